From an optimization exercise on the open Yosys and OpenROAD flow, aimed at small area; shortcuts taken in it are not production practice.
At most, simulation tests tie the RTL to the original design; equivalence was not proved.
The runs stand in the order in which they began. Some may have run side by side, so a run need not build on the results above it, and the first need not be the original design.
Not every run is shown, and edits may drop behaviour that the tests do not exercise.
No functional check of the RTL was part of runs 10 and 25.
Power and IR drop assume default switching activity.

<file path="design.v">
module mux16b2(
    input[15:0] a,
    input[15:0] b,
    input[0:0] s,
    output[15:0] r
);
assign r = (s == 0) ? a : b;
endmodule
module mux16b4(
    input[15:0] a,
    input[15:0] b,
    input[15:0] c,
    input[15:0] d,
    input[1:0] s,
    output[15:0] r
    );
assign r = s[1] ? (s[0] ? d : c) : (s[0] ? b : a); 
endmodule
module decoder3b8(
    input [2:0] in,
    output [7:0] out
);
assign out[0] = (in == 3'b000) ? 1 : 0;
assign out[1] = (in == 3'b001) ? 1 : 0;
assign out[2] = (in == 3'b010) ? 1 : 0;
assign out[3] = (in == 3'b011) ? 1 : 0;
assign out[4] = (in == 3'b100) ? 1 : 0;
assign out[5] = (in == 3'b101) ? 1 : 0;
assign out[6] = (in == 3'b110) ? 1 : 0;
assign out[7] = (in == 3'b111) ? 1 : 0;
endmodule
module Register(
    input [15:0] reg_input,
    input [0:0] reg_write,
    input [0:0] reset,
    input [0:0] CLK,
    output reg [15:0] reg_output
);
always @ (posedge(CLK))
begin
    if (reset != 1) begin
        if (reg_write == 1) begin
            reg_output <= reg_input;
        end
    end else begin 
        reg_output <= 'h0000;
    end
end
endmodule
module Register_neg(
    input [15:0] reg_input,
    input [0:0] reg_write,
    input [0:0] reset,
    input [0:0] CLK,
    output reg [15:0] reg_output
);
always @ (negedge(CLK))
begin
    if (reset != 1) begin
        if (reg_write == 1) begin
            reg_output <= reg_input;
        end
    end else begin 
        reg_output <= 'h0000;
    end
end
endmodule
module Register_File(
    input [2:0] Reg_address1,
    input [2:0] Reg_address2,
    input [2:0] Reg_address3,
    input [2:0] Reg_input_address,
    input [15:0] Reg_input_data,
    input CLK,
    input Reset,
    input Reg_Write,
    output [15:0] Reg_output1,
    output [15:0] Reg_output2,
    output [15:0] Reg_output3
);
wire [15:0] registers[7:0];
wire [7:0] decoder_output;
decoder3b8 decoder_inst (.in(Reg_input_address), .out(decoder_output));
Register_neg reg0(.reg_input(Reg_input_data), .reg_write(decoder_output[0] && Reg_Write),
    .reset(1'b1), .CLK(CLK), .reg_output(registers[0]));
Register_neg reg1(.reg_input(Reg_input_data), .reg_write(decoder_output[1] && Reg_Write),
    .reset(Reset), .CLK(CLK), .reg_output(registers[1]));
Register_neg reg2(.reg_input(Reg_input_data), .reg_write(decoder_output[2] && Reg_Write),
    .reset(Reset), .CLK(CLK), .reg_output(registers[2]));
Register_neg reg3(.reg_input(Reg_input_data), .reg_write(decoder_output[3] && Reg_Write),
    .reset(Reset), .CLK(CLK), .reg_output(registers[3]));
Register_neg reg4(.reg_input(Reg_input_data), .reg_write(decoder_output[4] && Reg_Write),
    .reset(Reset), .CLK(CLK), .reg_output(registers[4]));
Register_neg reg5(.reg_input(Reg_input_data), .reg_write(decoder_output[5] && Reg_Write),
    .reset(Reset), .CLK(CLK), .reg_output(registers[5]));
Register_neg reg6(.reg_input(Reg_input_data), .reg_write(decoder_output[6] && Reg_Write),
    .reset(Reset), .CLK(CLK), .reg_output(registers[6]));
Register_neg reg7(.reg_input(Reg_input_data), .reg_write(decoder_output[7] && Reg_Write),
    .reset(Reset), .CLK(CLK), .reg_output(registers[7]));
    wire [15:0] mux_connection1[1:0];
    wire [15:0] output1;
    mux16b4 lower1_mux1(.a(registers[0]), .b(registers[1]), .c(registers[2]), .d(registers[3]), 
                .s(Reg_address1[1:0]), .r(mux_connection1[0]));
    mux16b4 lower2_mux1(.a(registers[4]), .b(registers[5]), .c(registers[6]), .d(registers[7]), 
                .s(Reg_address1[1:0]), .r(mux_connection1[1]));
    mux16b2 upper_mux1(.a(mux_connection1[0]), .b(mux_connection1[1]), .s(Reg_address1[2]), .r(output1));
    wire [15:0] mux_connection2[1:0];
    wire [15:0] output2;
    mux16b4 lower1_mux2(.a(registers[0]), .b(registers[1]), .c(registers[2]), .d(registers[3]), 
                .s(Reg_address2[1:0]), .r(mux_connection2[0]));
    mux16b4 lower2_mux2(.a(registers[4]), .b(registers[5]), .c(registers[6]), .d(registers[7]), 
                .s(Reg_address2[1:0]), .r(mux_connection2[1]));
    mux16b2 upper_mux2(.a(mux_connection2[0]), .b(mux_connection2[1]), .s(Reg_address2[2]), .r(output2));
    wire [15:0] mux_connection3[1:0];
    wire [15:0] output3;
    mux16b4 lower1_mux3(.a(registers[0]), .b(registers[1]), .c(registers[2]), .d(registers[3]), 
                .s(Reg_address3[1:0]), .r(mux_connection3[0]));
    mux16b4 lower2_mux3(.a(registers[4]), .b(registers[5]), .c(registers[6]), .d(registers[7]), 
                .s(Reg_address3[1:0]), .r(mux_connection3[1]));
    mux16b2 upper_mux3(.a(mux_connection3[0]), .b(mux_connection3[1]), .s(Reg_address3[2]), .r(output3));
assign Reg_output1 = output1;
assign Reg_output2 = output2;
assign Reg_output3 = output3;
endmodule
module IF_ID(
    input [15:0] IPCP2,
    input [15:0] IPC,
    input [15:0] IIR,
    input CLK,
    input Reset,
    input RegWrite,
    output reg [15:0] OPCP2,
    output reg [15:0] OPC,
    output reg [15:0] OIR
);
always @ (posedge(CLK))
begin
    if (Reset != 1) begin
        if(RegWrite == 1) begin
            OPC <= IPC;
            OPCP2 <= IPCP2;
            OIR <= IIR;
        end
    end else begin 
        OPCP2 <= 'h0000;
        OPC <= 'h0000;
        OIR <= 'h0000;
    end
end
endmodule
module ID_EX(
    input [0:0] IRegWrite,
    input [0:0] IALUSrc,
    input [2:0] IALUOP,
    input [0:0] IMemWrite,
    input [0:0] IMemRead,
    input [1:0] IRegStore,
    input [15:0] IPCP2,
    input [15:0] I1stArg,
    input [15:0] I2ndArg,
    input [15:0] I3rdArg,
    input [15:0] IImm,
    input [2:0] IRs1,
    input [2:0] IRs2,
    input [2:0] IRd,
    input CLK,
    input Reset,
    input RB_write,
    output reg[0:0] ORegWrite,
    output reg[0:0] OALUSrc,
    output reg[2:0] OALUOP,
    output reg[0:0] OMemWrite,
    output reg[0:0] OMemRead,
    output reg[1:0] ORegStore,
    output reg[15:0] OPCP2,
    output reg[15:0] O1stArg,
    output reg[15:0] O2ndArg,
    output reg[15:0] O3rdArg,
    output reg[15:0] OImm,
    output reg[2:0] ORs1,
    output reg[2:0] ORs2,
    output reg[2:0] ORd
);
always @ (posedge(CLK))
begin
    if (Reset != 1) begin
        if(RB_write == 1) begin
            ORegWrite <= IRegWrite;
            OALUSrc <= IALUSrc;
            OALUOP <= IALUOP;
            OMemWrite <= IMemWrite;
            OMemRead <= IMemRead;
            ORegStore <= IRegStore;
            OPCP2 <= IPCP2;
            O1stArg <= I1stArg;
            O2ndArg <= I2ndArg;
            O3rdArg <= I3rdArg;
            OImm <= IImm;
            ORs1 <= IRs1;
            ORs2 <= IRs2;
            ORd <= IRd;
        end
    end else begin 
            ORegWrite <= 0;
            OALUSrc <= 0;
            OALUOP <= 0;
            OMemWrite <= 0;
            OMemRead <= 0;
            ORegStore <= 0;
            OPCP2 <= 0;
            O1stArg <= 0;
            O2ndArg <= 0;
            O3rdArg <= 0;
            OImm <= 0;
            ORs1 <= 0;
            ORs2 <= 0;
            ORd <= 0;
    end
end
endmodule
module EX_MEM(
    input [0:0] IRegWrite,
    input [0:0] IMemWrite,
    input [0:0] IMemRead,
    input [1:0] IRegStore,
    input [15:0] IPCP2,
    input [15:0] IALUResult,
    input [15:0] I3rdArg,
    input [2:0] IRd,
    input CLK,
    input Reset,
    input RegWrite,
    output reg[0:0] ORegWrite,
    output reg[0:0] OMemWrite,
    output reg[0:0] OMemRead,
    output reg[1:0] ORegStore,
    output reg[15:0] OPCP2,
    output reg[15:0] OALUResult,
    output reg[15:0] O3rdArg,
    output reg[2:0] ORd
);
always @ (posedge(CLK))
begin
    if (Reset != 1) begin
        if(RegWrite == 1) begin
            ORegWrite <= IRegWrite;
            OMemWrite <= IMemWrite;
            OMemRead <= IMemRead;
            ORegStore <= IRegStore;
            OPCP2 <= IPCP2;
            OALUResult <= IALUResult;
            O3rdArg <= I3rdArg;
            ORd <= IRd;
        end
    end else begin 
            ORegWrite <= 0;
            OMemWrite <= 0;
            OMemRead <= 0;
            ORegStore <= 0;
            OPCP2 <= 0;
            OALUResult <= 0;
            O3rdArg <= 0;
            ORd <= 0;
    end
end
endmodule
module MEM_WB(
    input [0:0] IRegWrite,
    input [1:0] IRegStore,
    input [15:0] IPCP2,
    input [15:0] IALUResult,
    input [15:0] IStoreMem,
    input [2:0] IRd,
    input CLK,
    input Reset,
    input RegWrite,
    output reg[0:0] ORegWrite,
    output reg[1:0] ORegStore,
    output reg[15:0] OPCP2,
    output reg[15:0] OALUResult,
    output reg[15:0] OStoreMem,
    output reg[2:0] ORd
);
always @ (posedge(CLK))
begin
    if (Reset != 1) begin
        if(RegWrite == 1) begin
            ORegWrite <= IRegWrite;
            ORegStore <= IRegStore;
            OPCP2 <= IPCP2;
            OALUResult <= IALUResult;
            OStoreMem <= IStoreMem;
            ORd <= IRd;
        end
    end else begin 
            ORegWrite <= 0;
            ORegStore <= 0;
            OPCP2 <= 0;
            OALUResult <= 0;
            OStoreMem <= 0;
            ORd <= 0;
    end
end
endmodule
module Control(
    input [2:0] opcode,
    input [3:0] func,
    input reset,
	input CLK,
    output reg RegWrite,
    output reg ALUsrc,
    output reg [2:0] ALUop,
    output reg MemWrite,
    output reg MemRead,
    output reg [1:0] RegStore,
    output reg Branch,
	output reg JumpOut
);
always @ *
begin
    RegWrite = 0;
    ALUsrc = 0;
    ALUop = 0;
    MemWrite = 0;
    MemRead = 0;
    RegStore = 0;
    Branch = 0;
    JumpOut = 0;
    if(opcode == 0) begin  
		ALUsrc = 1;
		RegStore = 1;
		RegWrite = 1;
		MemRead = 0;
		MemWrite = 0;
		Branch = 0;
		JumpOut = 0;
		if(func == 0) begin
			ALUop = 1;
		end
		if(func == 1) begin
			ALUop = 2;
		end
		if(func == 2) begin
			ALUop = 3;
		end
		if(func == 3) begin
			ALUop = 4;
		end
	 end
	 if(opcode == 1) begin  
		ALUsrc = 0;
		RegStore = 1;
		RegWrite = 1;
		MemRead = 0;
		MemWrite = 0;
		Branch = 0;
		JumpOut = 0;
		if(func[3:2] == 0) begin
			ALUop = 1;
		end
		if(func[3:2] == 1) begin
			ALUop = 5;
		end
		if(func[3:2] == 2) begin
			ALUop = 6;
		end
		if(func[3:2] == 3) begin
			ALUop = 7;
		end
	 end
	 if(opcode == 2) begin  
		ALUsrc = 0;
		RegStore = 0;
		RegWrite = 1;
		MemRead = 1;
		MemWrite = 0;
		Branch = 0;
		JumpOut = 0;
		ALUop = 1;
	 end
	 if(opcode == 3) begin  
		ALUsrc = 0;
		RegStore = 0;
		RegWrite = 0;
		MemRead = 0;
		MemWrite = 1;
		Branch = 0;
		JumpOut = 0;
		ALUop = 1;
	 end
	 if(opcode == 4 || opcode == 5) begin  
		ALUsrc = 0;
		RegStore = 0;
		RegWrite = 0;
		MemRead = 0;
		MemWrite = 0;
		Branch = 1;
		JumpOut = 0;
		ALUop = 2;
	 end
	 if(opcode == 6) begin  
		ALUsrc = 0;
		RegStore = 2;
		RegWrite = 1	;
		MemRead = 0;
		MemWrite = 0;
		Branch = 1;
		JumpOut = 0;
		ALUop = 0;
	 end
	 if(opcode == 7) begin  
		ALUsrc = 0;
		RegStore = 0;
		RegWrite = 0;
		MemRead = 0;
		MemWrite = 0;
		Branch = 1;
		JumpOut = 1;
		ALUop = 0;
	 end
	 if(reset == 1) begin  
		ALUsrc = 0;
		RegStore = 0;
		RegWrite = 0;
		MemRead = 0;
		MemWrite = 0;
		Branch = 0;
		JumpOut = 0;
		ALUop = 0;
	end
end
endmodule
module Comparator(
	input [15:0] FirstInput,
	input [15:0] SecondInput,
   	input [0:0] CLK,
	input [2:0] OPCode,
   	output reg [0:0]BranchComparison
);
always @ (*)
begin
	if (OPCode > 5) begin
		BranchComparison = 1;
	end
	else begin
		if (OPCode[0] == 0) begin
			if (FirstInput == SecondInput) begin 
			BranchComparison = 1;
			end
			else BranchComparison = 0;
		end
		else begin
			if (FirstInput < SecondInput) begin
				BranchComparison = 1;
			end
			else BranchComparison = 0;
		end
	end
end
endmodule
module Imm_Gen(
    input [15:0] instruction,
    output reg [15:0] immediate
);
wire [2:0] opcode = instruction[2:0];
always @* begin
    case (opcode)
        3'b001: immediate = {{11{instruction[13]}}, {instruction[13:9]}};
        3'b010: immediate = {{9{instruction[15]}}, {instruction[15:9]}};
        3'b011: immediate = {{9{instruction[15]}}, {instruction[15:9]}};
        3'b100: immediate = {{9{instruction[15]}}, {instruction[15:12]}, {instruction[5:3]}, 1'b0};
        3'b101: immediate = {{8{instruction[15]}}, {instruction[15:12]}, {instruction[5:3]}, 1'b0};
        3'b110: immediate = {{5{instruction[15]}}, {instruction[15:6]}, 1'b0};
        3'b111: immediate = {{5{instruction[15]}}, {instruction[15:6]}, 1'b0};
        default: immediate = 16'b0;
endcase
end
endmodule
module ALU(
	input signed [15:0] FirstInput,
	input signed [15:0] SecondInput,
	input [2:0] ALUOp,
    output reg signed[15:0]OutputData
);
always @ (*)
    begin
        OutputData = 0;  
        if (ALUOp == 0) begin 
                    OutputData = 0;
        end else if (ALUOp == 1) begin 
            OutputData = SecondInput + FirstInput;
        end else if (ALUOp == 2) begin 
                    OutputData = FirstInput - SecondInput;
        end else if (ALUOp == 3) begin 
                    OutputData = FirstInput | SecondInput;
        end else if (ALUOp == 4) begin 
                    OutputData = FirstInput & SecondInput;
        end else if (ALUOp == 5) begin 
                    OutputData = FirstInput << SecondInput;
        end else if (ALUOp == 6) begin 
                    OutputData = FirstInput >> SecondInput;
        end else if (ALUOp == 7) begin 
                    OutputData = (FirstInput | SecondInput) & ~(FirstInput & SecondInput);
        end 
    end
endmodule
module Forward(
	input [2:0] rs1EX,
	input [2:0] rs2EX,
	input [2:0] rdEX,
	input [2:0] rdMEM,
	input [2:0] rdWB,
	input [2:0] rs1,
	input [2:0] rs2,
	input RegWriteMEM,
	input RegWriteWB,
	output reg [1:0] fwd1EX,
	output reg [1:0] fwd2EX,
	output reg [0:0] fwd3EX,
	output reg [1:0] Bfwd1,
	output reg [1:0] Bfwd2,
	output reg [0:0] fwdMEM
);
	always @(*) begin
		fwd1EX = 2;
		fwd2EX = 2;
		fwd3EX = 1;
		fwdMEM = 1;
		Bfwd1 = 2;
		Bfwd2 = 2;
		if (rs1EX == rdMEM && RegWriteMEM == 1 && rs1EX != 0) begin
			fwd1EX = 0;
		end
		if (rs2EX == rdMEM && RegWriteMEM == 1 && rs2EX != 0) begin
			fwd2EX = 0;
		end
		if (rdEX == rdWB && RegWriteWB == 1 && rdEX != 0) begin
			fwd3EX = 0;
		end
		if (rdMEM == rdWB && RegWriteWB == 1 && rdMEM != 0) begin
			fwdMEM = 0;
		end
		if (rs1EX == rdWB && rs1EX != rdMEM && RegWriteWB == 1 && rs1EX != 0) begin
			fwd1EX = 1;
		end
		if (rs2EX == rdWB && rs2EX != rdMEM && RegWriteWB == 1 && rs2EX != 0) begin
			fwd2EX = 1;
		end
		if (rs1 == rdMEM && rs1 != 0 && RegWriteMEM == 1) begin
			Bfwd1 = 0;
		end
		if (rs2 == rdMEM && RegWriteMEM == 1 && rs2 != 0) begin
			Bfwd2 = 0;
		end
		if (rs1 == rdWB && RegWriteWB == 1 && rs1 != 0) begin
			Bfwd1 = 1;
		end
		if (rs2 == rdWB && RegWriteWB == 1 && rs2 != 0) begin
			Bfwd2 = 1;
		end
	end
endmodule
module Memory_Text
(
	input [15:0] data,
	input [15:0] addr,
	input we, clk,
	output [15:0] q,
	output [7:0] mem_addr,
	input [15:0] mem_q
);
wire[8:0] modified_addr;
assign modified_addr = {1'b0, addr[8:1]};
	reg [8:0] addr_reg;
	always @ (posedge clk)
	begin
		addr_reg <= modified_addr;
	end
	assign mem_addr = addr_reg[7:0];
	assign q = mem_q;
endmodule
module Memory_Data
(
	input [15:0] data,
	input [15:0] addr,
	input [15:0] in,
	input we, clk,
	output [15:0] out,
	output [15:0] q,
	output [7:0] mem_addr,
	output [15:0] mem_data,
	output mem_we,
	input [15:0] mem_q
);
wire[15:0] mem_in;
wire[15:0] mem_out;
assign mem_in = (addr == 0) ? 0 : data;
assign out = ((addr == 0) && (we == 1)) ? data : 0;  
assign mem_addr = addr[8:1];
assign mem_data = mem_in;
assign mem_we = we;
assign mem_out = mem_q;
assign q = (addr == 0) ? in : mem_out;
endmodule
module Fetch_Stage(
    input [15:0] pc_in,
    input reset,
    input clk,
    output reg [15:0] new_pc,
    output [15:0] old_pcp2,
    output reg [15:0] old_pc,
    output [15:0] ir,
    output [7:0] imem_addr,
    input [15:0] imem_data
);
wire [15:0] pc_out;
Register_neg pc (
    .reg_input(pc_in),
    .reg_write(1'b1),
    .reset(reset),
    .CLK(clk),
    .reg_output(pc_out)
);
wire [15:0] delayed_pc;
Register current_pc(
    .reg_input(pc_out),
    .reg_write(1'b1),
    .reset(reset),
    .CLK(clk),
    .reg_output(delayed_pc)
);
wire [15:0] current_pcp2_con;
assign current_pcp2_con = pc_out + 2;
Register current_pcp2(
    .reg_input(current_pcp2_con),
    .reg_write(1'b1),
    .reset(reset),
    .CLK(clk),
    .reg_output(old_pcp2)
);
Memory_Text instruction_memory(
    .data(16'h0000),
    .addr(pc_out),
    .we(1'b0),
    .clk(clk),
    .q(ir),
    .mem_addr(imem_addr),
    .mem_q(imem_data)
);
always @(*) begin
    if (reset == 0) begin
        new_pc = pc_out + 2;
        old_pc = delayed_pc;
    end
    else begin
        new_pc = 2;
        old_pc = 0;
    end
end
endmodule
module Decode_Stage(
    input [15:0] IPCP2,
    input [15:0] pc_in,
    input [15:0] ir_in,
    input [2:0] loadAddr,
    input [15:0] loadData,
    input [1:0] comparatorMux1Control,
    input [1:0] comparatorMux2Control,
    input [15:0] comparatorMuxForwardMEM,
    input [15:0] comparatorMuxForwardWB,
    input rf_write,
    input reset,
    input clk,
    input RB_write,
    output RegWrite,
    output ALUSrc,
    output [2:0] ALUOp,
    output [0:0] MemWrite,
    output [0:0] MemRead,
    output [1:0] RegStore,
    output [15:0] OPCP2,
    output [15:0] Arg1,
    output [15:0] Arg2,
    output [15:0] Arg3,
    output [15:0] Imm,
    output [2:0] Rs1,
    output [2:0] Rs2,
    output [2:0] Rd,
    output [15:0] new_pc,
    output [0:0] jump
);
wire [15:0] pc;
wire [15:0] ir;
IF_ID IFIDRB(
    .IPCP2(IPCP2),
    .IPC(pc_in),
    .IIR(ir_in),
    .CLK(clk),
    .Reset(reset),
    .RegWrite(RB_write),
    .OPCP2(OPCP2),
    .OPC(pc),
    .OIR(ir)
);
assign Rs1 = ir[8:6];
assign Rs2 = ir[11:9];
assign Rd = ir[5:3];
wire BranchCon;
wire JumpCon;
Control CUnit(
    .opcode(ir[2:0]),
    .func(ir[15:12]),
    .reset(reset),
    .CLK(clk),
    .RegWrite(RegWrite),
    .ALUsrc(ALUSrc),
    .ALUop(ALUOp),
    .MemWrite(MemWrite),
    .MemRead(MemRead),
    .RegStore(RegStore),
    .Branch(BranchCon),
    .JumpOut(JumpCon)
);
wire [15:0] arg1;
wire [15:0] arg2;
wire [15:0] arg3;
Register_File Regs(
    .Reg_address1(ir[8:6]),
    .Reg_address2(ir[11:9]),
    .Reg_address3(ir[5:3]),
    .Reg_input_address(loadAddr),
    .Reg_input_data(loadData),
    .CLK(clk),
    .Reset(reset),
    .Reg_Write(rf_write),
    .Reg_output1(arg1),
    .Reg_output2(arg2),
    .Reg_output3(arg3)
);
wire [15:0] immCon;
Imm_Gen genie(
    .instruction(ir),
    .immediate(immCon)
);
assign Imm = immCon;
wire [15:0] comparatorData1;
wire [15:0] comparatorData2;
mux16b4 comparatorMux1(
    .a(comparatorMuxForwardMEM),
    .b(comparatorMuxForwardWB),
    .c(arg1),
    .d(16'b0),
    .s(comparatorMux1Control),
    .r(comparatorData1)
);
mux16b4 comparatorMux2(
    .a(comparatorMuxForwardMEM),
    .b(comparatorMuxForwardWB),
    .c(arg2),
    .d(16'b0),
    .s(comparatorMux2Control),
    .r(comparatorData2)
);
reg [15:0] pc_added;
wire branchCompCon;
Comparator comp(
    .FirstInput(comparatorData1),
    .SecondInput(comparatorData2),
    .CLK(clk),
    .OPCode(ir[2:0]),
    .BranchComparison(branchCompCon)
);
assign jump = ~(BranchCon && branchCompCon);
always @ * begin
    pc_added = pc + immCon;
end
mux16b2 jumpMux(
    .a(pc_added),
    .b(arg3),
    .s(JumpCon),
    .r(new_pc)
);
assign Arg1 = arg1;
assign Arg2 = arg2;
assign Arg3 = arg3;
endmodule
module Execute_Stage(
    input IRegWrite,
    input IALUSrc,
    input [2:0] IALUOp,
    input IMemWrite,
    input IMemRead,
    input [1:0] IRegStore,
    input [15:0] IPCP2,
    input [15:0] I1stArg,
    input [15:0] I2ndArg,
    input [15:0] I3rdArg,
    input [15:0] Imm,
    input [2:0] IRs1,
    input [2:0] IRs2,
    input [2:0] IRd,
    input [15:0] ALUResultMEM,
    input [15:0] loadDataWB,
    input [1:0] muxFwd1select,
    input [1:0] muxFwd2select,
    input [0:0] muxFwd3select,
    input reset,
    input clk,
    input RB_write,
    output ORegWrite,
    output [1:0] ORegStore,
    output OMemWrite,
    output OMemRead,
    output [15:0] OPCP2,
    output [15:0] OALUResult,
    output [15:0] O3rdArg,
    output [2:0] ORs1,
    output [2:0] ORs2,
    output [2:0] ORd
);
wire ALUSrcCon;
wire [2:0] ALUOpCon;
wire [15:0] arg1;
wire [15:0] arg2;
wire [15:0] arg3;
wire [15:0] immCon;
ID_EX IDEXRB (
    .IRegWrite(IRegWrite),
    .IALUSrc(IALUSrc),
    .IALUOP(IALUOp),
    .IMemWrite(IMemWrite),
    .IMemRead(IMemRead),
    .IRegStore(IRegStore),
    .IPCP2(IPCP2),
    .I1stArg(I1stArg),
    .I2ndArg(I2ndArg),
    .I3rdArg(I3rdArg),
    .IImm(Imm),
    .IRs1(IRs1),
    .IRs2(IRs2),
    .IRd(IRd),
    .CLK(clk),
    .Reset(reset),
    .RB_write(RB_write),
    .ORegWrite(ORegWrite),
    .OALUSrc(ALUSrcCon),
    .OALUOP(ALUOpCon),
    .OMemWrite(OMemWrite),
    .OMemRead(OMemRead),
    .ORegStore(ORegStore),
    .OPCP2(OPCP2),
    .O1stArg(arg1),
    .O2ndArg(arg2),
    .O3rdArg(arg3),
    .OImm(immCon),
    .ORs1(ORs1),
    .ORs2(ORs2),
    .ORd(ORd)
);
wire [15:0] arg1MuxCon;
wire [15:0] arg2MuxCon;
mux16b4 arg1mux(
    .a(ALUResultMEM),
    .b(loadDataWB),
    .c(arg1),
    .d(16'b0),
    .s(muxFwd1select),
    .r(arg1MuxCon)
);
mux16b4 arg2mux(
    .a(ALUResultMEM),
    .b(loadDataWB),
    .c(arg2),
    .d(16'b0),
    .s(muxFwd2select),
    .r(arg2MuxCon)
);
mux16b2 fwd3rdargData(
    .a(loadDataWB),
    .b(arg3),
    .s(muxFwd3select),
    .r(O3rdArg)
);
wire [15:0] ALUIn2;
mux16b2 ALUIn2Mux(
    .a(immCon),
    .b(arg2MuxCon),
    .s(ALUSrcCon),
    .r(ALUIn2)
);
ALU exALU(
    .FirstInput(arg1MuxCon),
    .SecondInput(ALUIn2),
    .ALUOp(ALUOpCon),
    .OutputData(OALUResult)
);
endmodule
module Memory_Stage(
    input reset,
    input clk,
    input IRegWrite,
    input [1:0] IRegStore,
    input MemWrite,
    input MemRead,
    input [15:0] IPCP2,
    input [15:0] IALUResult,
    input [15:0] thirdArg,
    input [2:0] rdMem,
    input [15:0] loadData,
    input DataInSelect,
    input [15:0] in,
    output ORegWrite,
    output [1:0] ORegStore,
    output [15:0] OPCP2,
    output [15:0] OALUResult,
    output [15:0] OStoreMem,
    output [2:0] rdWB,
    output [15:0] out,
    output [7:0] dmem_addr,
    output [15:0] dmem_wdata,
    output dmem_we,
    input [15:0] dmem_rdata
);
wire [0:0] MemWriteCon;
wire [0:0] MemReadCon;
wire [15:0] thirdArgCon;
wire [15:0] ALUResultCon;
EX_MEM EXMEMRB(
    .IRegWrite(IRegWrite),
    .IMemWrite(MemWrite),
    .IMemRead(MemRead),
    .IRegStore(IRegStore),
    .IPCP2(IPCP2),
    .IALUResult(IALUResult),
    .I3rdArg(thirdArg),
    .IRd(rdMem),
    .CLK(clk),
    .Reset(reset),
    .RegWrite(1'b1),
    .ORegWrite(ORegWrite),
    .OMemWrite(MemWriteCon),
    .OMemRead(MemReadCon),
    .ORegStore(ORegStore),
    .OPCP2(OPCP2),
    .OALUResult(ALUResultCon),
    .O3rdArg(thirdArgCon),
    .ORd(rdWB)
);
assign OALUResult = ALUResultCon;
wire [15:0] dataInCon;
mux16b2 dataInMux(
    .a(loadData),
    .b(thirdArgCon),
    .s(DataInSelect),
    .r(dataInCon)
);
wire [15:0] StoreMemCon;
Memory_Data mem (
	.data(dataInCon),
	.addr(ALUResultCon),
	.we(MemWriteCon),
    .in(in),
	.clk(clk),
    .out(out),
	.q(StoreMemCon),
	.mem_addr(dmem_addr),
	.mem_data(dmem_wdata),
	.mem_we(dmem_we),
	.mem_q(dmem_rdata)
);
assign OStoreMem = StoreMemCon;
endmodule
module Write_Stage(
    input reset,
    input clk,
    input RegWrite,
    input [1:0] RegStore,
    input [15:0] IPCP2,
    input [15:0] ALUResult,
    input [15:0] StoreMem,
    input [2:0] rdWB,
    output [15:0] loadData,
    output [2:0] loadAddr,
    output [0:0] regWriteOut
);
wire [15:0] StoreMemCon;
wire [15:0] ALUResultCon;
wire [1:0] RegStoreCon;
wire [15:0] PCP2Con;
MEM_WB MEMWBRB(
    .IRegWrite(RegWrite),
    .IRegStore(RegStore),
    .IPCP2(IPCP2),
    .IALUResult(ALUResult),
    .IStoreMem(StoreMem),
    .IRd(rdWB),
    .CLK(clk),
    .Reset(reset),
    .RegWrite(1'b1),
    .ORegWrite(regWriteOut),
    .ORegStore(RegStoreCon),
    .OPCP2(PCP2Con),
    .OALUResult(ALUResultCon),
    .OStoreMem(StoreMemCon),
    .ORd(loadAddr)
);
mux16b4 RegStoreMux(
    .a(StoreMemCon),
    .b(ALUResultCon),
    .c(PCP2Con),
    .d(16'b0),
    .s(RegStoreCon),
    .r(loadData)
);
endmodule
module CPU(
    input [0:0] clk,
    input [0:0] reset,
    input [15:0] in,
    output [15:0] out,
    output [7:0] imem_addr,
    input [15:0] imem_data,
    output [7:0] dmem_addr,
    output [15:0] dmem_wdata,
    output dmem_we,
    input [15:0] dmem_rdata
);
wire [15:0] FnewPCCon;
wire [15:0] FPCP2Con;
wire [15:0] FPCCon;
wire [15:0] irCon;
wire jumpCon;
wire [15:0] newPCInCon;
wire [2:0] loadAddrWB;
wire [15:0] loadDataWB;
wire RegWriteDE;
wire ALUSrcDE;
wire [2:0] ALUOpDE;
wire [0:0] MemWriteDE;
wire [0:0] MemReadDE;
wire [1:0] RegStoreDE;
wire [15:0] OPCP2DE;
wire [15:0] Arg1DE;
wire [15:0] Arg2DE;
wire [15:0] Arg3DE;
wire [15:0] ImmDE;
wire [2:0] Rs1DE;
wire [2:0] Rs2DE;
wire [2:0] RdDE;
wire [15:0] new_pcDE;
wire ORegWriteEX;
wire [1:0] ORegStoreEX;
wire OMemWriteEX;
wire OMemReadEX;
wire [15:0] OPCP2EX;
wire [15:0] OALUResultEX;
wire [15:0] O3rdArgEX;
wire [2:0] ORs1EX;
wire [2:0] ORs2EX;
wire [2:0] ORdEX;
wire ORegWriteMEM;
wire [1:0] ORegStoreMEM;
wire [15:0] OPCP2MEM;
wire [15:0] OALUResultMEM;
wire [15:0] StoreMemMEM;
wire [2:0] rdMEM;
wire RegWriteWB;
wire [1:0] fwd1EX;
wire [1:0] fwd2EX;
wire [0:0] fwd3EX;
wire [1:0] Bfwd1;
wire [1:0] Bfwd2;
wire [0:0] fwdMEM;
mux16b2 pcMux (
    .a(new_pcDE),
    .b(FnewPCCon),
    .s(jumpCon),
    .r(newPCInCon)
);
Fetch_Stage fetch (
    .pc_in(newPCInCon),
    .reset(reset),
    .clk(clk),
    .new_pc(FnewPCCon),
    .old_pcp2(FPCP2Con),
    .old_pc(FPCCon),
    .ir(irCon),
    .imem_addr(imem_addr),
    .imem_data(imem_data)
);
Decode_Stage DeStage (
    .IPCP2(FPCP2Con),
    .pc_in(FPCCon),
    .ir_in(irCon),
    .loadAddr(loadAddrWB), 
    .loadData(loadDataWB),  
    .comparatorMux1Control(Bfwd1),
    .comparatorMux2Control(Bfwd2),
    .comparatorMuxForwardMEM(loadDataWB),
    .comparatorMuxForwardWB(loadDataWB),
    .rf_write(RegWriteWB),
    .reset(reset),
    .clk(clk),
    .RB_write(1'b1),
    .RegWrite(RegWriteDE),
    .ALUSrc(ALUSrcDE),
    .ALUOp(ALUOpDE),
    .MemWrite(MemWriteDE),
    .MemRead(MemReadDE),
    .RegStore(RegStoreDE),
    .OPCP2(OPCP2DE),
    .Arg1(Arg1DE),
    .Arg2(Arg2DE),
    .Arg3(Arg3DE),
    .Imm(ImmDE),
    .Rs1(Rs1DE),
    .Rs2(Rs2DE),
    .Rd(RdDE),
    .new_pc(new_pcDE),
    .jump(jumpCon)
);
Execute_Stage EXStage (
    .IRegWrite(RegWriteDE),
    .IALUSrc(ALUSrcDE),
    .IALUOp(ALUOpDE),
    .IMemWrite(MemWriteDE),
    .IMemRead(MemReadDE),
    .IRegStore(RegStoreDE),
    .IPCP2(OPCP2DE),
    .I1stArg(Arg1DE),
    .I2ndArg(Arg2DE),
    .I3rdArg(Arg3DE),
    .Imm(ImmDE),
    .IRs1(Rs1DE),
    .IRs2(Rs2DE),
    .IRd(RdDE),
    .ALUResultMEM(OALUResultMEM),
    .loadDataWB(loadDataWB),
    .muxFwd1select(fwd1EX),
    .muxFwd2select(fwd2EX),
    .muxFwd3select(fwd3EX),
    .reset(reset),
    .clk(clk),
    .RB_write(1'b1),
    .ORegWrite(ORegWriteEX),
    .ORegStore(ORegStoreEX),
    .OMemWrite(OMemWriteEX),
    .OMemRead(OMemReadEX),
    .OPCP2(OPCP2EX),
    .OALUResult(OALUResultEX),
    .O3rdArg(O3rdArgEX),
    .ORs1(ORs1EX),
    .ORs2(ORs2EX),
    .ORd(ORdEX)
);
Memory_Stage MEMStage (
    .reset(reset),
    .clk(clk),
    .IRegWrite(ORegWriteEX),
    .IRegStore(ORegStoreEX),
    .MemWrite(OMemWriteEX),
    .MemRead(OMemReadEX),
    .IPCP2(OPCP2EX),
    .IALUResult(OALUResultEX),
    .thirdArg(O3rdArgEX),
    .rdMem(ORdEX),
    .loadData(loadDataWB),
    .DataInSelect(fwdMEM),
    .in(in),
    .ORegWrite(ORegWriteMEM),
    .ORegStore(ORegStoreMEM),
    .OPCP2(OPCP2MEM),
    .OALUResult(OALUResultMEM),
    .OStoreMem(StoreMemMEM),
    .rdWB(rdMEM),
    .out(out),
    .dmem_addr(dmem_addr),
    .dmem_wdata(dmem_wdata),
    .dmem_we(dmem_we),
    .dmem_rdata(dmem_rdata)
);
Write_Stage WBStage (
    .reset(reset),
    .clk(clk),
    .RegWrite(ORegWriteMEM),
    .RegStore(ORegStoreMEM),
    .IPCP2(OPCP2MEM),
    .ALUResult(OALUResultMEM),
    .StoreMem(StoreMemMEM),
    .rdWB(rdMEM),
    .loadData(loadDataWB),
    .loadAddr(loadAddrWB),
    .regWriteOut(RegWriteWB)
);
Forward Forward_Unit (
    .rs1EX(ORs1EX),
    .rs2EX(ORs2EX),
    .rdEX(ORdEX),
    .rdMEM(rdMEM),
    .rdWB(loadAddrWB),
    .rs1(Rs1DE),
    .rs2(Rs2DE),
    .RegWriteMEM(ORegWriteMEM),
	.RegWriteWB(RegWriteWB),
    .fwd1EX(fwd1EX),
    .fwd2EX(fwd2EX),
    .fwd3EX(fwd3EX),
    .Bfwd1(Bfwd1),
    .Bfwd2(Bfwd2),
    .fwdMEM(fwdMEM)
);
endmodule
</file>
<file path="run.sh">
#!/bin/bash
# synth_recipe.tcl (not shown) runs the flow's synth.tcl, then flattens the netlist and writes it again
# the make line also repeats each setting of config.mk as NAME=value (left out here)
make -C /OpenROAD-flow-scripts/flow DESIGN_CONFIG=/design/flow/config.mk WORK_HOME=/design/flow/orfs CLKGATE_MAP_FILE= SYNTH_SCRIPT=/design/flow/synth_recipe.tcl finish
</file>
<file path="config.mk">
export PLATFORM = sky130hd
export DESIGN_NAME = CPU
export DESIGN_NICKNAME = CPU
export VERILOG_FILES = /design/flow/design.v
export SDC_FILE = /design/flow/constraint.sdc
export NUM_CORES = 4
export LEC_CHECK = 0
export CAP_MARGIN = 20
export CORE_MARGIN = 2
export CORE_UTILIZATION = 40
export SLEW_MARGIN = 20
</file>
<file path="constraint.sdc">
create_clock -name core_clock -period 14.0 [get_ports {clk}]
set_input_delay 2.8000 -clock core_clock [delete_from_list [all_inputs] [get_ports {clk}]]
set_output_delay 2.8000 -clock core_clock [all_outputs]
set_load 0.01 [all_outputs]
</file>
==> impl_results.md, run 1 <==
- Status: finished clean
- Gr usage total: 25.7%
- Leak Pwr: 10.0 nW
- Resized cells post-CTS: 0
- Total setup buffers inserted after CTS: 0
- Worst slew pin tran: 1210 ps
- Die area: 58600 sq um
- Register area share after synthesis: 36.7%
- Worst hold-check path type: reg -> reg
- VDD IR max: 105 uV
- Worst-path clk slew: 60 ps
- Max Cap Violations: 0
- Commonest cells post-synth: dfxtp_1, nor2_1, nor2b_1
- Critical Path Sink Type: flip-flop
- Worst Path Required: 7470 ps
- RSZ-0062 raised after global routing: no
- Met3 Usage GRT: 4.45%
- Largest area contributor in the netlist: dfxtp_1
- CP max FO: 17
- Die H: 242 um
- Cts hold-fix bufs: 0
- Startpoint Class: flip-flop
- Clock sinks: 415
- DR vias/cell: 5.84
- # DRC: 0
- Ant. Diodes: 0
- Asr flop ratio synth: 0%
- Placed Instance Area: 24100 sq um
- CTS root buf: clkbuf_16
- Worst Skew: 86.2 ps
- WP data arrival: 5400 ps
- Final setup fails: 0
- Post-route ant nets: 0
- Syn_area_per_cell: 8.85 sq um
- Fin nets: 2784
- Kind of critical path: reg -> reg
- Worst path max stage delay: 960 ps
- Starting DRC count in detailed routing: 2280
- Largest net degree at the start of global routing: 144
- Core ar.: 56200 sq um
- Antenna violations before repair: 2
- Clock latency on the worst-skew pair: 630 ps
- CTS tree: done
- Busiest grt layer: met2
- Slew headroom: 18.6%
- Num ports: 99
- Starting Density: 40.3%
- Ys Warns: 15
- DP HPWL: 54.9 mm
- Cell Chain, Critical Path: nor2b_2 > a21oi_1 > mux2i_1 > ha_1 > nand4_1 > o41ai_1 > a31oi_1 > or3b_2 > a21oi_2 > buf_4 > mux2_2
- Post-synth top area share: 36.7%
- Die Width: 242 um
- RD Place Congestion: 1.01
- Number of global-route vias before repair: 19400
- Fin area: 26000 sq um
- Yosys cell types: 96
- Layout cells sized above 1: 12.2%
- Global route overflow: 0
- Max-slew violation count: 0
- Grt met2 use: 41.7%
- Synth Register Bits: 415
- PwrDens: 118 nW/um^2
- Mapped Area: 22700 sq um
- Area contributors post-synth: dfxtp_1, nor2_1, a211oi_1
- Syn Nets: 2692
- Crit-path slowest cell: a21oi_1
- Layout Utilization: 46.3%
- Site Rows: 87
- First-pass GRT wire length: 118 mm
- Syn Inst Count: 2559
- Via count: 20100
- H-tree Lvls: 2
- Primary FF master, synth: dfxtp_1
- Total chip power: 3.06 mW
- Num CTS Buffers: 43
- Post-synth EDFFs: 0
- DR pass1 iterations: 6
- Final hold vios: 0
- Area Growth Syn to Fin: 14.7%
- Max clock buf depth: 3
- WL/cell: 22.7 um
- Met1 usage: 33.1%
- Total wire length: 78.0 mm
- Most frequent cell after synthesis: dfxtp_1
- Setup TNS: 0 ps
- PortBufs: 98
## power breakdown
group | switching, mW | internal (mW) | leakage, nW
Sequential | 0.0284 | 1.22 | 3.37
Combinational | 0.352 | 0.185 | 5.30
Clock | 0.593 | 0.680 | 1.36
Total | 0.973 | 2.08 | 10.0
## worst max-delay path, delay by kind of cell (launching register included)
kind	cells	cell delay (ps)
flops	1	930
simple gates	3	930
fa+ha+maj	1	380
compound gates	4	1690
buf+inv	1	300
mux	2	590
## final timing paths
path	startpoint	end	slack [ps]	cells past startpoint
min reg2reg	MEMStage.EXMEMRB.OPCP2[9]$_SDFF_PP0_	WBStage.MEMWBRB.OPCP2[9]$_SDFF_PP0_	430	1
max	WBStage.MEMWBRB.ORegStore[1]$_SDFF_PP0_	fetch.pc.reg_output[0]$_SDFFE_NP0P_	2070	11
min	MEMStage.EXMEMRB.OPCP2[9]$_SDFF_PP0_	WBStage.MEMWBRB.OPCP2[9]$_SDFF_PP0_	430	1
max reg2reg	WBStage.MEMWBRB.ORegStore[1]$_SDFF_PP0_	fetch.pc.reg_output[0]$_SDFFE_NP0P_	2070	11
## cells in the final DEF (no fill, tap or decap), types with 8 or more instances in the layout
cell type,instances
nor2b_1,176
o211ai_1,23
o31ai_1,9
o21ai_0,133
nand4_1,8
a2bb2oi_1,8
nand2_1,142
a21oi_1,110
ha_1,80
a21o_1,19
a221oi_1,9
mux2i_1,69
buf_4,52
a31oi_1,15
o22ai_1,12
or3_1,12
nor2_1,340
dfxtp_1,412
xor2_1,33
nand3_1,32
nand2b_1,11
inv_1,188
and2_1,15
xnor2_1,32
mux4_2,49
a211oi_1,152
mux2_2,87
clkbuf_16,44
nor3_1,27
clkdlybuf4s50_1,97
nor4_1,9
a221o_1,59
o21a_1,8
## per-layer routing
metal,vias to the layer above,part of all wire [%]
met5,-,0.029
met3,204,7.7
met1,9549,42
met2,952,46
met4,4,4.9
li1,9365,-
## cell families (layout without fill, tap and decap cells)
kind of cell,Yosys count,in the layout,share of synthesized area (%)
mux,208,208,12.5
buf+inv,300,425,5.43
simple gates,817,817,17.1
flops,415,415,36.7
compound gates,671,671,21.1
xor+xnor,65,65,2.51
fa+ha+maj,83,83,4.68
## final cells by class
cell class | count | area, sq um
Clock buffer | 50 | 1140
Clock inverter | 156 | 723
Fill cell | 5537 | 30200
Inverter | 68 | 256
Multi-Input combinational cell | 1844 | 13200
Sequential cell | 415 | 8310
Tap cell | 756 | 946
Timing Repair Buffer | 151 | 1400
## metrics by stage
step | worst slack [ps] | hold WS, ps | cells
after floorplan | 2270 | 414 | 2559
after global routing | 1870 | 446 | 3440
after CTS | 1950 | 431 | 3440
after global placement | 2010 | 416 | 3235
final | 2070 | 429 | 3440
after detailed placement | 1950 | 420 | 3235
==> run 2, diff against run 1 <==
==> design.v (replaced) <==
module CPU(
    input [0:0] clk,
    input [0:0] reset,
    input [15:0] in,
    output [15:0] out,
    output [7:0] imem_addr,
    input [15:0] imem_data,
    output [7:0] dmem_addr,
    output [15:0] dmem_wdata,
    output dmem_we,
    input [15:0] dmem_rdata
);
reg [15:0] pc;       
reg [15:0] fpc;      
reg [15:0] ir;       
reg        v;        
reg        lz;       
reg [15:0] A, B;     
reg [15:3] irE;      
reg [2:0]  opE;      
reg [15:0] resM;     
reg [15:0] dM;       
reg [2:0]  rdM;
reg        rwM, mwM, msM, jalM;
reg [15:0] valW;     
reg [2:0]  rdW;
reg        rwW;
reg [15:0] rf [1:7];  
wire [2:0] opD  = ir[2:0];
wire [2:0] rs1D = ir[8:6];
wire [2:0] rs2D = ir[11:9];
wire [2:0] rdD  = ir[5:3];
wire       useRd = (opD == 3'd3) || (opD == 3'd7);
wire [2:0] rbD   = useRd ? rdD : rs2D;
wire [15:0] ra = (rs1D == 3'd0) ? 16'd0 : rf[rs1D];
wire [15:0] rb = (rbD  == 3'd0) ? 16'd0 : rf[rbD];
wire c1f = (rs1D != 3'd0) && ((rs1D == rdM && rwM) || (rs1D == rdW && rwW));
wire c2f = (rs2D != 3'd0) && ((rs2D == rdM && rwM) || (rs2D == rdW && rwW));
wire [15:0] c1 = c1f ? valW : ra;
wire [15:0] c2 = c2f ? valW : rb;
wire isJalD = (opD == 3'd6);
wire take = v && (opD[2] && (opD[1] || (opD[0] ? (c1 < c2) : (c1 == c2))));
wire [15:0] immB = isJalD ? {{5{ir[15]}}, ir[15:6], 1'b0}
                          : {{8{ir[15]}}, ir[15:12], ir[5:3], 1'b0};
wire [15:0] target = (opD == 3'd7) ? rb : fpc + immB;
wire [15:0] inc = pc + {14'd0, ~(lz && v && isJalD), 1'b0};
always @(negedge clk) begin
    if (reset) pc <= 16'd0;
    else pc <= take ? target : inc;
    fpc <= pc;
end
assign imem_addr = fpc[8:1];
always @(posedge clk) begin
    ir <= imem_data;
    v  <= ~reset;
    lz <= ~v;
end
always @(posedge clk) begin
    A   <= isJalD ? inc : ra;
    B   <= rb;
    irE <= {ir[15], ir[14] | ~v, ir[13:6], ir[5:3] & {3{v}}};
    opE <= opD & {3{v}};
end
wire isR   = (opE == 3'd0);
wire isI   = (opE == 3'd1);
wire isL   = (opE == 3'd2);
wire isS   = (opE == 3'd3);
wire isBr  = (opE == 3'd4) || (opE == 3'd5);
wire isJal = (opE == 3'd6);
wire isJr  = (opE == 3'd7);
wire rwE   = isR || isI || isL || isJal;
wire msE   = !(isR || isI || isJal);    
wire [2:0] rs1E = irE[8:6];
wire [2:0] rs2E = irE[11:9];
wire [2:0] rdE  = irE[5:3];
wire [2:0] rsBE = isS ? rdE : rs2E;
wire [15:0] resMf = jalM ? 16'd0 : resM;
wire mA = !isJal && rs1E != 3'd0 && rs1E == rdM && rwM;
wire wA = !isJal && rs1E != 3'd0 && rs1E == rdW && rwW && rs1E != rdM;
wire [15:0] Af = mA ? resMf : (wA ? valW : A);
wire mB = !isS && rsBE != 3'd0 && rsBE == rdM && rwM;
wire wB = rsBE != 3'd0 && rsBE == rdW && rwW && (isS || rsBE != rdM);
wire [15:0] Bf = mB ? resMf : (wB ? valW : B);
wire [15:0] imm = isI   ? {{11{irE[13]}}, irE[13:9]} :
                  isJal ? {{5{irE[15]}}, irE[15:6], 1'b0} :
                  isBr  ? {{8{irE[15]}}, irE[15:12], irE[5:3], 1'b0} :
                          {{9{irE[15]}}, irE[15:9]};
wire [15:0] bin = isR ? Bf : imm;
wire [3:0] func = irE[15:12];
wire sub = (isR && func == 4'd1) || isJal || isBr;
wire [15:0] sum = Af + (sub ? ~bin : bin) + {15'd0, sub};
reg [15:0] alu;
always @(*) begin
    alu = sum;
    if (isJr) alu = 16'd0;
    else if (isR) begin
        case (func)
            4'd0, 4'd1: alu = sum;
            4'd2: alu = Af | Bf;
            4'd3: alu = Af & Bf;
            default: alu = 16'd0;
        endcase
    end else if (isI) begin
        case (irE[15:14])
            2'd0: alu = sum;
            2'd1: alu = irE[13] ? 16'd0 : (Af << irE[12:9]);
            2'd2: alu = irE[13] ? 16'd0 : (Af >> irE[12:9]);
            default: alu = Af ^ imm;
        endcase
    end
end
always @(posedge clk) begin
    resM <= alu;
    dM   <= Bf;
    rdM  <= rdE;
    msM  <= msE;
    jalM <= isJal;
    rwM  <= ~reset & rwE;
    mwM  <= ~reset & isS;
end
wire z = (resM == 16'd0);
wire fwdM = rdM != 3'd0 && rdM == rdW && rwW;
wire [15:0] sdata = fwdM ? valW : dM;
assign dmem_addr  = resM[8:1];
assign dmem_we    = mwM;
assign dmem_wdata = z ? 16'd0 : sdata;
assign out        = (z && mwM) ? sdata : 16'd0;
always @(posedge clk) begin
    valW <= msM ? (z ? in : dmem_rdata) : resM;
    rdW  <= rdM;
    rwW  <= rwM;
end
genvar gi;
generate
    for (gi = 1; gi < 8; gi = gi + 1) begin : regs
        always @(negedge clk) begin
            if (reset) rf[gi] <= 16'd0;
            else if (rwW && rdW == gi) rf[gi] <= valW;
        end
    end
endgenerate
endmodule
==> impl_results.md, run 2 <==
- Post-synth top area share: 30.9% (-5.7 points)
- Status: finished clean
- Num CTS Buffers: 34 (-21%)
- HP Start: pc[1]$_SDFF_NP0_
- Largest Register: rf
- Syn Nets: 2376 (-12%)
- Layout cells sized above 1: 8.05% (-4.1 points)
- Die Width: 213 um (-12%)
- CTS root buf: clkbuf_16
- Most frequent cell after synthesis: nand2_1
- Primary FF master, synth: dfxtp_1
- Global route overflow: 0 (unchanged)
- Crit-path slowest cell: nor2_1
- RD Place Congestion: 0.977 (-3.6%)
- Worst Path Required: 7520 ps (+50 ps)
- Final hold vios: 0 (unchanged)
- Power Internal: 1.72 mW (-18%)
- Switching power: 1.06 mW (+9.3%)
- Clock latency on the worst-skew pair: 610 ps (-20 ps)
- RSZ-0062 raised after global routing: no
- Die area: 45200 sq um (-23%)
- # DRC: 0 (unchanged)
- Setup TNS: 0 ps (unchanged)
- Fin nets: 2513 (-9.7%)
- DR pass1 iterations: 5 (-1)
- Syn_area_per_cell: 7.65 sq um (-14%)
- Worst-path clk slew: 70 ps (about the same)
- Yosys cell types: 84 (-13%)
- CP max FO: 32 (+15)
- Startpoint Class: flip-flop
- Ant. Diodes: 0 (unchanged)
- PwrDens: 136 nW/um^2 (+16%)
- Largest area contributor in the netlist: dfxtp_1
- Worst path max stage delay: 630 ps (-330 ps)
- Slew headroom: 23.8% (+5.3 points)
- WL/cell: 25.5 um (+12%)
- Max reg flops: 112
- Mapped Area: 17400 sq um (-23%)
- Fillers: 4316 (-22%)
- Cts hold-fix bufs: 0 (unchanged)
- Post-synth EDFFs: 0 (unchanged)
- Starting DRC count in detailed routing: 1789 (-22%)
- WP data arrival: 5880 ps (+480 ps)
- Area occupied by multi-input gates: 11100 sq um (-16%)
- Num ports: 99 (unchanged)
- Commonest non-fill, non-tap cell in the layout: nand2_1
- Ys Warns: 18 (+3)
- Cell Chain, Critical Path: nand2_1 > mux2_2 > nor2_1 > a221oi_1 > nor3_1 > mux2i_1 > ha_1 > nor2b_1 > o21a_1 > o21a_1 > o21a_1 > o21a_1 > o21a_1 > o21ai_0 > a21o_1 > a21oi_2 > buf_4 > or4_1 > a21oi_1
- Number of global-route vias before repair: 17400 (-10%)
- H-tree Lvls: 2 (unchanged)
- Site Rows: 76 (-13%)
- Synth Register Bits: 269 (-35%)
- VDD IR max: 148 uV (+40%)
- Max-slew violation count: 0 (unchanged)
- Max clock buf depth: 3 (unchanged)
- Max Cap Violations: 0 (unchanged)
- CTS tree: done
- DP HPWL: 55.9 mm (+1.7%)
- Logic pwr share: 26.6% (+9.0 points)
- PortBufs: 98 (unchanged)
- Die H: 213 um (-12%)
- Worst Skew: 77.8 ps (-8.47 ps)
- Area contributors post-synth: dfxtp_1, nand2_1, a21oi_1
- Area Growth Syn to Fin: 17.3%
- Gr usage total: 33.5% (+7.8 points)
- Leading cell types in the layout, fill and taps excluded: nand2_1, a21oi_1, dfxtp_1, inv_1, nor2_1
- First-pass GRT wire length: 112 mm (-4.9%)
- Leak Pwr: 8.11 nW (-19%)
- Clock sinks: 269 (-35%)
- Core ar.: 43000 sq um (-23%)
- Clock Power Share: 38.5% (-3.1 points)
- Asr flop ratio synth: 0% (unchanged)
- Worst slew pin tran: 1140 ps (-67.6 ps)
- Antenna violations before repair: 1 (-1)
- Crit Reg-Reg Startpoint: ir[0]$_DFF_P_
- Hold slack: 358 ps (-70.9 ps)
- DR vias/cell: 6.03 (+3.4%)
- Sw frac: 38.2% (+6.4 points)
- Syn Inst Count: 2275 (-11%)
- Crit path launch: ir[0]$_DFF_P_
- Total wire length: 76.9 mm (-1.5%)
- Critical Path Sink Type: flip-flop
- Register area share after synthesis: 30.9% (-5.7 points)
- Worst hold-check path type: reg -> reg
- Seq. cell area: 5390 sq um (-35%)
- Via count: 18200 (-9.2%)
- Final setup fails: 0 (unchanged)
- Post-route ant nets: 0 (unchanged)
- Seq pwr share: 34.9% (-5.9 points)
- Total setup buffers inserted after CTS: 0 (unchanged)
- Starting Density: 40.5% (+0.15 points)
- Kind of critical path: reg -> reg
- Commonest cells post-synth: nand2_1, a21oi_1, dfxtp_1
- Crit-path most repeated cell: o21a_1
- Largest net degree at the start of global routing: 89 (-38%)
- Resized cells post-CTS: 0 (unchanged)
-- run 2: cell count changes in the layout (fill, tap and decap cells not counted), sizes merged, moves of 52 or more --
| cell | before | now |
|---|---|---|
| a211oi | 157 | 25 |
| a21oi | 113 | 291 |
| dfxtp | 415 | 269 |
| mux2 | 87 | 25 |
| mux2i | 72 | 124 |
| nand2 | 142 | 419 |
| nor2 | 348 | 174 |
| nor2b | 177 | 19 |
-- run 2: path summary, 6_finish.rpt --
check	endpoint	slack (ps)	cells after the start
worst max register to register	pc[15]$_SDFF_NP0_	1640	19
worst max-delay path	pc[15]$_SDFF_NP0_	1640	19
worst min register to register	fpc[1]$_DFF_N_	360	0
worst min-delay path	fpc[1]$_DFF_N_	360	0
-- run 2: layer usage --
layer | global-route usage [%] | share of wire, % | vias up
li1 | - | - | 8347
met2 | 54.8 | 46 | 907
met3 | 6.07 | 7.7 | 191
met5 | 0 | 0 | -
met1 | 42.2 | 41 | 8775
met4 | 17.0 | 5.3 | 0
-- run 2: through the flow --
stage | total power [mW] | utilization [%] | std cells | area (sq um) | worst slack (ps)
2_1_floorplan | 1.46 | - | 2275 | 17400 | 2580
3_3_place_gp | 1.76 | 43.6 | 2818 | 18800 | 1900
4_1_cts | 2.78 | 47.5 | 3021 | 20400 | 1730
5_1_grt | 2.91 | 47.5 | 3021 | 20400 | 1260
6_report | 2.78 | 47.5 | 3021 | 20400 | 1640
3_5_place_dp | 1.76 | 43.6 | 2818 | 18800 | 1780
-- run 2: layout make-up --
class / instances / area share (%)
timing repair buffer: 148 / 6.63
inverter: 37 / 0.680
sequential: 269 / 26.4
clock buffer: 39 / 4.41
tap: 585 / 3.59
clock inverter: 165 / 3.74
multi-input combinational: 1778 / 54.5
-- run 2: cells by family after synthesis --
group | share of synthesized area (%)
xor+xnor | 4.53
mux | 11.1
compound gates | 22.7
fa+ha+maj | 4.73
flops | 30.9
buf+inv | 5.50
simple gates | 20.5
-- run 2: critical path: cells and delay by family, from the launching register on --
kind	cells	cell delay [ps]
flops	1	480
buf+inv	1	240
fa+ha+maj	1	340
mux	2	670
compound gates	10	1530
simple gates	5	2060
-- run 2: power by group through the flow --
stage	logic, mW	registers (mW)	clock network [mW]
floorplan	0.520	0.882	0.0626
global route	0.789	0.975	1.15
global placement	0.717	0.977	0.0626
finish	0.740	0.971	1.07
CTS	0.724	0.965	1.09
detailed placement	0.720	0.976	0.0626
==> run 3, diff against run 2 <==
--- a/config.mk
+++ b/config.mk
@@ -5,7 +5,9 @@
 export SDC_FILE = /design/flow/constraint.sdc
 export NUM_CORES = 4
 export LEC_CHECK = 0
+export ABC_AREA = 1
 export CAP_MARGIN = 20
 export CORE_MARGIN = 2
 export CORE_UTILIZATION = 40
+export CTS_BUF_LIST = sky130_fd_sc_hd__clkbuf_4
 export SLEW_MARGIN = 20
==> impl_results.md, run 3 <==
- Status: finished clean
- Clock sinks: 269 (unchanged)
- Slew headroom: 24.8% (+0.96 points)
- Max-slew violation count: 0 (unchanged)
- Post-route ant nets: 0 (unchanged)
- Area Growth Syn to Fin: 16.5%
- Syn Nets: 2608 (+9.8%)
- Crit path launch: ir[7]$_DFF_P_
- CTS tree: done
- HP Start: pc[15]$_SDFF_NP0_
- Synth Area in Compound Gates: 26.9% (+4.1 points)
- Clock latency on the worst-skew pair: 800 ps (+190 ps)
- Largest Register: rf
- Resized cells post-CTS: 0 (unchanged)
- Number of global-route vias before repair: 18200 (+4.4%)
- Crit-path slowest cell: dfxtp_1
- Asr flop ratio synth: 0% (unchanged)
- Num CTS Buffers: 78 (+130%)
- Adder-Cell Fraction of Synth Area: 3.92% (-0.81 points)
- VDD IR max: 51.9 uV (-65%)
- Post-synth top area share: 32.3% (+1.4 points)
- DP HPWL: 53.5 mm (-4.2%)
- Yosys cell types: 61 (-27%)
- Primary FF master, synth: dfxtp_1
- Max Cap Violations: 0 (unchanged)
- Layout cells sized above 1: 7.90% (-0.15 points)
- H-tree Lvls: 3 (+1)
- Grt met2 use: 49.6% (-5.2 points)
- Fin area: 19400 sq um (-4.9%)
- # DRC: 0 (unchanged)
- Syn_area_per_cell: 6.65 sq um (-13%)
- DR pass1 iterations: 5 (unchanged)
- Post-synthesis mux area share: 0% (-11 points)
- CP max FO: 30 (-6.3%)
- Site Rows: 74 (-2.6%)
- Max reg flops: 112 (unchanged)
- Worst hold-check path type: reg -> reg
- RD Place Congestion: 1.04 (+6.1%)
- First-pass GRT wire length: 108 mm (-3.6%)
- Max clock buf depth: 3 (unchanged)
- Layout Utilization: 47.3% (-0.16 points)
- Total setup buffers inserted after CTS: 0 (unchanged)
- Syn Inst Count: 2507 (+10%)
- Total chip power: 2.54 mW (-8.7%)
- Seq. cell area: 5390 sq um (about the same)
- WL/cell: 21.8 um (-15%)
- Die Width: 208 um (-2.1%)
- Global route overflow: 0 (unchanged)
- Crit-path most repeated cell: nand2_1
- Kind of critical path: reg -> reg
- Largest family of logic cells by synthesized area: compound AO/OA/AOI/OAI gates
- Worst-path clk slew: 60 ps (about the same)
- Final hold vios: 0 (unchanged)
- Worst Skew: 83.3 ps (+5.55 ps)
- Fillers: 4371 (+1.3%)
- Worst Path Required: 7590 ps (+70 ps)
- PortBufs: 98 (unchanged)
- Most frequent cell after synthesis: nand2_1
- Register area share after synthesis: 32.3% (+1.4 points)
- Synth Register Bits: 269 (unchanged)
- Num ports: 99 (unchanged)
- Post-synthesis simple-gate area fraction: 23.3% (+2.9 points)
- Worst path max stage delay: 650 ps (+20 ps)
- Area contributors post-synth: dfxtp_1, nand2_1, o21ai_0
- Commonest cells post-synth: nand2_1, o21ai_0, inv_1
- Commonest non-fill, non-tap cell in the layout: nand2_1
- RSZ-0062 raised after global routing: no
- Delay-heaviest family, CP: buffers and inverters
- Mapped Area: 16700 sq um (-4.2%)
- Fin nets: 2807 (+12%)
- Post-synth EDFFs: 0 (unchanged)
- Critical Path Sink Type: flip-flop
- Total wire length: 71.6 mm (-6.8%)
- Worst slew pin tran: 1130 ps (-15.9 ps)
- Startpoint Class: flip-flop
- Starting DRC count in detailed routing: 2180 (+22%)
- Largest net degree at the start of global routing: 66 (-26%)
- DR vias/cell: 5.75 (-4.7%)
- WP data arrival: 6410 ps (+530 ps)
- Die area: 43300 sq um (-4.2%)
- Starting Density: 40.6% (+0.14 points)
- Core ar.: 41000 sq um (-4.6%)
- Gr usage total: 32.4% (-1.1 points)
- Setup TNS: 0 ps (unchanged)
- Cell Chain, Critical Path: nor2_1 > buf_4 > inv_1 > nor2_1 > inv_1 > nand2_1 > inv_1 > o21ai_0 > ha_1 > nand2_1 > inv_1 > nand3_1 > o211ai_1 > nand2_1 > o2111ai_1 > nand2_1 > nand2_1 > clkinv_1 > o21ai_0 > a31oi_1
- PwrDens: 131 nW/um^2 (-4.0%)
- Via count: 18900 (+3.9%)
- Leak Pwr: 8.91 nW (+9.9%)
- CP bufs+invs: 6 (+5)
- Met1 usage: 42.3% (+0.10 points)
- Largest area contributor in the netlist: dfxtp_1
- Area occupied by multi-input gates: 9490 sq um (-15%)
- Leading cell types in the layout, fill and taps excluded: nand2_1, inv_1, o21ai_0, dfxtp_1, a21oi_1
- Final setup fails: 0 (unchanged)
- Cts hold-fix bufs: 0 (unchanged)
- Ys Warns: 18 (unchanged)
- Met3 Usage GRT: 7.02% (+0.95 points)
- Xor/xnor share of the synthesized area: 2.62% (-1.9 points)
- Antenna violations before repair: 2 (+1)
- CTS root buf: clkbuf_4
- Die H: 208 um (-2.1%)
- Crit Reg-Reg Startpoint: ir[7]$_DFF_P_
- Busiest grt layer: met2
- Placed Instance Area: 17900 sq um (-4.6%)
[run 3: changes by cell type after synthesis, sizes merged, moves of 50 or more]
cell / previous run / this run
inv: 36 / 302
o21ai: 122 / 339
nand3: 58 / 183
mux2i: 124 / 0
a21oi: 291 / 229
nand2: 419 / 481
xnor2: 65 / 15
[run 3: per-stage QoR]
stage	hold WS, ps	setup WS [ps]	cells
2_1_floorplan	326	3260	2507
3_3_place_gp	355	1550	3014
3_5_place_dp	360	1480	3015
4_1_cts	361	1450	3292
5_1_grt	366	620	3293
6_report	363	1170	3293
[run 3: worst paths after layout]
kind / to / slack [ps] / cells after the start
max: pc[2]$_SDFF_NP0_ / 1170 / 20
min: fpc[15]$_DFF_N_ / 360 / 0
max reg2reg: pc[2]$_SDFF_NP0_ / 1170 / 20
min reg2reg: fpc[15]$_DFF_N_ / 360 / 0
[run 3: cells by family after synthesis]
| kind of cell | Yosys count |
|---|---|
| DFF | 269 |
| buffers and inverters | 457 |
| xor gates and xnor gates | 49 |
| AOI/OAI and AO/OA | 777 |
| and+or+nand+nor | 904 |
| adders and majority gates | 51 |
[run 3: cell type report]
type                       instances  area share, %
multi-input combinational       1781           48.9
sequential                       269           27.7
timing repair buffer             126           6.24
inverter                         306           5.92
clock inverter                   181           4.04
clock buffer                      97           3.75
tap                              532           3.43
antenna                            1         0.0129
[run 3: worst reg2reg max path, delay by kind of cell (launching register included)]
| family | cells | cell delay (ps) |
|---|---|---|
| compound gates | 5 | 970 |
| fa+ha+maj | 1 | 340 |
| buf+inv | 6 | 2540 |
| flops | 1 | 650 |
| simple gates | 8 | 1160 |
[run 3: report_power, final]
part	switching [mW]	internal [mW]	total [mW]
clock network	0.488	0.433	0.921
logic	0.476	0.221	0.697
registers	0.0851	0.835	0.920
[run 3: routing by layer]
metal | part of all wire [%] | vias up
met5 | 0.015 | -
met4 | 5.3 | 2
met3 | 8.8 | 209
met2 | 44 | 1029
met1 | 42 | 8767
li1 | - | 8928
==> run 4, diff against run 3 <==
--- a/config.mk
+++ b/config.mk
@@ -9,5 +9,7 @@
 export CAP_MARGIN = 20
 export CORE_MARGIN = 2
 export CORE_UTILIZATION = 40
-export CTS_BUF_LIST = sky130_fd_sc_hd__clkbuf_4
+export CTS_BUF_LIST = sky130_fd_sc_hd__clkbuf_16
+export CTS_CLUSTER_DIAMETER = 60
+export CTS_CLUSTER_SIZE = 25
 export SLEW_MARGIN = 20
==> impl_results.md, run 4 <==
- Ant. Diodes: 0 (-1)
- Worst Hold Depth: 0 (unchanged)
- Leading cell types in the layout, fill and taps excluded: nand2_1, inv_1, o21ai_0, dfxtp_1, a21oi_1
- Syn Nets: 2608 (unchanged)
- R2R depth: 22 (+10%)
- Setup TNS: 0 ps (unchanged)
- Placed insts: 3015 (unchanged)
- Worst Skew: 72.4 ps (-10.9 ps)
- CP bufs+invs: 7 (+1)
- Register-to-register setup slack: 1290 ps (+120 ps)
- # DRC: 0 (unchanged)
- Worst Path Required: 7500 ps (-90 ps)
- WL/cell: 22.0 um (+1.3%)
- Clock Power Share: 37.1% (+0.8 points)
- Final hold vios: 0 (unchanged)
- Total wire length: 70.7 mm (-1.3%)
- RSZ-0062 raised after global routing: no
- Max reg flops: 112 (unchanged)
- Syn_area_per_cell: 6.65 sq um (unchanged)
- Largest area contributor in the netlist: dfxtp_1
- Die Width: 208 um (unchanged)
- Number of global-route vias before repair: 17700 (-2.9%)
- CTS root buf: clkbuf_16
- Via count: 18600 (-1.7%)
- Num ports: 99 (unchanged)
- Logic pwr share: 27.1% (-0.4 points)
- Starting Density: 40.6% (unchanged)
- Switching power: 1.06 mW (+0.90%)
- Fin nets: 2756 (-1.8%)
- Worst path max stage delay: 640 ps (about the same)
- Largest Register: rf
- RD Place Congestion: 1.04 (unchanged)
- Clock sinks: 269 (unchanged)
- Startpoint Class: flip-flop
- Critical Path Sink Type: flip-flop
- Cell Chain, Critical Path: nor2_1 > buf_4 > inv_1 > nor2_1 > inv_1 > nand2_1 > inv_1 > o21ai_0 > ha_1 > nand2_1 > inv_1 > nand3_1 > o211ai_1 > nand2_1 > o2111ai_1 > nand2_1 > nand2_1 > clkinv_1 > nor2_1 > nor2_1 > o21ai_0 > inv_1
- Power Internal: 1.51 mW (+1.4%)
- Max clock buf depth: 3 (unchanged)
- DP HPWL: 53.5 mm (unchanged)
- Total setup buffers inserted after CTS: 0 (unchanged)
- Seq pwr share: 35.8% (-0.4 points)
- Worst slew pin tran: 1110 ps (-13.6 ps)
- Area Growth Syn to Fin: 16.4%
- Post-synth EDFFs: 0 (unchanged)
- Resized cells post-CTS: 0 (unchanged)
- Final setup fails: 0 (unchanged)
- Commonest non-fill, non-tap cell in the layout: nand2_1
- Kind of critical path: reg -> reg
- Crit-path slowest cell: dfxtp_1
- Worst r2r dst: pc[9]$_SDFF_NP0_
- Register area share after synthesis: 32.3% (unchanged)
- CTS tree: done
- PwrDens: 132 nW/um^2 (+1.3%)
- Post-route ant nets: 0 (unchanged)
- Slew headroom: 25.8% (+0.99 points)
- Synth Register Bits: 269 (unchanged)
- Final std cells w/o fill: 3208 (-2.6%)
- Area contributors post-synth: dfxtp_1, nand2_1, o21ai_0
- Status: finished clean
- First-pass GRT wire length: 107 mm (-0.95%)
- Max Cap Violations: 0 (unchanged)
- Asr flop ratio synth: 0% (unchanged)
- Sw frac: 41.2% (-0.12 points)
- DR vias/cell: 5.80 (+0.94%)
- Antenna violations before repair: 0 (-2)
- Layout cells sized above 1: 5.64% (-2.3 points)
- Die area: 43300 sq um (unchanged)
- Worst hold-check path type: reg -> reg
- VDD IR max: 84.9 uV (+64%)
- Worst-path clk slew: 70 ps (about the same)
- Crit Reg-Reg Startpoint: ir[7]$_DFF_P_
- Clock latency on the worst-skew pair: 640 ps (-160 ps)
- Largest net degree at the start of global routing: 66 (unchanged)
- Core ar.: 41000 sq um (unchanged)
- Site Rows: 74 (unchanged)
- Global route overflow: 0 (unchanged)
- Delay-heaviest family, CP: buffers and inverters
- Min-Delay Endpoint: fpc[15]$_DFF_N_
- Die H: 208 um (unchanged)
- Ys Warns: 18 (unchanged)
- H-tree Lvls: 1 (-2)
- Total chip power: 2.57 mW (+1.2%)
- PortBufs: 98 (unchanged)
- Most frequent cell after synthesis: nand2_1
- Yosys cell types: 61 (unchanged)
- Starting DRC count in detailed routing: 2280 (+4.6%)
- Gr usage total: 31.9% (-0.50 points)
- Max-slew violation count: 0 (unchanged)
- WP data arrival: 6210 ps (-200 ps)
- HP Start: pc[15]$_SDFF_NP0_
- Commonest cells post-synth: nand2_1, o21ai_0, inv_1
- DR pass1 iterations: 7 (+2)
- Cts hold-fix bufs: 0 (unchanged)
- Primary FF master, synth: dfxtp_1
- Mapped Area: 16700 sq um (unchanged)
- Leak Pwr: 8.78 nW (-1.6%)
- Num CTS Buffers: 27 (-65%)
- Post-synth top area share: 32.3% (unchanged)
- CP max FO: 30 (unchanged)
- Syn Inst Count: 2507 (unchanged)
-- run 4: logic make-up after synthesis --
kind of cell | after synthesis | synth area share [%]
AOI/OAI and AO/OA | 777 | 26.9
DFF | 269 | 32.3
buffers and inverters | 457 | 10.9
adders and majority gates | 51 | 3.92
xor gates and xnor gates | 49 | 2.62
and+or+nand+nor | 904 | 23.3
-- run 4: cell type report --
type	count	area, sq um
flip-flops and latches	269	5390
clock inverters	167	818
clock buffers	27	676
well taps	532	666
multi-input cells	1781	9490
inverters	306	1150
fillers	4299	21600
repair buffers	126	1210
-- run 4: per-stage QoR --
| step | hold WS (ps) | setup slack, ps | utilization, % | instance area (sq um) |
|---|---|---|---|---|
| 6_report | 363 | 1290 | 47.3 | 19400 |
| 5_1_grt | 372 | 681 | 47.3 | 19400 |
| 4_1_cts | 362 | 1510 | 47.3 | 19400 |
| 3_5_place_dp | 360 | 1480 | 43.6 | 17900 |
| 3_3_place_gp | 355 | 1550 | 43.6 | 17900 |
| 2_1_floorplan | 326 | 3260 | - | 16700 |
-- run 4: worst max-delay path by stage --
stage                  start                 to  slack (ps)  cells after the start
2_1_floorplan  ir[0]$_DFF_P_  pc[14]$_SDFF_NP0_        3260                     23
3_3_place_gp   ir[7]$_DFF_P_   pc[1]$_SDFF_NP0_        1550                     22
3_5_place_dp   ir[7]$_DFF_P_   pc[1]$_SDFF_NP0_        1480                     22
4_1_cts        ir[7]$_DFF_P_   pc[1]$_SDFF_NP0_        1510                     22
5_1_grt        ir[7]$_DFF_P_   pc[9]$_SDFF_NP0_         680                     22
6_report       ir[7]$_DFF_P_   pc[9]$_SDFF_NP0_        1290                     22
-- run 4: metal layers --
layer,global-route usage (%),vias to the layer above,part of all wire [%]
met1,42.8,8675,42
met5,0,-,0
met3,5.48,180,9.0
met4,16.2,0,5.2
li1,-,8773,-
met2,49.3,992,44
-- run 4: power by group through the flow --
stage / combinational (mW) / sequential [mW] / clock, mW
5_1_grt: 0.758 / 0.922 / 1.03
3_3_place_gp: 0.676 / 0.929 / 0.0626
3_5_place_dp: 0.676 / 0.929 / 0.0626
2_1_floorplan: 0.449 / 0.877 / 0.0626
4_1_cts: 0.680 / 0.915 / 0.968
6_report: 0.696 / 0.918 / 0.954
==> run 5, diff against run 4 <==
--- a/config.mk
+++ b/config.mk
@@ -9,7 +9,7 @@
 export CAP_MARGIN = 20
 export CORE_MARGIN = 2
 export CORE_UTILIZATION = 40
-export CTS_BUF_LIST = sky130_fd_sc_hd__clkbuf_16
-export CTS_CLUSTER_DIAMETER = 60
-export CTS_CLUSTER_SIZE = 25
+export CTS_BUF_LIST = sky130_fd_sc_hd__clkbuf_8
+export CTS_CLUSTER_DIAMETER = 50
+export CTS_CLUSTER_SIZE = 20
 export SLEW_MARGIN = 20
==> impl_results.md, run 5 <==
- WL/cell: 22.0 um (-0.25%)
- Num ports: 99 (unchanged)
- CP max FO: 30 (unchanged)
- DP HPWL: 53.5 mm (unchanged)
- Most frequent cell after synthesis: nand2_1
- Worst Path Required: 7520 ps (+20 ps)
- Largest area contributor in the netlist: dfxtp_1
- Met1 usage: 42.7% (-0.10 points)
- Final setup fails: 0 (unchanged)
- Total wire length: 70.6 mm (-0.12%)
- Syn Nets: 2608 (unchanged)
- Leading cell types in the layout, fill and taps excluded: nand2_1, inv_1, o21ai_0, dfxtp_1, a21oi_1
- Layout cells sized above 1: 5.75% (+0.10 points)
- Max Cap Violations: 0 (unchanged)
- Syn_area_per_cell: 6.65 sq um (unchanged)
- Largest Register: rf
- Max clock buf depth: 3 (unchanged)
- PortBufs: 98 (unchanged)
- Global route overflow: 0 (unchanged)
- Grt met2 use: 48.8% (-0.52 points)
- Max reg flops: 112 (unchanged)
- First-pass GRT wire length: 107 mm (-0.28%)
- CP bufs+invs: 7 (unchanged)
- Max-slew violation count: 0 (unchanged)
- Post-synth EDFFs: 0 (unchanged)
- WP data arrival: 6280 ps (+70 ps)
- Area contributors post-synth: dfxtp_1, nand2_1, o21ai_0
- Largest net degree at the start of global routing: 66 (unchanged)
- Cell Chain, Critical Path: nor2_1 > buf_4 > inv_1 > nor2_1 > inv_1 > nand2_1 > inv_1 > o21ai_0 > ha_1 > nand2_1 > inv_1 > nand3_1 > o211ai_1 > nand2_1 > o2111ai_1 > nand2_1 > nand2_1 > clkinv_1 > nor2_1 > nor2_1 > o21ai_0 > inv_1
- Syn Inst Count: 2507 (unchanged)
- Die Width: 208 um (unchanged)
- Worst-path clk slew: 90 ps (+20 ps)
- Resized cells post-CTS: 0 (unchanged)
- Commonest non-fill, non-tap cell in the layout: nand2_1
- DR pass1 iterations: 7 (unchanged)
- Worst hold-check path type: reg -> reg
- Starting Density: 40.6% (unchanged)
- Site Rows: 74 (unchanged)
- Setup ws final: 1240 ps (-52.1 ps)
- Critical Path Sink Type: flip-flop
- RD Place Congestion: 1.04 (unchanged)
- Slew headroom: 24.8% (-1.0 points)
- Register area share after synthesis: 32.3% (unchanged)
- CTS tree: done
- Clock latency on the worst-skew pair: 700 ps (+60 ps)
- Crit-path slowest cell: dfxtp_1
- Status: finished clean
- Post-synth top area share: 32.3% (unchanged)
- RSZ-0062 raised after global routing: no
- Primary FF master, synth: dfxtp_1
- Worst Skew: 73.8 ps (+1.45 ps)
- Commonest cells post-synth: nand2_1, o21ai_0, inv_1
- Antenna violations before repair: 0 (unchanged)
- Num CTS Buffers: 29 (+7.4%)
- Ys Warns: 18 (unchanged)
- Via count: 18600 (-0.22%)
- Fillers: 4331 (+0.74%)
- Leak Pwr: 8.69 nW (-0.96%)
- Yosys cell types: 61 (unchanged)
- Asr flop ratio synth: 0% (unchanged)
- Area Growth Syn to Fin: 15.1%
- Ant. Diodes: 0 (unchanged)
- Die H: 208 um (unchanged)
- Post-route ant nets: 0 (unchanged)
- Clock sinks: 269 (unchanged)
- DP Worst Slack: 1480 ps (unchanged)
- Total setup buffers inserted after CTS: 0 (unchanged)
- Final hold vios: 0 (unchanged)
- Gr usage total: 31.9% (-0.049 points)
- Layout Utilization: 46.8% (-0.52 points)
- Synth Register Bits: 269 (unchanged)
- Delay-heaviest family, CP: buffers and inverters
- # DRC: 0 (unchanged)
- Hold slack: 314 ps (-48.8 ps)
- Cts hold-fix bufs: 0 (unchanged)
- DR vias/cell: 5.78 (-0.34%)
- Number of global-route vias before repair: 17700 (+0.11%)
- Setup TNS: 0 ps (unchanged)
- H-tree Lvls: 1 (unchanged)
- Worst path max stage delay: 650 ps (about the same)
- VDD IR max: 62.7 uV (-26%)
- Mapped Area: 16700 sq um (unchanged)
- PwrDens: 127 nW/um^2 (-3.8%)
- Kind of critical path: reg -> reg
- Startpoint Class: flip-flop
- Core ar.: 41000 sq um (unchanged)
- Fin nets: 2758 (+0.073%)
- Met3 Usage GRT: 5.45% (-0.030 points)
- Worst slew pin tran: 1130 ps (+13.9 ps)
- Starting DRC count in detailed routing: 2145 (-5.9%)
- Die area: 43300 sq um (unchanged)
- Busiest grt layer: met2
- CTS root buf: clkbuf_8
## run 5: cell counts after synthesis
No cell type changed its count.
## run 5: path summary, 6_finish.rpt
kind	slack, ps	depth (start not counted)	from	endpoint
worst max-delay path	1240	22	ir[7]$_DFF_P_	pc[9]$_SDFF_NP0_
worst min-delay path	310	0	pc[15]$_SDFF_NP0_	fpc[15]$_DFF_N_
worst max register to register	1240	22	ir[7]$_DFF_P_	pc[9]$_SDFF_NP0_
worst min register to register	310	0	pc[15]$_SDFF_NP0_	fpc[15]$_DFF_N_
## run 5: logic make-up after synthesis
group | count (synthesis) | synth area share (%)
adder cells (fa/ha/maj) | 51 | 3.92
flip-flops | 269 | 32.3
AO/OA/AOI/OAI | 777 | 26.9
buffers and inverters | 457 | 10.9
AND/OR/NAND/NOR | 904 | 23.3
XOR/XNOR | 49 | 2.62
## run 5: power by group
group	switching (mW)	internal, mW
Clock	0.465	0.365
Sequential	0.0841	0.833
Combinational	0.475	0.221
## run 5: metal layers
layer	vias to the layer above	wire length, um
li1	8778	-
met1	8695	30100
met2	921	30600
met3	185	5960
met4	0	3870
met5	-	0
## run 5: layout make-up
type	instances	area [sq um]	share of cell area (%)
multi-input cells	1781	9490	49.5
well taps	532	666	3.47
repair buffers	126	1210	6.31
clock inverters	169	881	4.59
flip-flops and latches	269	5390	28.1
clock buffers	29	399	2.08
inverters	306	1150	5.99
## run 5: stage by stage
step	instance area (sq um)	std cells	power, mW
floorplan	16700	2507	1.39
global placement	17900	3014	1.67
detailed placement	17900	3015	1.67
CTS	19200	3212	2.44
global route	19200	3212	2.58
finish	19200	3212	2.44
==> run 6, diff against run 5 <==
==> design.v (replaced) <==
module CPU(
    input [0:0] clk,
    input [0:0] reset,
    input [15:0] in,
    output [15:0] out,
    output [7:0] imem_addr,
    input [15:0] imem_data,
    output [7:0] dmem_addr,
    output [15:0] dmem_wdata,
    output dmem_we,
    input [15:0] dmem_rdata
);
reg [15:0] pc;       
reg [15:0] fpc;      
reg [15:0] ir;       
reg        v;        
reg        lz;       
reg [15:0] A, B;     
reg [15:3] irE;      
reg [2:0]  opE;      
reg [15:0] resM;     
reg [15:0] dM;       
reg [2:0]  rdM;
reg        rwM, mwM, msM, jalM;
reg [15:0] valW;     
reg [2:0]  rdW;
reg        rwW;
reg [15:0] rf [1:7];  
wire [2:0] opD  = ir[2:0];
wire [2:0] rs1D = ir[8:6];
wire [2:0] rs2D = ir[11:9];
wire [2:0] rdD  = ir[5:3];
wire isJalD = (opD == 3'd6);
wire isJrD  = (opD == 3'd7);
wire useRd  = (opD == 3'd3) || isJrD;
wire [2:0] rbD = useRd ? rdD : rs2D;
wire [15:0] inc = pc + {14'd0, ~(lz && v && isJalD), 1'b0};
reg [15:0] ra, rb;
integer k;
always @(*) begin
    ra = inc & {16{isJalD}};
    rb = 16'd0;
    for (k = 1; k < 8; k = k + 1) begin
        ra = ra | (rf[k] & {16{rs1D == k && !isJalD}});
        rb = rb | (rf[k] & {16{rbD == k}});
    end
end
wire c1f = (rs1D != 3'd0) && ((rs1D == rdM && rwM) || (rs1D == rdW && rwW));
wire c2f = (rs2D != 3'd0) && ((rs2D == rdM && rwM) || (rs2D == rdW && rwW));
wire [15:0] c1 = c1f ? valW : ra;
wire [15:0] c2 = c2f ? valW : rb;
wire take = v && (opD[2] && (opD[1] || (opD[0] ? (c1 < c2) : (c1 == c2))));
wire [15:0] immB = isJalD ? {{5{ir[15]}}, ir[15:6], 1'b0}
                          : {{8{ir[15]}}, ir[15:12], ir[5:3], 1'b0};
wire [15:0] tgt = fpc + immB;
wire selJr  = !reset && take && isJrD;
wire selTgt = !reset && take && !isJrD;
wire selInc = !reset && !take;
always @(negedge clk) begin
    pc  <= (rb & {16{selJr}}) | (tgt & {16{selTgt}}) | (inc & {16{selInc}});
    fpc <= pc;
end
assign imem_addr = fpc[8:1];
always @(posedge clk) begin
    ir <= imem_data;
    v  <= ~reset;
    lz <= ~v;
end
always @(posedge clk) begin
    A   <= ra;
    B   <= rb;
    irE <= {ir[15], ir[14] | ~v, ir[13:6], ir[5:3] & {3{v}}};
    opE <= opD & {3{v}};
end
wire isR   = (opE == 3'd0);
wire isI   = (opE == 3'd1);
wire isL   = (opE == 3'd2);
wire isS   = (opE == 3'd3);
wire isBr  = (opE == 3'd4) || (opE == 3'd5);
wire isJal = (opE == 3'd6);
wire isJr  = (opE == 3'd7);
wire rwE   = isR || isI || isL || isJal;
wire msE   = !(isR || isI || isJal);    
wire [2:0] rs1E = irE[8:6];
wire [2:0] rs2E = irE[11:9];
wire [2:0] rdE  = irE[5:3];
wire [2:0] rsBE = isS ? rdE : rs2E;
wire mA = !isJal && rs1E != 3'd0 && rs1E == rdM && rwM;
wire wA = !isJal && rs1E != 3'd0 && rs1E == rdW && rwW && rs1E != rdM;
wire mAv = mA && !jalM;
wire nA = !mA && !wA;
wire [15:0] Af = (resM & {16{mAv}}) | (valW & {16{wA}}) | (A & {16{nA}});
wire mB = !isS && rsBE != 3'd0 && rsBE == rdM && rwM;
wire wB = rsBE != 3'd0 && rsBE == rdW && rwW && (isS || rsBE != rdM);
wire mBv = mB && !jalM;
wire nB = !mB && !wB;
wire [15:0] Bf = (resM & {16{mBv}}) | (valW & {16{wB}}) | (B & {16{nB}});
wire [15:0] imm = isI   ? {{11{irE[13]}}, irE[13:9]} :
                  isJal ? {{5{irE[15]}}, irE[15:6], 1'b0} :
                  isBr  ? {{8{irE[15]}}, irE[15:12], irE[5:3], 1'b0} :
                          {{9{irE[15]}}, irE[15:9]};
wire [15:0] bin = isR ? Bf : imm;
wire [3:0] func = irE[15:12];
wire sub = (isR && func == 4'd1) || isJal || isBr;
wire [15:0] sum = Af + (bin ^ {16{sub}}) + {15'd0, sub};
wire shr = irE[15];
wire [15:0] shin, shout, shrev;
genvar gi;
generate
    for (gi = 0; gi < 16; gi = gi + 1) begin : rev
        assign shin[gi]  = shr ? Af[15 - gi] : Af[gi];
        assign shrev[gi] = shout[15 - gi];
    end
endgenerate
assign shout = shin << irE[12:9];
wire opSum = (isR && func[3:1] == 3'd0) || (isI && irE[15:14] == 2'd0) ||
             isL || isS || isBr || isJal;
wire opOr  = isR && func == 4'd2;
wire opAnd = isR && func == 4'd3;
wire opXor = isI && irE[15:14] == 2'd3;
wire opShl = isI && irE[15:14] == 2'd1 && !irE[13];
wire opShr = isI && irE[15:14] == 2'd2 && !irE[13];
wire [15:0] alu = (sum   & {16{opSum}}) |
                  ((Af | bin) & {16{opOr}}) |
                  ((Af & bin) & {16{opAnd}}) |
                  ((Af ^ bin) & {16{opXor}}) |
                  (shout & {16{opShl}}) |
                  (shrev & {16{opShr}});
always @(posedge clk) begin
    resM <= alu;
    dM   <= Bf;
    rdM  <= rdE;
    msM  <= msE;
    jalM <= isJal;
    rwM  <= ~reset & rwE;
    mwM  <= ~reset & isS;
end
wire z = (resM == 16'd0);
wire fwdM = rdM != 3'd0 && rdM == rdW && rwW;
wire [15:0] sdata = fwdM ? valW : dM;
assign dmem_addr  = resM[8:1];
assign dmem_we    = mwM;
assign dmem_wdata = sdata & {16{~z}};
assign out        = sdata & {16{z && mwM}};
wire selIn  = msM && z;
wire selMem = msM && !z;
always @(posedge clk) begin
    valW <= (in & {16{selIn}}) | (dmem_rdata & {16{selMem}}) | (resM & {16{!msM}});
    rdW  <= rdM;
    rwW  <= rwM;
end
generate
    for (gi = 1; gi < 8; gi = gi + 1) begin : regs
        always @(negedge clk) begin
            if (reset) rf[gi] <= 16'd0;
            else if (rwW && rdW == gi) rf[gi] <= valW;
        end
    end
endgenerate
endmodule
==> impl_results.md, run 6 <==
- Site Rows: 72 (-2.7%)
- Clock sinks: 269 (unchanged)
- Max Cap Violations: 0 (unchanged)
- Post-route ant nets: 0 (unchanged)
- Syn_area_per_cell: 7.06 sq um (+6.2%)
- Primary FF master, synth: dfxtp_1
- RSZ-0062 raised after global routing: no
- Commonest non-fill, non-tap cell in the layout: nand2_1
- Logic pwr share: 21.2% (-7.3 points)
- Worst Path Required: 7560 ps (+40 ps)
- WP data arrival: 6330 ps (+50 ps)
- Starting DRC count in detailed routing: 1679 (-22%)
- Asr flop ratio synth: 0% (unchanged)
- Worst path max stage delay: 840 ps (+190 ps)
- Synth Register Bits: 269 (unchanged)
- CTS tree: done
- Global route overflow: 0 (unchanged)
- Worst slew pin tran: 1030 ps (-92.4 ps)
- Max-slew violation count: 0 (unchanged)
- VDD IR max: 84.1 uV (+34%)
- Core ar.: 38600 sq um (-6.0%)
- Sw frac: 39.5% (-2.4 points)
- Die H: 202 um (-3.2%)
- Switching power: 895 uW (-13%)
- Die area: 40600 sq um (-6.2%)
- Total chip power: 2.26 mW (-7.3%)
- Worst r2r dst: pc[13]$_DFF_N_
- Cell Chain, Critical Path: nand2_1 > o21ai_2 > inv_2 > nor3_2 > inv_2 > o2111ai_1 > o21ai_0 > ha_1 > inv_1 > o21bai_1 > a221oi_1 > o211ai_1 > nand2_1 > nand2_1 > a21oi_2 > nand2_1 > nor3b_2 > a21oi_1 > o21ai_1
- Crit-path slowest cell: nor3b_2
- CTS root buf: clkbuf_8
- Largest area contributor in the netlist: dfxtp_1
- Layout cells sized above 1: 8.40% (+2.7 points)
- DP HPWL: 47.1 mm (-12%)
- Min-Delay Endpoint: fpc[7]$_DFF_N_
- Post-synth top area share: 34.5% (+2.2 points)
- Post-synth EDFFs: 0 (unchanged)
- Syn Nets: 2340 (-10%)
- Register-to-register setup slack: 1230 ps (-20 ps)
- Crit-path most repeated cell: nand2_1
- Gr usage total: 30.3% (-1.6 points)
- Cts hold-fix bufs: 0 (unchanged)
- Total setup buffers inserted after CTS: 0 (unchanged)
- Commonest cells post-synth: nand2_1, dfxtp_1, inv_1
- Clock Power Share: 39.5% (+5.5 points)
- HP Start: pc[7]$_DFF_N_
- Starting Density: 40.5% (-0.15 points)
- Kind of critical path: reg -> reg
- # DRC: 0 (unchanged)
- Antenna violations before repair: 0 (unchanged)
- Slew headroom: 30.7% (+6.0 points)
- R2R depth: 19 (-14%)
- Total wire length: 62.8 mm (-11%)
- Max reg flops: 112 (unchanged)
- Clock latency on the worst-skew pair: 630 ps (-70 ps)
- Status: finished clean
- Leak Pwr: 8.11 nW (-6.6%)
- Via count: 16800 (-9.7%)
- Syn Inst Count: 2210 (-12%)
- Ys Warns: 2 (-16)
- Fin nets: 2531 (-8.2%)
- PortBufs: 98 (unchanged)
- H-tree Lvls: 2 (+1)
- Critical Path Sink Type: flip-flop
- Worst Skew: 40.6 ps (-33.3 ps)
- CP max FO: 16 (-47%)
- Hold slack: 361 ps (+47.3 ps)
- Num CTS Buffers: 36 (+24%)
- Largest net degree at the start of global routing: 114 (+73%)
- Most frequent cell after synthesis: nand2_1
- Setup TNS: 0 ps (unchanged)
- Worst Hold Depth: 0 (unchanged)
- Worst-path clk slew: 90 ps (about the same)
- Leading cell types in the layout, fill and taps excluded: nand2_1, inv_1, dfxtp_1, o21ai_0, a21oi_1
- Seq pwr share: 39.3% (+1.8 points)
- DR vias/cell: 5.69 (-1.6%)
- PwrDens: 123 nW/um^2 (-3.3%)
- First-pass GRT wire length: 94.2 mm (-12%)
- Final setup fails: 0 (unchanged)
- Power Internal: 1.37 mW (-3.5%)
- Num ports: 99 (unchanged)
- Crit Reg-Reg Startpoint: ir[1]$_DFF_P_
- Area contributors post-synth: dfxtp_1, nand2_1, o21ai_0
- Final hold vios: 0 (unchanged)
- Largest Register: rf
- Number of global-route vias before repair: 16000 (-9.5%)
- Area Growth Syn to Fin: 17.7%
- Resized cells post-CTS: 0 (unchanged)
- Fillers: 4035 (-6.8%)
- Max clock buf depth: 3 (unchanged)
- Yosys cell types: 60 (-1.6%)
- Mapped Area: 15600 sq um (-6.3%)
- WL/cell: 21.3 um (-3.1%)
- RD Place Congestion: 0.981 (-5.4%)
- Register area share after synthesis: 34.5% (+2.2 points)
- Die Width: 202 um (-3.2%)
- DR pass1 iterations: 6 (-1)
- Worst hold-check path type: reg -> reg
- Startpoint Class: flip-flop
-- run 6: changes by cell type after synthesis, sizes merged, moves of 7 or more --
| cell | before | now |
|---|---|---|
| o21ai | 339 | 223 |
| inv | 302 | 237 |
| o22ai | 63 | 29 |
| nor2 | 173 | 141 |
| a221oi | 17 | 46 |
| ha | 49 | 78 |
| clkbuf | 105 | 77 |
| a21oi | 229 | 202 |
| nand2 | 481 | 455 |
| o211ai | 56 | 35 |
| clkinv | 5 | 18 |
| nand4 | 21 | 29 |
| xnor2 | 15 | 8 |
-- run 6: logic make-up (layout without fill, tap and decap cells) --
logic type / Yosys count / after routing / synth area share [%]
AO/OA/AOI/OAI: 598 / 598 / 23.1
XOR/XNOR: 36 / 36 / 2.02
adder cells (fa/ha/maj): 80 / 80 / 6.51
buffers and inverters: 373 / 592 / 9.63
flip-flops: 269 / 269 / 34.5
other: 0 / 2 / 0
AND/OR/NAND/NOR: 854 / 854 / 24.3
-- run 6: worst max path at each step --
stage,end,slack [ps],start
finish,pc[13]$_DFF_N_,1230,ir[1]$_DFF_P_
global route,pc[6]$_DFF_N_,480,ir[0]$_DFF_P_
CTS,pc[12]$_DFF_N_,1270,ir[0]$_DFF_P_
detailed placement,pc[12]$_DFF_N_,1350,ir[0]$_DFF_P_
global placement,pc[5]$_DFF_N_,1460,ir[1]$_DFF_P_
floorplan,pc[9]$_DFF_N_,2410,ir[0]$_DFF_P_
-- run 6: critical path, delay by kind of cell (launching register included) --
| family | cells | cell delay (ps) |
|---|---|---|
| AND/OR/NAND/NOR | 6 | 2200 |
| adder cells (fa/ha/maj) | 1 | 350 |
| buffers and inverters | 3 | 470 |
| AO/OA/AOI/OAI | 9 | 2230 |
| flip-flops | 1 | 440 |
-- run 6: metal layers --
layer / part of all wire, % / GRT usage [%]
met3: 7.9 / 5.54
met1: 41 / 37.8
met4: 6.5 / 18.9
met2: 45 / 48.3
met5: 0 / 0
-- run 6: final cells by class --
cell class	count	area [sq um]	area share (%)
clock inverter	173	921	5.01
multi-input combinational	1568	8750	47.6
tap	518	648	3.53
timing repair buffer	128	1210	6.56
antenna	2	5.00	0.0272
inverter	254	953	5.19
sequential	269	5390	29.3
clock buffer	37	509	2.77
-- run 6: power groups by stage --
stage	Sequential (mW)	Clock [mW]	Combinational [mW]
2_1_floorplan	0.860	0.0626	0.318
3_3_place_gp	0.901	0.0626	0.468
3_5_place_dp	0.899	0.0626	0.470
4_1_cts	0.886	0.912	0.473
5_1_grt	0.891	0.976	0.526
6_report	0.889	0.895	0.480
-- run 6: stage by stage --
step,setup WS (ps),std cells,utilization [%],area (sq um)
6_report,1230,2949,47.7,18400
2_1_floorplan,2410,2210,-,15600
3_5_place_dp,1350,2738,43.9,16900
5_1_grt,480,2947,47.6,18400
4_1_cts,1270,2947,47.6,18400
3_3_place_gp,1460,2738,43.9,16900
==> run 7, diff against run 6 <==
--- a/design.v
+++ b/design.v
@@ -52,7 +52,8 @@
 wire take = v && (opD[2] && (opD[1] || (opD[0] ? (c1 < c2) : (c1 == c2))));
 wire [15:0] immB = isJalD ? {{5{ir[15]}}, ir[15:6], 1'b0}
                           : {{8{ir[15]}}, ir[15:12], ir[5:3], 1'b0};
-wire [15:0] tgt = fpc + immB;
+wire [15:0] tgt;
+ripple_add #(16) tgt_add (.a(fpc), .b(immB), .ci(1'b0), .s(tgt));
 wire selJr  = !reset && take && isJrD;
 wire selTgt = !reset && take && !isJrD;
 wire selInc = !reset && !take;
@@ -102,7 +103,8 @@
 wire [15:0] bin = isR ? Bf : imm;
 wire [3:0] func = irE[15:12];
 wire sub = (isR && func == 4'd1) || isJal || isBr;
-wire [15:0] sum = Af + (bin ^ {16{sub}}) + {15'd0, sub};
+wire [15:0] sum;
+ripple_add #(16) alu_add (.a(Af), .b(bin ^ {16{sub}}), .ci(sub), .s(sum));
 wire shr = irE[15];
 wire [15:0] shin, shout, shrev;
 genvar gi;
@@ -120,10 +122,11 @@
 wire opXor = isI && irE[15:14] == 2'd3;
 wire opShl = isI && irE[15:14] == 2'd1 && !irE[13];
 wire opShr = isI && irE[15:14] == 2'd2 && !irE[13];
+wire logAnd = opAnd || opOr;
+wire logXor = opOr || opXor;
 wire [15:0] alu = (sum   & {16{opSum}}) |
-                  ((Af | bin) & {16{opOr}}) |
-                  ((Af & bin) & {16{opAnd}}) |
-                  ((Af ^ bin) & {16{opXor}}) |
+                  ((Af & bin) & {16{logAnd}}) |
+                  ((Af ^ bin) & {16{logXor}}) |
                   (shout & {16{opShl}}) |
                   (shrev & {16{opShr}});
 always @(posedge clk) begin
@@ -158,3 +161,19 @@
     end
 endgenerate
 endmodule
+module ripple_add #(parameter W = 16) (
+    input [W-1:0] a,
+    input [W-1:0] b,
+    input ci,
+    output [W-1:0] s
+);
+wire [W:0] c;
+assign c[0] = ci;
+genvar i;
+generate
+    for (i = 0; i < W; i = i + 1) begin : bit_
+        assign s[i] = a[i] ^ b[i] ^ c[i];
+        assign c[i+1] = (a[i] & b[i]) | (c[i] & (a[i] ^ b[i]));
+    end
+endgenerate
+endmodule
==> config.mk (replaced) <==
export PLATFORM = sky130hd
export DESIGN_NAME = CPU
export DESIGN_NICKNAME = CPU
export VERILOG_FILES = /design/flow/design.v
export SDC_FILE = /design/flow/constraint.sdc
export NUM_CORES = 4
export LEC_CHECK = 0
export ABC_AREA = 1
export CAP_MARGIN = 0
export CORE_MARGIN = 2
export CORE_UTILIZATION = 40
export CTS_BUF_LIST = sky130_fd_sc_hd__clkbuf_4
export CTS_CLUSTER_DIAMETER = 40
export CTS_CLUSTER_SIZE = 12
export SLEW_MARGIN = 0
==> impl_results.md, run 7 <==
- WP data arrival: 7250 ps (+920 ps)
- Largest family of logic cells by synthesized area: simple AND/OR/NAND/NOR gates
- Mapped Area: 14900 sq um (-4.8%)
- Final hold vios: 0 (unchanged)
- Asr flop ratio synth: 0% (unchanged)
- Worst Hold Depth: 0 (unchanged)
- Total setup buffers inserted after CTS: 0 (unchanged)
- Antenna violations before repair: 1 (+1)
- Clock sinks: 269 (unchanged)
- Critical Path Sink Type: flip-flop
- Max-slew violation count: 0 (unchanged)
- Cell Chain, Critical Path: nand3_2 > nand2_1 > o21ai_0 > ha_1 > fa_1 > fa_1 > fa_1 > fa_1 > fa_1 > fa_1 > fa_1 > fa_1 > inv_1 > fa_1 > fa_1 > fa_1 > inv_1 > fa_1 > fa_1 > xnor2_1 > xor2_1 > inv_1 > nand4_1 > nand3_1
- Xor/xnor share of the synthesized area: 1.89% (-0.13 points)
- Largest area contributor in the netlist: dfxtp_1
- Leak Pwr: 7.74 nW (-4.7%)
- WL/cell: 21.3 um (about the same)
- Area occupied by multi-input gates: 8170 sq um (-6.6%)
- Post-synth EDFFs: 0 (unchanged)
- Crit-path slowest cell: fa_1
- Slew headroom: 22.7% (-8.0 points)
- Worst slew pin tran: 1160 ps (+125 ps)
- DR pass1 iterations: 8 (+2)
- Layout Utilization: 47.8% (+0.091 points)
- Synth Area in Compound Gates: 20.2% (-2.9 points)
- Ys Warns: 2 (unchanged)
- Worst path max stage delay: 450 ps (-390 ps)
- Met2 WL post-DR: 26.9 mm (-4.5%)
- Die H: 197 um (-2.4%)
- Total wire length: 58.1 mm (-7.5%)
- HP Start: irE[5]$_DFF_P_
- Met3 wire len: 4.73 mm (-4.3%)
- Highest metal used: met4
- Largest net degree at the start of global routing: 83 (-27%)
- Post-synthesis mux area share: 0% (unchanged)
- Leading cell types in the layout, fill and taps excluded: nand2_1, inv_1, dfxtp_1, nand3_1, o21ai_0
- Area contributors post-synth: dfxtp_1, nand2_1, nand3_1
- Max reg flops: 112 (unchanged)
- Fin area: 17500 sq um (-4.9%)
- Resized cells post-CTS: 0 (unchanged)
- Primary FF master, synth: dfxtp_1
- Commonest non-fill, non-tap cell in the layout: nand2_1
- PwrDens: 125 nW/um^2 (+1.5%)
- # DRC: 0 (unchanged)
- VDD IR max: 84.2 uV (about the same)
- R2R depth: 24 (+5)
- First-pass GRT wire length: 87.7 mm (-6.9%)
- Syn Inst Count: 2040 (-7.7%)
- Die area: 38700 sq um (-4.7%)
- CTS tree: done
- Synth Register Bits: 269 (unchanged)
- Placed Instance Area: 16100 sq um (-5.0%)
- Most frequent cell after synthesis: nand2_1
- Layout cells sized above 1: 7.87% (-0.53 points)
- Largest Register: rf
- Setup TNS: 0 ps (unchanged)
- RSZ-0062 raised after global routing: no
- Die Width: 197 um (-2.4%)
- Area Growth Syn to Fin: 17.7% (about the same)
- Syn_area_per_cell: 7.28 sq um (+3.1%)
- Worst-path clk slew: 130 ps (+40 ps)
- CP max FO: 6 (-10)
- Post-route ant nets: 0 (unchanged)
- Delay-heaviest family, CP: adder cells
- Status: finished clean
- Fillers: 3750 (-7.1%)
- Syn Nets: 2152 (-8.0%)
- Num ports: 99 (unchanged)
- Global route overflow: 0 (unchanged)
- Site Rows: 70 (-2.8%)
- Fin nets: 2339 (-7.6%)
- Total chip power: 2.19 mW (-3.4%)
- Commonest cells post-synth: nand2_1, dfxtp_1, nand3_1
- RD Place Congestion: 0.987 (+0.60%)
- Core ar.: 36600 sq um (-5.0%)
- Min-Delay Endpoint: rdM[2]$_DFF_P_
- Starting Density: 40.6% (+0.088 points)
- Seq. cell area: 5390 sq um (unchanged)
- Worst Skew: 39.6 ps (-1.01 ps)
- Post-synthesis simple-gate area fraction: 26.0% (+1.8 points)
- Post-synth top area share: 36.3% (+1.8 points)
- DP HPWL: 42.2 mm (-10%)
- Register area share after synthesis: 36.3% (+1.8 points)
- Adder-Cell Fraction of Synth Area: 6.59% (+0.078 points)
- Crit-path most repeated cell: fa_1
- Cts hold-fix bufs: 0 (unchanged)
- Worst r2r dst: pc[15]$_DFF_N_
- Kind of critical path: reg -> reg
- Worst Path Required: 7620 ps (+60 ps)
- Startpoint Class: flip-flop
- Max Cap Violations: 0 (unchanged)
- Yosys cell types: 49 (-18%)
- Worst hold-check path type: reg -> reg
- Number of global-route vias before repair: 15100 (-5.7%)
- Final setup fails: 0 (unchanged)
- CTS root buf: clkbuf_4
- DR vias/cell: 5.80 (+1.9%)
- Met1 WL: 23.8 mm (-6.8%)
- Gr usage total: 29.7% (-0.61 points)
- H-tree Lvls: 2 (unchanged)
- Register-to-register setup slack: 370 ps (-860 ps)
- Clock latency on the worst-skew pair: 750 ps (+120 ps)
- Crit Reg-Reg Startpoint: ir[1]$_DFF_P_
- Num CTS Buffers: 43 (+19%)
- CP bufs+invs: 3 (unchanged)
- PortBufs: 98 (unchanged)
- Max clock buf depth: 3 (unchanged)
- Via count: 15800 (-5.7%)
- Starting DRC count in detailed routing: 1814 (+8.0%)
-- run 7: changes by cell type in the layout (fill, tap and decap cells not counted), sizes merged, moves of 8 or more --
cell / previous run / this run
o22ai: 29 / 20
fa: 2 / 27
o211ai: 35 / 24
inv: 390 / 341
nand2: 455 / 376
nor2: 141 / 116
o221ai: 11 / 3
nand3: 184 / 209
nand4: 29 / 116
nor3: 22 / 10
a21oi: 202 / 169
ha: 78 / 35
o21ai: 223 / 210
-- run 7: routing by layer --
| layer | track usage (%) | vias to the layer above |
|---|---|---|
| li1 | - | 7461 |
| met1 | 37.1 | 7367 |
| met2 | 49.0 | 826 |
| met3 | 5.85 | 168 |
| met4 | 14.5 | 0 |
| met5 | 0 | - |
-- run 7: per-stage QoR --
step                hold WS, ps  cells  setup slack (ps)
finish                      349   2730               367
global route                338   2730              35.8
CTS                         344   2729               255
detailed placement          344   2507               325
global placement            342   2507               392
floorplan                   326   2040               281
-- run 7: area by class of cell --
cell class / instances / area share, %
Sequential cell: 269 / 30.8
Antenna cell: 1 / 0.0143
Tap cell: 468 / 3.35
Multi-Input combinational cell: 1440 / 46.7
Inverter: 200 / 4.32
Timing Repair Buffer: 129 / 6.94
Clock buffer: 44 / 1.89
Clock inverter: 179 / 5.96
-- run 7: how the worst max path moves through the flow --
stage	start	endpoint	slack [ps]	cells past startpoint
after floorplan	ir[0]$_DFF_P_	pc[15]$_DFF_N_	280	26
after global placement	ir[0]$_DFF_P_	pc[15]$_DFF_N_	390	25
after detailed placement	ir[0]$_DFF_P_	pc[15]$_DFF_N_	320	25
after CTS	ir[0]$_DFF_P_	pc[15]$_DFF_N_	250	25
after global routing	ir[1]$_DFF_P_	pc[15]$_DFF_N_	40	24
final	ir[1]$_DFF_P_	pc[15]$_DFF_N_	370	24
-- run 7: report_power, final --
| group | leakage [nW] | switching [mW] | internal (mW) |
|---|---|---|---|
| Combinational | 4.32 | 0.279 | 0.140 |
| Sequential | 2.20 | 0.0666 | 0.819 |
| Clock | 1.21 | 0.471 | 0.411 |
| Total | 7.74 | 0.816 | 1.37 |
-- run 7: cells by family (layout without fill, tap and decap cells) --
logic type	count (synthesis)	count (layout)
compound gates	511	511
fa+ha+maj	62	62
other cells	0	1
simple gates	835	835
buf+inv	331	552
xor+xnor	32	32
flops	269	269
==> run 8, diff against run 7 <==
==> config.mk (replaced) <==
export PLATFORM = sky130hd
export DESIGN_NAME = CPU
export DESIGN_NICKNAME = CPU
export VERILOG_FILES = /design/flow/design.v
export SDC_FILE = /design/flow/constraint.sdc
export NUM_CORES = 4
export LEC_CHECK = 0
export ABC_AREA = 1
export CAP_MARGIN = 20
export CORE_MARGIN = 2
export CORE_UTILIZATION = 40
export CTS_BUF_LIST = sky130_fd_sc_hd__clkbuf_8
export CTS_CLUSTER_DIAMETER = 50
export CTS_CLUSTER_SIZE = 20
export SLEW_MARGIN = 20
==> impl_results.md, run 8 <==
- Post-synthesis mux area share: 0% (unchanged)
- Placed insts: 2507 (unchanged)
- Max reg flops: 112 (unchanged)
- Post-synth EDFFs: 0 (unchanged)
- Die Width: 197 um (unchanged)
- Crit Reg-Reg Startpoint: ir[0]$_DFF_P_
- Largest area contributor in the netlist: dfxtp_1
- Global route overflow: 0 (unchanged)
- CP bufs+invs: 4 (+1)
- Register area share after synthesis: 36.3% (unchanged)
- Delay-heaviest family, CP: adder cells
- Crit-path slowest cell: fa_1
- Post-synth top area share: 36.3% (unchanged)
- Post-route ant nets: 0 (unchanged)
- Commonest cells post-synth: nand2_1, dfxtp_1, nand3_1
- Site Rows: 70 (unchanged)
- HP Start: irE[5]$_DFF_P_
- Slew headroom: 27.6% (+4.8 points)
- Register-to-register setup slack: 390 ps (+30 ps)
- Ant. Diodes: 0 (-1)
- Clock sinks: 269 (unchanged)
- Most frequent cell after synthesis: nand2_1
- Area contributors post-synth: dfxtp_1, nand2_1, nand3_1
- DR pass1 iterations: 9 (+1)
- Max-slew violation count: 0 (unchanged)
- DP HPWL: 42.2 mm (about the same)
- Critical Path Sink Type: flip-flop
- DR vias/cell: 5.81 (+0.27%)
- Num CTS Buffers: 35 (-19%)
- CTS root buf: clkbuf_8
- Largest family of logic cells by synthesized area: simple AND/OR/NAND/NOR gates
- Leak Pwr: 7.67 nW (-0.78%)
- Core ar.: 36600 sq um (unchanged)
- Largest net degree at the start of global routing: 83 (unchanged)
- Die H: 197 um (unchanged)
- Status: finished clean
- Layout cells sized above 1: 7.09% (-0.79 points)
- Post-synthesis simple-gate area fraction: 26.0% (unchanged)
- Fillers: 3818 (+1.8%)
- Largest Register: rf
- Final hold vios: 0 (unchanged)
- Fin nets: 2331 (-0.34%)
- Worst slew pin tran: 1090 ps (-73.7 ps)
- Worst r2r dst: pc[15]$_DFF_N_
- Min-Delay Endpoint: rdM[2]$_DFF_P_
- First-pass GRT wire length: 87.7 mm (about the same)
- Number of global-route vias before repair: 15100 (+0.046%)
- # DRC: 0 (unchanged)
- Worst hold-check path type: reg -> reg
- WP data arrival: 7090 ps (-160 ps)
- Final setup fails: 0 (unchanged)
- Gr usage total: 29.7% (about the same)
- Cts hold-fix bufs: 0 (unchanged)
- Crit-path most repeated cell: fa_1
- Setup TNS: 0 ps (unchanged)
- Area Growth Syn to Fin: 17.0%
- CP max FO: 6 (unchanged)
- PortBufs: 98 (unchanged)
- Worst Skew: 62.5 ps (+22.9 ps)
- Num ports: 99 (unchanged)
- Syn Inst Count: 2040 (unchanged)
- Max clock buf depth: 3 (unchanged)
- RSZ-0062 raised after global routing: no
- Crit path launch: ir[0]$_DFF_P_
- Startpoint Class: flip-flop
- Fin area: 17400 sq um (-0.59%)
- Placed Instance Area: 16100 sq um (about the same)
- Starting Density: 40.6% (unchanged)
- Total wire length: 57.9 mm (-0.23%)
- Commonest non-fill, non-tap cell in the layout: nand2_1
- Worst path max stage delay: 450 ps (about the same)
- Ys Warns: 2 (unchanged)
- R2R depth: 25 (+4.2%)
- Syn_area_per_cell: 7.28 sq um (unchanged)
- CTS tree: done
- WP depth: 25 (+4.2%)
- Total setup buffers inserted after CTS: 0 (unchanged)
- Primary FF master, synth: dfxtp_1
- Syn Nets: 2152 (unchanged)
- Asr flop ratio synth: 0% (unchanged)
- Max Cap Violations: 0 (unchanged)
- Worst-path clk slew: 100 ps (-30 ps)
- Starting DRC count in detailed routing: 1698 (-6.4%)
- Adder-Cell Fraction of Synth Area: 6.59% (unchanged)
- PwrDens: 120 nW/um^2 (-3.7%)
- Kind of critical path: reg -> reg
- Yosys cell types: 49 (unchanged)
- Final std cells w/o fill: 2712 (-0.66%)
- Synth Area in Compound Gates: 20.2% (unchanged)
- Leading cell types in the layout, fill and taps excluded: nand2_1, inv_1, dfxtp_1, nand3_1, o21ai_0
- Worst Path Required: 7480 ps (-140 ps)
- RD Place Congestion: 0.987 (unchanged)
- Clock latency on the worst-skew pair: 620 ps (-130 ps)
- WL/cell: 21.4 um (+0.43%)
- Worst Hold Depth: 0 (unchanged)
- Mapped Area: 14900 sq um (unchanged)
- Layout Utilization: 47.5% (-0.28 points)
- H-tree Lvls: 2 (unchanged)
- Antenna violations before repair: 0 (-1)
- VDD IR max: 100 uV (+19%)
- Via count: 15800 (-0.39%)
- Die area: 38700 sq um (unchanged)
- Resized cells post-CTS: 0 (unchanged)
- Xor/xnor share of the synthesized area: 1.89% (unchanged)
- Synth Register Bits: 269 (unchanged)
run 8: changes by cell type in the layout (fill, tap and decap cells not counted), moves of 4 or more:
cell	previous run	this run
clkbuf_4	44	0
clkbuf_8	0	37
bufinv_16	9	1
inv_6	10	4
inv_1	314	318
run 8: cell type report:
| class | instances | area [sq um] | share of cell area [%] |
|---|---|---|---|
| clock buffers | 37 | 509 | 2.93 |
| clock inverters | 169 | 756 | 4.35 |
| inverters | 200 | 756 | 4.35 |
| multi-input cells | 1440 | 8170 | 47.0 |
| flip-flops and latches | 269 | 5390 | 31.0 |
| well taps | 468 | 586 | 3.37 |
| repair buffers | 129 | 1210 | 6.98 |
run 8: how the worst max path moves through the flow:
stage | to | slack, ps
finish | pc[15]$_DFF_N_ | 390
global route | pc[15]$_DFF_N_ | 60
CTS | pc[15]$_DFF_N_ | 350
detailed placement | pc[15]$_DFF_N_ | 340
global placement | pc[15]$_DFF_N_ | 390
floorplan | pc[15]$_DFF_N_ | 280
run 8: layer usage:
metal	wire [um]	vias to the layer above	global-route usage, %
li1	-	7426	-
met1	23800	7407	36.9
met2	26800	764	48.9
met3	4550	163	6.31
met4	2720	0	14.9
met5	0	-	0
run 8: cell families (layout without fill, tap and decap cells):
logic type                 after synthesis  count (layout)
adders and majority gates               62              62
and+or+nand+nor                        835             835
DFF                                    269             269
xor gates and xnor gates                32              32
buffers and inverters                  331             535
AOI/OAI and AO/OA                      511             511
run 8: worst register-to-register path: cells and delay by family, from the launching register on:
kind	cells	cell delay, ps
DFF	1	350
AOI/OAI and AO/OA	1	80
adders and majority gates	14	4970
buffers and inverters	4	270
and+or+nand+nor	4	440
xor gates and xnor gates	2	350
run 8: metrics by stage:
stage / total power [mW] / worst slack, ps / hold slack (ps)
2_1_floorplan: 1.20 / 281 / 326
3_3_place_gp: 1.36 / 392 / 342
5_1_grt: 2.22 / 64.0 / 359
4_1_cts: 2.11 / 346 / 351
3_5_place_dp: 1.37 / 345 / 341
6_report: 2.09 / 392 / 349
run 8: report_power, final:
part	leakage [nW]	total [mW]	switching (mW)	internal (mW)
logic	4.32	0.417	0.277	0.140
registers	2.20	0.886	0.0665	0.820
clock network	1.15	0.789	0.453	0.336
total	7.67	2.09	0.797	1.30
==> run 9, diff against run 8 <==
--- a/config.mk
+++ b/config.mk
@@ -8,7 +8,7 @@
 export ABC_AREA = 1
 export CAP_MARGIN = 20
 export CORE_MARGIN = 2
-export CORE_UTILIZATION = 40
+export CORE_UTILIZATION = 65
 export CTS_BUF_LIST = sky130_fd_sc_hd__clkbuf_8
 export CTS_CLUSTER_DIAMETER = 50
 export CTS_CLUSTER_SIZE = 20
==> impl_results.md, run 9 <==
- Startpoint Class: flip-flop
- Final hold vios: 0 (unchanged)
- DR pass1 iterations: 9 (unchanged)
- Global route overflow: 0 (unchanged)
- Total wire length: 57.7 mm (-0.34%)
- Commonest non-fill, non-tap cell in the layout: nand2_1
- Num CTS Buffers: 29 (-17%)
- Placed insts: 2326 (-7.2%)
- Via count: 16700 (+5.6%)
- Syn_area_per_cell: 7.28 sq um (unchanged)
- Ant. Diodes: 0 (unchanged)
- Worst Hold Depth: 0 (unchanged)
- Layout Utilization: 76.4% (+29 points)
- WL/cell: 22.9 um (+7.1%)
- Max clock buf depth: 3 (unchanged)
- Leak Pwr: 7.68 nW (about the same)
- Worst Path Required: 7550 ps (+70 ps)
- Largest Register: rf
- Num ports: 99 (unchanged)
- Fin area: 17200 sq um (-1.1%)
- Area Growth Syn to Fin: 15.8%
- Final std cells w/o fill: 2523 (-7.0%)
- Asr flop ratio synth: 0% (unchanged)
- PortBufs: 98 (unchanged)
- Syn Inst Count: 2040 (unchanged)
- Core ar.: 22500 sq um (-39%)
- Crit-path slowest cell: fa_1
- Leading cell types in the layout, fill and taps excluded: nand2_1, inv_1, dfxtp_1, nand3_1, o21ai_0
- DP HPWL: 40.3 mm (-4.5%)
- Worst Skew: 60.5 ps (-2.01 ps)
- Synth Register Bits: 269 (unchanged)
- Crit-path most repeated cell: fa_1
- Post-route ant nets: 0 (unchanged)
- CTS root buf: clkbuf_8
- Clock sinks: 269 (unchanged)
- Mapped Area: 14900 sq um (unchanged)
- Antenna violations before repair: 0 (unchanged)
- Setup ws final: 288 ps (-104 ps)
- Final setup fails: 0 (unchanged)
- Total setup buffers inserted after CTS: 0 (unchanged)
- First-pass GRT wire length: 87.8 mm (about the same)
- PwrDens: 125 nW/um^2 (+3.5%)
- Worst-path clk slew: 110 ps (about the same)
- Cts hold-fix bufs: 0 (unchanged)
- Status: finished clean
- Total chip power: 2.14 mW (+2.4%)
- Commonest cells post-synth: nand2_1, dfxtp_1, nand3_1
- Yosys cell types: 49 (unchanged)
- Hold slack: 353 ps (+4.09 ps)
- Die area: 24100 sq um (-38%)
- Worst path max stage delay: 520 ps (+70 ps)
- Max reg flops: 112 (unchanged)
- Setup TNS: 0 ps (unchanged)
- Placed Instance Area: 15900 sq um (-1.4%)
- Primary FF master, synth: dfxtp_1
- WP data arrival: 7260 ps (+170 ps)
- Post-synth top area share: 36.3% (unchanged)
- Syn Nets: 2152 (unchanged)
- Max-slew violation count: 0 (unchanged)
- Fillers: 1643 (-57%)
- Starting Density: 66.0% (+25 points)
- H-tree Lvls: 1 (-1)
- CTS tree: done
- Fin nets: 2327 (-0.17%)
- Register area share after synthesis: 36.3% (unchanged)
- DR vias/cell: 6.60 (+14%)
- R2R depth: 25 (unchanged)
- Slew headroom: 35.8% (+8.3 points)
- CP max FO: 6 (unchanged)
- Layout cells sized above 1: 6.97% (-0.12 points)
- Site Rows: 55 (-21%)
- Post-synth EDFFs: 0 (unchanged)
- DP Worst Slack: 214 ps (-131 ps)
- VDD IR max: 138 uV (+38%)
- Ys Warns: 2 (unchanged)
- RSZ-0062 raised after global routing: no
- Starting DRC count in detailed routing: 2636 (+55%)
- Clock latency on the worst-skew pair: 690 ps (+70 ps)
- # DRC: 0 (unchanged)
- Largest net degree at the start of global routing: 61 (-27%)
- Number of global-route vias before repair: 15800 (+4.9%)
- Die H: 155 um (-21%)
- Worst hold-check path type: reg -> reg
- RD Place Congestion: 1.01 (+2.8%)
- Worst slew pin tran: 961 ps (-124 ps)
- Most frequent cell after synthesis: nand2_1
- Largest area contributor in the netlist: dfxtp_1
- Max Cap Violations: 0 (unchanged)
- Critical Path Sink Type: flip-flop
- Kind of critical path: reg -> reg
- Area contributors post-synth: dfxtp_1, nand2_1, nand3_1
- Gr usage total: 47.0% (+17 points)
- Die Width: 155 um (-21%)
-- run 9: path summary, 6_finish.rpt --
path | start | to | slack [ps]
max reg2reg | ir[0]$_DFF_P_ | pc[15]$_DFF_N_ | 290
min | pc[9]$_DFF_N_ | fpc[9]$_DFF_N_ | 350
max | ir[0]$_DFF_P_ | pc[15]$_DFF_N_ | 290
min reg2reg | pc[9]$_DFF_N_ | fpc[9]$_DFF_N_ | 350
-- run 9: layout make-up --
cell class	instances	area, sq um	share of cell area [%]
Multi-Input combinational cell	1440	8180	47.5
Timing Repair Buffer	131	1230	7.15
Tap cell	285	357	2.07
Sequential cell	269	5390	31.3
Clock inverter	168	880	5.12
Clock buffer	30	413	2.40
Inverter	200	754	4.39
-- run 9: routing by layer --
| metal | track usage, % | vias to the layer above | routed length (um) |
|---|---|---|---|
| met3 | 12.8 | 338 | 7600 |
| met5 | 0 | - | 0 |
| li1 | - | 7410 | - |
| met2 | 72.5 | 1332 | 25000 |
| met4 | 33.5 | 0 | 4620 |
| met1 | 57.0 | 7570 | 20500 |
-- run 9: critical path, delay by kind of cell, from the launching register on --
family	cells	cell delay, ps
and+or+nand+nor	4	390
DFF	1	360
adders and majority gates	14	5040
AOI/OAI and AO/OA	1	110
xor gates and xnor gates	2	410
buffers and inverters	4	290
-- run 9: what timing repair did --
item	4_1_cts	5_1_grt
gates resized for setup	0	2
endpoints found under the setup margin	0	1
endpoints found under the hold margin	0	0
-- run 9: power breakdown --
group / total (mW) / internal, mW / switching, mW
Combinational: 0.421 / 0.140 / 0.281
Clock: 0.832 / 0.328 / 0.504
Sequential: 0.890 / 0.818 / 0.0716
-- run 9: kinds of logic (layout without fill, tap and decap cells) --
kind of cell	count (synthesis)	after routing	share of synthesized area [%]
simple gates	835	835	26.0
xor+xnor	32	32	1.89
flops	269	269	36.3
compound gates	511	511	20.2
buf+inv	331	529	9.08
fa+ha+maj	62	62	6.59
==> run 10, diff against run 9 <==
--- a/design.v
+++ b/design.v
@@ -34,15 +34,17 @@
 wire isJrD  = (opD == 3'd7);
 wire useRd  = (opD == 3'd3) || isJrD;
 wire [2:0] rbD = useRd ? rdD : rs2D;
-wire [15:0] inc = pc + {14'd0, ~(lz && v && isJalD), 1'b0};
+wire [15:0] inc = pc + 16'd2;
+wire byA = !isJalD && rs1D != 3'd0 && rs1D == rdW && rwW;
+wire byB = !isJrD  && rbD  != 3'd0 && rbD  == rdW && rwW;
 reg [15:0] ra, rb;
 integer k;
 always @(*) begin
-    ra = inc & {16{isJalD}};
-    rb = 16'd0;
+    ra = (fpc & {16{isJalD}}) | (valW & {16{byA}});
+    rb = valW & {16{byB}};
     for (k = 1; k < 8; k = k + 1) begin
-        ra = ra | (rf[k] & {16{rs1D == k && !isJalD}});
-        rb = rb | (rf[k] & {16{rbD == k}});
+        ra = ra | (rf[k] & {16{rs1D == k && !isJalD && !byA}});
+        rb = rb | (rf[k] & {16{rbD == k && !byB}});
     end
 end
 wire c1f = (rs1D != 3'd0) && ((rs1D == rdM && rwM) || (rs1D == rdW && rwW));
@@ -57,11 +59,11 @@
 wire selJr  = !reset && take && isJrD;
 wire selTgt = !reset && take && !isJrD;
 wire selInc = !reset && !take;
-always @(negedge clk) begin
+always @(posedge clk) begin
     pc  <= (rb & {16{selJr}}) | (tgt & {16{selTgt}}) | (inc & {16{selInc}});
     fpc <= pc;
 end
-assign imem_addr = fpc[8:1];
+assign imem_addr = pc[8:1];
 always @(posedge clk) begin
     ir <= imem_data;
     v  <= ~reset;
@@ -70,7 +72,7 @@
 always @(posedge clk) begin
     A   <= ra;
     B   <= rb;
-    irE <= {ir[15], ir[14] | ~v, ir[13:6], ir[5:3] & {3{v}}};
+    irE <= {ir[15], ir[14] | ~v, ir[13:10], isJalD ? ~lz : ir[9], ir[8:6], ir[5:3] & {3{v}}};
     opE <= opD & {3{v}};
 end
 wire isR   = (opE == 3'd0);
@@ -97,12 +99,12 @@
 wire nB = !mB && !wB;
 wire [15:0] Bf = (resM & {16{mBv}}) | (valW & {16{wB}}) | (B & {16{nB}});
 wire [15:0] imm = isI   ? {{11{irE[13]}}, irE[13:9]} :
-                  isJal ? {{5{irE[15]}}, irE[15:6], 1'b0} :
+                  isJal ? {14'd0, irE[9], 1'b0} :
                   isBr  ? {{8{irE[15]}}, irE[15:12], irE[5:3], 1'b0} :
                           {{9{irE[15]}}, irE[15:9]};
 wire [15:0] bin = isR ? Bf : imm;
 wire [3:0] func = irE[15:12];
-wire sub = (isR && func == 4'd1) || isJal || isBr;
+wire sub = (isR && func == 4'd1) || isBr;
 wire [15:0] sum;
 ripple_add #(16) alu_add (.a(Af), .b(bin ^ {16{sub}}), .ci(sub), .s(sum));
 wire shr = irE[15];
@@ -154,7 +156,7 @@
 end
 generate
     for (gi = 1; gi < 8; gi = gi + 1) begin : regs
-        always @(negedge clk) begin
+        always @(posedge clk) begin
             if (reset) rf[gi] <= 16'd0;
             else if (rwW && rdW == gi) rf[gi] <= valW;
         end
--- a/config.mk
+++ b/config.mk
@@ -8,7 +8,7 @@
 export ABC_AREA = 1
 export CAP_MARGIN = 20
 export CORE_MARGIN = 2
-export CORE_UTILIZATION = 65
+export CORE_UTILIZATION = 40
 export CTS_BUF_LIST = sky130_fd_sc_hd__clkbuf_8
 export CTS_CLUSTER_DIAMETER = 50
 export CTS_CLUSTER_SIZE = 20
==> impl_results.md, run 10 <==
- Post-synthesis mux area share: 0% (unchanged)
- Critical Path Sink Type: flip-flop
- Largest net degree at the start of global routing: 116 (+90%)
- Kind of critical path: reg -> reg
- Largest Register: rf
- Area contributors post-synth: dfxtp_1, nand2_1, nand3_1
- RSZ-0062 raised after global routing: no
- Worst hold-check path type: reg -> reg
- VDD IR max: 93.5 uV (-32%)
- Syn Inst Count: 2189 (+7.3%)
- Synth Register Bits: 269 (unchanged)
- Register area share after synthesis: 34.9% (-1.3 points)
- Layout cells sized above 1: 7.84% (+0.87 points)
- CP max FO: 21 (+15)
- Post-synthesis simple-gate area fraction: 27.6% (+1.6 points)
- Max clock buf depth: 3 (unchanged)
- Post-synth top area share: 34.9% (-1.3 points)
- Cts hold-fix bufs: 0 (unchanged)
- Min-Delay Endpoint: fpc[0]$_DFF_P_
- Post-route ant nets: 0 (unchanged)
- CP bufs+invs: 5 (+1)
- Leak Pwr: 7.14 nW (-7.0%)
- Global route overflow: 0 (unchanged)
- Resized cells post-CTS: 0 (unchanged)
- Clock sinks: 269 (unchanged)
- Final hold vios: 0 (unchanged)
- Starting Density: 40.8% (-25 points)
- Adder-Cell Fraction of Synth Area: 6.26% (-0.33 points)
- Fin nets: 2315 (-0.52%)
- # DRC: 0 (unchanged)
- Yosys cell types: 55 (+12%)
- Num ports: 99 (unchanged)
- Final min period: 9800 ps
- Antenna violations before repair: 0 (unchanged)
- Commonest cells post-synth: nand2_1, dfxtp_1, inv_1
- Area Growth Syn to Fin: 12.9%
- Via count: 15700 (-5.7%)
- Die H: 200 um (+29%)
- PortBufs: 98 (unchanged)
- Ant. Diodes: 0 (unchanged)
- Crit-path most repeated cell: fa_1
- DP HPWL: 49.3 mm (+22%)
- Die area: 40100 sq um (+67%)
- WP depth: 37 (+48%)
- Syn_area_per_cell: 7.05 sq um (-3.2%)
- Largest area contributor in the netlist: dfxtp_1
- Worst r2r dst: resM[15]$_DFF_P_
- CTS root buf: clkbuf_8
- R2R depth: 37 (+48%)
- Post-synth EDFFs: 0 (unchanged)
- Worst path max stage delay: 730 ps (+210 ps)
- Delay-heaviest family, CP: adder cells
- WL/cell: 23.9 um (+4.2%)
- Worst Path Required: 14510 ps (+6960 ps)
- H-tree Lvls: 2 (+1)
- Crit Reg-Reg Startpoint: irE[11]$_DFF_P_
- Max Cap Violations: 0 (unchanged)
- Synth Area in Compound Gates: 19.5% (-0.69 points)
- Syn Nets: 2300 (+6.9%)
- Gr usage total: 32.1% (-15 points)
- Number of global-route vias before repair: 14900 (-6.1%)
- Total chip power: 2.12 mW (-1.1%)
- RD Place Congestion: 0.979 (-3.5%)
- Setup TNS: 0 ps (unchanged)
- Status: finished clean
- Most frequent cell after synthesis: nand2_1
- Crit-path slowest cell: dfxtp_1
- Die Width: 200 um (+29%)
- Total setup buffers inserted after CTS: 0 (unchanged)
- Worst Hold Depth: 0 (unchanged)
- Worst-path clk slew: 80 ps (-30 ps)
- Site Rows: 71 (+29%)
- Fmax: 102 MHz
- Core ar.: 37800 sq um (+68%)
- Startpoint Class: flip-flop
- Max reg flops: 112 (unchanged)
- Final setup fails: 0 (unchanged)
- Final Cycle Share: 70.0%
- Slew headroom: 26.4% (-9.4 points)
- Largest family of logic cells by synthesized area: simple AND/OR/NAND/NOR gates
- Asr flop ratio synth: 0% (unchanged)
- Worst Skew: 37.7 ps (-22.7 ps)
- Ys Warns: 2 (unchanged)
- PwrDens: 122 nW/um^2 (-2.4%)
- HP Start: pc[0]$_DFF_P_
- Clock latency on the worst-skew pair: 650 ps (-40 ps)
- Worst slew pin tran: 1100 ps (+135 ps)
- Register-to-register setup slack: 4200 ps (+3920 ps)
- Max-slew violation count: 0 (unchanged)
- Commonest non-fill, non-tap cell in the layout: nand2_1
- Leading cell types in the layout, fill and taps excluded: nand2_1, dfxtp_1, inv_1, nand3_1, a21oi_1
- Xor/xnor share of the synthesized area: 1.42% (-0.47 points)
- Num CTS Buffers: 36 (+24%)
- WP data arrival: 10310 ps (+3050 ps)
- First-pass GRT wire length: 96.3 mm (+9.7%)
- DR pass1 iterations: 5 (-4)
- Mapped Area: 15400 sq um (+3.9%)
- Total wire length: 65.4 mm (+13%)
- Starting DRC count in detailed routing: 1439 (-45%)
- DR vias/cell: 5.73 (-13%)
- CTS tree: done
- Primary FF master, synth: dfxtp_1
-- run 10: worst max path at each step --
| stage | from | slack (ps) | end |
|---|---|---|---|
| 2_1_floorplan | opE[1]$_DFF_P_ | 5620 | resM[15]$_DFF_P_ |
| 3_3_place_gp | irE[11]$_DFF_P_ | 4340 | resM[15]$_DFF_P_ |
| 3_5_place_dp | irE[11]$_DFF_P_ | 4340 | resM[15]$_DFF_P_ |
| 4_1_cts | irE[11]$_DFF_P_ | 4280 | resM[15]$_DFF_P_ |
| 5_1_grt | irE[11]$_DFF_P_ | 3650 | resM[15]$_DFF_P_ |
| 6_report | irE[11]$_DFF_P_ | 4200 | resM[15]$_DFF_P_ |
-- run 10: power breakdown --
| part | internal [mW] | switching, mW | leakage [nW] | total [mW] |
|---|---|---|---|---|
| combinational | 0.156 | 0.330 | 4.50 | 0.485 |
| sequential | 0.820 | 0.0833 | 2.20 | 0.904 |
| clock | 0.337 | 0.392 | 0.440 | 0.729 |
-- run 10: cell type report --
| cell class | count | area [sq um] |
|---|---|---|
| Fill cell | 3978 | 20400 |
| Multi-Input combinational cell | 1538 | 8480 |
| Sequential cell | 269 | 5390 |
| Timing Repair Buffer | 117 | 1120 |
| Inverter | 242 | 912 |
| Tap cell | 511 | 639 |
| Clock buffer | 37 | 509 |
| Clock inverter | 28 | 362 |
-- run 10: through the flow --
step | cells | utilization (%) | cell area (sq um) | setup WS [ps] | hold WS, ps
final | 2742 | 46.0 | 17400 | 4200 | 355
after global routing | 2742 | 46.0 | 17400 | 3650 | 361
after floorplan | 2189 | - | 15400 | 5620 | 329
after global placement | 2677 | 43.7 | 16500 | 4340 | 336
after CTS | 2742 | 46.0 | 17400 | 4280 | 356
after detailed placement | 2677 | 43.7 | 16500 | 4340 | 344
-- run 10: metal layers --
layer / up-vias / GRT usage (%) / part of all wire [%]
li1: 7418 / - / -
met1: 7402 / 39.6 / 40
met2: 682 / 52.2 / 46
met3: 199 / 4.46 / 6.6
met4: 0 / 21.6 / 7.8
met5: - / 0 / 0
-- run 10: cell families after synthesis --
| family | count (synthesis) |
|---|---|
| XOR/XNOR | 25 |
| AND/OR/NAND/NOR | 932 |
| adder cells (fa/ha/maj) | 61 |
| AO/OA/AOI/OAI | 520 |
| buffers and inverters | 382 |
| flip-flops | 269 |
==> run 11, diff against run 10 <==
--- a/design.v
+++ b/design.v
@@ -47,8 +47,8 @@
         rb = rb | (rf[k] & {16{rbD == k && !byB}});
     end
 end
-wire c1f = (rs1D != 3'd0) && ((rs1D == rdM && rwM) || (rs1D == rdW && rwW));
-wire c2f = (rs2D != 3'd0) && ((rs2D == rdM && rwM) || (rs2D == rdW && rwW));
+wire c1f = (rs1D != 3'd0) && rs1D == rdM && rwM;
+wire c2f = (rs2D != 3'd0) && rs2D == rdM && rwM;
 wire [15:0] c1 = c1f ? valW : ra;
 wire [15:0] c2 = c2f ? valW : rb;
 wire take = v && (opD[2] && (opD[1] || (opD[0] ? (c1 < c2) : (c1 == c2))));
==> impl_results.md, run 11 <==
- Critical Path Sink Type: flip-flop
- Die area: 40100 sq um (-0.14%)
- Ys Warns: 2 (unchanged)
- Crit-path slowest cell: dfxtp_1
- Clock Power Share: 34.4% (about the same)
- Post-route ant nets: 0 (unchanged)
- Max Cap Violations: 0 (unchanged)
- Crit-path most repeated cell: fa_1
- Total setup buffers inserted after CTS: 0 (unchanged)
- PortBufs: 98 (unchanged)
- Global route overflow: 0 (unchanged)
- Syn Inst Count: 2136 (-2.4%)
- CTS root buf: clkbuf_8
- Die H: 200 um (about the same)
- Register area share after synthesis: 35.0% (+0.051 points)
- Clock sinks: 269 (unchanged)
- DP HPWL: 48.0 mm (-2.7%)
- Final min period: 9600 ps (-192 ps)
- Worst-path clk slew: 80 ps (about the same)
- Max-slew violation count: 0 (unchanged)
- Syn Nets: 2247 (-2.3%)
- # DRC: 0 (unchanged)
- Leading cell types in the layout, fill and taps excluded: nand2_1, dfxtp_1, nand3_1, inv_1, o21ai_0
- Asr flop ratio synth: 0% (unchanged)
- Setup ws final: 4400 ps (+192 ps)
- Resized cells post-CTS: 0 (unchanged)
- Worst Skew: 74.4 ps (+36.7 ps)
- Sw frac: 36.7% (-1.3 points)
- Final Cycle Share: 68.6% (-1.4 points)
- Final hold vios: 0 (unchanged)
- WL/cell: 23.8 um (-0.22%)
- Most frequent cell after synthesis: nand2_1
- Syn_area_per_cell: 7.21 sq um (+2.3%)
- Largest Register: rf
- Num CTS Buffers: 36 (unchanged)
- CP max FO: 21 (unchanged)
- Largest net degree at the start of global routing: 114 (-1.7%)
- First-pass GRT wire length: 94.6 mm (-1.8%)
- Clock latency on the worst-skew pair: 650 ps (about the same)
- Max clock buf depth: 3 (unchanged)
- CTS tree: done
- Kind of critical path: reg -> reg
- Yosys cell types: 58 (+5.5%)
- Status: finished clean
- Startpoint Class: flip-flop
- Worst hold-check path type: reg -> reg
- RD Place Congestion: 1.01 (+3.1%)
- Delay-heaviest family, CP: adder cells
- DR pass1 iterations: 6 (+1)
- Num ports: 99 (unchanged)
- Crit Reg-Reg Startpoint: irE[11]$_DFF_P_
- Worst path max stage delay: 680 ps (-50 ps)
- Site Rows: 71 (unchanged)
- Setup TNS: 0 ps (unchanged)
- Worst slew pin tran: 1050 ps (-49.7 ps)
- Total chip power: 2.09 mW (-1.5%)
- DP Worst Slack: 4430 ps (+92.7 ps)
- Commonest non-fill, non-tap cell in the layout: nand2_1
- Logic pwr share: 21.8% (-1.1 points)
- Gr usage total: 31.4% (-0.74 points)
- Via count: 15700 (-0.11%)
- Synth Register Bits: 269 (unchanged)
- Starting Density: 40.8% (about the same)
- Fin area: 17400 sq um (-0.17%)
- WP data arrival: 10110 ps (-200 ps)
- Die Width: 200 um (about the same)
- Area Growth Syn to Fin: 12.9% (about the same)
- Power Internal: 1.32 mW (+0.60%)
- Starting DRC count in detailed routing: 1497 (+4.0%)
- Fin nets: 2262 (-2.3%)
- Commonest cells post-synth: nand2_1, dfxtp_1, nand3_1
- Max reg flops: 112 (unchanged)
- Core ar.: 37800 sq um (-0.23%)
- HP Start: rwM$_DFF_P_
- Register-to-register setup slack: 4400 ps (+190 ps)
- Placed Instance Area: 16500 sq um (-0.20%)
- Switching power: 765 uW (-5.0%)
- Area contributors post-synth: dfxtp_1, nand2_1, nand3_1
- Antenna violations before repair: 0 (unchanged)
- PwrDens: 120 nW/um^2 (-1.4%)
- RSZ-0062 raised after global routing: no
- Leak Pwr: 6.97 nW (-2.4%)
- DR vias/cell: 5.83 (+1.8%)
- Final setup fails: 0 (unchanged)
- Cts hold-fix bufs: 0 (unchanged)
- Total wire length: 64.1 mm (-2.1%)
- Fmax: 104 MHz (+2.0%)
- Slew headroom: 30.1% (+3.7 points)
- Number of global-route vias before repair: 14700 (-1.1%)
- Primary FF master, synth: dfxtp_1
- VDD IR max: 87.1 uV (-6.9%)
- H-tree Lvls: 2 (unchanged)
- Layout cells sized above 1: 9.32% (+1.5 points)
- Seq pwr share: 43.8% (+1.1 points)
- Worst Path Required: 14500 ps (about the same)
- Post-synth EDFFs: 0 (unchanged)
- Mapped Area: 15400 sq um (-0.15%)
- CP bufs+invs: 5 (unchanged)
- Largest area contributor in the netlist: dfxtp_1
- Post-synth top area share: 35.0% (+0.051 points)
- Crit path launch: irE[11]$_DFF_P_
==> run 11: cell count changes after synthesis, sizes merged, moves of 5 or more <==
cell	change
nand2	-40
nor2	-38
nand3	+34
inv	-23
o22ai	+17
o2111ai	-14
nor3	+13
a21oi	-9
nor4	+7
o221ai	-6
a211oi	-5
a22oi	+5
==> run 11: final cells by class <==
cell class | instances | area [sq um]
clock inverters | 24 | 287
repair buffers | 117 | 1120
well taps | 511 | 639
multi-input cells | 1512 | 8560
inverters | 215 | 807
clock buffers | 42 | 578
diodes | 1 | 2.50
flip-flops and latches | 269 | 5390
fillers | 3870 | 20400
==> run 11: worst paths after layout <==
path / end / depth (start not counted)
max reg2reg: resM[15]$_DFF_P_ / 35
min reg2reg: rwW$_DFF_P_ / 0
max: resM[15]$_DFF_P_ / 35
min: rwW$_DFF_P_ / 0
==> run 11: metrics by stage <==
step	util, %	cells	hold slack [ps]
floorplan	-	2136	326
global placement	43.7	2623	337
detailed placement	43.7	2623	340
CTS	46.0	2689	356
global route	46.0	2690	360
finish	46.0	2691	339
==> run 11: power groups by stage <==
stage          sequential (mW)  clock (mW)  combinational (mW)
6_report                 0.914       0.717               0.455
5_1_grt                  0.916       0.754               0.496
3_3_place_gp             0.930           0               0.442
4_1_cts                  0.910       0.728               0.448
2_1_floorplan            0.869           0               0.306
3_5_place_dp             0.927           0               0.445
==> run 11: layer usage <==
metal | global-route usage (%) | vias up | routed length [um]
met1 | 38.5 | 7392 | 25300
met2 | 50.9 | 778 | 29300
met5 | 0 | - | 0
met3 | 5.00 | 207 | 4930
met4 | 20.7 | 0 | 4540
li1 | - | 7307 | -
==> run 11: cells by family after synthesis <==
logic type	after synthesis	synth area share [%]
simple gates	911	27.8
buf+inv	355	9.85
flops	269	35.0
fa+ha+maj	61	6.27
xor+xnor	26	1.53
compound gates	514	19.6
==> run 11: worst register-to-register path: cells and delay by family, from the launching register on <==
kind	cells	cell delay, ps
AO/OA/AOI/OAI	3	490
XOR/XNOR	3	390
adder cells (fa/ha/maj)	14	5920
buffers and inverters	5	860
flip-flops	1	680
AND/OR/NAND/NOR	10	1170
==> run 12, diff against run 11 <==
--- a/config.mk
+++ b/config.mk
@@ -10,6 +10,6 @@
 export CORE_MARGIN = 2
 export CORE_UTILIZATION = 40
 export CTS_BUF_LIST = sky130_fd_sc_hd__clkbuf_8
-export CTS_CLUSTER_DIAMETER = 50
-export CTS_CLUSTER_SIZE = 20
+export CTS_CLUSTER_DIAMETER = 60
+export CTS_CLUSTER_SIZE = 14
 export SLEW_MARGIN = 20
==> impl_results.md, run 12 <==
- Status: finished clean
- Die area: 40100 sq um (unchanged)
- Die H: 200 um (unchanged)
- Post-route ant nets: 0 (unchanged)
- Starting DRC count in detailed routing: 1529 (+2.1%)
- Total setup buffers inserted after CTS: 0 (unchanged)
- Final std cells w/o fill: 2677 (-0.52%)
- Worst slew pin tran: 1100 ps (+57.5 ps)
- CTS tree: done
- Post-synthesis simple-gate area fraction: 27.8% (unchanged)
- Final hold vios: 0 (unchanged)
- WP data arrival: 10200 ps (+90 ps)
- Area contributors post-synth: dfxtp_1, nand2_1, nand3_1
- Yosys cell types: 58 (unchanged)
- Post-synth top area share: 35.0% (unchanged)
- Power Internal: 1.26 mW (-4.6%)
- Leak Pwr: 6.90 nW (-1.0%)
- Area Growth Syn to Fin: 11.7%
- Largest net degree at the start of global routing: 114 (unchanged)
- Leading cell types in the layout, fill and taps excluded: nand2_1, dfxtp_1, nand3_1, inv_1, o21ai_0
- Global route overflow: 0 (unchanged)
- Startpoint Class: flip-flop
- Worst Skew: 41.1 ps (-33.3 ps)
- H-tree Lvls: 1 (-1)
- Final setup fails: 0 (unchanged)
- Adder-Cell Fraction of Synth Area: 6.27% (unchanged)
- Final Cycle Share: 68.9% (+0.30 points)
- Worst path max stage delay: 680 ps (about the same)
- Core ar.: 37800 sq um (unchanged)
- Worst hold-check path type: reg -> reg
- CP bufs+invs: 5 (unchanged)
- Commonest non-fill, non-tap cell in the layout: nand2_1
- PwrDens: 116 nW/um^2 (-3.5%)
- Cts hold-fix bufs: 0 (unchanged)
- Kind of critical path: reg -> reg
- Via count: 15500 (-1.0%)
- RSZ-0062 raised after global routing: no
- CTS root buf: clkbuf_8
- VDD IR max: 79.0 uV (-9.3%)
- Num CTS Buffers: 31 (-14%)
- PortBufs: 98 (unchanged)
- Asr flop ratio synth: 0% (unchanged)
- First-pass GRT wire length: 94.5 mm (about the same)
- RD Place Congestion: 1.01 (unchanged)
- Fillers: 3890 (+0.52%)
- Largest area contributor in the netlist: dfxtp_1
- Layout cells sized above 1: 8.73% (-0.59 points)
- Slew headroom: 26.1% (-4.0 points)
- Number of global-route vias before repair: 14600 (-0.64%)
- Max Cap Violations: 0 (unchanged)
- Clock sinks: 269 (unchanged)
- Register area share after synthesis: 35.0% (unchanged)
- # DRC: 0 (unchanged)
- Syn Nets: 2247 (unchanged)
- Starting Density: 40.8% (unchanged)
- Ant. Diodes: 0 (-1)
- Syn Inst Count: 2136 (unchanged)
- Total wire length: 63.9 mm (-0.30%)
- WL/cell: 23.9 um (+0.22%)
- Mapped Area: 15400 sq um (unchanged)
- Most frequent cell after synthesis: nand2_1
- Antenna violations before repair: 0 (unchanged)
- Max clock buf depth: 3 (unchanged)
- DR vias/cell: 5.80 (-0.51%)
- Max-slew violation count: 0 (unchanged)
- Seq pwr share: 45.9% (+2.1 points)
- Final min period: 9640 ps (+41.4 ps)
- Commonest cells post-synth: nand2_1, dfxtp_1, nand3_1
- Site Rows: 71 (unchanged)
- Largest family of logic cells by synthesized area: simple AND/OR/NAND/NOR gates
- Synth Area in Compound Gates: 19.6% (unchanged)
- Num ports: 99 (unchanged)
- Post-synth EDFFs: 0 (unchanged)
- DP HPWL: 48.0 mm (unchanged)
- Worst Path Required: 14550 ps (+50 ps)
- Worst-path clk slew: 90 ps (about the same)
- Die Width: 200 um (unchanged)
- CP max FO: 21 (unchanged)
- Fin nets: 2257 (-0.22%)
- Crit-path slowest cell: dfxtp_1
- Delay-heaviest family, CP: adder cells
- Clock Power Share: 31.3% (-3.1 points)
- Largest Register: rf
- Syn_area_per_cell: 7.21 sq um (unchanged)
- DR pass1 iterations: 6 (unchanged)
- Hold slack: 343 ps (+4.03 ps)
- Fmax: 104 MHz (-0.43%)
- Clock latency on the worst-skew pair: 690 ps (+40 ps)
- Setup TNS: 0 ps (unchanged)
- Crit-path most repeated cell: fa_1
- Critical Path Sink Type: flip-flop
- Placed insts: 2623 (unchanged)
- Post-synthesis mux area share: 0% (unchanged)
- Max reg flops: 112 (unchanged)
- Sw frac: 36.7% (+0.086 points)
- Logic pwr share: 22.8% (+1.0 points)
- Total chip power: 1.99 mW (-4.5%)
- Switching power: 732 uW (-4.2%)
- Gr usage total: 31.1% (-0.21 points)
- Resized cells post-CTS: 0 (unchanged)
- Primary FF master, synth: dfxtp_1
- Ys Warns: 2 (unchanged)
- Xor/xnor share of the synthesized area: 1.53% (unchanged)
- Synth Register Bits: 269 (unchanged)
## run 12: cell counts after synthesis
No cell type changed its count.
## run 12: layer usage
layer  vias to the layer above  global-route usage [%]  wire length, um
li1                       7283                       -                -
met1                      7309                    38.5            25600
met2                       733                    50.5            28900
met3                       198                    5.39             4670
met4                         0                    19.4             4650
met5                         -                       0                0
## run 12: power by group through the flow
stage / combinational, mW / clock, mW / sequential, mW
finish: 0.454 / 0.625 / 0.914
CTS: 0.448 / 0.636 / 0.910
detailed placement: 0.445 / 0 / 0.927
floorplan: 0.306 / 0 / 0.869
global route: 0.496 / 0.666 / 0.916
global placement: 0.442 / 0 / 0.930
## run 12: worst reg2reg max path: cells and delay by family (launching register included)
family	cells	cell delay [ps]
AND/OR/NAND/NOR	10	1170
XOR/XNOR	3	390
buffers and inverters	5	860
AO/OA/AOI/OAI	3	490
adder cells (fa/ha/maj)	14	5940
flip-flops	1	680
## run 12: cell type report
| cell class | count | area, sq um | share of cell area, % |
|---|---|---|---|
| tap | 511 | 639 | 3.72 |
| clock inverter | 19 | 228 | 1.32 |
| inverter | 215 | 807 | 4.69 |
| multi-input combinational | 1512 | 8560 | 49.7 |
| timing repair buffer | 117 | 1120 | 6.53 |
| clock buffer | 34 | 468 | 2.72 |
| sequential | 269 | 5390 | 31.3 |
## run 12: logic make-up after synthesis
family,count (synthesis)
flops,269
buf+inv,355
xor+xnor,26
fa+ha+maj,61
simple gates,911
compound gates,514
## run 12: final timing paths
check             startpoint                to  slack, ps  depth (start not counted)
min reg2reg   irE[5]$_DFF_P_    rdM[2]$_DFF_P_        340                          0
max          irE[11]$_DFF_P_  resM[15]$_DFF_P_       4360                         35
min           irE[5]$_DFF_P_    rdM[2]$_DFF_P_        340                          0
max reg2reg  irE[11]$_DFF_P_  resM[15]$_DFF_P_       4360                         35
## run 12: metrics by stage
stage	instance area [sq um]	util (%)	setup slack (ps)
6_report	17200	45.6	4360
5_1_grt	17200	45.6	3820
4_1_cts	17200	45.6	4370
3_5_place_dp	16500	43.7	4430
3_3_place_gp	16500	43.7	4520
2_1_floorplan	15400	-	5700
==> run 13, diff against run 12 <==
--- a/config.mk
+++ b/config.mk
@@ -10,6 +10,6 @@
 export CORE_MARGIN = 2
 export CORE_UTILIZATION = 40
 export CTS_BUF_LIST = sky130_fd_sc_hd__clkbuf_8
-export CTS_CLUSTER_DIAMETER = 60
-export CTS_CLUSTER_SIZE = 14
+export CTS_CLUSTER_DIAMETER = 70
+export CTS_CLUSTER_SIZE = 12
 export SLEW_MARGIN = 20
==> impl_results.md, run 13 <==
- Startpoint Class: flip-flop
- Worst hold-check path type: reg -> reg
- Worst path max stage delay: 680 ps (about the same)
- CP bufs+invs: 5 (unchanged)
- Min-Delay Endpoint: rwW$_DFF_P_
- First-pass GRT wire length: 94.5 mm (about the same)
- Fin nets: 2254 (-0.13%)
- CP max FO: 21 (unchanged)
- Max clock buf depth: 3 (unchanged)
- Number of global-route vias before repair: 14500 (-0.45%)
- Total wire length: 63.7 mm (-0.19%)
- Yosys cell types: 58 (unchanged)
- CTS root buf: clkbuf_8
- Crit Reg-Reg Startpoint: irE[11]$_DFF_P_
- Leading cell types in the layout, fill and taps excluded: nand2_1, dfxtp_1, nand3_1, inv_1, o21ai_0
- R2R depth: 35 (unchanged)
- PortBufs: 98 (unchanged)
- RSZ-0062 raised after global routing: no
- Register area share after synthesis: 35.0% (unchanged)
- Num CTS Buffers: 28 (-9.7%)
- WP depth: 35 (unchanged)
- Syn Nets: 2247 (unchanged)
- DR pass1 iterations: 6 (unchanged)
- RD Place Congestion: 1.01 (unchanged)
- Setup TNS: 0 ps (unchanged)
- Max-slew violation count: 0 (unchanged)
- Die Width: 200 um (unchanged)
- Die area: 40100 sq um (unchanged)
- Max Cap Violations: 0 (unchanged)
- Worst Skew: 81.9 ps (+40.8 ps)
- Resized cells post-CTS: 0 (unchanged)
- WP data arrival: 10130 ps (-70 ps)
- Worst Path Required: 14510 ps (-40 ps)
- Syn_area_per_cell: 7.21 sq um (unchanged)
- Most frequent cell after synthesis: nand2_1
- Mapped Area: 15400 sq um (unchanged)
- Cts hold-fix bufs: 0 (unchanged)
- Syn Inst Count: 2136 (unchanged)
- Max reg flops: 112 (unchanged)
- Largest net degree at the start of global routing: 114 (unchanged)
- Commonest cells post-synth: nand2_1, dfxtp_1, nand3_1
- Worst Hold Depth: 0 (unchanged)
- Area Growth Syn to Fin: 10.2%
- HP Start: rwM$_DFF_P_
- Layout cells sized above 1: 7.91% (-0.82 points)
- Final setup fails: 0 (unchanged)
- DR vias/cell: 5.84 (+0.69%)
- Worst-path clk slew: 90 ps (about the same)
- Crit-path most repeated cell: fa_1
- Clock sinks: 269 (unchanged)
- Gr usage total: 31.1% (-0.032 points)
- Status: finished clean
- Worst slew pin tran: 1070 ps (-31.0 ps)
- Post-route ant nets: 0 (unchanged)
- Die H: 200 um (unchanged)
- Primary FF master, synth: dfxtp_1
- Clock latency on the worst-skew pair: 690 ps (about the same)
- Leak Pwr: 6.79 nW (-1.6%)
- CTS tree: done
- VDD IR max: 87.8 uV (+11%)
- Crit-path slowest cell: dfxtp_1
- DP HPWL: 48.0 mm (unchanged)
- Asr flop ratio synth: 0% (unchanged)
- PwrDens: 109 nW/um^2 (-6.0%)
- Antenna violations before repair: 0 (unchanged)
- Synth Register Bits: 269 (unchanged)
- WL/cell: 24.0 um (+0.41%)
- Site Rows: 71 (unchanged)
- Worst r2r dst: resM[15]$_DFF_P_
- Ys Warns: 2 (unchanged)
- Final hold vios: 0 (unchanged)
- Area contributors post-synth: dfxtp_1, nand2_1, nand3_1
- Kind of critical path: reg -> reg
- Post-synth EDFFs: 0 (unchanged)
- Post-synth top area share: 35.0% (unchanged)
- Critical Path Sink Type: flip-flop
- Num ports: 99 (unchanged)
- H-tree Lvls: 1 (unchanged)
- Final min period: 9620 ps (-26.6 ps)
- Largest Register: rf
- Core ar.: 37800 sq um (unchanged)
- Layout Utilization: 44.9% (-0.65 points)
- Starting Density: 40.8% (unchanged)
- Global route overflow: 0 (unchanged)
- Starting DRC count in detailed routing: 1406 (-8.0%)
- Commonest non-fill, non-tap cell in the layout: nand2_1
- Final Cycle Share: 68.7% (-0.19 points)
- Fmax: 104 MHz (+0.28%)
- Largest area contributor in the netlist: dfxtp_1
- Register-to-register setup slack: 4380 ps (+30 ps)
- Slew headroom: 28.3% (+2.2 points)
- Total setup buffers inserted after CTS: 0 (unchanged)
- # DRC: 0 (unchanged)
- Via count: 15500 (+0.090%)
- Delay-heaviest family, CP: adder cells
## run 13: worst max path at each step
stage,from,to
after floorplan,opE[1]$_DFF_P_,resM[15]$_DFF_P_
after global placement,irE[11]$_DFF_P_,resM[15]$_DFF_P_
after detailed placement,irE[11]$_DFF_P_,resM[15]$_DFF_P_
after CTS,irE[11]$_DFF_P_,resM[15]$_DFF_P_
after global routing,irE[11]$_DFF_P_,resM[15]$_DFF_P_
final,irE[11]$_DFF_P_,resM[15]$_DFF_P_
## run 13: final cells by class
type / count / area [sq um]
multi-input combinational: 1512 / 8560
inverter: 215 / 807
clock buffer: 28 / 385
tap: 511 / 639
sequential: 269 / 5390
fill: 3907 / 20800
timing repair buffer: 117 / 1120
antenna: 1 / 2.50
clock inverter: 8 / 63.8
## run 13: routing by layer
layer / share of wire (%) / GRT usage (%) / vias to the layer above
li1: - / - / 7266
met1: 40 / 38.7 / 7311
met2: 46 / 50.7 / 772
met3: 7.8 / 5.06 / 188
met4: 7.0 / 18.8 / 0
met5: 0 / 0 / -
## run 13: per-stage QoR
| step | area, sq um | cells | total power [mW] | hold slack (ps) | worst slack, ps |
|---|---|---|---|---|---|
| 2_1_floorplan | 15400 | 2136 | 1.17 | 326 | 5700 |
| 3_3_place_gp | 16500 | 2623 | 1.37 | 337 | 4520 |
| 3_5_place_dp | 16500 | 2623 | 1.37 | 340 | 4430 |
| 4_1_cts | 17000 | 2659 | 1.85 | 341 | 4390 |
| 5_1_grt | 17000 | 2660 | 1.93 | 358 | 3830 |
| 6_report | 17000 | 2661 | 1.85 | 327 | 4380 |
## run 13: report_power, final
group          internal (mW)  leakage (nW)  switching [mW]  total, mW
combinational          0.148          4.35           0.306      0.454
clock                  0.187         0.239           0.293      0.480
sequential             0.821          2.20          0.0922      0.913
## run 13: cell families after synthesis
| kind of cell | after synthesis | synth area share [%] |
|---|---|---|
| flip-flops | 269 | 35.0 |
| AND/OR/NAND/NOR | 911 | 27.8 |
| AO/OA/AOI/OAI | 514 | 19.6 |
| XOR/XNOR | 26 | 1.53 |
| buffers and inverters | 355 | 9.85 |
| adder cells (fa/ha/maj) | 61 | 6.27 |
## run 13: worst register-to-register path: cells and delay by family (launching register included)
family | cells | cell delay, ps
adders and majority gates | 14 | 5940
and+or+nand+nor | 10 | 1160
DFF | 1 | 680
xor gates and xnor gates | 3 | 390
buffers and inverters | 5 | 860
AOI/OAI and AO/OA | 3 | 490
==> run 14, diff against run 13 <==
--- a/design.v
+++ b/design.v
@@ -51,11 +51,14 @@
 wire c2f = (rs2D != 3'd0) && rs2D == rdM && rwM;
 wire [15:0] c1 = c1f ? valW : ra;
 wire [15:0] c2 = c2f ? valW : rb;
-wire take = v && (opD[2] && (opD[1] || (opD[0] ? (c1 < c2) : (c1 == c2))));
+wire [15:0] cdiff;
+wire cnb;
+ripple_add #(16) cmp_sub (.a(c1), .b(~c2), .ci(1'b1), .s(cdiff), .co(cnb));
+wire take = v && (opD[2] && (opD[1] || (opD[0] ? !cnb : (cdiff == 16'd0))));
 wire [15:0] immB = isJalD ? {{5{ir[15]}}, ir[15:6], 1'b0}
                           : {{8{ir[15]}}, ir[15:12], ir[5:3], 1'b0};
 wire [15:0] tgt;
-ripple_add #(16) tgt_add (.a(fpc), .b(immB), .ci(1'b0), .s(tgt));
+ripple_add #(16) tgt_add (.a(fpc), .b(immB), .ci(1'b0), .s(tgt), .co());
 wire selJr  = !reset && take && isJrD;
 wire selTgt = !reset && take && !isJrD;
 wire selInc = !reset && !take;
@@ -106,7 +109,9 @@
 wire [3:0] func = irE[15:12];
 wire sub = (isR && func == 4'd1) || isBr;
 wire [15:0] sum;
-ripple_add #(16) alu_add (.a(Af), .b(bin ^ {16{sub}}), .ci(sub), .s(sum));
+wire [15:0] gen;
+wire opLog;
+alu_add alu_add (.a(Af), .b(bin ^ {16{sub}}), .ci(sub), .kill(opLog), .s(sum), .g(gen));
 wire shr = irE[15];
 wire [15:0] shin, shout, shrev;
 genvar gi;
@@ -124,11 +129,11 @@
 wire opXor = isI && irE[15:14] == 2'd3;
 wire opShl = isI && irE[15:14] == 2'd1 && !irE[13];
 wire opShr = isI && irE[15:14] == 2'd2 && !irE[13];
-wire logAnd = opAnd || opOr;
-wire logXor = opOr || opXor;
-wire [15:0] alu = (sum   & {16{opSum}}) |
-                  ((Af & bin) & {16{logAnd}}) |
-                  ((Af ^ bin) & {16{logXor}}) |
+assign opLog = opOr || opAnd || opXor;
+wire selSum = opSum || opOr || opXor;
+wire selGen = opOr || opAnd;
+wire [15:0] alu = (sum   & {16{selSum}}) |
+                  (gen   & {16{selGen}}) |
                   (shout & {16{opShl}}) |
                   (shrev & {16{opShr}});
 always @(posedge clk) begin
@@ -167,7 +172,8 @@
     input [W-1:0] a,
     input [W-1:0] b,
     input ci,
-    output [W-1:0] s
+    output [W-1:0] s,
+    output co
 );
 wire [W:0] c;
 assign c[0] = ci;
@@ -178,4 +184,24 @@
         assign c[i+1] = (a[i] & b[i]) | (c[i] & (a[i] ^ b[i]));
     end
 endgenerate
+assign co = c[W];
 endmodule
+module alu_add (
+    input [15:0] a,
+    input [15:0] b,
+    input ci,
+    input kill,
+    output [15:0] s,
+    output [15:0] g
+);
+wire [16:0] c;
+assign c[0] = ci;
+genvar i;
+generate
+    for (i = 0; i < 16; i = i + 1) begin : bit_
+        assign s[i] = a[i] ^ b[i] ^ c[i];
+        assign g[i] = (a[i] & b[i]) | (c[i] & (a[i] ^ b[i]));
+        assign c[i+1] = g[i] & ~kill;
+    end
+endgenerate
+endmodule
==> impl_results.md, run 14 <==
- Sw frac: 36.4% (-0.97 points)
- WL/cell: 24.5 um (+2.5%)
- Ys Warns: 2 (unchanged)
- Fmax: 82.7 MHz (-20%)
- Largest area contributor in the netlist: dfxtp_1
- Antenna violations before repair: 1 (+1)
- H-tree Lvls: 1 (unchanged)
- Primary FF master, synth: dfxtp_1
- DP Worst Slack: 2010 ps (-2420 ps)
- Gr usage total: 33.1% (+2.0 points)
- Max-slew violation count: 0 (unchanged)
- Worst Skew: 18.0 ps (-63.9 ps)
- Fillers: 3746 (-4.1%)
- Area contributors post-synth: dfxtp_1, nand2_1, nand3_1
- Mapped Area: 14800 sq um (-3.8%)
- Largest net degree at the start of global routing: 117 (+2.6%)
- Max Cap Violations: 0 (unchanged)
- WP data arrival: 12690 ps (+2560 ps)
- Area occupied by multi-input gates: 8120 sq um (-5.1%)
- Post-synth top area share: 36.4% (+1.4 points)
- Synth Register Bits: 269 (unchanged)
- DR vias/cell: 5.89 (+0.82%)
- Worst-path clk slew: 80 ps (about the same)
- Syn Inst Count: 2082 (-2.5%)
- CP bufs+invs: 6 (+1)
- Core ar.: 36500 sq um (-3.3%)
- Total wire length: 63.6 mm (-0.24%)
- Power Internal: 1.18 mW (+2.4%)
- Worst hold-check path type: reg -> reg
- Number of global-route vias before repair: 14600 (+0.35%)
- # DRC: 0 (unchanged)
- Critical Path Sink Type: flip-flop
- Clock Power Share: 27.4% (+1.4 points)
- Starting DRC count in detailed routing: 1619 (+15%)
- Post-synth EDFFs: 0 (unchanged)
- Via count: 15200 (-1.9%)
- Final min period: 12090 ps (+2480 ps)
- Global route overflow: 0 (unchanged)
- Largest Register: rf
- Leak Pwr: 6.78 nW (about the same)
- Die H: 196 um (-1.9%)
- Cts hold-fix bufs: 0 (unchanged)
- Seq pwr share: 48.8% (-0.6 points)
- Logic pwr share: 23.8% (-0.8 points)
- RD Place Congestion: 1.05 (+4.4%)
- Delay-heaviest family, CP: adder cells
- Asr flop ratio synth: 0% (unchanged)
- Final setup fails: 0 (unchanged)
- Startpoint Class: flip-flop
- Starting Density: 40.5% (-0.24 points)
- Most frequent cell after synthesis: nand2_1
- Die Width: 196 um (-1.9%)
- Final Cycle Share: 86.4% (+18 points)
- CP max FO: 15 (-29%)
- DR pass1 iterations: 6 (unchanged)
- Kind of critical path: reg -> reg
- Clock sinks: 269 (unchanged)
- Setup ws final: 1910 ps (-2480 ps)
- Worst path max stage delay: 530 ps (-150 ps)
- Status: finished clean
- Slew headroom: 28.6% (+0.34 points)
- Setup TNS: 0 ps (unchanged)
- Clock latency on the worst-skew pair: 640 ps (-50 ps)
- Total setup buffers inserted after CTS: 0 (unchanged)
- Resized cells post-CTS: 0 (unchanged)
- Fin nets: 2208 (-2.0%)
- Final hold vios: 0 (unchanged)
- Site Rows: 70 (-1.4%)
- CTS root buf: clkbuf_8
- Leading cell types in the layout, fill and taps excluded: nand2_1, dfxtp_1, nand3_1, a21oi_1, o21ai_0
- Commonest cells post-synth: nand2_1, dfxtp_1, nand3_1
- Num ports: 99 (unchanged)
- Post-route ant nets: 0 (unchanged)
- Worst slew pin tran: 1070 ps (-2.05 ps)
- Max clock buf depth: 3 (unchanged)
- Crit-path most repeated cell: fa_1
- Switching power: 679 uW (-1.8%)
- Yosys cell types: 50 (-14%)
- Num CTS Buffers: 29 (+3.6%)
- Syn_area_per_cell: 7.11 sq um (-1.3%)
- Syn Nets: 2178 (-3.1%)
- VDD IR max: 68.2 uV (-22%)
- PwrDens: 112 nW/um^2 (+3.3%)
- CTS tree: done
- Layout cells sized above 1: 6.69% (-1.2 points)
- Seq. cell area: 5390 sq um (unchanged)
- First-pass GRT wire length: 95.3 mm (+0.85%)
- Die area: 38600 sq um (-3.8%)
- Crit-path slowest cell: inv_1
- Worst Path Required: 14590 ps (+80 ps)
- DP HPWL: 49.0 mm (+2.0%)
- PortBufs: 98 (unchanged)
- Area Growth Syn to Fin: 11.9%
- Commonest non-fill, non-tap cell in the layout: nand2_1
- Register area share after synthesis: 36.4% (+1.4 points)
- RSZ-0062 raised after global routing: no
- Max reg flops: 112 (unchanged)
==> run 14: changes by cell type after synthesis, moves of 24 or more <==
cell     delta
o22ai_1    -24
nand3_1    -40
nand4_1    +24
ha_1       -30
inv_1      -28
nand2_1    +45
==> run 14: layer usage <==
| metal | share of wire [%] | vias to the layer above | track usage, % |
|---|---|---|---|
| li1 | - | 7094 | - |
| met2 | 44 | 740 | 52.0 |
| met1 | 44 | 7273 | 45.5 |
| met3 | 8.7 | 138 | 6.86 |
| met4 | 3.5 | 2 | 10.5 |
| met5 | 0.017 | - | 0 |
==> run 14: path summary, 6_finish.rpt <==
kind                                startpoint              to  slack (ps)  cells past startpoint
worst min register to register  irE[4]$_DFF_P_  rdM[1]$_DFF_P_         350                      0
worst min-delay path            irE[4]$_DFF_P_  rdM[1]$_DFF_P_         350                      0
worst max-delay path             ir[0]$_DFF_P_  pc[11]$_DFF_P_        1910                     42
worst max register to register   ir[0]$_DFF_P_  pc[11]$_DFF_P_        1910                     42
==> run 14: cell families after synthesis <==
group	synth area share [%]
XOR/XNOR	1.60
flip-flops	36.4
adder cells (fa/ha/maj)	6.02
AO/OA/AOI/OAI	18.5
AND/OR/NAND/NOR	28.4
buffers and inverters	9.13
==> run 14: through the flow <==
stage          util (%)  std cells  total power [mW]  hold WS (ps)  area [sq um]
5_1_grt            45.4       2589              1.95           366         16600
4_1_cts            45.3       2589              1.86           355         16600
6_report           45.4       2590              1.86           355         16600
3_5_place_dp       43.9       2549              1.36           338         16000
2_1_floorplan         -       2082              1.15           326         14800
3_3_place_gp       43.9       2549              1.36           339         16000
==> run 14: area by class of cell <==
class / count / area share [%]
clock inverter: 10 / 0.589
clock buffer: 30 / 2.49
antenna: 1 / 0.0151
multi-input combinational: 1485 / 49.0
timing repair buffer: 131 / 7.42
tap: 468 / 3.53
sequential: 269 / 32.5
inverter: 196 / 4.44
==> run 14: power groups by stage <==
stage	Clock, mW	Sequential (mW)	Combinational [mW]
6_report	0.511	0.909	0.443
5_1_grt	0.552	0.911	0.487
4_1_cts	0.523	0.905	0.435
3_5_place_dp	0	0.922	0.433
3_3_place_gp	0	0.924	0.434
2_1_floorplan	0	0.867	0.286
==> run 14: worst reg2reg max path: cells and delay by family, from the launching register on <==
family / cells / cell delay, ps
buffers and inverters: 6 / 1530
AOI/OAI and AO/OA: 6 / 890
adders and majority gates: 15 / 6570
and+or+nand+nor: 15 / 2670
DFF: 1 / 390
==> run 15, diff against run 14 <==
--- a/config.mk
+++ b/config.mk
@@ -9,7 +9,7 @@
 export CAP_MARGIN = 20
 export CORE_MARGIN = 2
 export CORE_UTILIZATION = 40
-export CTS_BUF_LIST = sky130_fd_sc_hd__clkbuf_8
+export CTS_BUF_LIST = sky130_fd_sc_hd__clkbuf_4
 export CTS_CLUSTER_DIAMETER = 70
-export CTS_CLUSTER_SIZE = 12
+export CTS_CLUSTER_SIZE = 8
 export SLEW_MARGIN = 20
==> impl_results.md, run 15 <==
- Post-synth EDFFs: 0 (unchanged)
- Register-to-register setup slack: 1880 ps (-30 ps)
- Core ar.: 36500 sq um (unchanged)
- Status: finished clean
- Setup TNS: 0 ps (unchanged)
- Final min period: 12120 ps (+25.7 ps)
- Placed insts: 2549 (unchanged)
- Die H: 196 um (unchanged)
- Worst Path Required: 14710 ps (+120 ps)
- Ys Warns: 2 (unchanged)
- Syn Nets: 2178 (unchanged)
- Mapped Area: 14800 sq um (unchanged)
- Commonest cells post-synth: nand2_1, dfxtp_1, nand3_1
- Register area share after synthesis: 36.4% (unchanged)
- CTS root buf: clkbuf_4
- PwrDens: 111 nW/um^2 (-1.4%)
- Worst path max stage delay: 520 ps (about the same)
- Syn_area_per_cell: 7.11 sq um (unchanged)
- Crit-path slowest cell: inv_1
- Placed Instance Area: 16000 sq um (unchanged)
- Global route overflow: 0 (unchanged)
- Die area: 38600 sq um (unchanged)
- Area contributors post-synth: dfxtp_1, nand2_1, nand3_1
- Critical Path Sink Type: flip-flop
- RD Place Congestion: 1.05 (unchanged)
- Antenna violations before repair: 4 (+3)
- Largest Register: rf
- PortBufs: 98 (unchanged)
- RSZ-0062 raised after global routing: no
- # DRC: 0 (unchanged)
- Worst Skew: 58.9 ps (+40.9 ps)
- Cts hold-fix bufs: 0 (unchanged)
- Most frequent cell after synthesis: nand2_1
- Max reg flops: 112 (unchanged)
- Crit-path most repeated cell: fa_1
- Max clock buf depth: 3 (unchanged)
- Kind of critical path: reg -> reg
- Final hold vios: 0 (unchanged)
- Total setup buffers inserted after CTS: 0 (unchanged)
- WL/cell: 24.6 um (+0.26%)
- Worst slew pin tran: 1050 ps (-19.0 ps)
- Post-synth top area share: 36.4% (unchanged)
- Yosys cell types: 50 (unchanged)
- Die Width: 196 um (unchanged)
- Fin area: 16500 sq um (-0.58%)
- Worst-path clk slew: 90 ps (about the same)
- CP max FO: 15 (unchanged)
- Commonest non-fill, non-tap cell in the layout: nand2_1
- Via count: 15400 (+1.0%)
- First-pass GRT wire length: 96.2 mm (+0.99%)
- Slew headroom: 29.9% (+1.3 points)
- Asr flop ratio synth: 0% (unchanged)
- Max Cap Violations: 0 (unchanged)
- Final Cycle Share: 86.6% (+0.18 points)
- Post-route ant nets: 0 (unchanged)
- Leak Pwr: 6.74 nW (-0.61%)
- Resized cells post-CTS: 0 (unchanged)
- Fin nets: 2220 (+0.54%)
- Number of global-route vias before repair: 14800 (+1.3%)
- VDD IR max: 70.6 uV (+3.5%)
- Gr usage total: 33.5% (+0.45 points)
- Starting DRC count in detailed routing: 1661 (+2.6%)
- Final setup fails: 0 (unchanged)
- CTS tree: done
- Primary FF master, synth: dfxtp_1
- Starting Density: 40.5% (unchanged)
- H-tree Lvls: 2 (+1)
- WP data arrival: 12830 ps (+140 ps)
- Startpoint Class: flip-flop
- Synth Register Bits: 269 (unchanged)
- Max-slew violation count: 0 (unchanged)
- DP HPWL: 49.0 mm (unchanged)
- Worst hold-check path type: reg -> reg
- Syn Inst Count: 2082 (unchanged)
- Clock sinks: 269 (unchanged)
- Leading cell types in the layout, fill and taps excluded: nand2_1, dfxtp_1, nand3_1, a21oi_1, o21ai_0
- Fmax: 82.5 MHz (-0.21%)
- DR pass1 iterations: 6 (unchanged)
- Largest net degree at the start of global routing: 117 (unchanged)
- DR vias/cell: 5.92 (+0.54%)
- Clock latency on the worst-skew pair: 800 ps (+160 ps)
- Layout cells sized above 1: 7.04% (+0.34 points)
- Num ports: 99 (unchanged)
- Total wire length: 64.1 mm (+0.76%)
- Site Rows: 70 (unchanged)
- Area Growth Syn to Fin: 11.2%
- Num CTS Buffers: 41 (+41%)
- Largest area contributor in the netlist: dfxtp_1
- Final std cells w/o fill: 2603 (+0.50%)
[run 15: power by group]
part	total, mW	switching [mW]	internal [mW]	leakage, nW
Combinational	0.443	0.296	0.148	4.31
Clock	0.473	0.295	0.178	0.230
Sequential	0.909	0.0914	0.818	2.20
[run 15: path summary, 6_finish.rpt]
check / from / endpoint / cells after the start
setup / recovery: ir[0]$_DFF_P_ / pc[11]$_DFF_P_ / 42
hold / removal: irE[4]$_DFF_P_ / rdM[1]$_DFF_P_ / 0
setup reg to reg: ir[0]$_DFF_P_ / pc[11]$_DFF_P_ / 42
hold reg to reg: irE[4]$_DFF_P_ / rdM[1]$_DFF_P_ / 0
[run 15: kinds of logic after synthesis]
group / Yosys count / synth area share [%]
AND/OR/NAND/NOR: 926 / 28.4
XOR/XNOR: 27 / 1.60
buffers and inverters: 328 / 9.13
flip-flops: 269 / 36.4
adder cells (fa/ha/maj): 46 / 6.02
AO/OA/AOI/OAI: 486 / 18.5
[run 15: layout make-up]
type                            count  area, sq um
Inverter                          196          736
Antenna cell                        3         7.51
Fill cell                        3760        20100
Multi-Input combinational cell   1485         8120
Timing Repair Buffer              131         1230
Tap cell                          468          586
Clock buffer                       42          315
Clock inverter                      9         93.8
Sequential cell                   269         5390
[run 15: critical path, delay by kind of cell (launching register included)]
kind	cells	cell delay, ps
compound gates	6	890
buf+inv	6	1530
fa+ha+maj	15	6570
flops	1	390
simple gates	15	2650
[run 15: through the flow]
stage	total power, mW	hold slack [ps]	setup WS (ps)	utilization, %
after floorplan	1.15	326	3770	-
after global placement	1.36	339	2360	43.9
after detailed placement	1.36	338	2010	43.9
after CTS	1.82	356	1980	45.0
after global routing	1.91	368	1120	45.1
final	1.83	355	1880	45.1
[run 15: per-layer routing]
layer,track usage [%],routed length (um),share of wire (%),vias to the layer above
met5,0,25,0.039,-
met4,12.8,2340,3.7,4
met3,6.83,5370,8.4,147
met2,52.1,28100,44,715
met1,45.9,28200,44,7404
li1,-,-,-,7136
==> run 16, diff against run 15 <==
--- a/config.mk
+++ b/config.mk
@@ -12,4 +12,5 @@
 export CTS_BUF_LIST = sky130_fd_sc_hd__clkbuf_4
 export CTS_CLUSTER_DIAMETER = 70
 export CTS_CLUSTER_SIZE = 8
+export GPL_TIMING_DRIVEN = 0
 export SLEW_MARGIN = 20
==> impl_results.md, run 16 <==
- # DRC: 0 (unchanged)
- Leading cell types in the layout, fill and taps excluded: nand2_1, dfxtp_1, nand3_1, a21oi_1, o21ai_0
- DP HPWL: 55.6 mm (+14%)
- PortBufs: 98 (unchanged)
- Post-synth EDFFs: 0 (unchanged)
- Worst hold-check path type: reg -> reg
- Largest Register: rf
- Worst Skew: 66.3 ps (+7.37 ps)
- Crit Reg-Reg Startpoint: ir[1]$_DFF_P_
- Total setup buffers inserted after CTS: 0 (unchanged)
- Synth Register Bits: 269 (unchanged)
- Fin nets: 2318 (+4.4%)
- Core ar.: 36500 sq um (unchanged)
- Num CTS Buffers: 40 (-2.4%)
- First-pass GRT wire length: 99.2 mm (+3.1%)
- DR vias/cell: 5.90 (-0.25%)
- Crit path launch: ir[1]$_DFF_P_
- Mapped Area: 14800 sq um (unchanged)
- Max clock buf depth: 3 (unchanged)
- Worst-path clk slew: 90 ps (about the same)
- WL/cell: 25.4 um (+3.2%)
- Register area share after synthesis: 36.4% (unchanged)
- Final setup fails: 0 (unchanged)
- Die area: 38600 sq um (unchanged)
- Syn Inst Count: 2082 (unchanged)
- Critical Path Sink Type: flip-flop
- Number of global-route vias before repair: 15000 (+1.2%)
- Post-route ant nets: 0 (unchanged)
- RD Place Congestion: 0.957 (-9.2%)
- Largest net degree at the start of global routing: 12 (-90%)
- Starting Density: 40.5% (unchanged)
- Asr flop ratio synth: 0% (unchanged)
- Final hold vios: 0 (unchanged)
- Die Width: 196 um (unchanged)
- Global route overflow: 0 (unchanged)
- Cts hold-fix bufs: 0 (unchanged)
- Yosys cell types: 50 (unchanged)
- Max reg flops: 112 (unchanged)
- Via count: 15900 (+3.3%)
- Delay-heaviest family, CP: adder cells
- Syn Nets: 2178 (unchanged)
- WP data arrival: 13740 ps (+910 ps)
- Site Rows: 70 (unchanged)
- Ys Warns: 2 (unchanged)
- Crit-path slowest cell: nor4_1
- Max-slew violation count: 0 (unchanged)
- Leak Pwr: 6.87 nW (+1.8%)
- Commonest cells post-synth: nand2_1, dfxtp_1, nand3_1
- Startpoint Class: flip-flop
- Clock sinks: 269 (unchanged)
- Post-synth top area share: 36.4% (unchanged)
- Clock latency on the worst-skew pair: 820 ps (+20 ps)
- Crit-path most repeated cell: fa_1
- Status: finished clean
- Final min period: 13010 ps (+887 ps)
- H-tree Lvls: 2 (unchanged)
- Area contributors post-synth: dfxtp_1, nand2_1, nand3_1
- DR pass1 iterations: 6 (unchanged)
- Fmax: 76.9 MHz (-6.8%)
- Antenna violations before repair: 2 (-2)
- CP max FO: 10 (-5)
- CP bufs+invs: 7 (+1)
- CTS tree: done
- Resized cells post-CTS: 0 (unchanged)
- Starting DRC count in detailed routing: 1790 (+7.8%)
- Total wire length: 68.5 mm (+6.9%)
- Worst Path Required: 14740 ps (+30 ps)
- Worst slew pin tran: 1190 ps (+134 ps)
- Fillers: 3815 (+1.5%)
- PwrDens: 109 nW/um^2 (-1.2%)
- HP Start: ir[6]$_DFF_P_
- Die H: 196 um (unchanged)
- Layout cells sized above 1: 6.60% (-0.43 points)
- Gr usage total: 35.3% (+1.7 points)
- Area Growth Syn to Fin: 13.2%
- Commonest non-fill, non-tap cell in the layout: nand2_1
- Final Cycle Share: 92.9% (+6.3 points)
- Max Cap Violations: 0 (unchanged)
- Kind of critical path: reg -> reg
- RSZ-0062 raised after global routing: no
- Syn_area_per_cell: 7.11 sq um (unchanged)
- Primary FF master, synth: dfxtp_1
- Largest area contributor in the netlist: dfxtp_1
- Layout Utilization: 45.9% (+0.79 points)
- VDD IR max: 58.8 uV (-17%)
- Setup TNS: 0 ps (unchanged)
- Worst path max stage delay: 720 ps (+200 ps)
- CTS root buf: clkbuf_4
- Num ports: 99 (unchanged)
- Most frequent cell after synthesis: nand2_1
- Slew headroom: 20.2% (-9.7 points)
## run 16: area by class of cell
type / count / area (sq um) / area share [%]
clock inverters: 5 / 55.1 / 0.329
plain buffers: 132 / 617 / 3.68
repair buffers: 98 / 981 / 5.85
inverters: 196 / 736 / 4.39
flip-flops and latches: 269 / 5390 / 32.1
well taps: 468 / 586 / 3.49
diodes: 2 / 5.00 / 0.0299
clock buffers: 42 / 315 / 1.88
multi-input cells: 1485 / 8080 / 48.2
## run 16: kinds of logic (layout without fill, tap and decap cells)
logic type / Yosys count / after routing / synth area share [%]
buffers and inverters: 328 / 473 / 9.13
adders and majority gates: 46 / 46 / 6.02
DFF: 269 / 269 / 36.4
xor gates and xnor gates: 27 / 27 / 1.60
AOI/OAI and AO/OA: 486 / 486 / 18.5
other: 0 / 2 / 0
and+or+nand+nor: 926 / 926 / 28.4
## run 16: through the flow
stage          std cells  area [sq um]  hold slack [ps]  worst slack [ps]  power [mW]
4_1_cts             2695         16700              362              1250        1.83
3_5_place_dp        2648         16400              344              1310        1.38
6_report            2697         16800              356               994        1.83
5_1_grt             2696         16800              365               346        1.91
2_1_floorplan       2082         14800              326              3770        1.15
3_3_place_gp        2648         16400              335              1430        1.37
## run 16: routing by layer
layer,vias up,track usage (%),part of all wire (%)
met2,788,53.4,43
met1,7652,50.0,44
met3,137,7.02,9.6
li1,7345,-,-
met4,0,12.1,3.4
met5,-,0,0
## run 16: report_power, final
| group | internal (mW) | total (mW) | leakage, nW | switching (mW) |
|---|---|---|---|---|
| Combinational | 0.162 | 0.479 | 4.45 | 0.317 |
| Clock | 0.159 | 0.460 | 0.220 | 0.301 |
| Sequential | 0.818 | 0.895 | 2.20 | 0.0776 |
## run 16: final timing paths
kind	slack, ps	cells after the start	endpoint
max	990	38	pc[6]$_DFF_P_
min	360	0	irE[6]$_DFF_P_
max reg2reg	990	38	pc[6]$_DFF_P_
min reg2reg	360	0	irE[6]$_DFF_P_
==> run 17, diff against run 16 <==
--- a/config.mk
+++ b/config.mk
@@ -8,9 +8,8 @@
 export ABC_AREA = 1
 export CAP_MARGIN = 20
 export CORE_MARGIN = 2
-export CORE_UTILIZATION = 40
+export CORE_UTILIZATION = 50
 export CTS_BUF_LIST = sky130_fd_sc_hd__clkbuf_4
 export CTS_CLUSTER_DIAMETER = 70
 export CTS_CLUSTER_SIZE = 8
-export GPL_TIMING_DRIVEN = 0
 export SLEW_MARGIN = 20
==> impl_results.md, run 17 <==
- Core ar.: 29400 sq um (-19%)
- Area Growth Syn to Fin: 9.93%
- Crit path launch: irE[9]$_DFF_P_
- WL/cell: 24.3 um (-4.3%)
- Final Cycle Share: 87.6% (-5.3 points)
- Primary FF master, synth: dfxtp_1
- Synth Register Bits: 269 (unchanged)
- Starting DRC count in detailed routing: 2619 (+46%)
- Num CTS Buffers: 40 (unchanged)
- Worst hold-check path type: reg -> reg
- Crit-path slowest cell: dfxtp_1
- Layout cells sized above 1: 6.69% (+0.091 points)
- Commonest cells post-synth: nand2_1, dfxtp_1, nand3_1
- Die H: 176 um (-10%)
- Final hold vios: 0 (unchanged)
- Total chip power: 1.79 mW (-2.2%)
- HP Start: rdM[1]$_DFF_P_
- RD Place Congestion: 1.06 (+11%)
- Mapped Area: 14800 sq um (unchanged)
- Clock latency on the worst-skew pair: 710 ps (-110 ps)
- Critical Path Sink Type: flip-flop
- Worst slew pin tran: 1040 ps (-148 ps)
- H-tree Lvls: 2 (unchanged)
- Post-route ant nets: 0 (unchanged)
- Gr usage total: 39.1% (+3.8 points)
- First-pass GRT wire length: 91.4 mm (-7.9%)
- Placed Instance Area: 15900 sq um (-2.9%)
- RSZ-0062 raised after global routing: no
- Startpoint Class: flip-flop
- CTS root buf: clkbuf_4
- Via count: 15800 (-0.89%)
- Worst Path Required: 14630 ps (-110 ps)
- Syn Nets: 2178 (unchanged)
- Die area: 31000 sq um (-20%)
- Resized cells post-CTS: 0 (unchanged)
- Fin area: 16300 sq um (-2.9%)
- Leak Pwr: 6.70 nW (-2.4%)
- Max Cap Violations: 0 (unchanged)
- Kind of critical path: reg -> reg
- PortBufs: 98 (unchanged)
- Syn Inst Count: 2082 (unchanged)
- Syn_area_per_cell: 7.11 sq um (unchanged)
- Cts hold-fix bufs: 0 (unchanged)
- Final min period: 12260 ps (-743 ps)
- Crit Reg-Reg Startpoint: irE[9]$_DFF_P_
- Total wire length: 61.1 mm (-11%)
- Max-slew violation count: 0 (unchanged)
- Clock sinks: 269 (unchanged)
- Asr flop ratio synth: 0% (unchanged)
- Final setup fails: 0 (unchanged)
- DP HPWL: 45.2 mm (-19%)
- Slew headroom: 30.9% (+11 points)
- Largest net degree at the start of global routing: 117 (+105)
- Area contributors post-synth: dfxtp_1, nand2_1, nand3_1
- DR pass1 iterations: 8 (+2)
- Largest Register: rf
- Layout Utilization: 55.4% (+9.5 points)
- Yosys cell types: 50 (unchanged)
- DP Worst Slack: 1960 ps (+649 ps)
- Die Width: 176 um (-10%)
- Most frequent cell after synthesis: nand2_1
- DR vias/cell: 6.28 (+6.3%)
- PwrDens: 110 nW/um^2 (+0.64%)
- Post-synth top area share: 36.4% (unchanged)
- Num ports: 99 (unchanged)
- Leading cell types in the layout, fill and taps excluded: nand2_1, dfxtp_1, nand3_1, a21oi_1, o21ai_0
- CP max FO: 19 (+9)
- Site Rows: 63 (-10%)
- Ys Warns: 2 (unchanged)
- # DRC: 0 (unchanged)
- Starting Density: 50.4% (+9.8 points)
- Max reg flops: 112 (unchanged)
- Worst-path clk slew: 110 ps (+20 ps)
- Fin nets: 2213 (-4.5%)
- Largest area contributor in the netlist: dfxtp_1
- CTS tree: done
- Number of global-route vias before repair: 14700 (-2.1%)
- Total setup buffers inserted after CTS: 0 (unchanged)
- Setup TNS: 0 ps (unchanged)
- Setup ws final: 1740 ps (+743 ps)
- Post-synth EDFFs: 0 (unchanged)
- WP data arrival: 12890 ps (-850 ps)
- Register area share after synthesis: 36.4% (unchanged)
- Commonest non-fill, non-tap cell in the layout: nand2_1
- Max clock buf depth: 3 (unchanged)
- Global route overflow: 0 (unchanged)
- Status: finished clean
- Antenna violations before repair: 2 (unchanged)
- Fmax: 81.5 MHz (+6.1%)
- VDD IR max: 80.9 uV (+38%)
- Worst path max stage delay: 680 ps (-40 ps)
- Worst Skew: 73.0 ps (+6.72 ps)
## run 17: cell counts after synthesis
No cell type changed its count.
## run 17: layout make-up
class / count / area (sq um)
diodes: 2 / 5.00
clock buffers: 43 / 323
clock inverters: 4 / 46.3
fillers: 2901 / 13100
inverters: 196 / 736
multi-input cells: 1485 / 8110
flip-flops and latches: 269 / 5390
well taps: 390 / 488
repair buffers: 125 / 1180
## run 17: cells by family after synthesis
group | count (synthesis) | synth area share [%]
AND/OR/NAND/NOR | 926 | 28.4
AO/OA/AOI/OAI | 486 | 18.5
buffers and inverters | 328 | 9.13
flip-flops | 269 | 36.4
adder cells (fa/ha/maj) | 46 | 6.02
XOR/XNOR | 27 | 1.60
## run 17: worst paths after layout
check,end,depth (start not counted),slack [ps]
min,rdW[1]$_DFF_P_,0,350
min reg2reg,rdW[1]$_DFF_P_,0,350
max,resM[15]$_DFF_P_,61,1740
max reg2reg,resM[15]$_DFF_P_,61,1740
## run 17: critical path, delay by kind of cell (launching register included)
kind	cells	cell delay (ps)
compound gates	3	630
xor+xnor	1	180
fa+ha+maj	15	6860
buf+inv	18	1880
flops	1	680
simple gates	24	2000
## run 17: report_power, final
group,switching (mW),total (mW),leakage (nW),internal [mW]
clock network,0.279,0.441,0.218,0.161
logic,0.297,0.445,4.28,0.148
registers,0.0904,0.908,2.20,0.818
## run 17: per-layer routing
layer	global-route usage, %	share of wire, %	vias up
li1	-	-	7124
met2	57.5	42	1089
met4	13.7	3.6	0
met1	55.8	42	7414
met3	9.71	12	153
met5	0	0	-
## run 17: through the flow
step / cells / hold WS, ps
global placement: 2465 / 339
CTS: 2512 / 367
detailed placement: 2465 / 345
finish: 2514 / 348
floorplan: 2082 / 326
global route: 2513 / 344
==> run 18, diff against run 17 <==
--- a/config.mk
+++ b/config.mk
@@ -8,8 +8,9 @@
 export ABC_AREA = 1
 export CAP_MARGIN = 20
 export CORE_MARGIN = 2
-export CORE_UTILIZATION = 50
-export CTS_BUF_LIST = sky130_fd_sc_hd__clkbuf_4
-export CTS_CLUSTER_DIAMETER = 70
-export CTS_CLUSTER_SIZE = 8
+export CORE_UTILIZATION = 40
+export CTS_BUF_LIST = sky130_fd_sc_hd__clkbuf_4 sky130_fd_sc_hd__clkbuf_8
+export CTS_CLUSTER_DIAMETER = 80
+export CTS_CLUSTER_SIZE = 10
+export PLACE_DENSITY = 0.75
 export SLEW_MARGIN = 20
==> impl_results.md, run 18 <==
- Post-synthesis mux area share: 0% (unchanged)
- PwrDens: 112 nW/um^2 (+1.8%)
- Final setup fails: 0 (unchanged)
- Synth Register Bits: 269 (unchanged)
- Via count: 15200 (-3.4%)
- DP Worst Slack: 1900 ps (-57.2 ps)
- Worst Path Required: 14590 ps (-40 ps)
- Num CTS Buffers: 31 (-23%)
- Site Rows: 70 (+11%)
- Setup ws final: 1780 ps (+47.7 ps)
- Synth Area in Compound Gates: 18.5% (unchanged)
- Xor/xnor share of the synthesized area: 1.60% (unchanged)
- Number of global-route vias before repair: 14700 (+0.55%)
- Clock latency on the worst-skew pair: 660 ps (-50 ps)
- CTS tree: done
- Worst slew pin tran: 989 ps (-47.9 ps)
- Core ar.: 36500 sq um (+24%)
- Post-synth top area share: 36.4% (unchanged)
- Area occupied by multi-input gates: 8120 sq um (about the same)
- Mapped Area: 14800 sq um (unchanged)
- Largest area contributor in the netlist: dfxtp_1
- H-tree Lvls: 1 (-1)
- Leading cell types in the layout, fill and taps excluded: nand2_1, dfxtp_1, nand3_1, a21oi_1, o21ai_0
- Placed insts: 2543 (+3.2%)
- Starting Density: 40.5% (-9.8 points)
- Startpoint Class: flip-flop
- Adder-Cell Fraction of Synth Area: 6.02% (unchanged)
- CTS root buf: clkbuf_8
- Global route overflow: 0 (unchanged)
- First-pass GRT wire length: 92.7 mm (+1.4%)
- Largest family of logic cells by synthesized area: simple AND/OR/NAND/NOR gates
- Register area share after synthesis: 36.4% (unchanged)
- Starting DRC count in detailed routing: 1713 (-35%)
- Worst hold-check path type: reg -> reg
- Final Cycle Share: 87.3% (-0.34 points)
- Slew headroom: 33.6% (+2.7 points)
- Worst r2r dst: resM[15]$_DFF_P_
- Fin nets: 2204 (-0.41%)
- Die H: 196 um (+12%)
- Max-slew violation count: 0 (unchanged)
- CP bufs+invs: 18 (unchanged)
- WP depth: 61 (unchanged)
- Total chip power: 1.85 mW (+3.0%)
- Primary FF master, synth: dfxtp_1
- Critical Path Sink Type: flip-flop
- DP HPWL: 46.2 mm (+2.1%)
- Antenna violations before repair: 0 (-2)
- Cts hold-fix bufs: 0 (unchanged)
- Kind of critical path: reg -> reg
- WP data arrival: 12810 ps (-80 ps)
- Placed Instance Area: 16000 sq um (+0.63%)
- Gr usage total: 31.7% (-7.4 points)
- Delay-heaviest family, CP: adder cells
- Max clock buf depth: 3 (unchanged)
- PortBufs: 98 (unchanged)
- Syn_area_per_cell: 7.11 sq um (unchanged)
- WL/cell: 23.7 um (-2.4%)
- Fin area: 16500 sq um (+1.2%)
- Die Width: 196 um (+12%)
- Max Cap Violations: 0 (unchanged)
- Total wire length: 61.1 mm (about the same)
- Post-route ant nets: 0 (unchanged)
- # DRC: 0 (unchanged)
- Die area: 38600 sq um (+24%)
- Crit-path slowest cell: dfxtp_1
- Post-synth EDFFs: 0 (unchanged)
- Worst Hold Depth: 0 (unchanged)
- Syn Nets: 2178 (unchanged)
- Min-Delay Endpoint: fpc[0]$_DFF_P_
- RD Place Congestion: 1.04 (-1.6%)
- Yosys cell types: 50 (unchanged)
- Area Growth Syn to Fin: 11.3%
- Register-to-register setup slack: 1780 ps (+50 ps)
- Final std cells w/o fill: 2579 (+2.6%)
- Clock sinks: 269 (unchanged)
- Largest net degree at the start of global routing: 116 (-0.85%)
- Ant. Diodes: 0 (-2)
- Status: finished clean
- DR pass1 iterations: 6 (-2)
- Area contributors post-synth: dfxtp_1, nand2_1, nand3_1
- Fillers: 3723 (+28%)
- Max reg flops: 112 (unchanged)
- Asr flop ratio synth: 0% (unchanged)
- Worst path max stage delay: 720 ps (+40 ps)
- Fmax: 81.9 MHz (+0.39%)
- Final hold vios: 0 (unchanged)
- Ys Warns: 2 (unchanged)
- Worst Skew: 17.7 ps (-55.3 ps)
- Crit Reg-Reg Startpoint: irE[9]$_DFF_P_
- R2R depth: 61 (unchanged)
- Seq. cell area: 5390 sq um (unchanged)
- Largest Register: rf
- Commonest non-fill, non-tap cell in the layout: nand2_1
- HP Start: pc[0]$_DFF_P_
- Total setup buffers inserted after CTS: 0 (unchanged)
- Layout Utilization: 45.1% (-10 points)
- RSZ-0062 raised after global routing: no
- Commonest cells post-synth: nand2_1, dfxtp_1, nand3_1
- Worst-path clk slew: 80 ps (-30 ps)
- VDD IR max: 73.9 uV (-8.6%)
- CP max FO: 19 (unchanged)
- Final min period: 12220 ps (-47.7 ps)
- DR vias/cell: 5.91 (-5.8%)
- Hold slack: 349 ps (+1.57 ps)
- Resized cells post-CTS: 0 (unchanged)
- Setup TNS: 0 ps (unchanged)
- Leak Pwr: 6.73 nW (+0.40%)
- Post-synthesis simple-gate area fraction: 28.4% (unchanged)
- Num ports: 99 (unchanged)
- Layout cells sized above 1: 6.21% (-0.49 points)
- Most frequent cell after synthesis: nand2_1
- Syn Inst Count: 2082 (unchanged)
-- run 18: cell type report --
class	instances	share of cell area (%)
multi-input cells	1485	49.2
flip-flops and latches	269	32.7
clock buffers	34	2.76
well taps	468	3.55
repair buffers	125	7.18
clock inverters	2	0.121
inverters	196	4.46
-- run 18: layer usage --
metal,vias up,part of all wire (%),GRT usage (%)
li1,7086,-,-
met1,7212,40,40.3
met2,758,46,52.0
met3,192,7.6,5.13
met4,0,6.1,16.6
met5,-,0,0
-- run 18: worst reg2reg max path: cells and delay by family, from the launching register on --
kind,cells,cell delay [ps]
adders and majority gates,15,6780
and+or+nand+nor,24,1960
buffers and inverters,18,1940
DFF,1,720
AOI/OAI and AO/OA,3,590
xor gates and xnor gates,1,170
-- run 18: kinds of logic after synthesis --
logic type	count (synthesis)
adder cells (fa/ha/maj)	46
buffers and inverters	328
AO/OA/AOI/OAI	486
AND/OR/NAND/NOR	926
XOR/XNOR	27
flip-flops	269
-- run 18: worst max-delay path by stage --
stage,to,slack (ps),startpoint
finish,resM[15]$_DFF_P_,1780,irE[9]$_DFF_P_
global route,resM[15]$_DFF_P_,950,irE[9]$_DFF_P_
CTS,resM[15]$_DFF_P_,1850,irE[9]$_DFF_P_
detailed placement,resM[15]$_DFF_P_,1900,irE[9]$_DFF_P_
global placement,resM[15]$_DFF_P_,2160,irE[9]$_DFF_P_
floorplan,resM[15]$_DFF_P_,3770,irE[9]$_DFF_P_
-- run 18: where the power goes --
part           switching, mW  internal, mW
Clock                  0.287         0.210
Combinational          0.290         0.147
Sequential            0.0948         0.818
Total                  0.672          1.18
==> run 19, diff against run 18 <==
--- a/config.mk
+++ b/config.mk
@@ -9,8 +9,8 @@
 export CAP_MARGIN = 20
 export CORE_MARGIN = 2
 export CORE_UTILIZATION = 40
-export CTS_BUF_LIST = sky130_fd_sc_hd__clkbuf_4 sky130_fd_sc_hd__clkbuf_8
-export CTS_CLUSTER_DIAMETER = 80
-export CTS_CLUSTER_SIZE = 10
+export CTS_BUF_LIST = sky130_fd_sc_hd__clkbuf_4
+export CTS_CLUSTER_DIAMETER = 70
+export CTS_CLUSTER_SIZE = 8
 export PLACE_DENSITY = 0.75
 export SLEW_MARGIN = 20
==> impl_results.md, run 19 <==
- Starting Density: 40.5% (unchanged)
- Final min period: 12270 ps (+50.8 ps)
- Starting DRC count in detailed routing: 1593 (-7.0%)
- Asr flop ratio synth: 0% (unchanged)
- Max-slew violation count: 0 (unchanged)
- Max reg flops: 112 (unchanged)
- PwrDens: 111 nW/um^2 (-1.3%)
- PortBufs: 98 (unchanged)
- Yosys cell types: 50 (unchanged)
- Leading cell types in the layout, fill and taps excluded: nand2_1, dfxtp_1, nand3_1, a21oi_1, o21ai_0
- CTS root buf: clkbuf_4
- Die area: 38600 sq um (unchanged)
- Status: finished clean
- Post-synth top area share: 36.4% (unchanged)
- Area occupied by multi-input gates: 8120 sq um (unchanged)
- Layout Utilization: 44.9% (-0.19 points)
- DP HPWL: 46.2 mm (unchanged)
- Die H: 196 um (unchanged)
- CP max FO: 19 (unchanged)
- Startpoint Class: flip-flop
- Max Cap Violations: 0 (unchanged)
- Fillers: 3748 (+0.67%)
- Die Width: 196 um (unchanged)
- Max clock buf depth: 3 (unchanged)
- Post-route ant nets: 0 (unchanged)
- Hold slack: 357 ps (+8.17 ps)
- Num CTS Buffers: 40 (+29%)
- Critical Path Sink Type: flip-flop
- Mapped Area: 14800 sq um (unchanged)
- RD Place Congestion: 1.04 (unchanged)
- Fmax: 81.5 MHz (-0.41%)
- Leak Pwr: 6.71 nW (-0.20%)
- Commonest non-fill, non-tap cell in the layout: nand2_1
- WL/cell: 23.7 um (-0.17%)
- Seq. cell area: 5390 sq um (unchanged)
- Area contributors post-synth: dfxtp_1, nand2_1, nand3_1
- Worst slew pin tran: 1000 ps (+14.5 ps)
- Total wire length: 61.4 mm (+0.41%)
- First-pass GRT wire length: 92.7 mm (about the same)
- Kind of critical path: reg -> reg
- VDD IR max: 69.9 uV (-5.4%)
- CTS tree: done
- Synth Register Bits: 269 (unchanged)
- Largest area contributor in the netlist: dfxtp_1
- Syn_area_per_cell: 7.11 sq um (unchanged)
- WP data arrival: 12930 ps (+120 ps)
- Gr usage total: 31.9% (+0.16 points)
- Clock latency on the worst-skew pair: 800 ps (+140 ps)
- Area Growth Syn to Fin: 10.8%
- # DRC: 0 (unchanged)
- Fin nets: 2213 (+0.41%)
- Worst hold-check path type: reg -> reg
- Syn Nets: 2178 (unchanged)
- Setup TNS: 0 ps (unchanged)
- Final hold vios: 0 (unchanged)
- Resized cells post-CTS: 0 (unchanged)
- Register area share after synthesis: 36.4% (unchanged)
- Core ar.: 36500 sq um (unchanged)
- Syn Inst Count: 2082 (unchanged)
- Num ports: 99 (unchanged)
- DR pass1 iterations: 6 (unchanged)
- Cts hold-fix bufs: 0 (unchanged)
- Post-synth EDFFs: 0 (unchanged)
- Worst path max stage delay: 740 ps (+20 ps)
- Most frequent cell after synthesis: nand2_1
- Final Cycle Share: 87.6% (+0.36 points)
- Site Rows: 70 (unchanged)
- Total setup buffers inserted after CTS: 0 (unchanged)
- Ys Warns: 2 (unchanged)
- Largest Register: rf
- Via count: 15400 (+1.1%)
- Antenna violations before repair: 2 (+2)
- Final setup fails: 0 (unchanged)
- RSZ-0062 raised after global routing: no
- Number of global-route vias before repair: 15000 (+1.5%)
- Slew headroom: 32.6% (-0.98 points)
- Worst-path clk slew: 90 ps (about the same)
- Worst Skew: 90.2 ps (+72.5 ps)
- Worst Path Required: 14660 ps (+70 ps)
- Global route overflow: 0 (unchanged)
- Primary FF master, synth: dfxtp_1
- DR vias/cell: 5.94 (+0.52%)
- Crit-path slowest cell: dfxtp_1
- Layout cells sized above 1: 6.69% (+0.48 points)
- Commonest cells post-synth: nand2_1, dfxtp_1, nand3_1
- Clock sinks: 269 (unchanged)
- Largest net degree at the start of global routing: 116 (unchanged)
- H-tree Lvls: 2 (+1)
run 19: changes by cell type in the layout (fill, tap and decap cells not counted), sizes merged:
| cell | delta |
|---|---|
| bufinv | +2 |
| clkbuf | +10 |
| clkinv | +2 |
| diode | +3 |
| inv | -2 |
run 19: logic make-up after synthesis:
| kind of cell | count (synthesis) | share of synthesized area (%) |
|---|---|---|
| simple gates | 926 | 28.4 |
| buf+inv | 328 | 9.13 |
| compound gates | 486 | 18.5 |
| fa+ha+maj | 46 | 6.02 |
| flops | 269 | 36.4 |
| xor+xnor | 27 | 1.60 |
run 19: final cells by class:
type | instances | share of cell area (%)
Tap cell | 468 | 3.57
Clock buffer | 44 | 2.01
Sequential cell | 269 | 32.8
Inverter | 196 | 4.48
Timing Repair Buffer | 125 | 7.21
Multi-Input combinational cell | 1485 | 49.4
Clock inverter | 4 | 0.419
Antenna cell | 3 | 0.0457
run 19: per-stage QoR:
step,setup WS (ps),cells,instance area (sq um),power (mW)
floorplan,3770,2082,14800,1.15
CTS,1840,2591,16400,1.81
finish,1730,2594,16400,1.82
global placement,2160,2543,16000,1.35
global route,944,2593,16400,1.89
detailed placement,1900,2543,16000,1.35
run 19: worst max-delay path: cells and delay by family (launching register included):
family	cells	cell delay (ps)
DFF	1	740
adders and majority gates	15	6790
AOI/OAI and AO/OA	3	590
and+or+nand+nor	24	1970
buffers and inverters	18	1940
xor gates and xnor gates	1	170
run 19: final timing paths:
| check | slack (ps) | cells past startpoint | from | end |
|---|---|---|---|---|
| max | 1730 | 61 | irE[9]$_DFF_P_ | resM[15]$_DFF_P_ |
| min | 360 | 0 | pc[0]$_DFF_P_ | fpc[0]$_DFF_P_ |
| max reg2reg | 1730 | 61 | irE[9]$_DFF_P_ | resM[15]$_DFF_P_ |
| min reg2reg | 360 | 0 | pc[0]$_DFF_P_ | fpc[0]$_DFF_P_ |
run 19: routing by layer:
layer	GRT usage [%]	vias to the layer above	routed length [um]
li1	-	7122	-
met1	40.0	7301	24400
met2	51.7	783	28000
met3	5.68	210	5020
met4	18.4	0	3950
met5	0	-	0
run 19: where the power goes:
group          total (mW)  switching [mW]  internal [mW]
Combinational       0.438           0.291          0.147
Clock               0.465           0.283          0.182
Sequential          0.913          0.0950          0.818
==> run 20, diff against run 19 <==
--- a/config.mk
+++ b/config.mk
@@ -12,5 +12,5 @@
 export CTS_BUF_LIST = sky130_fd_sc_hd__clkbuf_4
 export CTS_CLUSTER_DIAMETER = 70
 export CTS_CLUSTER_SIZE = 8
-export PLACE_DENSITY = 0.75
+export PLACE_DENSITY = 0.92
 export SLEW_MARGIN = 20
==> impl_results.md, run 20 <==
- DP HPWL: 44.3 mm (-4.1%)
- Post-synthesis simple-gate area fraction: 28.4% (unchanged)
- Die H: 196 um (unchanged)
- Number of global-route vias before repair: 14700 (-1.5%)
- Primary FF master, synth: dfxtp_1
- RSZ-0062 raised after global routing: no
- Num CTS Buffers: 40 (unchanged)
- Logic pwr share: 25.0% (+0.9 points)
- Register-to-register setup slack: 1790 ps (+50 ps)
- Asr flop ratio synth: 0% (unchanged)
- Crit-path slowest cell: fa_1
- Site Rows: 70 (unchanged)
- Commonest cells post-synth: nand2_1, dfxtp_1, nand3_1
- DR vias/cell: 6.08 (+2.4%)
- H-tree Lvls: 2 (unchanged)
- Synth Area in Compound Gates: 18.5% (unchanged)
- Max Cap Violations: 0 (unchanged)
- Status: finished clean
- Power Internal: 1.10 mW (-3.8%)
- Largest area contributor in the netlist: dfxtp_1
- Setup TNS: 0 ps (unchanged)
- Commonest non-fill, non-tap cell in the layout: nand2_1
- Max-slew violation count: 0 (unchanged)
- Crit Reg-Reg Startpoint: ir[0]$_DFF_P_
- Via count: 15800 (+2.5%)
- Worst slew pin tran: 1050 ps (+49.1 ps)
- Largest Register: rf
- Area contributors post-synth: dfxtp_1, nand2_1, nand3_1
- Die Width: 196 um (unchanged)
- Gr usage total: 31.0% (-0.93 points)
- Syn_area_per_cell: 7.11 sq um (unchanged)
- Worst hold-check path type: reg -> reg
- Critical Path Sink Type: flip-flop
- Synth Register Bits: 269 (unchanged)
- Xor/xnor share of the synthesized area: 1.60% (unchanged)
- Worst Hold Depth: 0 (unchanged)
- Fin nets: 2220 (+0.32%)
- Hold slack: 344 ps (-13.8 ps)
- Min-Delay Endpoint: rdM[1]$_DFF_P_
- Final Cycle Share: 87.2% (-0.38 points)
- DP Worst Slack: 2030 ps (+125 ps)
- Clock Power Share: 24.1% (-1.5 points)
- Max reg flops: 112 (unchanged)
- Crit-path most repeated cell: fa_1
- Layout cells sized above 1: 6.82% (+0.13 points)
- Final min period: 12210 ps (-52.6 ps)
- Crit path launch: ir[0]$_DFF_P_
- DR pass1 iterations: 7 (+1)
- Post-synth top area share: 36.4% (unchanged)
- Cts hold-fix bufs: 0 (unchanged)
- CP max FO: 15 (-4)
- Final setup fails: 0 (unchanged)
- Antenna violations before repair: 2 (unchanged)
- Total setup buffers inserted after CTS: 0 (unchanged)
- Max clock buf depth: 3 (unchanged)
- Adder-Cell Fraction of Synth Area: 6.02% (unchanged)
- Startpoint Class: flip-flop
- Total wire length: 60.6 mm (-1.4%)
- CTS root buf: clkbuf_4
- Layout Utilization: 44.9% (-0.048 points)
- WL/cell: 23.3 um (-1.5%)
- Setup ws final: 1790 ps (+52.6 ps)
- R2R depth: 43 (-30%)
- Fin area: 16400 sq um (-0.11%)
- Worst-path clk slew: 100 ps (about the same)
- Largest family of logic cells by synthesized area: simple AND/OR/NAND/NOR gates
- Ys Warns: 2 (unchanged)
- Switching power: 673 uW (+0.60%)
- Final hold vios: 0 (unchanged)
- Num ports: 99 (unchanged)
- Sw frac: 37.9% (+1.0 points)
- # DRC: 0 (unchanged)
- Fmax: 81.9 MHz (+0.43%)
- RD Place Congestion: 1.00 (-3.9%)
- Leak Pwr: 6.72 nW (about the same)
- VDD IR max: 67.7 uV (-3.2%)
- Kind of critical path: reg -> reg
- Worst Skew: 122 ps (+31.3 ps)
- Yosys cell types: 50 (unchanged)
- Die area: 38600 sq um (unchanged)
- Worst Path Required: 14750 ps (+90 ps)
- Core ar.: 36500 sq um (unchanged)
- Leading cell types in the layout, fill and taps excluded: nand2_1, dfxtp_1, nand3_1, a21oi_1, o21ai_0
- Placed Instance Area: 16000 sq um (+0.26%)
- Clock sinks: 269 (unchanged)
- Mapped Area: 14800 sq um (unchanged)
- First-pass GRT wire length: 90.3 mm (-2.6%)
- Most frequent cell after synthesis: nand2_1
- CTS tree: done
- Placed insts: 2550 (+0.28%)
- WP data arrival: 12960 ps (+30 ps)
- Seq pwr share: 50.9% (+0.6 points)
- Syn Nets: 2178 (unchanged)
- Worst path max stage delay: 500 ps (-240 ps)
- PwrDens: 108 nW/um^2 (-2.1%)
- Syn Inst Count: 2082 (unchanged)
- Starting DRC count in detailed routing: 2173 (+36%)
- Final std cells w/o fill: 2597 (+0.12%)
- Post-synthesis mux area share: 0% (unchanged)
- Post-synth EDFFs: 0 (unchanged)
- Slew headroom: 29.8% (-2.8 points)
- Starting Density: 40.5% (unchanged)
- Total chip power: 1.78 mW (-2.2%)
- Largest net degree at the start of global routing: 117 (+0.86%)
- PortBufs: 98 (unchanged)
- Post-route ant nets: 0 (unchanged)
- Register area share after synthesis: 36.4% (unchanged)
- Global route overflow: 0 (unchanged)
- Clock latency on the worst-skew pair: 800 ps (about the same)
- Area Growth Syn to Fin: 10.7%
- HP Start: irE[4]$_DFF_P_
- Worst r2r dst: pc[12]$_DFF_P_
- Resized cells post-CTS: 0 (unchanged)
-- run 20: cell counts after synthesis --
No cell type changed its count.
-- run 20: worst max-delay path: cells and delay by family, from the launching register on --
family	cells	cell delay, ps
compound gates	5	680
fa+ha+maj	15	6660
buf+inv	7	1520
flops	1	380
simple gates	16	2930
-- run 20: worst max-delay path by stage --
stage	end	slack [ps]	depth (start not counted)
final	pc[12]$_DFF_P_	1790	43
after global placement	resM[15]$_DFF_P_	2200	61
after global routing	resM[15]$_DFF_P_	1120	61
after CTS	pc[12]$_DFF_P_	2020	44
after floorplan	resM[15]$_DFF_P_	3770	63
after detailed placement	pc[12]$_DFF_P_	2030	44
-- run 20: cell type report --
class                           count  area [sq um]
Antenna cell                        2          5.00
Inverter                          196           736
Tap cell                          468           586
Multi-Input combinational cell   1485          8110
Sequential cell                   269          5390
Timing Repair Buffer              132          1240
Fill cell                        3623         20100
Clock buffer                       40           300
Clock inverter                      5          37.5
-- run 20: cells by family after synthesis --
group | count (synthesis)
AND/OR/NAND/NOR | 926
AO/OA/AOI/OAI | 486
buffers and inverters | 328
adder cells (fa/ha/maj) | 46
XOR/XNOR | 27
flip-flops | 269
-- run 20: routing by layer --
metal | wire [um] | vias up | global-route usage, %
li1 | - | 7138 | -
met5 | 13 | - | 0.639
met1 | 24800 | 7356 | 42.4
met4 | 2890 | 2 | 14.2
met3 | 7580 | 217 | 7.99
met2 | 25300 | 1088 | 45.6
-- run 20: power groups by stage --
stage	clock (mW)	sequential [mW]	combinational (mW)
after floorplan	0	0.867	0.286
after global placement	0	0.918	0.425
after detailed placement	0	0.916	0.432
after CTS	0.430	0.899	0.434
after global routing	0.457	0.905	0.483
final	0.428	0.904	0.445
==> run 21, diff against run 20 <==
--- a/config.mk
+++ b/config.mk
@@ -12,5 +12,5 @@
 export CTS_BUF_LIST = sky130_fd_sc_hd__clkbuf_4
 export CTS_CLUSTER_DIAMETER = 70
 export CTS_CLUSTER_SIZE = 8
-export PLACE_DENSITY = 0.92
+export PLACE_DENSITY = 0.85
 export SLEW_MARGIN = 20
==> impl_results.md, run 21 <==
- Status: finished clean
- Clock sinks: 269 (unchanged)
- Asr flop ratio synth: 0% (unchanged)
- Starting Density: 40.5% (unchanged)
- VDD IR max: 74.3 uV (+9.7%)
- Slew headroom: 32.1% (+2.2 points)
- Area Growth Syn to Fin: 10.2%
- Syn Nets: 2178 (unchanged)
- Layout cells sized above 1: 6.47% (-0.35 points)
- Post-route ant nets: 0 (unchanged)
- Commonest non-fill, non-tap cell in the layout: nand2_1
- CP max FO: 19 (+4)
- Commonest cells post-synth: nand2_1, dfxtp_1, nand3_1
- Most frequent cell after synthesis: nand2_1
- Register area share after synthesis: 36.4% (unchanged)
- Critical Path Sink Type: flip-flop
- Max Cap Violations: 0 (unchanged)
- Cts hold-fix bufs: 0 (unchanged)
- Largest Register: rf
- # DRC: 0 (unchanged)
- Fmax: 82.2 MHz (+0.42%)
- Setup TNS: 0 ps (unchanged)
- Num CTS Buffers: 40 (unchanged)
- WL/cell: 23.5 um (+0.77%)
- Num ports: 99 (unchanged)
- DR pass1 iterations: 5 (-2)
- Synth Register Bits: 269 (unchanged)
- Placed insts: 2539 (-0.43%)
- CTS tree: done
- Area contributors post-synth: dfxtp_1, nand2_1, nand3_1
- Largest net degree at the start of global routing: 116 (-0.85%)
- Adder-Cell Fraction of Synth Area: 6.02% (unchanged)
- R2R depth: 61 (+42%)
- Core ar.: 36500 sq um (unchanged)
- Via count: 15600 (-1.2%)
- Synth Area in Compound Gates: 18.5% (unchanged)
- Gr usage total: 31.2% (+0.21 points)
- Final Cycle Share: 86.9% (-0.37 points)
- Final setup fails: 0 (unchanged)
- H-tree Lvls: 2 (unchanged)
- Primary FF master, synth: dfxtp_1
- Delay-heaviest family, CP: adder cells
- WP depth: 61 (+42%)
- Worst hold-check path type: reg -> reg
- Crit Reg-Reg Startpoint: irE[9]$_DFF_P_
- Kind of critical path: reg -> reg
- Final min period: 12160 ps (-51.6 ps)
- DR vias/cell: 6.03 (-0.86%)
- Die H: 196 um (unchanged)
- Site Rows: 70 (unchanged)
- CTS root buf: clkbuf_4
- Worst path max stage delay: 720 ps (+220 ps)
- Total setup buffers inserted after CTS: 0 (unchanged)
- Max clock buf depth: 3 (unchanged)
- Largest family of logic cells by synthesized area: simple AND/OR/NAND/NOR gates
- Worst Hold Depth: 0 (unchanged)
- Resized cells post-CTS: 0 (unchanged)
- Post-synth top area share: 36.4% (unchanged)
- Die Width: 196 um (unchanged)
- Syn_area_per_cell: 7.11 sq um (unchanged)
- Die area: 38600 sq um (unchanged)
- Leading cell types in the layout, fill and taps excluded: nand2_1, dfxtp_1, nand3_1, a21oi_1, o21ai_0
- Yosys cell types: 50 (unchanged)
- Post-synthesis mux area share: 0% (unchanged)
- Global route overflow: 0 (unchanged)
- Crit path launch: irE[9]$_DFF_P_
- Final hold vios: 0 (unchanged)
- Final std cells w/o fill: 2587 (-0.39%)
- PortBufs: 98 (unchanged)
- Worst slew pin tran: 1010 ps (-41.1 ps)
- Syn Inst Count: 2082 (unchanged)
- Fin nets: 2209 (-0.50%)
- Mapped Area: 14800 sq um (unchanged)
- First-pass GRT wire length: 91.5 mm (+1.4%)
- Clock latency on the worst-skew pair: 720 ps (-80 ps)
- Crit-path slowest cell: dfxtp_1
- Post-synthesis simple-gate area fraction: 28.4% (unchanged)
- Placed Instance Area: 16000 sq um (-0.43%)
- Starting DRC count in detailed routing: 1975 (-9.1%)
- Xor/xnor share of the synthesized area: 1.60% (unchanged)
- RD Place Congestion: 1.03 (+2.7%)
- Ys Warns: 2 (unchanged)
- Worst-path clk slew: 100 ps (about the same)
- Antenna violations before repair: 1 (-1)
- WP data arrival: 12830 ps (-130 ps)
- PwrDens: 109 nW/um^2 (+0.54%)
- HP Start: pc[14]$_DFF_P_
- Fin area: 16300 sq um (-0.43%)
- Post-synth EDFFs: 0 (unchanged)
- Largest area contributor in the netlist: dfxtp_1
- Max reg flops: 112 (unchanged)
- Total wire length: 60.8 mm (+0.38%)
- CP bufs+invs: 18 (+11)
- Total chip power: 1.78 mW (+0.11%)
- Worst Path Required: 14670 ps (-80 ps)
- Max-slew violation count: 0 (unchanged)
- Number of global-route vias before repair: 14800 (+0.32%)
- Leak Pwr: 6.67 nW (-0.65%)
- DP HPWL: 45.4 mm (+2.4%)
- Worst Skew: 64.5 ps (-57.0 ps)
- RSZ-0062 raised after global routing: no
- Startpoint Class: flip-flop
run 21: cell counts after synthesis:
No cell type changed its count.
run 21: worst register-to-register path: cells and delay by family, from the launching register on:
family | cells | cell delay (ps)
flops | 1 | 720
buf+inv | 18 | 1900
compound gates | 3 | 560
simple gates | 24 | 1980
xor+xnor | 1 | 170
fa+ha+maj | 15 | 6790
run 21: cell families (layout without fill, tap and decap cells):
logic type,after synthesis,after routing
AND/OR/NAND/NOR,926,926
AO/OA/AOI/OAI,486,486
buffers and inverters,328,364
flip-flops,269,269
adder cells (fa/ha/maj),46,46
XOR/XNOR,27,27
other,0,1
run 21: stage by stage:
stage / hold WS [ps] / utilization [%] / setup slack, ps
final: 343 / 44.7 / 1840
after floorplan: 326 / - / 3770
after global placement: 336 / 43.7 / 2330
after detailed placement: 346 / 43.7 / 2060
after CTS: 358 / 44.7 / 2020
after global routing: 367 / 44.7 / 1200
run 21: power breakdown:
part	internal, mW	switching [mW]	total, mW
Combinational	0.148	0.296	0.444
Sequential	0.818	0.0960	0.914
Clock	0.143	0.278	0.421
run 21: path summary, 6_finish.rpt:
kind / end / slack (ps)
worst max-delay path: resM[15]$_DFF_P_ / 1840
worst min-delay path: fpc[14]$_DFF_P_ / 340
worst max register to register: resM[15]$_DFF_P_ / 1840
worst min register to register: fpc[14]$_DFF_P_ / 340
run 21: area by class of cell:
class	instances	area (sq um)
multi-input cells	1485	8120
diodes	1	2.50
flip-flops and latches	269	5390
inverters	196	736
clock buffers	43	323
repair buffers	121	1150
well taps	468	586
fillers	3698	20200
clock inverters	4	21.3
run 21: per-layer routing:
layer  wire (um)  part of all wire (%)  up-vias  GRT usage [%]
li1            -                     -     7106              -
met5           0                     0        -              0
met3        6090                    10      210           5.87
met2       27600                    45      974           50.3
met1       23400                    38     7315           39.4
met4        3690                   6.1        0           17.2
==> run 22, diff against run 21 <==
--- a/config.mk
+++ b/config.mk
@@ -5,7 +5,7 @@
 export SDC_FILE = /design/flow/constraint.sdc
 export NUM_CORES = 4
 export LEC_CHECK = 0
-export ABC_AREA = 1
+export ABC_AREA = 0
 export CAP_MARGIN = 20
 export CORE_MARGIN = 2
 export CORE_UTILIZATION = 40
==> impl_results.md, run 22 <==
- Status: finished clean
- DR pass1 iterations: 8 (+3)
- Register-to-register setup slack: 1470 ps (-370 ps)
- WP data arrival: 13180 ps (+350 ps)
- Synth Register Bits: 269 (unchanged)
- Final std cells w/o fill: 2299 (-11%)
- Total wire length: 55.4 mm (-8.8%)
- Starting Density: 40.7% (+0.12 points)
- Total setup buffers inserted after CTS: 0 (unchanged)
- Gr usage total: 28.2% (-3.0 points)
- Die area: 38900 sq um (+0.77%)
- Die H: 197 um (+0.38%)
- Largest net degree at the start of global routing: 67 (-42%)
- Slew headroom: 25.7% (-6.4 points)
- Final setup fails: 0 (unchanged)
- RD Place Congestion: 1.02 (-1.3%)
- Post-synth EDFFs: 0 (unchanged)
- Clock latency on the worst-skew pair: 720 ps (about the same)
- Register area share after synthesis: 36.1% (-0.28 points)
- PortBufs: 98 (unchanged)
- Final hold vios: 0 (unchanged)
- CTS root buf: clkbuf_4
- Global route overflow: 0 (unchanged)
- Area contributors post-synth: dfxtp_1, nand2_1, fa_1
- Antenna violations before repair: 1 (unchanged)
- RSZ-0062 raised after global routing: no
- Crit-path slowest cell: dfxtp_1
- DP HPWL: 39.9 mm (-12%)
- Kind of critical path: reg -> reg
- Site Rows: 70 (unchanged)
- CP max FO: 26 (+7)
- Critical Path Sink Type: flip-flop
- Leading cell types in the layout, fill and taps excluded: nand2_1, dfxtp_1, nor2_1, a21oi_1, clkdlybuf4s50_1
- CTS tree: done
- Worst Path Required: 14650 ps (-20 ps)
- Area Growth Syn to Fin: 11.0%
- Num ports: 99 (unchanged)
- Yosys cell types: 82 (+64%)
- Clock sinks: 269 (unchanged)
- Startpoint Class: flip-flop
- Resized cells post-CTS: 0 (unchanged)
- Worst slew pin tran: 1110 ps (+103 ps)
- Max clock buf depth: 3 (unchanged)
- Via count: 14400 (-7.6%)
- H-tree Lvls: 2 (unchanged)
- PwrDens: 107 nW/um^2 (-1.8%)
- Mapped Area: 14900 sq um (+0.79%)
- Asr flop ratio synth: 0% (unchanged)
- Setup TNS: 0 ps (unchanged)
- Core ar.: 36700 sq um (+0.48%)
- Worst path max stage delay: 820 ps (+100 ps)
- Crit-path most repeated cell: fa_1
- Final min period: 12530 ps (+369 ps)
- First-pass GRT wire length: 83.7 mm (-8.6%)
- DR vias/cell: 6.27 (+4.0%)
- Die Width: 197 um (+0.38%)
- Max-slew violation count: 0 (unchanged)
- Largest Register: rf
- WL/cell: 24.1 um (+2.6%)
- Leak Pwr: 5.99 nW (-10%)
- Ys Warns: 2 (unchanged)
- Syn_area_per_cell: 8.32 sq um (+17%)
- Starting DRC count in detailed routing: 1686 (-15%)
- Delay-heaviest family, CP: adder cells
- Num CTS Buffers: 40 (unchanged)
- VDD IR max: 47.7 uV (-36%)
- Most frequent cell after synthesis: nand2_1
- Commonest cells post-synth: nand2_1, dfxtp_1, nor2_1
- Largest area contributor in the netlist: dfxtp_1
- # DRC: 0 (unchanged)
- Commonest non-fill, non-tap cell in the layout: nand2_1
- Cts hold-fix bufs: 0 (unchanged)
- Placed insts: 2250 (-11%)
- Post-synth top area share: 36.1% (-0.28 points)
- Layout cells sized above 1: 8.91% (+2.4 points)
- Number of global-route vias before repair: 14000 (-5.0%)
- Fmax: 79.8 MHz (-2.9%)
- Final Cycle Share: 89.5% (+2.6 points)
- Max Cap Violations: 0 (unchanged)
- Primary FF master, synth: dfxtp_1
- Worst Skew: 73.7 ps (+9.20 ps)
- Worst-path clk slew: 90 ps (about the same)
- CP bufs+invs: 1 (-17)
- Syn Inst Count: 1793 (-14%)
- Post-route ant nets: 0 (unchanged)
- Worst hold-check path type: reg -> reg
- Syn Nets: 1889 (-13%)
- Max reg flops: 112 (unchanged)
- Fin nets: 1920 (-13%)
run 22: cell count changes after synthesis, moves of 68 or more:
cell,before,now
nand3_1,186,65
mux2i_1,0,68
nand2_1,424,336
inv_1,167,22
nand4_1,103,22
o21ai_0,176,42
run 22: worst reg2reg max path, delay by kind of cell (launching register included):
kind	cells	cell delay [ps]
adder cells (fa/ha/maj)	15	6610
multiplexers	3	740
buffers and inverters	1	230
AO/OA/AOI/OAI	7	1020
AND/OR/NAND/NOR	16	3090
flip-flops	1	820
run 22: area by class of cell:
| class | count | area [sq um] |
|---|---|---|
| Clock buffer | 41 | 308 |
| Clock inverter | 6 | 50.0 |
| Fill cell | 3551 | 20100 |
| Inverter | 24 | 90.1 |
| Tap cell | 468 | 586 |
| Timing Repair Buffer | 144 | 1320 |
| Multi-Input combinational cell | 1345 | 8820 |
| Antenna cell | 2 | 5.00 |
| Sequential cell | 269 | 5390 |
run 22: through the flow:
step	total power, mW	hold WS, ps	instance area [sq um]	util, %	setup WS (ps)
6_report	1.77	353	16600	45.1	1470
3_5_place_dp	1.35	332	16200	44.2	1620
4_1_cts	1.76	355	16600	45.1	1630
3_3_place_gp	1.34	332	16200	44.2	1810
2_1_floorplan	1.17	324	14900	-	2730
5_1_grt	1.85	364	16600	45.1	776
run 22: layer usage:
layer	part of all wire, %	wire length (um)	up-vias	global-route usage [%]
met5	0	0	-	0
met4	6.5	3600	0	17.1
met3	10	5600	202	5.89
met2	46	25500	872	46.4
met1	37	20700	6866	33.9
li1	-	-	6478	-
run 22: cells by family after synthesis:
logic type	Yosys count	share of synthesized area [%]
compound gates	456	21.6
simple gates	693	20.8
buf+inv	179	5.23
fa+ha+maj	46	5.97
mux	103	7.50
xor+xnor	47	2.76
flops	269	36.1
run 22: where the power goes:
| group | switching, mW | internal (mW) | total, mW | leakage, nW |
|---|---|---|---|---|
| Sequential | 0.120 | 0.817 | 0.937 | 2.20 |
| Clock | 0.272 | 0.156 | 0.428 | 0.218 |
| Combinational | 0.236 | 0.172 | 0.409 | 3.57 |
run 22: worst paths after layout:
kind,end,from,depth (start not counted)
max,resM[15]$_DFF_P_,opE[1]$_DFF_P_,42
min,fpc[0]$_DFF_P_,pc[0]$_DFF_P_,0
max reg2reg,resM[15]$_DFF_P_,opE[1]$_DFF_P_,42
min reg2reg,fpc[0]$_DFF_P_,pc[0]$_DFF_P_,0
==> run 23, diff against run 22 <==
==> config.mk (replaced) <==
export PLATFORM = sky130hd
export DESIGN_NAME = CPU
export DESIGN_NICKNAME = CPU
export VERILOG_FILES = /design/flow/design.v
export SDC_FILE = /design/flow/constraint.sdc
export NUM_CORES = 4
export LEC_CHECK = 0
export ABC_AREA = 1
export CAP_MARGIN = 20
export CORE_MARGIN = 2
export CORE_UTILIZATION = 40
export CTS_BUF_LIST = sky130_fd_sc_hd__clkbuf_4
export CTS_CLUSTER_DIAMETER = 60
export CTS_CLUSTER_SIZE = 9
export PLACE_DENSITY = 0.85
export SLEW_MARGIN = 20
==> impl_results.md, run 23 <==
- WL/cell: 23.4 um (-2.8%)
- Starting Density: 40.5% (-0.12 points)
- Clock sinks: 269 (unchanged)
- DP Worst Slack: 2060 ps (+441 ps)
- Final min period: 12110 ps (-421 ps)
- Min-Delay Endpoint: fpc[0]$_DFF_P_
- Primary FF master, synth: dfxtp_1
- WP data arrival: 12760 ps (-420 ps)
- Leak Pwr: 6.66 nW (+11%)
- Largest Register: rf
- VDD IR max: 68.5 uV (+44%)
- Critical Path Sink Type: flip-flop
- PortBufs: 98 (unchanged)
- Total wire length: 60.6 mm (+9.4%)
- Num ports: 99 (unchanged)
- PwrDens: 109 nW/um^2 (+1.5%)
- Final Cycle Share: 86.5% (-3.0 points)
- Die area: 38600 sq um (-0.76%)
- Post-route ant nets: 0 (unchanged)
- Total chip power: 1.77 mW (about the same)
- Worst path max stage delay: 710 ps (-110 ps)
- Most frequent cell after synthesis: nand2_1
- Worst Hold Depth: 0 (unchanged)
- Total setup buffers inserted after CTS: 0 (unchanged)
- CTS tree: done
- Largest area contributor in the netlist: dfxtp_1
- Worst slew pin tran: 1080 ps (-34.0 ps)
- Fin area: 16300 sq um (-1.5%)
- Global route overflow: 0 (unchanged)
- Worst Skew: 63.8 ps (-9.88 ps)
- Delay-heaviest family, CP: adder cells
- RD Place Congestion: 1.03 (+1.3%)
- DR pass1 iterations: 6 (-2)
- R2R depth: 61 (+45%)
- Slew headroom: 27.4% (+1.7 points)
- Commonest non-fill, non-tap cell in the layout: nand2_1
- H-tree Lvls: 2 (unchanged)
- Post-synth EDFFs: 0 (unchanged)
- Antenna violations before repair: 1 (unchanged)
- Area contributors post-synth: dfxtp_1, nand2_1, nand3_1
- Commonest cells post-synth: nand2_1, dfxtp_1, nand3_1
- Die H: 196 um (-0.38%)
- Fmax: 82.6 MHz (+3.5%)
- Crit-path slowest cell: dfxtp_1
- # DRC: 0 (unchanged)
- Die Width: 196 um (-0.38%)
- Worst hold-check path type: reg -> reg
- CP max FO: 19 (-27%)
- Via count: 15600 (+8.1%)
- Final setup fails: 0 (unchanged)
- Syn Nets: 2178 (+15%)
- CTS root buf: clkbuf_4
- Gr usage total: 31.1% (+2.9 points)
- Syn_area_per_cell: 7.11 sq um (-15%)
- Register-to-register setup slack: 1890 ps (+420 ps)
- Area Growth Syn to Fin: 10.2%
- Yosys cell types: 50 (-39%)
- Clock latency on the worst-skew pair: 720 ps (about the same)
- Post-synth top area share: 36.4% (+0.28 points)
- Status: finished clean
- Core ar.: 36500 sq um (-0.48%)
- Register area share after synthesis: 36.4% (+0.28 points)
- Worst r2r dst: resM[15]$_DFF_P_
- Mapped Area: 14800 sq um (-0.78%)
- Site Rows: 70 (unchanged)
- Layout cells sized above 1: 6.38% (-2.5 points)
- Max clock buf depth: 3 (unchanged)
- Max-slew violation count: 0 (unchanged)
- First-pass GRT wire length: 91.2 mm (+9.0%)
- Starting DRC count in detailed routing: 1858 (+10%)
- RSZ-0062 raised after global routing: no
- Fin nets: 2206 (+15%)
- Max Cap Violations: 0 (unchanged)
- CP bufs+invs: 18 (+17)
- Final hold vios: 0 (unchanged)
- Setup ws final: 1890 ps (+421 ps)
- Startpoint Class: flip-flop
- Resized cells post-CTS: 0 (unchanged)
- Largest net degree at the start of global routing: 116 (+73%)
- DR vias/cell: 6.02 (-4.0%)
- Cts hold-fix bufs: 0 (unchanged)
- Crit Reg-Reg Startpoint: irE[9]$_DFF_P_
- DP HPWL: 45.4 mm (+14%)
- Ys Warns: 2 (unchanged)
- Num CTS Buffers: 37 (-7.5%)
- HP Start: pc[0]$_DFF_P_
- Placed Instance Area: 16000 sq um (-1.4%)
- Worst-path clk slew: 110 ps (+20 ps)
- Number of global-route vias before repair: 14800 (+5.3%)
- Asr flop ratio synth: 0% (unchanged)
- Worst Path Required: 14650 ps (about the same)
- Leading cell types in the layout, fill and taps excluded: nand2_1, dfxtp_1, nand3_1, a21oi_1, o21ai_0
- Setup TNS: 0 ps (unchanged)
- Syn Inst Count: 2082 (+16%)
- Synth Register Bits: 269 (unchanged)
- Kind of critical path: reg -> reg
- Max reg flops: 112 (unchanged)
run 23: changes by cell type after synthesis, sizes merged, moves of 43 or more:
cell and change:
o21ai +153, nand3 +132, a22oi -57, a21oi +43
nand2 +105, mux2i -69, inv +156, nand4 +82
run 23: per-stage QoR:
stage | hold slack [ps] | cells | util (%)
floorplan | 326 | 2082 | -
global placement | 336 | 2539 | 43.7
detailed placement | 346 | 2539 | 43.7
CTS | 358 | 2585 | 44.7
global route | 367 | 2586 | 44.7
finish | 361 | 2587 | 44.7
run 23: cells by family after synthesis:
logic type / share of synthesized area, %
simple gates: 28.4
xor+xnor: 1.60
fa+ha+maj: 6.02
buf+inv: 9.13
compound gates: 18.5
flops: 36.4
run 23: worst max-delay path by stage:
stage / startpoint / to / slack [ps] / depth (start not counted)
4_1_cts: irE[9]$_DFF_P_ / resM[15]$_DFF_P_ / 2050 / 61
3_5_place_dp: irE[9]$_DFF_P_ / resM[15]$_DFF_P_ / 2060 / 61
2_1_floorplan: irE[9]$_DFF_P_ / resM[15]$_DFF_P_ / 3770 / 63
6_report: irE[9]$_DFF_P_ / resM[15]$_DFF_P_ / 1890 / 61
3_3_place_gp: irE[9]$_DFF_P_ / resM[15]$_DFF_P_ / 2330 / 61
5_1_grt: irE[9]$_DFF_P_ / resM[15]$_DFF_P_ / 1220 / 61
run 23: power by group:
part / switching, mW / leakage, nW / internal, mW
logic: 0.296 / 4.26 / 0.148
clock network: 0.276 / 0.203 / 0.138
registers: 0.0964 / 2.20 / 0.818
total: 0.668 / 6.66 / 1.10
run 23: layout make-up:
class	count	area, sq um
Sequential cell	269	5390
Antenna cell	2	5.00
Timing Repair Buffer	121	1150
Inverter	196	736
Multi-Input combinational cell	1485	8120
Tap cell	468	586
Clock inverter	5	28.8
Clock buffer	41	308
Fill cell	3689	20200
run 23: worst register-to-register path, delay by kind of cell, from the launching register on:
family | cells | cell delay, ps
compound gates | 3 | 550
buf+inv | 18 | 1900
xor+xnor | 1 | 170
flops | 1 | 710
fa+ha+maj | 15 | 6780
simple gates | 24 | 1990
run 23: layer usage:
metal | wire length (um) | share of wire (%) | up-vias | GRT usage [%]
met5 | 0 | 0 | - | 0
met4 | 4040 | 6.7 | 0 | 18.0
met3 | 6200 | 10 | 237 | 5.90
met2 | 27300 | 45 | 923 | 49.8
met1 | 23100 | 38 | 7324 | 39.2
li1 | - | - | 7099 | -
==> run 24, diff against run 23 <==
--- a/config.mk
+++ b/config.mk
@@ -10,7 +10,7 @@
 export CORE_MARGIN = 2
 export CORE_UTILIZATION = 40
 export CTS_BUF_LIST = sky130_fd_sc_hd__clkbuf_4
-export CTS_CLUSTER_DIAMETER = 60
-export CTS_CLUSTER_SIZE = 9
+export CTS_CLUSTER_DIAMETER = 100
+export CTS_CLUSTER_SIZE = 8
 export PLACE_DENSITY = 0.85
 export SLEW_MARGIN = 20
==> impl_results.md, run 24 <==
- Area Growth Syn to Fin: 10.0%
- Leak Pwr: 6.66 nW (-0.10%)
- Synth Register Bits: 269 (unchanged)
- Worst Skew: 51.1 ps (-12.7 ps)
- CTS tree: done
- Setup TNS: 0 ps (unchanged)
- CTS root buf: clkbuf_4
- Worst slew pin tran: 1020 ps (-60.3 ps)
- Startpoint Class: flip-flop
- Crit path launch: irE[9]$_DFF_P_
- Die area: 38600 sq um (unchanged)
- WP depth: 61 (unchanged)
- Via count: 15600 (+0.40%)
- Mapped Area: 14800 sq um (unchanged)
- Largest area contributor in the netlist: dfxtp_1
- WP data arrival: 12810 ps (+50 ps)
- Post-route ant nets: 0 (unchanged)
- Resized cells post-CTS: 0 (unchanged)
- Number of global-route vias before repair: 14800 (+0.26%)
- H-tree Lvls: 2 (unchanged)
- Register area share after synthesis: 36.4% (unchanged)
- Syn Inst Count: 2082 (unchanged)
- CP bufs+invs: 18 (unchanged)
- WL/cell: 23.5 um (+0.39%)
- Starting Density: 40.5% (unchanged)
- Worst hold-check path type: reg -> reg
- Status: finished clean
- Most frequent cell after synthesis: nand2_1
- Clock sinks: 269 (unchanged)
- R2R depth: 61 (unchanged)
- Syn Nets: 2178 (unchanged)
- Worst path max stage delay: 710 ps (about the same)
- Fmax: 82.3 MHz (-0.35%)
- Largest Register: rf
- Kind of critical path: reg -> reg
- Fin nets: 2208 (+0.091%)
- CP max FO: 19 (unchanged)
- Crit-path slowest cell: dfxtp_1
- Post-synth top area share: 36.4% (unchanged)
- Worst Path Required: 14660 ps (about the same)
- Final min period: 12150 ps (+43.0 ps)
- # DRC: 0 (unchanged)
- Global route overflow: 0 (unchanged)
- Slew headroom: 31.5% (+4.1 points)
- Worst r2r dst: resM[15]$_DFF_P_
- Asr flop ratio synth: 0% (unchanged)
- Num ports: 99 (unchanged)
- Delay-heaviest family, CP: adder cells
- Critical Path Sink Type: flip-flop
- Met1 usage: 39.2% (about the same)
- Hold slack: 345 ps (-16.6 ps)
- First-pass GRT wire length: 91.2 mm (about the same)
- Area contributors post-synth: dfxtp_1, nand2_1, nand3_1
- Die Width: 196 um (unchanged)
- Core ar.: 36500 sq um (unchanged)
- Largest net degree at the start of global routing: 116 (unchanged)
- Layout Utilization: 44.6% (-0.075 points)
- Syn_area_per_cell: 7.11 sq um (unchanged)
- Starting DRC count in detailed routing: 1838 (-1.1%)
- Gr usage total: 31.1% (+0.034 points)
- Max reg flops: 112 (unchanged)
- Final hold vios: 0 (unchanged)
- Antenna violations before repair: 1 (unchanged)
- Leading cell types in the layout, fill and taps excluded: nand2_1, dfxtp_1, nand3_1, a21oi_1, o21ai_0
- Die H: 196 um (unchanged)
- DP HPWL: 45.4 mm (unchanged)
- DR vias/cell: 6.05 (+0.52%)
- Max Cap Violations: 0 (unchanged)
- Max clock buf depth: 3 (unchanged)
- Final setup fails: 0 (unchanged)
- Site Rows: 70 (unchanged)
- Commonest non-fill, non-tap cell in the layout: nand2_1
- Layout cells sized above 1: 6.29% (-0.086 points)
- PortBufs: 98 (unchanged)
- Total setup buffers inserted after CTS: 0 (unchanged)
- Primary FF master, synth: dfxtp_1
- Final Cycle Share: 86.8% (+0.31 points)
- Ys Warns: 2 (unchanged)
- RSZ-0062 raised after global routing: no
- Clock latency on the worst-skew pair: 710 ps (about the same)
- Num CTS Buffers: 39 (+5.4%)
- Register-to-register setup slack: 1850 ps (-40 ps)
- Worst Hold Depth: 0 (unchanged)
- Crit Reg-Reg Startpoint: irE[9]$_DFF_P_
- DR pass1 iterations: 6 (unchanged)
- RD Place Congestion: 1.03 (unchanged)
- Grt met2 use: 49.7% (-0.053 points)
- Busiest grt layer: met2
- Yosys cell types: 50 (unchanged)
- PwrDens: 108 nW/um^2 (-0.42%)
- Cts hold-fix bufs: 0 (unchanged)
- Total wire length: 60.8 mm (+0.27%)
- Commonest cells post-synth: nand2_1, dfxtp_1, nand3_1
- VDD IR max: 57.9 uV (-15%)
- Worst-path clk slew: 100 ps (about the same)
- Setup crit end: resM[15]$_DFF_P_
- Max-slew violation count: 0 (unchanged)
- Post-synth EDFFs: 0 (unchanged)
- Met3 Usage GRT: 5.89% (-0.017 points)
## run 24: cell counts after synthesis
Identical to the previous run, type by type.
## run 24: routing by layer
metal	vias to the layer above	part of all wire, %
met3	231	10
met2	985	45
li1	7098	-
met4	0	6.5
met5	-	0
met1	7332	38
## run 24: cell type report
class | instances | area [sq um]
Clock inverter | 4 | 16.3
Inverter | 196 | 736
Antenna cell | 2 | 5.00
Timing Repair Buffer | 121 | 1150
Multi-Input combinational cell | 1485 | 8120
Tap cell | 468 | 586
Fill cell | 3703 | 20200
Clock buffer | 39 | 293
Sequential cell | 269 | 5390
## run 24: through the flow
| step | setup WS, ps | power (mW) | std cells | area [sq um] |
|---|---|---|---|---|
| floorplan | 3770 | 1.15 | 2082 | 14800 |
| global placement | 2330 | 1.35 | 2539 | 16000 |
| detailed placement | 2060 | 1.35 | 2539 | 16000 |
| CTS | 2020 | 1.75 | 2582 | 16300 |
| global route | 1200 | 1.84 | 2583 | 16300 |
| finish | 1850 | 1.76 | 2584 | 16300 |
## run 24: where the power goes
part	switching [mW]	leakage [nW]	total [mW]	internal [mW]
Combinational	0.296	4.26	0.444	0.148
Sequential	0.0957	2.20	0.914	0.818
Clock	0.274	0.196	0.404	0.130
## run 24: cells by family (layout without fill, tap and decap cells)
family	count (synthesis)	count (layout)	share of synthesized area [%]
buffers and inverters	328	360	9.13
and+or+nand+nor	926	926	28.4
adders and majority gates	46	46	6.02
xor gates and xnor gates	27	27	1.60
AOI/OAI and AO/OA	486	486	18.5
other	0	2	0
DFF	269	269	36.4
## run 24: worst register-to-register path, delay by kind of cell (launching register included)
family / cells / cell delay (ps)
compound gates: 3 / 550
xor+xnor: 1 / 170
fa+ha+maj: 15 / 6780
buf+inv: 18 / 1890
flops: 1 / 710
simple gates: 24 / 1990
## run 24: how the worst min path moves through the flow
stage                               from               to  slack [ps]
after floorplan            ir[6]$_DFF_P_   irE[6]$_DFF_P_         330
after global placement     pc[0]$_DFF_P_   fpc[0]$_DFF_P_         340
after detailed placement   pc[0]$_DFF_P_   fpc[0]$_DFF_P_         350
after CTS                  pc[0]$_DFF_P_   fpc[0]$_DFF_P_         360
after global routing      pc[14]$_DFF_P_  fpc[14]$_DFF_P_         360
final                     pc[14]$_DFF_P_  fpc[14]$_DFF_P_         340
==> run 25, diff against run 24 <==
--- a/design.v
+++ b/design.v
@@ -162,8 +162,7 @@
 generate
     for (gi = 1; gi < 8; gi = gi + 1) begin : regs
         always @(posedge clk) begin
-            if (reset) rf[gi] <= 16'd0;
-            else if (rwW && rdW == gi) rf[gi] <= valW;
+            if (reset || (rwW && rdW == gi)) rf[gi] <= valW & {16{~reset}};
         end
     end
 endgenerate
--- a/config.mk
+++ b/config.mk
@@ -10,7 +10,7 @@
 export CORE_MARGIN = 2
 export CORE_UTILIZATION = 40
 export CTS_BUF_LIST = sky130_fd_sc_hd__clkbuf_4
-export CTS_CLUSTER_DIAMETER = 100
+export CTS_CLUSTER_DIAMETER = 70
 export CTS_CLUSTER_SIZE = 8
 export PLACE_DENSITY = 0.85
 export SLEW_MARGIN = 20
==> impl_results.md, run 25 <==
- Met1 WL: 19.9 mm (-15%)
- Fin nets: 1999 (-9.5%)
- Area contributors post-synth: edfxtp_1, dfxtp_1, nand2_1
- Post-route ant nets: 0 (unchanged)
- Register area share after synthesis: 44.3% (+7.9 points)
- Die Width: 196 um (-0.40%)
- Commonest non-fill, non-tap cell in the layout: nand2_1
- Kind of critical path: reg -> reg
- Met3 wire len: 6.06 mm (-0.13%)
- Hold slack: 361 ps (+16.2 ps)
- Mapped Area: 14700 sq um (-0.81%)
- PwrDens: 136 nW/um^2 (+26%)
- Number of global-route vias before repair: 13600 (-8.0%)
- H-tree Lvls: 2 (unchanged)
- WP data arrival: 12780 ps (-30 ps)
- Max Cap Violations: 0 (unchanged)
- RSZ-0062 raised after global routing: no
- Clock latency on the worst-skew pair: 690 ps (-20 ps)
- Core ar.: 36300 sq um (-0.48%)
- Status: finished clean
- Worst Path Required: 14610 ps (-50 ps)
- Setup TNS: 0 ps (unchanged)
- Crit-path most repeated cell: fa_1
- Final hold vios: 0 (unchanged)
- Syn Inst Count: 1830 (-12%)
- Commonest cells post-synth: nand2_1, nand3_1, nor2_1
- Synth Register Bits: 269 (unchanged)
- Startpoint Class: flip-flop
- Met2 WL post-DR: 24.3 mm (-11%)
- Cts hold-fix bufs: 0 (unchanged)
- Delay-heaviest family, CP: adder cells
- Starting DRC count in detailed routing: 2132 (+16%)
- Fillers: 3528 (-4.7%)
- Global route overflow: 0 (unchanged)
- Die H: 196 um (-0.40%)
- Worst Skew: 40.0 ps (-11.1 ps)
- DR pass1 iterations: 7 (+1)
- Layout cells sized above 1: 6.92% (+0.63 points)
- Max clock buf depth: 3 (unchanged)
- RD Place Congestion: 1.00 (-2.8%)
- Critical Path Sink Type: flip-flop
- Yosys cell types: 56 (+12%)
- Clock sinks: 269 (unchanged)
- Antenna violations before repair: 1 (unchanged)
- Num CTS Buffers: 39 (unchanged)
- PortBufs: 98 (unchanged)
- Primary FF master, synth: dfxtp_1
- Ys Warns: 2 (unchanged)
- First-pass GRT wire length: 81.6 mm (-11%)
- Leak Pwr: 6.92 nW (+3.9%)
- Slew headroom: 41.9% (+10 points)
- Total setup buffers inserted after CTS: 0 (unchanged)
- Num ports: 99 (unchanged)
- Total wire length: 54.0 mm (-11%)
- Fmax: 82.2 MHz (-0.15%)
- Most frequent cell after synthesis: nand2_1
- Leading cell types in the layout, fill and taps excluded: nand2_1, nand3_1, nor2_1, dfxtp_1, inv_1
- CP bufs+invs: 5 (-13)
- Worst hold-check path type: reg -> reg
- VDD IR max: 49.1 uV (-15%)
- CP max FO: 23 (+4)
- Post-synth EDFFs: 112 (+112)
- Final setup fails: 0 (unchanged)
- WL/cell: 22.6 um (-4.0%)
- Highest metal used: met4
- Syn_area_per_cell: 8.03 sq um (+13%)
- Largest Register: rf
- Worst slew pin tran: 869 ps (-151 ps)
- Via count: 14200 (-9.1%)
- Max reg flops: 112 (unchanged)
- Site Rows: 70 (unchanged)
- Post-synth top area share: 22.9% (-13 points)
- Starting Density: 40.4% (-0.14 points)
- Largest net degree at the start of global routing: 33 (-72%)
- CTS tree: done
- Final Cycle Share: 86.9% (+0.13 points)
- Max-slew violation count: 0 (unchanged)
- CTS root buf: clkbuf_4
- Final min period: 12170 ps (+18.2 ps)
- Gr usage total: 28.0% (-3.1 points)
- Crit-path slowest cell: nor2_1
- Resized cells post-CTS: 0 (unchanged)
- DR vias/cell: 5.95 (-1.7%)
- Worst path max stage delay: 660 ps (-50 ps)
- Largest area contributor in the netlist: edfxtp_1
- Syn Nets: 1926 (-12%)
- # DRC: 0 (unchanged)
- Die area: 38300 sq um (-0.80%)
- Area Growth Syn to Fin: 12.1%
- Asr flop ratio synth: 0% (unchanged)
- DP HPWL: 39.8 mm (-12%)
- Worst-path clk slew: 90 ps (about the same)
## run 25: cell count changes after synthesis, moves of 35 or more
cell / delta
a21oi_1: -130
edfxtp_1: +112
dfxtp_1: -112
clkbuf_1: -51
o21ai_0: -118
nor2_1: +35
## run 25: final cells by class
type                    count  area (sq um)  area share (%)
diodes                      1          2.50          0.0152
clock buffers              58           435            2.64
clock inverters             2          60.1           0.365
inverters                 183           687            4.17
multi-input cells        1292          7060            42.9
flip-flops and latches    269          6510            39.5
well taps                 468           586            3.56
repair buffers            118          1130            6.87
## run 25: layer usage
metal / vias up / global-route usage [%]
met3: 240 / 5.84
li1: 6380 / -
met4: 0 / 17.2
met1: 6567 / 35.0
met2: 1042 / 44.6
met5: - / 0
## run 25: path summary, 6_finish.rpt
path	startpoint	end	slack, ps	cells after the start
hold / removal	pc[0]$_DFF_P_	fpc[0]$_DFF_P_	360	0
setup reg to reg	rdW[0]$_DFF_P_	pc[10]$_DFF_P_	1830	37
setup / recovery	rdW[0]$_DFF_P_	pc[10]$_DFF_P_	1830	37
hold reg to reg	pc[0]$_DFF_P_	fpc[0]$_DFF_P_	360	0
## run 25: cells by family after synthesis
group / after synthesis / synth area share (%)
buffers and inverters: 269 / 7.73
adders and majority gates: 46 / 6.06
muxes: 1 / 0.0681
xor gates and xnor gates: 25 / 1.49
AOI/OAI and AO/OA: 255 / 10.8
and+or+nand+nor: 965 / 29.5
DFF: 269 / 44.3
## run 25: where the power goes
| group | internal (mW) | total (mW) | switching, mW |
|---|---|---|---|
| clock | 0.223 | 0.496 | 0.273 |
| sequential | 0.951 | 1.08 | 0.132 |
| combinational | 0.237 | 0.658 | 0.421 |
| total | 1.41 | 2.24 | 0.826 |
## run 25: per-stage QoR
step	util (%)	power, mW	std cells	cell area, sq um	setup slack, ps
6_report	45.3	2.24	2391	16500	1830
5_1_grt	45.3	2.35	2391	16500	1330
3_3_place_gp	43.9	1.72	2330	16000	2140
3_5_place_dp	43.9	1.73	2330	16000	2010
4_1_cts	45.3	2.22	2390	16500	2000
2_1_floorplan	-	1.45	1830	14700	3950
